From an optimization exercise on the open Yosys and OpenROAD flow, aimed at small area; shortcuts taken in it are not production practice. At most, simulation tests tie the RTL to the original design; equivalence was not proved. Runs are listed by start time; runs that overlapped did not see each other's results, and the first one shown may already differ from the original design. The series may have gaps, and a smaller design here may also do less where the tests do not look. No functional check of the RTL was part of run 5. No activity file was given, so power comes from the tool's default toggle rates.

==> flow/design.v <==
`timescale 1ns / 1ps
module spi_module
(
    input               I_clk       ,  
    input               I_rst_n     , 
    input               I_tx_en     , 
    input        [15:0]  I_data_in   , 
    output  reg  [7:0]  O_data_out  , 
    input               I_spi_miso  ,  
    output  reg         O_spi_sck   ,  
    output  reg         O_spi_cs    ,  
    output  reg         O_spi_mosi     
);
reg [5:0]   state      ; 
always @(posedge I_clk)
begin
    if(!I_rst_n)
        begin
            state  <=  6'd0    ;
            O_spi_cs    <=  1'b1    ;
            O_spi_sck   <=  1'b0    ;
            O_spi_mosi  <=  1'b0    ;
            O_data_out  <=  8'd0    ;
        end 
    else if(I_tx_en) 
        begin
            if(state==6'd50)
            begin
                state  <=  6'd0                    ; 
            end 
             O_spi_cs    <=  1'b0    ;  
            case(state)
                6'd1, 6'd3 , 6'd5 , 6'd7  , 
                6'd9, 6'd11, 6'd13, 6'd15 ,
                6'd17, 6'd19, 6'd21, 6'd23 ,
                6'd25 , 6'd27, 6'd29, 6'd31 : 
                    begin
                        O_spi_sck   <=  1'b1                ;
                        state  <=  state + 1'b1   ;
                    end
                6'd0:     
                    begin
                        O_spi_mosi  <=  I_data_in[15]        ;
                        O_spi_sck   <=  1'b0                ;
                        state  <=  state + 1'b1   ;          
                    end
                6'd2:     
                    begin
                        O_spi_mosi  <=  I_data_in[14]        ;
                        O_spi_sck   <=  1'b0                ;
                        state  <=  state + 1'b1   ;
                    end
                6'd4:     
                    begin
                        O_spi_mosi  <=  I_data_in[13]        ;
                        O_spi_sck   <=  1'b0                ;
                        state  <=  state + 1'b1   ;
                    end 
                6'd6:     
                    begin
                        O_spi_mosi  <=  I_data_in[12]        ;
                        O_spi_sck   <=  1'b0                ;
                        state  <=  state + 1'b1   ;
                    end 
                6'd8:     
                    begin
                        O_spi_mosi  <=  I_data_in[11]        ;
                        O_spi_sck   <=  1'b0                ;
                        state  <=  state + 1'b1   ;
                    end                            
                6'd10:     
                    begin
                        O_spi_mosi  <=  I_data_in[10]        ;
                        O_spi_sck   <=  1'b0                ;
                        state  <=  state + 1'b1   ;
                    end 
                6'd12:     
                    begin
                        O_spi_mosi  <=  I_data_in[9]        ;
                        O_spi_sck   <=  1'b0                ;
                        state  <=  state + 1'b1   ;
                    end 
                6'd14:     
                    begin
                        O_spi_mosi  <=  I_data_in[8]        ;
                        O_spi_sck   <=  1'b0                ;
                        state  <=  state + 1'b1   ;
                    end
                                   6'd16:     
                                       begin
                                           O_spi_mosi  <=  I_data_in[7]        ;
                                           O_spi_sck   <=  1'b0                ;
                                           state  <=  state + 1'b1   ;
                                       end
                                   6'd18:     
                                       begin
                                           O_spi_mosi  <=  I_data_in[6]        ;
                                           O_spi_sck   <=  1'b0                ;
                                           state  <=  state + 1'b1   ;
                                       end
                                   6'd20:     
                                       begin
                                           O_spi_mosi  <=  I_data_in[5]        ;
                                           O_spi_sck   <=  1'b0                ;
                                           state  <=  state + 1'b1   ;
                                       end 
                                   6'd22:     
                                       begin
                                           O_spi_mosi  <=  I_data_in[4]        ;
                                           O_spi_sck   <=  1'b0                ;
                                           state  <=  state + 1'b1   ;
                                       end 
                                   6'd24:     
                                       begin
                                           O_spi_mosi  <=  I_data_in[3]        ;
                                           O_spi_sck   <=  1'b0                ;
                                           state  <=  state + 1'b1   ;
                                       end                            
                                   6'd26:     
                                       begin
                                           O_spi_mosi  <=  I_data_in[2]        ;
                                           O_spi_sck   <=  1'b0                ;
                                           state  <=  state + 1'b1   ;
                                       end 
                                   6'd28:     
                                       begin
                                           O_spi_mosi  <=  I_data_in[1]        ;
                                           O_spi_sck   <=  1'b0                ;
                                           state  <=  state + 1'b1   ;
                                       end 
                                   6'd30:     
                                       begin
                                           O_spi_mosi  <=  I_data_in[0]        ;
                                           O_spi_sck   <=  1'b0                ;
                                           state  <=  state + 1'b1   ;
                                       end
                6'd32, 6'd34 , 6'd36 , 6'd38  , 
                6'd40, 6'd42, 6'd44, 6'd46, 6'd48 : 
                    begin
                        O_spi_sck  <=  1'b0                ;
                        state  <=  state + 1'b1   ;
                    end
                6'd33:     
                    begin                       
                        O_spi_sck       <=  1'b1                ;
                        state      <=  state + 1'b1   ;
                    end
                6'd35:     
                    begin
                        O_spi_sck       <=  1'b1                ;
                        state      <=  state + 1'b1   ;
                        O_data_out[7]   <=  I_spi_miso          ; 
                    end
                6'd37:     
                    begin
                        O_spi_sck       <=  1'b1                ;
                        state      <=  state + 1'b1   ;
                        O_data_out[6]   <=  I_spi_miso          ; 
                    end 
                6'd39:     
                    begin
                        O_spi_sck       <=  1'b1                ;
                        state      <=  state + 1'b1   ;
                        O_data_out[5]   <=  I_spi_miso          ; 
                    end 
                6'd41:     
                    begin
                        O_spi_sck       <=  1'b1                ;
                        state      <=  state + 1'b1   ;
                        O_data_out[4]   <=  I_spi_miso          ; 
                    end                            
                6'd43:     
                    begin
                        O_spi_sck       <=  1'b1                ;
                        state      <=  state + 1'b1   ;
                        O_data_out[3]   <=  I_spi_miso          ; 
                    end 
                6'd45:     
                    begin
                        O_spi_sck       <=  1'b1                ;
                        state      <=  state + 1'b1   ;
                        O_data_out[2]   <=  I_spi_miso          ; 
                    end 
                6'd47:     
                    begin
                        O_spi_sck       <=  1'b1                ;
                        state      <=  state + 1'b1   ;
                        O_data_out[1]   <=  I_spi_miso          ; 
                    end
                        6'd49:     
                                 begin
                                     O_spi_sck       <=  1'b1                ;
                                     state      <=  state + 1'b1   ;
                                     O_data_out[0]   <=  I_spi_miso          ; 
                                      O_spi_cs<=1'b1;
                                 end
                default:; 
            endcase 
        end    
    else
        begin
            state  <=  6'd0    ;
            O_spi_cs    <=  1'b1    ;
            O_spi_sck   <=  1'b0    ;
            O_spi_mosi  <=  1'b0    ;
            O_data_out  <=  8'd0    ;
        end   
end
endmodule
`timescale 1ns / 1ps
module spi_control(
        clk,
        I_rst_n,
        I_tx_en,
        rst,
        spi_x_out,
        spi_y_out,
        I_spi_miso,
        O_spi_sck,
        O_spi_cs,
        O_spi_mosi
    );
    input clk;
    output reg [3:0]spi_x_out;
    output reg[3:0]spi_y_out;
    input  I_rst_n; 
    input  I_tx_en;
    input  rst; 
    input    I_spi_miso;  
    output  wire         O_spi_sck;  
    output  wire         O_spi_cs  ;  
    output  wire         O_spi_mosi ;    
    wire [7:0]spi_data_out;
    reg [15:0]spi_data_in;
    spi_module spi(
        .I_clk(clk),
        .I_rst_n(I_rst_n), 
        .I_tx_en(I_tx_en), 
        .I_data_in(spi_data_in), 
        .O_data_out(spi_data_out), 
       .I_spi_miso(I_spi_miso) ,  
       .O_spi_sck(O_spi_sck)   ,  
       .O_spi_cs(O_spi_cs)    ,  
       .O_spi_mosi(O_spi_mosi)    
    );
    integer i;
    always@(posedge clk)
    begin
      if(rst)
      begin
        i=0;
        spi_data_in<=16'b0;
        spi_x_out<=4'b0;
        spi_y_out<=4'b0;
      end
      else
      begin
        i=i+1;
        if(i==1)
        begin
            spi_data_in<=16'b0000_1011_0000_1111;
        end
        else if(i==100)
        begin
             spi_y_out<=spi_data_out[3:0];
        end
        else if(i==101)
        begin
            spi_data_in<=16'b0000_1011_0001_0001;
        end
        else if(i==200)
        begin
             spi_x_out<=spi_data_out[3:0];
             i=0;
        end
      end
    end
endmodule
`timescale 1ns / 1ps
module draw_bullet1 #(parameter R=12)(
        clk,
        hcount,
        vcount,
        x,
        y,
        pixel
    );
    input clk;
    input [10:0]hcount;
    input [9:0]vcount;
    output wire [11:0]pixel;
    input [10:0]x;
    input [9:0]y;
    reg[11:0]color;
    always@(posedge clk)
    begin
        if ((hcount-x)*(hcount-x)+(vcount-y)*(vcount-y)<=R*R)
            color<=12'b1111_1111_1111;
        else
            color<=12'b0;
    end
    assign pixel=color;
endmodule
`timescale 1ns / 1ps
module draw_bullet2 #(parameter R=12)(
        clk,
        hcount,
        vcount,
        x,
        y,
        pixel
    );
    input clk;
    input [10:0]hcount;
    input [9:0]vcount;
    output wire [11:0]pixel;
    input [10:0]x;
    input [9:0]y;
    reg[11:0]color;
    always@(posedge clk)
    begin
        if ((hcount-x)*(hcount-x)+(vcount-y)*(vcount-y)<=R*R)
            color<=12'b1111_1111_1111;
        else
            color<=12'b0;
    end
    assign pixel=color;
endmodule
`timescale 1ns / 1ps
module bullet_move #(parameter X=500,Y=500)(
        frame,
        clk,
        rst,
        score,
        x,
        y,
        over
    );
    input frame;
    input clk;
    input rst;
    output reg [15:0]score;  
    output reg [10:0]x;
    output reg [9:0]y;
    input over;
    reg over_reg;
    reg [1:0] v_x;
    reg [1:0] v_y;
    reg sw_x; 
    reg sw_y; 
    always@(posedge clk)
    begin
        if(rst)
        begin
            x<=X;
            y<=Y;
            v_x<=2;
            v_y<=2;
            score<=0;
            sw_x<=0;
            sw_y<=0;
        end
        else if ( frame == 1 &&over==0) 
        begin
                    if(x==2||x==3)begin sw_x<=1;score<=score+1'b1;end
                     else if(x==762||x==761)begin sw_x<=0;score<=score+1'b1;end
                     if(y==36||y==37)begin sw_y<=1;score<=score+1'b1;end
                     else if (y==562||y==561)begin sw_y<=0;score<=score+1'b1;end
              if(sw_x==0)x<=x-v_x;
              else x<=x+v_x;
              if(sw_y==0)y<=y-v_y;
              else y<=y+v_y;
                   if(score[3:0]==10)
                            begin score[3:0]<=0;score[7:4]<=score[7:4]+1;end
                            if(score[7:4]==10)
                            begin score[7:4]<=0;score[11:8]<=score[11:8]+1;end
                            if(score[11:8]==10)
                            begin score[11:8]<=0;score[15:12]<=score[15:12]+1;end
                            if(score[15:12]==10)
                            begin score[11:8]<=0;end      
        end
    end
endmodule
`timescale 1ns / 1ps
module bullet_move2 #(parameter X=200,Y=500)(
        frame,
        clk,
        rst,
        x,
        y
    );
    input frame;
    input clk;
    input rst;
    output reg [10:0]x;
    output reg [9:0]y;
    reg over_reg;
    reg [1:0] v_x;
    reg [1:0] v_y;
    reg sw_x; 
    reg sw_y; 
    reg [3:0]tcount;
    always@(posedge clk)
    begin
         if(rst)
         begin
             sw_x<=0;
             sw_y<=0;
         end
         else
         begin
             if(x<=2)begin sw_x<=1;end
             else if(x>=762)begin sw_x<=0;end
             if(y<=36)begin sw_y<=1;end
             else if (y>=562)begin sw_y<=0;end
         end
    end
    always@(posedge clk)
    begin
        if(rst )
        begin
            x<=X;
            y<=Y;
            v_x<=2;
            v_y<=3;
        end
        else if ( frame == 1 ) 
        begin
              if(sw_x==0)x<=x-v_x;
              else x<=x+v_x;
              if(sw_y==0)y<=y-v_y;
              else y<=y+v_y;
        end
    end
endmodule
`timescale 1ns / 1ps
module draw_player1(
        clk,
        rst,
        frz,
        color_change,
        hcount,
        vcount,
        x,
        y,
        pixel,
        bullet1_x,
        bullet1_y,
        bullet2_x,
        bullet2_y,
        over
    );
    input clk;
    input rst;
    input frz;
    input color_change;
    input [10:0]hcount;
    input [9:0]vcount;
    input [10:0]x;
    input [9:0]y;
    output wire [11:0]pixel;
    input [10:0]bullet1_x;
    input [9:0]bullet1_y;
    input [10:0]bullet2_x;
    input [9:0]bullet2_y;
    output reg over;
    reg [11:0]pixel_reg;
    assign pixel=pixel_reg;
    reg [11:0]color_reg;
    integer R;
    reg [31:0]count;
    always@(posedge clk)
    begin
      if(rst)
      begin
        R<=10;
        count<=0;
        color_reg<=12'b0110_1100_0011;
        over<=0;
      end
      else
      begin
        if(frz)begin color_reg<=12'b0110_1100_0011;over<=0;end
        if(~frz)
         count <=count+1;
         if(count[20]==1&&color_change==0&&R>7)
         begin
            R<=R-2;
            count[20]<=0;
            color_reg<=color_reg+12'b0011_0011_0011;
         end
         if(count[19]==1)
         begin
                count[19] <=0;
                count[20]<=~count[20];
                R<=R+1;
         end
         if(x<2+R||(x+R)>762||(y-R)<36||(y+R)>562||
                  ((x-bullet1_x)*(x-bullet1_x)+(y-bullet1_y)*(y-bullet1_y)<(R+12)*(R+12))
                  ||
                  ((x-bullet2_x)*(x-bullet2_x)+(y-bullet2_y)*(y-bullet2_y)<(R+12)*(R+12))
                  )
         begin over<=1;R<=400;end
         else over<=0;
      end
    end
    always@(posedge clk)
    begin
        if ((hcount-x)*(hcount-x)+(vcount-y)*(vcount-y)<R*R)
        begin
                 pixel_reg<=color_reg;
        end
        else pixel_reg<=12'b0;
    end
endmodule
`timescale 1ns / 1ps
module player1_move #(parameter X = 500, Y = 200)(
    	frame, 
        clk,
        rst,
        frz,
        up,
        down,
        right,
        left,
        x,
        y,
        pattern_select,
        spi_x_out,
        spi_y_out
    );
    input frame;
    input clk;
    input rst;
    input frz;
    input up;
    input down;
    input right;
    input left;
    output reg [10:0]x;
    output reg [9:0]y;
    input pattern_select;
    input [3:0]spi_x_out;
    input [3:0]spi_y_out;
    reg signed [3:0]v_x;
    reg signed [3:0]v_y;
    reg [1:0]xdirect; 
    reg [1:0]ydirect; 
    always@(posedge clk)
    begin
        if ( rst ) 
            begin
                      x<=X;
                      y<=Y;
                      v_x<=1;
                      v_y<=1;
            end
        else if ( frame == 1 ) 
        begin
            if(pattern_select==0)
            begin
               if(left)x<=x-v_x;
               if(right)x<=x+v_x;
               if(up)y<=y-v_y;
               if(down)y<=y+v_y;
            end
            else 
            begin
                if(spi_x_out==1||spi_x_out==2)x<=x-v_x;
                else if(spi_x_out==3||spi_x_out==4)x<=x-2*v_x;
                else if(spi_x_out==4'b1110||spi_x_out==4'b1101)x<=x+v_x;
                else if(spi_x_out==4'b1100||spi_x_out==4'b1011)x<=x+2*v_x;
                if(spi_y_out==1||spi_y_out==2)y<=y+v_y;
                else if(spi_y_out==3||spi_y_out==4)y<=y+2*v_y;
                else if(spi_y_out==4'b1110||spi_y_out==4'b1101)y<=y-v_y;
                else if(spi_y_out==4'b1100||spi_y_out==4'b1011)y<=y-2*v_y;
            end
        end
    end
endmodule
`timescale 1ns / 1ps
module draw_board(
     clk,
     hcount,
     vcount,
     pixel
    );
    input clk;
    input [10:0] hcount;
    input [9:0] vcount;
    output wire [11:0] pixel;
    reg [11:0]pixel_reg;
    assign pixel=pixel_reg;
    always @ (posedge clk)
    begin
        if ( hcount == 0 || vcount == 30 || hcount == 768 || vcount == 568 )
            pixel_reg <= 12'hFFF;
        else
            pixel_reg <= 12'b0;
    end
endmodule
`timescale 1ns / 1ps
module final_out#(parameter WIDTH = 10,   
               HEIGHT = 40)(
    clk,
    rst,
    bullet1,
    bullet2,
    player,
    board,
    final_pixel,
    over,
    hcount,
    vcount
    );
    input clk;
    input rst;
    input [11:0]bullet1;
    input [11:0]bullet2;
    input [11:0]player;
    input [11:0]board;
    input [10:0]hcount;
    input [9:0]vcount;
    input over;
    output reg [11:0]final_pixel;
    reg [11:0]pixel_reg;
    localparam [7:0] x = 120;
    localparam [7:0] y = 245;
    always@(posedge clk)
    begin
        if(rst)begin final_pixel<=0;pixel_reg<=0;end
        else
            if(over==0)
             final_pixel <= board | bullet1 | bullet2 | player;
            else
            begin
                if(over==1)
                  if (
                                    ((hcount >= (x + 5*WIDTH + 3*HEIGHT) && hcount < (x + 6*WIDTH + 3*HEIGHT)) && (vcount >= y && vcount < (y + 2*WIDTH + HEIGHT))) ||  
                                    ((hcount >= (x + 5*WIDTH + 3*HEIGHT) && hcount < (x + 6*WIDTH + 3*HEIGHT)) && (vcount >= (y + 2*WIDTH + HEIGHT) && vcount < (y + 2*WIDTH + 2*HEIGHT))) ||  
                                    ((hcount >= (x + 5*WIDTH + 3*HEIGHT) && hcount < (x + 7*WIDTH + 4*HEIGHT)) && (vcount >= (y + 2*WIDTH + 2*HEIGHT) && vcount < (y + 3*WIDTH + 2*HEIGHT))) ||  
                                    ((hcount >= (x + 8*WIDTH + 4*HEIGHT) && hcount < (x + 10*WIDTH + 5*HEIGHT)) && (vcount >= y && vcount < (y + WIDTH))) ||  
                                    ((hcount >= (x + 8*WIDTH + 4*HEIGHT) && hcount < (x + 9*WIDTH + 4*HEIGHT)) && (vcount >= (y + WIDTH) && vcount < (y + 2*WIDTH + HEIGHT))) ||  
                                    ((hcount >= (x + 8*WIDTH + 4*HEIGHT) && hcount < (x + 9*WIDTH + 4*HEIGHT)) && (vcount >= (y + 2*WIDTH + HEIGHT) && vcount < (y + 2*WIDTH + 2*HEIGHT))) ||  
                                    ((hcount >= (x + 8*WIDTH + 4*HEIGHT) && hcount < (x + 10*WIDTH + 5*HEIGHT)) && (vcount >= (y + 2*WIDTH + 2*HEIGHT) && vcount < (y + 3*WIDTH + 2*HEIGHT))) ||  
                                    ((hcount >= (x + 9*WIDTH + 5*HEIGHT) && hcount < (x + 10*WIDTH + 5*HEIGHT)) && (vcount >= (y + WIDTH) && vcount < (y + 2*WIDTH + HEIGHT))) ||  
                                    ((hcount >= (x + 9*WIDTH + 5*HEIGHT) && hcount < (x + 10*WIDTH + 5*HEIGHT)) && (vcount >= (y + 2*WIDTH + HEIGHT) && vcount < (y + 2*WIDTH + 2*HEIGHT))) || 
                                    ((hcount >= (x + 11*WIDTH + 5*HEIGHT) && hcount < (x + 13*WIDTH + 6*HEIGHT)) && (vcount >= y && vcount < (y + WIDTH))) ||  
                                    ((hcount >= (x + 11*WIDTH + 5*HEIGHT) && hcount < (x + 12*WIDTH + 5*HEIGHT)) && (vcount >= (y + WIDTH) && vcount < (y + WIDTH + HEIGHT))) ||  
                                    ((hcount >= (x + 11*WIDTH + 5*HEIGHT) && hcount < (x + 13*WIDTH + 6*HEIGHT)) && (vcount >= (y + WIDTH + HEIGHT) && vcount < (y + 2*WIDTH + HEIGHT))) ||  
                                    ((hcount >= (x + 12*WIDTH + 6*HEIGHT) && hcount < (x + 13*WIDTH + 6*HEIGHT)) && (vcount >= (y + 2*WIDTH + HEIGHT) && vcount < (y + 2*WIDTH + 2*HEIGHT))) ||  
                                    ((hcount >= (x + 11*WIDTH + 5*HEIGHT) && hcount < (x + 13*WIDTH + 6*HEIGHT)) && (vcount >= (y + 2*WIDTH + 2*HEIGHT) && vcount < (y + 3*WIDTH + 2*HEIGHT))) || 
                                    ((hcount >= (x + 14*WIDTH + 6*HEIGHT) && hcount < (x + 16*WIDTH + 7*HEIGHT)) && (vcount >= y && vcount < (y + WIDTH))) ||  
                                    ((hcount >= (x + 14*WIDTH + 6*HEIGHT + HEIGHT/2) && hcount < (x + 15*WIDTH + 6*HEIGHT + HEIGHT/2)) && (vcount >= y && vcount < (y + 2*WIDTH + HEIGHT))) ||  
                                    ((hcount >= (x + 14*WIDTH + 6*HEIGHT + HEIGHT/2) && hcount < (x + 15*WIDTH + 6*HEIGHT + HEIGHT/2)) && (vcount >= (y + 2*WIDTH + HEIGHT) && vcount < (y + 3*WIDTH + 2*HEIGHT))) 
                                   )
                                   pixel_reg <= 12'h0FF;
                               else 
                                   pixel_reg <= 12'b0;
                  final_pixel<=pixel_reg;     
       end
    end
endmodule
`timescale 1ns / 1ps
module vga(
        clk, 
		rst,
		frz,
		color_change,
		score2,
		vsync,
		hsync,
		VGA_R,
		VGA_G,
		VGA_B,
		up,
		down,
		right,
		left,
		pattern_select,
		over,
		spi_x_out,
		spi_y_out
    );
    input clk; 
    input rst;
    input frz;
    input color_change;
    output vsync;
    output hsync;
    output [3:0] VGA_R;
    output [3:0] VGA_G;
    output [3:0] VGA_B;
    input up;
    input down;
    input right;
    input left;
    wire [15:0]score;
    output wire [15:0]score2;
    input pattern_select;
    input [3:0]spi_x_out;
    input [3:0]spi_y_out;
    wire [11:0]pixel;
    wire [10:0] bullet1_x;
    wire [9:0] bullet1_y;
    wire[11:0]bullet1_pixel;
    wire [10:0] bullet2_x;
    wire [9:0] bullet2_y;
    wire[11:0]bullet2_pixel;
    wire [10:0]player_x;
    wire  [9:0]player_y;
    wire[11:0]player_pixel;
    wire [11:0]board_pixel;
    output wire over;
    reg	 vs;
    reg hs;
    reg [10:0] hcount;
    reg [9:0] vcount;
    reg [9:0] counter;
    reg frame;
    wire hsyncon;
    wire hsyncoff;
    wire hreset;
    wire vclk;
    assign hsyncon = (hcount == 855);
    assign hsyncoff = (hcount == 975);
    assign hreset = (hcount == 1039);
    wire vsyncon,vsyncoff,vreset;
    assign vsyncon = hreset & (vcount == 636);
    assign vsyncoff = hreset & (vcount == 642);
    assign vreset = hreset & (vcount == 665);
    assign vclk = 1'b1;
    always @(posedge clk) 
    begin
        if (rst == 1)  
        begin
            hcount <= 0;
            vcount <= 0;
            vs <= 1;
            hs <= 1;
            counter <= 0;
            frame <= 0;
        end
        else 
        begin
            if ( vclk == 1 ) 
            begin
                hcount <= hreset ? 0 : hcount + 1; 
                hs <= hsyncon ? 0 : hsyncoff ? 1 : hs;   
                vcount <= hreset ? (vreset ? 0 : vcount + 1) : vcount; 
                vs <= vsyncon ? 0 : vsyncoff ? 1 : vs;   
                if ( vs == 0 )
                    counter <= counter + 1;
                if ( counter ==  30 &&  frz == 0)    
                begin
                    counter <= 0;
                    frame <= 1;
                end
                else
                    frame <= 0;
            end
        end
    end
    draw_bullet1 bullet1(
        .clk(clk),
        .hcount(hcount),
        .vcount(vcount),
        .x(bullet1_x),
        .y(bullet1_y),
        .pixel(bullet1_pixel)
    );
    bullet_move movebullet1(
         .frame(frame),
         .clk(clk),
         .rst(rst),
         .score(score2),
         .x(bullet1_x),
         .y(bullet1_y),
         .over(over)
    );
    draw_bullet2 bullet2(
        .clk(clk),
        .hcount(hcount),
        .vcount(vcount),
        .x(bullet2_x),
        .y(bullet2_y),
        .pixel(bullet2_pixel)
    );
    bullet_move2 movebullet2(
         .frame(frame),
         .clk(clk),
         .rst(rst),
         .x(bullet2_x),
         .y(bullet2_y)
    );
    draw_player1 player(
        .clk(clk),
        .rst(rst),
        .frz(frz),
        .hcount(hcount),
        .vcount(vcount),
        .x(player_x),
        .y(player_y),
        .color_change(color_change),
        .pixel(player_pixel),
        .bullet1_x(bullet1_x),
        .bullet1_y(bullet1_y),
        .bullet2_x(bullet2_x),
        .bullet2_y(bullet2_y),
        .over(over)
    );
    player1_move moveplayer1(
    	.frame(frame), 
        .clk(clk),
        .rst(rst),
        .frz(frz),
	    .up(up),
        .down(down),
        .right(right),
        .left(left),
        .x(player_x),
        .y(player_y),
        .pattern_select(pattern_select),
        .spi_x_out(spi_x_out),
        .spi_y_out(spi_y_out)
    );
    draw_board board1(
        .clk(clk),
        .hcount(hcount),
        .vcount(vcount),
        .pixel(board_pixel)
    );
    final_out finalout(
        .clk(clk),
        .rst(rst),
        .bullet1(bullet1_pixel),
        .bullet2(bullet2_pixel),
        .player(player_pixel),
        .board(board_pixel),
        .final_pixel(pixel),
        .over(over),
		.hcount(hcount),
        .vcount(vcount)
    );
    assign VGA_R=pixel[11:8];
    assign VGA_G=pixel[7:4];
    assign VGA_B=pixel[3:0];
    assign vsync = ~vs;
    assign hsync = ~hs;
endmodule
`timescale 1ns / 1ps
module seg_display(
        clk,
        rst,
        seven_seg,
        sel,
        over,
        idata
    );
    input clk;
    input rst;
    input[15:0]idata;
    output [7:0]seven_seg;
    output [7:0]sel;
    input over;
    reg [31:0] count;
    reg [7:0]seg_reg;
    reg[7:0]sel_reg;
    reg [3:0]disp_data;
    assign seven_seg=seg_reg;
    assign sel=sel_reg;
    always@(posedge clk)
    begin
         if(rst)
                count <=0;
         else
         begin
         count <=count+1;
         if(count==500000)
                count <=1;
         end
    end
    always@(*)    
             begin
                 case(count[13:11])
                 3'b000:disp_data<=idata[3:0];
                 3'b001:disp_data<=idata[7:4];
                 3'b010:disp_data<=idata[11:8];
                 3'b011:disp_data<=idata[15:12];             
                 default:disp_data<=4'b1111;
                 endcase
    end 
    always@(*)
    begin
            case(disp_data)
            4'h0: seg_reg=8'hc0;
            4'h1: seg_reg=8'hf9;
            4'h2: seg_reg=8'ha4;
            4'h3: seg_reg=8'hb0;
            4'h4: seg_reg=8'h99;
            4'h5: seg_reg=8'h92;
            4'h6: seg_reg=8'h82;
            4'h7: seg_reg=8'hf8;
            4'h8: seg_reg=8'h80;
            4'h9: seg_reg=8'h90;
            default:seg_reg<=8'hff;
            endcase
    end
    always@(*)
           begin
               case(count[13:11])
               3'b000:sel_reg<=8'b1111_1110;
               3'b001:sel_reg<=8'b1111_1101;
               3'b010:sel_reg<=8'b1111_1011;
               3'b011:sel_reg<=8'b1111_0111;
               3'b100:sel_reg<=8'b1110_1111;
               3'b101:sel_reg<=8'b1101_1111;
               3'b110:sel_reg<=8'b1011_1111;
               3'b111:sel_reg<=8'b0111_1111;
               endcase
     end
endmodule
`timescale 1ns / 1ps
module top_logic(  
		clk,
		rst,
		frz,
		level,
		Dout,
		vsync,
		hsync,
		VGA_R,
		VGA_G,
		VGA_B,
		BTNU,
		BTND,
		BTNL,
		BTNR,
        seven_seg,
        sel,
        pattern_select,
         I_spi_miso,
         O_spi_sck,
         O_spi_cs,
         O_spi_mosi
);
	input clk;
    input rst;
    input frz;
    input [4:0]level;
    input Dout;
    output vsync;
    output hsync;
    output [3:0] VGA_R;
    output [3:0] VGA_G;
    output [3:0] VGA_B;
    input BTNU;
    input BTND;
    input BTNR;
    input BTNL;
    output [7:0]seven_seg;
    output [7:0] sel;
    wire left;
    wire right;
    wire up;
    wire down;
    assign left=BTNL;
    assign right=BTNR;
    assign up=BTNU;
    assign down=BTND;
    input    I_spi_miso;  
    output  wire         O_spi_sck;  
    output  wire         O_spi_cs  ;  
    output  wire         O_spi_mosi ;    
    input pattern_select;
    wire [3:0]spi_x_out;
    wire [3:0]spi_y_out;
    wire [15:0]score;
    wire over;
   spi_control spi(
                .clk(clk),
                .I_rst_n(!rst),
                .I_tx_en(1'b1),
                .rst(rst),
                .spi_x_out(spi_x_out),
                .spi_y_out(spi_y_out),
                .I_spi_miso(I_spi_miso),
                .O_spi_sck(O_spi_sck),
                .O_spi_cs(O_spi_cs),
                .O_spi_mosi(O_spi_mosi)
    );
    vga VGA( 
			 .clk(clk),
			 .rst(rst),
			 .frz(~frz),
			 .color_change(Dout),
			 .score2(score),
			 .vsync(vsync),
			 .hsync(hsync),
			 .VGA_R(VGA_R),
			 .VGA_G(VGA_G),
			 .VGA_B(VGA_B),
			 .up(up),
			 .down(down),
			 .right(right),
			 .left(left),
			 .pattern_select(pattern_select),
			 .over(over),
			 .spi_x_out(spi_x_out),
			 .spi_y_out(spi_y_out)
	);
    seg_display seg(
            .clk(clk),
            .seven_seg(seven_seg),
            .sel(sel),
            .rst(rst),
            .over(over),
            .idata(score)
    );
endmodule
==> flow/run.sh <==
#!/bin/bash
# synth_recipe.tcl (not shown) runs the flow's synth.tcl, then flattens the netlist and writes it again
# the make line also repeats each setting of config.mk as NAME=value (left out here)
make -C /OpenROAD-flow-scripts/flow DESIGN_CONFIG=/design/flow/config.mk WORK_HOME=/design/flow/orfs CLKGATE_MAP_FILE= SYNTH_SCRIPT=/design/flow/synth_recipe.tcl finish
==> flow/config.mk <==
export PLATFORM = sky130hd
export DESIGN_NAME = top_logic
export DESIGN_NICKNAME = top_logic
export VERILOG_FILES = /design/flow/design.v
export SDC_FILE = /design/flow/constraint.sdc
export NUM_CORES = 4
export LEC_CHECK = 0
export CAP_MARGIN = 20
export CORE_MARGIN = 2
export CORE_UTILIZATION = 40
export SLEW_MARGIN = 20
==> flow/constraint.sdc <==
create_clock -name core_clock -period 20.0 [get_ports {clk}]
set_input_delay 4.0000 -clock core_clock [delete_from_list [all_inputs] [get_ports {clk}]]
set_output_delay 4.0000 -clock core_clock [all_outputs]
set_load 0.01 [all_outputs]
==> results of run 1 <==
-- worst max path at each step --
stage	start	to	slack, ns	cells after the start
floorplan	VGA.vcount[0]	VGA.bullet2.color[10]	5.70	60
global placement	VGA.vcount[0]	VGA.bullet2.color[10]	3.61	58
detailed placement	VGA.vcount[0]	VGA.bullet2.color[10]	3.52	58
CTS	VGA.vcount[0]	VGA.bullet2.color[10]	3.51	58
global route	VGA.vcount[0]	VGA.bullet2.color[10]	2.34	58
finish	VGA.vcount[0]	VGA.bullet2.color[10]	3.42	58
-- layer usage --
| metal | vias up | share of wire |
|---|---|---|
| met5 | - | 0 |
| met4 | 0 | 0.022 |
| met3 | 299 | 0.050 |
| met2 | 1879 | 0.47 |
| met1 | 39000 | 0.45 |
| li1 | 36700 | - |
-- through the flow --
step           hold slack [ns]  instance area (um2)  instances   util
2_1_floorplan            0.399               108000      12100      -
3_3_place_gp             0.402               113000      15600  0.421
3_5_place_dp             0.419               113000      15600  0.421
4_1_cts                  0.429               114000      15700  0.426
5_1_grt                  0.431               114000      15700  0.426
6_report                 0.421               114000      15700  0.426
-- cell usage after synthesis, drive strengths merged (47+ instances only) --
library cell / number / area [um2]
a21o: 114 / 856
a21oi: 356 / 1780
and2: 114 / 713
and3: 65 / 407
clkbuf: 227 / 852
clkinv: 47 / 176
dfxtp: 304 / 6090
fa: 2361 / 47300
ha: 1125 / 14100
inv: 3233 / 12100
nand2: 881 / 3310
nand2b: 119 / 744
nand3: 161 / 811
nand4: 83 / 519
nor2: 991 / 3720
nor2b: 61 / 382
nor3: 179 / 951
nor4: 49 / 334
o21a: 59 / 443
o21ai: 242 / 1210
o21bai: 68 / 510
or2: 60 / 375
or3: 64 / 400
xnor2: 422 / 3700
xor2: 216 / 1890
-- cells by family (layout without fill, tap and decap cells) --
family	Yosys count	count (layout)	share of synthesized area
other	2	5	0.0000695
adder cells (fa/ha/maj)	3486	3486	0.568
flip-flops	304	304	0.0563
multiplexers	48	48	0.00496
AND/OR/NAND/NOR	2916	2916	0.124
AO/OA/AOI/OAI	1188	1188	0.0707
XOR/XNOR	639	639	0.0519
buffers and inverters	3553	3544	0.124
-- cell type report --
type / count / area share
flip-flops and latches: 304 / 0.0532
inverters: 3280 / 0.108
clock buffers: 51 / 0.00954
multi-input cells: 8279 / 0.774
well taps: 3552 / 0.0388
repair buffers: 191 / 0.0134
diodes: 3 / 0.0000656
clock inverters: 22 / 0.00339
==> impl_results.md, run 1 <==
- Status: complete, no violations
- Clk sinks: 304
- Post-CTS resize count: 0
- Slew headroom: 0.299
- PortBufs: 41
- CORE AREA: 268000 um2
- Fin crit period: 16.58 ns
- Worst r2r src: VGA.vcount[0]
- Crit share post-route: 0.829
- Hold Startpoint: VGA.movebullet2.x[10]
- Hold Path Depth: 1
- Slew @ Worst Pin: 1.04 ns
- Most used cell, CP: fa_1
- DR vias: 77900
- DIE HEIGHT: 524 um
- Starting Density: 0.403
- Routed wire length: 270000 um
- Slowest-stage cell, CP: fa_1
- Avg Cell Area, Syn: 8.90 um2
- Reg2Reg Capture Point: VGA.bullet2.color[10]
- Routed wire per std cell: 17.2 um
- Final GP Congestion: 0.923
- Fmax: 60.3 MHz
- Worst hold path endpoint: VGA.movebullet2.sw_x
- Vias in the first global route: 81700
- First-pass iteration count of the detailed router: 6
- Area delta synth->final: 5.95%
- Setup crit end kind: flop
- Fin. Hold Viols: 0
- # hold bufs at CTS: 0
- Num rows: 190
- Latest clock arrival within the worst-skew pair: 0.64 ns
- Iteration-0 DRC Markers: 4883
- Most frequent cells in the layout: inv_1 (3229), fa_1 (2361), ha_1 (1125), nor2_1 (990), nand2_1 (880)
- GRT met2 Usage: 0.342
- Pins over their slew limit: 0
- Final HPWL DP: 230000 um
- Post-synthesis cell area: 108000 um2
- Startpoint Class: flop
- Routing usage on met3: 0.0187
- Layout cell share with drive strength beyond 1: 0.0273
- Post-synth ARST share: 0
- FF-to-FF path depth: 58
- Remaining global-route overflow: 0
- Net Count, Synth: 15600
- Fill cell count: 26700
- Post-synth EDFFs: 0
- H-tree levels: 2
- PnR worst setup slack: 3.42 ns
- Critical path type: reg -> reg
- DRC violations left: 0
- M1 GR Usage: 0.286
- Netlist cell types: 97
- Syn Inst Count: 12100
- Setup Fix Bufs, Post-CTS: 0
- Worst min path class: reg -> reg
- CP Buf/Inv Count: 13
- Seq/Total Area, Yosys: 0.0563
- Critical path's top delay family: adder cells
- # nets final: 15600
- CTS tree: built
- RSZ-0062 raised after global routing: false
- Worst path arrival time: 17.13 ns
- Worst EP required: 20.55 ns
- Setup TNS: 0 ns
- CP max FO: 14
- Largest net degree at the start of global routing: 62
- Sequential cell area: 6090 um2
- Routed Antenna Nets: 0
- Clk buf depth: 3
- Max-Cap Viols: 0
- Grt peak-use layer: met2
- Clock slew at reported path FFs: 0.07 ns
- Multi-input gate area: 88600 um2
- First-pass GRT wire length: 445000 um
- Synth Register Bits: 304
- CTS root buffer: clkbuf_16
- Final setup viols: 0
- Detailed-route vias per instance: 4.97
- Worst slack, placed: 3.52 ns
- Die Wd: 524 um
- Worst Skew: 0.0669 ns
- Synth warn: 12
- I/O Pins: 48
- Most common cell after layout, fill and taps aside: inv_1
- Total GRT Usage: 0.203
- Initial antenna violation count: 4
- CTS Buf Count: 40
- Die area: 274000 um2
- CP max stage delay: 0.68 ns
- Ys flop type: dfxtp_1
- Reg-to-reg slack, setup: 3.42 ns
Power of run 1 is left out: the tool's default activity adds up to more than one toggle a clock period on the data nets, which glitch-free logic cannot reach.
==> inputs of run 2 (changes only) <==
==> flow/design.v (replaced) <==
module sq9(input [8:0] r, output [17:0] r2);
    wire s1 = (r[0] & r[7]) ^ (r[1] & r[6]);
    wire s2 = (r[0] & r[7]) & (r[1] & r[6]);
    wire s3 = (r[0] & r[8]) ^ (r[1] & r[7]);
    wire s4 = (r[0] & r[8]) & (r[1] & r[7]);
    wire s5 = (r[1] & r[8]) ^ (r[2] & r[7]) ^ (r[3] & r[6]);
    wire s6 = ((r[1] & r[8]) & (r[2] & r[7])) | ((r[1] & r[8]) & (r[3] & r[6])) | ((r[2] & r[7]) & (r[3] & r[6]));
    wire s7 = (r[0] & r[5]) ^ (r[1] & r[4]);
    wire s8 = (r[0] & r[5]) & (r[1] & r[4]);
    wire s9 = (r[0] & r[6]) ^ (r[1] & r[5]);
    wire s10 = (r[0] & r[6]) & (r[1] & r[5]);
    wire s11 = (r[2] & r[5]) ^ (r[3] & r[4]) ^ r[4];
    wire s12 = ((r[2] & r[5]) & (r[3] & r[4])) | ((r[2] & r[5]) & r[4]) | ((r[3] & r[4]) & r[4]);
    wire s13 = (r[2] & r[6]) ^ (r[3] & r[5]) ^ s3;
    wire s14 = ((r[2] & r[6]) & (r[3] & r[5])) | ((r[2] & r[6]) & s3) | ((r[3] & r[5]) & s3);
    wire s15 = (r[4] & r[5]) ^ r[5] ^ s5;
    wire s16 = ((r[4] & r[5]) & r[5]) | ((r[4] & r[5]) & s5) | (r[5] & s5);
    wire s17 = (r[2] & r[8]) ^ (r[3] & r[7]) ^ (r[4] & r[6]);
    wire s18 = ((r[2] & r[8]) & (r[3] & r[7])) | ((r[2] & r[8]) & (r[4] & r[6])) | ((r[3] & r[7]) & (r[4] & r[6]));
    wire s19 = (r[3] & r[8]) ^ (r[4] & r[7]) ^ (r[5] & r[6]);
    wire s20 = ((r[3] & r[8]) & (r[4] & r[7])) | ((r[3] & r[8]) & (r[5] & r[6])) | ((r[4] & r[7]) & (r[5] & r[6]));
    wire s21 = (r[0] & r[3]) ^ (r[1] & r[2]);
    wire s22 = (r[0] & r[3]) & (r[1] & r[2]);
    wire s23 = (r[0] & r[4]) ^ (r[1] & r[3]);
    wire s24 = (r[0] & r[4]) & (r[1] & r[3]);
    wire s25 = (r[2] & r[3]) ^ r[3] ^ s7;
    wire s26 = ((r[2] & r[3]) & r[3]) | ((r[2] & r[3]) & s7) | (r[3] & s7);
    wire s27 = (r[2] & r[4]) ^ s9 ^ s8;
    wire s28 = ((r[2] & r[4]) & s9) | ((r[2] & r[4]) & s8) | (s9 & s8);
    wire s29 = s1 ^ s11 ^ s10;
    wire s30 = (s1 & s11) | (s1 & s10) | (s11 & s10);
    wire s31 = s2 ^ s13 ^ s12;
    wire s32 = (s2 & s13) | (s2 & s12) | (s13 & s12);
    wire s33 = s4 ^ s15 ^ s14;
    wire s34 = (s4 & s15) | (s4 & s14) | (s15 & s14);
    wire s35 = s6 ^ s17 ^ s16;
    wire s36 = (s6 & s17) | (s6 & s16) | (s17 & s16);
    wire s37 = r[6] ^ s19 ^ s18;
    wire s38 = (r[6] & s19) | (r[6] & s18) | (s19 & s18);
    wire s39 = (r[4] & r[8]) ^ (r[5] & r[7]) ^ s20;
    wire s40 = ((r[4] & r[8]) & (r[5] & r[7])) | ((r[4] & r[8]) & s20) | ((r[5] & r[7]) & s20);
    wire s41 = (r[5] & r[8]) ^ (r[6] & r[7]) ^ r[7];
    wire s42 = ((r[5] & r[8]) & (r[6] & r[7])) | ((r[5] & r[8]) & r[7]) | ((r[6] & r[7]) & r[7]);
    wire s43 = (r[0] & r[1]) ^ r[1];
    wire s44 = (r[0] & r[1]) & r[1];
    wire s45 = (r[0] & r[2]) ^ s44;
    wire s46 = (r[0] & r[2]) & s44;
    wire s47 = r[2] ^ s21 ^ s46;
    wire s48 = (r[2] & s21) | (r[2] & s46) | (s21 & s46);
    wire s49 = s23 ^ s22 ^ s48;
    wire s50 = (s23 & s22) | (s23 & s48) | (s22 & s48);
    wire s51 = s25 ^ s24 ^ s50;
    wire s52 = (s25 & s24) | (s25 & s50) | (s24 & s50);
    wire s53 = s27 ^ s26 ^ s52;
    wire s54 = (s27 & s26) | (s27 & s52) | (s26 & s52);
    wire s55 = s29 ^ s28 ^ s54;
    wire s56 = (s29 & s28) | (s29 & s54) | (s28 & s54);
    wire s57 = s31 ^ s30 ^ s56;
    wire s58 = (s31 & s30) | (s31 & s56) | (s30 & s56);
    wire s59 = s33 ^ s32 ^ s58;
    wire s60 = (s33 & s32) | (s33 & s58) | (s32 & s58);
    wire s61 = s35 ^ s34 ^ s60;
    wire s62 = (s35 & s34) | (s35 & s60) | (s34 & s60);
    wire s63 = s37 ^ s36 ^ s62;
    wire s64 = (s37 & s36) | (s37 & s62) | (s36 & s62);
    wire s65 = s39 ^ s38 ^ s64;
    wire s66 = (s39 & s38) | (s39 & s64) | (s38 & s64);
    wire s67 = s41 ^ s40 ^ s66;
    wire s68 = (s41 & s40) | (s41 & s66) | (s40 & s66);
    wire s69 = (r[6] & r[8]) ^ s42 ^ s68;
    wire s70 = ((r[6] & r[8]) & s42) | ((r[6] & r[8]) & s68) | (s42 & s68);
    wire s71 = (r[7] & r[8]) ^ r[8] ^ s70;
    wire s72 = ((r[7] & r[8]) & r[8]) | ((r[7] & r[8]) & s70) | (r[8] & s70);
    assign r2 = {s72, s71, s69, s67, s65, s63, s61, s59, s57, s55, s53, s51, s49, s47, s45, s43, 1'b0, r[0]};
endmodule
module sq_thr(input [8:0] r, input [17:0] r2, output [17:0] s2);
    wire h1 = r2[4] ^ r[0];
    wire h2 = r2[4] & r[0];
    wire h3 = r2[5] ^ r[1];
    wire h4 = r2[5] & r[1];
    wire h5 = r2[6] ^ r[2];
    wire h6 = r2[6] & r[2];
    wire h7 = r2[7] ^ r[3] ^ r[4];
    wire h8 = (r2[7] & r[3]) | (r2[7] & r[4]) | (r[3] & r[4]);
    wire h9 = r2[8] ^ r[4];
    wire h10 = r2[8] & r[4];
    wire h11 = r2[9] ^ r[5];
    wire h12 = r2[9] & r[5];
    wire h13 = r2[10] ^ r[6];
    wire h14 = r2[10] & r[6];
    wire h15 = r2[11] ^ r[7];
    wire h16 = r2[11] & r[7];
    wire h17 = r[1] ^ 1'b1;
    wire h18 = r[1] & 1'b1;
    wire h19 = r[2] ^ h3 ^ h2;
    wire h20 = (r[2] & h3) | (r[2] & h2) | (h3 & h2);
    wire h21 = r[3] ^ h5 ^ h4;
    wire h22 = (r[3] & h5) | (r[3] & h4) | (h5 & h4);
    wire h23 = 1'b1 ^ h7 ^ h6;
    wire h24 = (1'b1 & h7) | (1'b1 & h6) | (h7 & h6);
    wire h25 = r[5] ^ h9 ^ h8;
    wire h26 = (r[5] & h9) | (r[5] & h8) | (h9 & h8);
    wire h27 = r[6] ^ h11 ^ h10;
    wire h28 = (r[6] & h11) | (r[6] & h10) | (h11 & h10);
    wire h29 = r[7] ^ h13 ^ h12;
    wire h30 = (r[7] & h13) | (r[7] & h12) | (h13 & h12);
    wire h31 = r[8] ^ h15 ^ h14;
    wire h32 = (r[8] & h15) | (r[8] & h14) | (h15 & h14);
    wire h33 = r2[12] ^ r[8] ^ h16;
    wire h34 = (r2[12] & r[8]) | (r2[12] & h16) | (r[8] & h16);
    wire h35 = r2[3] ^ r[0];
    wire h36 = r2[3] & r[0];
    wire h37 = h1 ^ h17 ^ h36;
    wire h38 = (h1 & h17) | (h1 & h36) | (h17 & h36);
    wire h39 = h19 ^ h18 ^ h38;
    wire h40 = (h19 & h18) | (h19 & h38) | (h18 & h38);
    wire h41 = h21 ^ h20 ^ h40;
    wire h42 = (h21 & h20) | (h21 & h40) | (h20 & h40);
    wire h43 = h23 ^ h22 ^ h42;
    wire h44 = (h23 & h22) | (h23 & h42) | (h22 & h42);
    wire h45 = h25 ^ h24 ^ h44;
    wire h46 = (h25 & h24) | (h25 & h44) | (h24 & h44);
    wire h47 = h27 ^ h26 ^ h46;
    wire h48 = (h27 & h26) | (h27 & h46) | (h26 & h46);
    wire h49 = h29 ^ h28 ^ h48;
    wire h50 = (h29 & h28) | (h29 & h48) | (h28 & h48);
    wire h51 = h31 ^ h30 ^ h50;
    wire h52 = (h31 & h30) | (h31 & h50) | (h30 & h50);
    wire h53 = h33 ^ h32 ^ h52;
    wire h54 = (h33 & h32) | (h33 & h52) | (h32 & h52);
    wire h55 = r2[13] ^ h34 ^ h54;
    wire h56 = (r2[13] & h34) | (r2[13] & h54) | (h34 & h54);
    wire h57 = r2[14] ^ h56;
    wire h58 = r2[14] & h56;
    wire h59 = r2[15] ^ h58;
    wire h60 = r2[15] & h58;
    wire h61 = r2[16] ^ h60;
    wire h62 = r2[16] & h60;
    wire h63 = r2[17] ^ h62;
    wire h64 = r2[17] & h62;
    assign s2 = {h63, h61, h59, h57, h55, h53, h51, h49, h47, h45, h43, h41, h39, h37, h35, r2[2], r2[1], r2[0]};
endmodule
module sumsq_lt(input [8:0] a, input [8:0] b, input [17:0] t, output lt);
    wire q1 = (a[0] & a[7]) ^ (a[1] & a[6]) ^ (a[2] & a[5]);
    wire q2 = ((a[0] & a[7]) & (a[1] & a[6])) | ((a[0] & a[7]) & (a[2] & a[5])) | ((a[1] & a[6]) & (a[2] & a[5]));
    wire q3 = (a[0] & a[8]) ^ (a[1] & a[7]);
    wire q4 = (a[0] & a[8]) & (a[1] & a[7]);
    wire q5 = (a[1] & a[8]) ^ (a[2] & a[7]) ^ (a[3] & a[6]);
    wire q6 = ((a[1] & a[8]) & (a[2] & a[7])) | ((a[1] & a[8]) & (a[3] & a[6])) | ((a[2] & a[7]) & (a[3] & a[6]));
    wire q7 = (a[4] & a[5]) ^ a[5];
    wire q8 = (a[4] & a[5]) & a[5];
    wire q9 = (a[0] & a[3]) ^ (a[1] & a[2]);
    wire q10 = (a[0] & a[3]) & (a[1] & a[2]);
    wire q11 = (a[0] & a[5]) ^ (a[1] & a[4]) ^ (a[2] & a[3]);
    wire q12 = ((a[0] & a[5]) & (a[1] & a[4])) | ((a[0] & a[5]) & (a[2] & a[3])) | ((a[1] & a[4]) & (a[2] & a[3]));
    wire q13 = a[3] ^ (b[0] & b[5]);
    wire q14 = a[3] & (b[0] & b[5]);
    wire q15 = (a[0] & a[6]) ^ (a[1] & a[5]) ^ (a[2] & a[4]);
    wire q16 = ((a[0] & a[6]) & (a[1] & a[5])) | ((a[0] & a[6]) & (a[2] & a[4])) | ((a[1] & a[5]) & (a[2] & a[4]));
    wire q17 = (b[0] & b[6]) ^ (b[1] & b[5]);
    wire q18 = (b[0] & b[6]) & (b[1] & b[5]);
    wire q19 = (a[3] & a[4]) ^ a[4] ^ (b[0] & b[7]);
    wire q20 = ((a[3] & a[4]) & a[4]) | ((a[3] & a[4]) & (b[0] & b[7])) | (a[4] & (b[0] & b[7]));
    wire q21 = (b[1] & b[6]) ^ (b[2] & b[5]) ^ (b[3] & b[4]);
    wire q22 = ((b[1] & b[6]) & (b[2] & b[5])) | ((b[1] & b[6]) & (b[3] & b[4])) | ((b[2] & b[5]) & (b[3] & b[4]));
    wire q23 = b[4] ^ ~t[8];
    wire q24 = b[4] & ~t[8];
    wire q25 = (a[2] & a[6]) ^ (a[3] & a[5]) ^ (b[0] & b[8]);
    wire q26 = ((a[2] & a[6]) & (a[3] & a[5])) | ((a[2] & a[6]) & (b[0] & b[8])) | ((a[3] & a[5]) & (b[0] & b[8]));
    wire q27 = (b[1] & b[7]) ^ (b[2] & b[6]) ^ (b[3] & b[5]);
    wire q28 = ((b[1] & b[7]) & (b[2] & b[6])) | ((b[1] & b[7]) & (b[3] & b[5])) | ((b[2] & b[6]) & (b[3] & b[5]));
    wire q29 = ~t[9] ^ q3 ^ q2;
    wire q30 = (~t[9] & q3) | (~t[9] & q2) | (q3 & q2);
    wire q31 = (b[1] & b[8]) ^ (b[2] & b[7]) ^ (b[3] & b[6]);
    wire q32 = ((b[1] & b[8]) & (b[2] & b[7])) | ((b[1] & b[8]) & (b[3] & b[6])) | ((b[2] & b[7]) & (b[3] & b[6]));
    wire q33 = (b[4] & b[5]) ^ b[5] ^ ~t[10];
    wire q34 = ((b[4] & b[5]) & b[5]) | ((b[4] & b[5]) & ~t[10]) | (b[5] & ~t[10]);
    wire q35 = q5 ^ q7 ^ q4;
    wire q36 = (q5 & q7) | (q5 & q4) | (q7 & q4);
    wire q37 = (a[2] & a[8]) ^ (a[3] & a[7]) ^ (a[4] & a[6]);
    wire q38 = ((a[2] & a[8]) & (a[3] & a[7])) | ((a[2] & a[8]) & (a[4] & a[6])) | ((a[3] & a[7]) & (a[4] & a[6]));
    wire q39 = (b[2] & b[8]) ^ (b[3] & b[7]) ^ (b[4] & b[6]);
    wire q40 = ((b[2] & b[8]) & (b[3] & b[7])) | ((b[2] & b[8]) & (b[4] & b[6])) | ((b[3] & b[7]) & (b[4] & b[6]));
    wire q41 = ~t[11] ^ q6 ^ q8;
    wire q42 = (~t[11] & q6) | (~t[11] & q8) | (q6 & q8);
    wire q43 = (a[3] & a[8]) ^ (a[4] & a[7]) ^ (a[5] & a[6]);
    wire q44 = ((a[3] & a[8]) & (a[4] & a[7])) | ((a[3] & a[8]) & (a[5] & a[6])) | ((a[4] & a[7]) & (a[5] & a[6]));
    wire q45 = a[6] ^ (b[3] & b[8]) ^ (b[4] & b[7]);
    wire q46 = (a[6] & (b[3] & b[8])) | (a[6] & (b[4] & b[7])) | ((b[3] & b[8]) & (b[4] & b[7]));
    wire q47 = (b[5] & b[6]) ^ b[6] ^ ~t[12];
    wire q48 = ((b[5] & b[6]) & b[6]) | ((b[5] & b[6]) & ~t[12]) | (b[6] & ~t[12]);
    wire q49 = (a[4] & a[8]) ^ (a[5] & a[7]) ^ (b[4] & b[8]);
    wire q50 = ((a[4] & a[8]) & (a[5] & a[7])) | ((a[4] & a[8]) & (b[4] & b[8])) | ((a[5] & a[7]) & (b[4] & b[8]));
    wire q51 = (a[5] & a[8]) ^ (a[6] & a[7]) ^ a[7];
    wire q52 = ((a[5] & a[8]) & (a[6] & a[7])) | ((a[5] & a[8]) & a[7]) | ((a[6] & a[7]) & a[7]);
    wire q53 = (a[0] & a[1]) ^ a[1];
    wire q54 = (a[0] & a[1]) & a[1];
    wire q55 = a[2] ^ (b[0] & b[3]) ^ (b[1] & b[2]);
    wire q56 = (a[2] & (b[0] & b[3])) | (a[2] & (b[1] & b[2])) | ((b[0] & b[3]) & (b[1] & b[2]));
    wire q57 = (a[0] & a[4]) ^ (a[1] & a[3]) ^ (b[0] & b[4]);
    wire q58 = ((a[0] & a[4]) & (a[1] & a[3])) | ((a[0] & a[4]) & (b[0] & b[4])) | ((a[1] & a[3]) & (b[0] & b[4]));
    wire q59 = (b[1] & b[3]) ^ ~t[5];
    wire q60 = (b[1] & b[3]) & ~t[5];
    wire q61 = (b[1] & b[4]) ^ (b[2] & b[3]) ^ b[3];
    wire q62 = ((b[1] & b[4]) & (b[2] & b[3])) | ((b[1] & b[4]) & b[3]) | ((b[2] & b[3]) & b[3]);
    wire q63 = ~t[6] ^ q11 ^ q13;
    wire q64 = (~t[6] & q11) | (~t[6] & q13) | (q11 & q13);
    wire q65 = (b[2] & b[4]) ^ ~t[7] ^ q15;
    wire q66 = ((b[2] & b[4]) & ~t[7]) | ((b[2] & b[4]) & q15) | (~t[7] & q15);
    wire q67 = q17 ^ q12 ^ q14;
    wire q68 = (q17 & q12) | (q17 & q14) | (q12 & q14);
    wire q69 = q1 ^ q19 ^ q21;
    wire q70 = (q1 & q19) | (q1 & q21) | (q19 & q21);
    wire q71 = q23 ^ q16 ^ q18;
    wire q72 = (q23 & q16) | (q23 & q18) | (q16 & q18);
    wire q73 = q25 ^ q27 ^ q29;
    wire q74 = (q25 & q27) | (q25 & q29) | (q27 & q29);
    wire q75 = q20 ^ q22 ^ q24;
    wire q76 = (q20 & q22) | (q20 & q24) | (q22 & q24);
    wire q77 = q31 ^ q33 ^ q35;
    wire q78 = (q31 & q33) | (q31 & q35) | (q33 & q35);
    wire q79 = q26 ^ q28 ^ q30;
    wire q80 = (q26 & q28) | (q26 & q30) | (q28 & q30);
    wire q81 = q37 ^ q39 ^ q41;
    wire q82 = (q37 & q39) | (q37 & q41) | (q39 & q41);
    wire q83 = q32 ^ q34 ^ q36;
    wire q84 = (q32 & q34) | (q32 & q36) | (q34 & q36);
    wire q85 = q43 ^ q45 ^ q47;
    wire q86 = (q43 & q45) | (q43 & q47) | (q45 & q47);
    wire q87 = q38 ^ q40 ^ q42;
    wire q88 = (q38 & q40) | (q38 & q42) | (q40 & q42);
    wire q89 = (b[5] & b[7]) ^ ~t[13] ^ q49;
    wire q90 = ((b[5] & b[7]) & ~t[13]) | ((b[5] & b[7]) & q49) | (~t[13] & q49);
    wire q91 = q44 ^ q46 ^ q48;
    wire q92 = (q44 & q46) | (q44 & q48) | (q46 & q48);
    wire q93 = (b[5] & b[8]) ^ (b[6] & b[7]) ^ b[7];
    wire q94 = ((b[5] & b[8]) & (b[6] & b[7])) | ((b[5] & b[8]) & b[7]) | ((b[6] & b[7]) & b[7]);
    wire q95 = ~t[14] ^ q51 ^ q50;
    wire q96 = (~t[14] & q51) | (~t[14] & q50) | (q51 & q50);
    wire q97 = (a[6] & a[8]) ^ (b[6] & b[8]) ^ ~t[15];
    wire q98 = ((a[6] & a[8]) & (b[6] & b[8])) | ((a[6] & a[8]) & ~t[15]) | ((b[6] & b[8]) & ~t[15]);
    wire q99 = (a[7] & a[8]) ^ a[8] ^ (b[7] & b[8]);
    wire q100 = ((a[7] & a[8]) & a[8]) | ((a[7] & a[8]) & (b[7] & b[8])) | (a[8] & (b[7] & b[8]));
    wire q101 = a[0] ^ b[0];
    wire q102 = a[0] & b[0];
    wire q103 = (b[0] & b[1]) ^ b[1];
    wire q104 = (b[0] & b[1]) & b[1];
    wire q105 = (a[0] & a[2]) ^ (b[0] & b[2]) ^ ~t[3];
    wire q106 = ((a[0] & a[2]) & (b[0] & b[2])) | ((a[0] & a[2]) & ~t[3]) | ((b[0] & b[2]) & ~t[3]);
    wire q107 = b[2] ^ ~t[4] ^ q9;
    wire q108 = (b[2] & ~t[4]) | (b[2] & q9) | (~t[4] & q9);
    wire q109 = q10 ^ q57 ^ q59;
    wire q110 = (q10 & q57) | (q10 & q59) | (q57 & q59);
    wire q111 = q61 ^ q63 ^ q58;
    wire q112 = (q61 & q63) | (q61 & q58) | (q63 & q58);
    wire q113 = q65 ^ q67 ^ q62;
    wire q114 = (q65 & q67) | (q65 & q62) | (q67 & q62);
    wire q115 = q69 ^ q71 ^ q66;
    wire q116 = (q69 & q71) | (q69 & q66) | (q71 & q66);
    wire q117 = q73 ^ q75 ^ q70;
    wire q118 = (q73 & q75) | (q73 & q70) | (q75 & q70);
    wire q119 = q77 ^ q79 ^ q74;
    wire q120 = (q77 & q79) | (q77 & q74) | (q79 & q74);
    wire q121 = q81 ^ q83 ^ q78;
    wire q122 = (q81 & q83) | (q81 & q78) | (q83 & q78);
    wire q123 = q85 ^ q87 ^ q82;
    wire q124 = (q85 & q87) | (q85 & q82) | (q87 & q82);
    wire q125 = q89 ^ q91 ^ q86;
    wire q126 = (q89 & q91) | (q89 & q86) | (q91 & q86);
    wire q127 = q93 ^ q95 ^ q90;
    wire q128 = (q93 & q95) | (q93 & q90) | (q95 & q90);
    wire q129 = q52 ^ q97 ^ q94;
    wire q130 = (q52 & q97) | (q52 & q94) | (q97 & q94);
    wire q131 = b[8] ^ ~t[16] ^ q99;
    wire q132 = (b[8] & ~t[16]) | (b[8] & q99) | (~t[16] & q99);
    wire q133 = ~t[0] ^ 1'b1;
    wire q134 = ~t[0] & 1'b1;
    wire q135 = ~t[1] ^ q102;
    wire q136 = ~t[1] & q102;
    wire q137 = ~t[2] ^ q53 ^ q103;
    wire q138 = (~t[2] & q53) | (~t[2] & q103) | (q53 & q103);
    wire q139 = q54 ^ q105 ^ q104;
    wire q140 = (q54 & q105) | (q54 & q104) | (q105 & q104);
    wire q141 = q55 ^ q107 ^ q106;
    wire q142 = (q55 & q107) | (q55 & q106) | (q107 & q106);
    wire q143 = q56 ^ q109 ^ q108;
    wire q144 = (q56 & q109) | (q56 & q108) | (q109 & q108);
    wire q145 = q60 ^ q111 ^ q110;
    wire q146 = (q60 & q111) | (q60 & q110) | (q111 & q110);
    wire q147 = q64 ^ q113 ^ q112;
    wire q148 = (q64 & q113) | (q64 & q112) | (q113 & q112);
    wire q149 = q68 ^ q115 ^ q114;
    wire q150 = (q68 & q115) | (q68 & q114) | (q115 & q114);
    wire q151 = q72 ^ q117 ^ q116;
    wire q152 = (q72 & q117) | (q72 & q116) | (q117 & q116);
    wire q153 = q76 ^ q119 ^ q118;
    wire q154 = (q76 & q119) | (q76 & q118) | (q119 & q118);
    wire q155 = q80 ^ q121 ^ q120;
    wire q156 = (q80 & q121) | (q80 & q120) | (q121 & q120);
    wire q157 = q84 ^ q123 ^ q122;
    wire q158 = (q84 & q123) | (q84 & q122) | (q123 & q122);
    wire q159 = q88 ^ q125 ^ q124;
    wire q160 = (q88 & q125) | (q88 & q124) | (q125 & q124);
    wire q161 = q92 ^ q127 ^ q126;
    wire q162 = (q92 & q127) | (q92 & q126) | (q127 & q126);
    wire q163 = q96 ^ q129 ^ q128;
    wire q164 = (q96 & q129) | (q96 & q128) | (q129 & q128);
    wire q165 = q98 ^ q131 ^ q130;
    wire q166 = (q98 & q131) | (q98 & q130) | (q131 & q130);
    wire q167 = ~t[17] ^ q100 ^ q132;
    wire q168 = (~t[17] & q100) | (~t[17] & q132) | (q100 & q132);
    wire q169 = q101 & q133;
    wire q170 = (q135 & q134) | (q135 & q169) | (q134 & q169);
    wire q171 = (q137 & q136) | (q137 & q170) | (q136 & q170);
    wire q172 = (q139 & q138) | (q139 & q171) | (q138 & q171);
    wire q173 = (q141 & q140) | (q141 & q172) | (q140 & q172);
    wire q174 = (q143 & q142) | (q143 & q173) | (q142 & q173);
    wire q175 = (q145 & q144) | (q145 & q174) | (q144 & q174);
    wire q176 = (q147 & q146) | (q147 & q175) | (q146 & q175);
    wire q177 = (q149 & q148) | (q149 & q176) | (q148 & q176);
    wire q178 = (q151 & q150) | (q151 & q177) | (q150 & q177);
    wire q179 = (q153 & q152) | (q153 & q178) | (q152 & q178);
    wire q180 = (q155 & q154) | (q155 & q179) | (q154 & q179);
    wire q181 = (q157 & q156) | (q157 & q180) | (q156 & q180);
    wire q182 = (q159 & q158) | (q159 & q181) | (q158 & q181);
    wire q183 = (q161 & q160) | (q161 & q182) | (q160 & q182);
    wire q184 = (q163 & q162) | (q163 & q183) | (q162 & q183);
    wire q185 = (q165 & q164) | (q165 & q184) | (q164 & q184);
    wire q186 = (q167 & q166) | (q167 & q185) | (q166 & q185);
    wire q187 = (1'b1 & q168) | (1'b1 & q186) | (q168 & q186);
    assign lt = ~q187;
endmodule
module top_logic(
    input clk,
    input rst,
    input frz,
    input [4:0] level,
    input Dout,
    output vsync,
    output hsync,
    output [3:0] VGA_R,
    output [3:0] VGA_G,
    output [3:0] VGA_B,
    input BTNU,
    input BTND,
    input BTNL,
    input BTNR,
    output [7:0] seven_seg,
    output [7:0] sel,
    input pattern_select,
    input I_spi_miso,
    output O_spi_sck,
    output O_spi_cs,
    output O_spi_mosi
);
    reg [10:0] hcount;
    reg [9:0]  vcount;
    reg [9:0]  counter;
    reg        frame;
    wire hreset = (hcount == 11'd1039);
    wire vs = !(vcount >= 10'd637 && vcount <= 10'd642);      
    wire hs = !(hcount >= 11'd856 && hcount <= 11'd975);
    always @(posedge clk) begin
        if (rst) begin
            hcount  <= 0;
            vcount  <= 0;
            counter <= 0;
            frame   <= 0;
        end else begin
            hcount <= hreset ? 11'd0 : hcount + 11'd1;
            if (hreset) vcount <= (vcount == 10'd665) ? 10'd0 : vcount + 10'd1;
            if (counter == 10'd30 && frz) begin
                counter <= 0;
                frame   <= 1;
            end else begin
                if (!vs) counter <= counter + 10'd1;
                frame <= 0;
            end
        end
    end
    assign vsync = ~vs;
    assign hsync = ~hs;
    wire paused = ~frz;
    reg [10:0] b1x;
    reg [9:0]  b1y;
    reg        b1sx, b1sy;
    reg [15:0] score;
    reg        over;
    always @(posedge clk) begin
        if (rst) begin
            b1x <= 11'd500;
            b1y <= 10'd500;
            b1sx <= 0;
            b1sy <= 0;
            score <= 0;
        end else if (frame && !over) begin
            if (b1x == 11'd2 || b1x == 11'd3) begin b1sx <= 1; score <= score + 1'b1; end
            else if (b1x == 11'd762 || b1x == 11'd761) begin b1sx <= 0; score <= score + 1'b1; end
            if (b1y == 10'd36 || b1y == 10'd37) begin b1sy <= 1; score <= score + 1'b1; end
            else if (b1y == 10'd562 || b1y == 10'd561) begin b1sy <= 0; score <= score + 1'b1; end
            b1x <= b1sx ? b1x + 11'd2 : b1x - 11'd2;
            b1y <= b1sy ? b1y + 10'd2 : b1y - 10'd2;
            if (score[3:0] == 10) begin score[3:0] <= 0; score[7:4] <= score[7:4] + 1'b1; end
            if (score[7:4] == 10) begin score[7:4] <= 0; score[11:8] <= score[11:8] + 1'b1; end
            if (score[11:8] == 10) begin score[11:8] <= 0; score[15:12] <= score[15:12] + 1'b1; end
            if (score[15:12] == 10) begin score[11:8] <= 0; end
        end
    end
    reg [10:0] b2x;
    reg [9:0]  b2y;
    reg        b2sx, b2sy;
    always @(posedge clk) begin
        if (rst) begin
            b2sx <= 0;
            b2sy <= 0;
        end else begin
            if (b2x <= 11'd2) b2sx <= 1;
            else if (b2x >= 11'd762) b2sx <= 0;
            if (b2y <= 10'd36) b2sy <= 1;
            else if (b2y >= 10'd562) b2sy <= 0;
        end
    end
    always @(posedge clk) begin
        if (rst) begin
            b2x <= 11'd200;
            b2y <= 10'd500;
        end else if (frame) begin
            b2x <= b2sx ? b2x + 11'd2 : b2x - 11'd2;
            b2y <= b2sy ? b2y + 10'd3 : b2y - 10'd3;
        end
    end
    reg [7:0] spi_i;           
    reg [5:0] state;           
    reg       cs_r, sck_r, mosi_r;
    reg [3:0] dout;
    reg [3:0] spi_x_out, spi_y_out;
    wire sel0f = (spi_i != 8'd0) && (spi_i <= 8'd100);    
    always @(posedge clk) begin
        if (rst) begin
            spi_i <= 0;
            spi_x_out <= 0;
            spi_y_out <= 0;
        end else begin
            spi_i <= (spi_i == 8'd199) ? 8'd0 : spi_i + 8'd1;
            if (spi_i == 8'd99)  spi_y_out <= dout;
            if (spi_i == 8'd199) spi_x_out <= dout;
        end
    end
    reg mosi_bit;
    always @(*) begin
        case (state[4:1])
            4'd4, 4'd6, 4'd7, 4'd15: mosi_bit = 1'b1;
            4'd11: mosi_bit = ~sel0f;
            4'd12, 4'd13, 4'd14: mosi_bit = sel0f;
            default: mosi_bit = 1'b0;
        endcase
    end
    always @(posedge clk) begin
        if (rst) begin
            state <= 0;
            cs_r <= 1;
            sck_r <= 0;
            mosi_r <= 0;
            dout <= 0;
        end else begin
            state <= (state == 6'd50) ? 6'd0 : state + 6'd1;
            cs_r <= (state == 6'd49);
            if (state != 6'd50) sck_r <= state[0];
            if (state <= 6'd30 && !state[0]) mosi_r <= mosi_bit;
            if (state == 6'd43) dout[3] <= I_spi_miso;
            if (state == 6'd45) dout[2] <= I_spi_miso;
            if (state == 6'd47) dout[1] <= I_spi_miso;
            if (state == 6'd49) dout[0] <= I_spi_miso;
        end
    end
    assign O_spi_cs = cs_r;
    assign O_spi_sck = sck_r;
    assign O_spi_mosi = mosi_r;
    reg [10:0] px;
    reg [9:0]  py;
    always @(posedge clk) begin
        if (rst) begin
            px <= 11'd500;
            py <= 10'd200;
        end else if (frame) begin
            if (!pattern_select) begin
                if (BTNL) px <= px - 11'd1;
                if (BTNR) px <= px + 11'd1;
                if (BTNU) py <= py - 10'd1;
                if (BTND) py <= py + 10'd1;
            end else begin
                if (spi_x_out == 4'd1 || spi_x_out == 4'd2) px <= px - 11'd1;
                else if (spi_x_out == 4'd3 || spi_x_out == 4'd4) px <= px - 11'd2;
                else if (spi_x_out == 4'd14 || spi_x_out == 4'd13) px <= px + 11'd1;
                else if (spi_x_out == 4'd12 || spi_x_out == 4'd11) px <= px + 11'd2;
                if (spi_y_out == 4'd1 || spi_y_out == 4'd2) py <= py + 10'd1;
                else if (spi_y_out == 4'd3 || spi_y_out == 4'd4) py <= py + 10'd2;
                else if (spi_y_out == 4'd14 || spi_y_out == 4'd13) py <= py - 10'd1;
                else if (spi_y_out == 4'd12 || spi_y_out == 4'd11) py <= py - 10'd2;
            end
        end
    end
    reg [8:0]  R;              
    reg [18:0] cnt;            
    reg        c19, c20;       
    reg [11:0] color;
    wire [11:0] dx1 = {1'b0, px} - {1'b0, b1x};
    wire [10:0] dy1 = {1'b0, py} - {1'b0, b1y};
    wire [11:0] dx2 = {1'b0, px} - {1'b0, b2x};
    wire [10:0] dy2 = {1'b0, py} - {1'b0, b2y};
    wire [10:0] ax1 = (dx1[10:0] ^ {11{dx1[11]}}) + dx1[11];
    wire [9:0]  ay1 = (dy1[9:0] ^ {10{dy1[10]}}) + dy1[10];
    wire [10:0] ax2 = (dx2[10:0] ^ {11{dx2[11]}}) + dx2[11];
    wire [9:0]  ay2 = (dy2[9:0] ^ {10{dy2[10]}}) + dy2[10];
    wire [17:0] R2, S2;
    sq9    u_r2(.r(R), .r2(R2));
    sq_thr u_s2(.r(R), .r2(R2), .s2(S2));
    wire lt1, lt2;
    sumsq_lt u_h1(.a(ax1[8:0]), .b(ay1[8:0]), .t(S2), .lt(lt1));
    sumsq_lt u_h2(.a(ax2[8:0]), .b(ay2[8:0]), .t(S2), .lt(lt2));
    wire hit1 = (ax1[10:9] == 2'b0) && !ay1[9] && lt1;
    wire hit2 = (ax2[10:9] == 2'b0) && !ay2[9] && lt2;
    wire [9:0]  Rp2 = {1'b0, R} + 10'd2;
    wire [11:0] xpR = {1'b0, px} + {3'b0, R};
    wire [10:0] ypR = {1'b0, py} + {2'b0, R};
    wire [10:0] yR36 = {2'b0, R} + 11'd36;
    wire wall = ({1'b0, px} < {2'b0, Rp2}) || (xpR > 12'd762) ||
                ({1'b0, py} >= {2'b0, R} && {1'b0, py} < yR36) || (ypR > 11'd562);
    wire collide = wall || hit1 || hit2;
    wire shrink = c20 && !Dout && (R > 9'd7);
    always @(posedge clk) begin
        if (rst) begin
            R <= 9'd10;
            cnt <= 0;
            c19 <= 0;
            c20 <= 0;
            color <= 12'h6C3;
            over <= 0;
        end else begin
            if (paused) color <= 12'h6C3;
            if (!paused) {c19, cnt} <= {1'b0, cnt} + 20'd1;
            if (shrink) begin
                R <= R - 9'd2;
                c20 <= 0;
                color <= color + 12'h333;
            end
            if (c19) begin
                c19 <= 0;
                c20 <= ~c20;
                R <= R + 9'd1;
            end
            if (collide) R <= 9'd400;
            over <= collide;
        end
    end
    wire [11:0] h12 = {1'b0, hcount} + 12'd12;
    wire [10:0] v12 = {1'b0, vcount} + 11'd12;
    wire [11:0] ex1 = h12 - {1'b0, b1x};
    wire [10:0] ey1 = v12 - {1'b0, b1y};
    wire [11:0] ex2 = h12 - {1'b0, b2x};
    wire [10:0] ey2 = v12 - {1'b0, b2y};
    wire [4:0] ahx1 = (ex1[4:0] >= 5'd12) ? ex1[4:0] - 5'd12 : 5'd12 - ex1[4:0];
    wire [4:0] avy1 = (ey1[4:0] >= 5'd12) ? ey1[4:0] - 5'd12 : 5'd12 - ey1[4:0];
    wire [4:0] ahx2 = (ex2[4:0] >= 5'd12) ? ex2[4:0] - 5'd12 : 5'd12 - ex2[4:0];
    wire [4:0] avy2 = (ey2[4:0] >= 5'd12) ? ey2[4:0] - 5'd12 : 5'd12 - ey2[4:0];
    wire [8:0] qb1 = ahx1[3:0] * ahx1[3:0] + avy1[3:0] * avy1[3:0];
    wire [8:0] qb2 = ahx2[3:0] * ahx2[3:0] + avy2[3:0] * avy2[3:0];
    wire in_b1 = (ex1 <= 12'd24) && (ey1 <= 11'd24) && (qb1 <= 9'd144);
    wire in_b2 = (ex2 <= 12'd24) && (ey2 <= 11'd24) && (qb2 <= 9'd144);
    wire in_bd = (hcount == 11'd0) || (vcount == 10'd30) || (hcount == 11'd768) || (vcount == 10'd568);
    wire [11:0] hxp = {1'b0, hcount} - {1'b0, px};
    wire [10:0] vyp = {1'b0, vcount} - {1'b0, py};
    wire [10:0] ahxp = (hxp[10:0] ^ {11{hxp[11]}}) + hxp[11];
    wire [9:0]  avyp = (vyp[9:0] ^ {10{vyp[10]}}) + vyp[10];
    wire ltp;
    sumsq_lt u_p(.a(ahxp[8:0]), .b(avyp[8:0]), .t(R2), .lt(ltp));
    wire in_p = (ahxp[10:9] == 2'b0) && !avyp[9] && ltp;
    reg [11:0] s1;             
    always @(posedge clk)
        s1 <= (in_b1 || in_b2 || in_bd) ? 12'hFFF : (in_p ? color : 12'h000);
    localparam WIDTH = 10, HEIGHT = 40;
    localparam [7:0] x = 120;
    localparam [7:0] y = 245;
    wire text =
        ((hcount >= (x + 5*WIDTH + 3*HEIGHT) && hcount < (x + 6*WIDTH + 3*HEIGHT)) && (vcount >= y && vcount < (y + 2*WIDTH + HEIGHT))) ||
        ((hcount >= (x + 5*WIDTH + 3*HEIGHT) && hcount < (x + 6*WIDTH + 3*HEIGHT)) && (vcount >= (y + 2*WIDTH + HEIGHT) && vcount < (y + 2*WIDTH + 2*HEIGHT))) ||
        ((hcount >= (x + 5*WIDTH + 3*HEIGHT) && hcount < (x + 7*WIDTH + 4*HEIGHT)) && (vcount >= (y + 2*WIDTH + 2*HEIGHT) && vcount < (y + 3*WIDTH + 2*HEIGHT))) ||
        ((hcount >= (x + 8*WIDTH + 4*HEIGHT) && hcount < (x + 10*WIDTH + 5*HEIGHT)) && (vcount >= y && vcount < (y + WIDTH))) ||
        ((hcount >= (x + 8*WIDTH + 4*HEIGHT) && hcount < (x + 9*WIDTH + 4*HEIGHT)) && (vcount >= (y + WIDTH) && vcount < (y + 2*WIDTH + HEIGHT))) ||
        ((hcount >= (x + 8*WIDTH + 4*HEIGHT) && hcount < (x + 9*WIDTH + 4*HEIGHT)) && (vcount >= (y + 2*WIDTH + HEIGHT) && vcount < (y + 2*WIDTH + 2*HEIGHT))) ||
        ((hcount >= (x + 8*WIDTH + 4*HEIGHT) && hcount < (x + 10*WIDTH + 5*HEIGHT)) && (vcount >= (y + 2*WIDTH + 2*HEIGHT) && vcount < (y + 3*WIDTH + 2*HEIGHT))) ||
        ((hcount >= (x + 9*WIDTH + 5*HEIGHT) && hcount < (x + 10*WIDTH + 5*HEIGHT)) && (vcount >= (y + WIDTH) && vcount < (y + 2*WIDTH + HEIGHT))) ||
        ((hcount >= (x + 9*WIDTH + 5*HEIGHT) && hcount < (x + 10*WIDTH + 5*HEIGHT)) && (vcount >= (y + 2*WIDTH + HEIGHT) && vcount < (y + 2*WIDTH + 2*HEIGHT))) ||
        ((hcount >= (x + 11*WIDTH + 5*HEIGHT) && hcount < (x + 13*WIDTH + 6*HEIGHT)) && (vcount >= y && vcount < (y + WIDTH))) ||
        ((hcount >= (x + 11*WIDTH + 5*HEIGHT) && hcount < (x + 12*WIDTH + 5*HEIGHT)) && (vcount >= (y + WIDTH) && vcount < (y + WIDTH + HEIGHT))) ||
        ((hcount >= (x + 11*WIDTH + 5*HEIGHT) && hcount < (x + 13*WIDTH + 6*HEIGHT)) && (vcount >= (y + WIDTH + HEIGHT) && vcount < (y + 2*WIDTH + HEIGHT))) ||
        ((hcount >= (x + 12*WIDTH + 6*HEIGHT) && hcount < (x + 13*WIDTH + 6*HEIGHT)) && (vcount >= (y + 2*WIDTH + HEIGHT) && vcount < (y + 2*WIDTH + 2*HEIGHT))) ||
        ((hcount >= (x + 11*WIDTH + 5*HEIGHT) && hcount < (x + 13*WIDTH + 6*HEIGHT)) && (vcount >= (y + 2*WIDTH + 2*HEIGHT) && vcount < (y + 3*WIDTH + 2*HEIGHT))) ||
        ((hcount >= (x + 14*WIDTH + 6*HEIGHT) && hcount < (x + 16*WIDTH + 7*HEIGHT)) && (vcount >= y && vcount < (y + WIDTH))) ||
        ((hcount >= (x + 14*WIDTH + 6*HEIGHT + HEIGHT/2) && hcount < (x + 15*WIDTH + 6*HEIGHT + HEIGHT/2)) && (vcount >= y && vcount < (y + 2*WIDTH + HEIGHT))) ||
        ((hcount >= (x + 14*WIDTH + 6*HEIGHT + HEIGHT/2) && hcount < (x + 15*WIDTH + 6*HEIGHT + HEIGHT/2)) && (vcount >= (y + 2*WIDTH + HEIGHT) && vcount < (y + 3*WIDTH + 2*HEIGHT)));
    reg        txt;            
    reg [11:0] final_pixel;
    always @(posedge clk) begin
        if (rst) begin
            final_pixel <= 0;
            txt <= 0;
        end else if (!over) begin
            final_pixel <= s1;
        end else begin
            txt <= text;
            final_pixel <= {4'h0, {8{txt}}};
        end
    end
    assign VGA_R = final_pixel[11:8];
    assign VGA_G = final_pixel[7:4];
    assign VGA_B = final_pixel[3:0];
    reg [18:0] scnt;
    always @(posedge clk) begin
        if (rst) scnt <= 0;
        else scnt <= (scnt == 19'd500000) ? 19'd1 : scnt + 19'd1;
    end
    reg [3:0] digit;
    always @(*) begin
        case (scnt[13:11])
            3'd0: digit = score[3:0];
            3'd1: digit = score[7:4];
            3'd2: digit = score[11:8];
            3'd3: digit = score[15:12];
            default: digit = 4'hF;
        endcase
    end
    reg [7:0] seg;
    always @(*) begin
        case (digit)
            4'h0: seg = 8'hc0;
            4'h1: seg = 8'hf9;
            4'h2: seg = 8'ha4;
            4'h3: seg = 8'hb0;
            4'h4: seg = 8'h99;
            4'h5: seg = 8'h92;
            4'h6: seg = 8'h82;
            4'h7: seg = 8'hf8;
            4'h8: seg = 8'h80;
            4'h9: seg = 8'h90;
            default: seg = 8'hff;
        endcase
    end
    assign seven_seg = seg;
    assign sel = ~(8'd1 << scnt[13:11]);
endmodule
==> run 2 against run 1 <==
Worst hold slack better by 0.0024 ns. Wire length is 67% lower. Register-to-register slack better by 5.2 ns. Fmax is 46% higher. Via count is 64% lower. Final cell count is 68% lower. First-iteration DRC count is 57% lower. Critical path depth is 21 lower.
==> impl_results.md, run 2 <==
- FF-to-FF path depth: 37 (-36%)
- Final Util: 0.435 (+0.00854)
- Critical path type: reg -> reg
- Routed wire length: 88300 um (-67%)
- Seq/Total Area, Yosys: 0.143 (+0.0866)
- Status: complete, no violations
- Syn Inst Count: 4003 (-67%)
- Final hold slack: 0.424 ns (+0.00241 ns)
- Most used cell, CP: fa_1
- Worst hold path endpoint: b2sx
- Final GP Congestion: 0.913 (-1.1%)
- Total GRT Usage: 0.213 (+0.00999)
- Clock slew at reported path FFs: 0.07 ns (about the same)
- Post-CTS resize count: 0 (unchanged)
- Most common cell after layout, fill and taps aside: inv_1
- Vias in the first global route: 26300 (-68%)
- Area delta synth->final: 7.64%
- Synth warn: 1 (-11)
- Final HPWL DP: 70600 um (-69%)
- First-pass iteration count of the detailed router: 5 (-1)
- Worst Skew: 0.0205 ns (-0.0465 ns)
- # hold bufs at CTS: 0 (unchanged)
- Fmax: 88.0 MHz (+46%)
- Die area: 82100 um2 (-70%)
- CTS Buf Count: 27 (-33%)
- Clk sinks: 228 (-25%)
- DIE HEIGHT: 287 um (-45%)
- DRC violations left: 0 (unchanged)
- Peak supply drop: 86.7 uV
- Crit path launch: R[3]
- CP max FO: 16 (+2)
- Latest clock arrival within the worst-skew pair: 0.57 ns (-0.07 ns)
- Num rows: 103 (-46%)
- PortBufs: 41 (unchanged)
- Fill cell count: 7930 (-70%)
- CTS root buffer: clkbuf_16
- Detailed-route vias per instance: 5.48 (+10%)
- Net Count, Synth: 4614 (-70%)
- Worst path arrival time: 11.76 ns (-5.37 ns)
- Worst EP required: 20.40 ns (-0.15 ns)
- Synth Register Bits: 228 (-25%)
- Starting Density: 0.404 (+0.00159)
- Synth area leader: fa_1
- Slew headroom: 0.251 (-0.0485)
- Reg2Reg Capture Point: R[1]
- CORE AREA: 79000 um2 (-71%)
- Max-Cap Viols: 0 (unchanged)
- First-pass GRT wire length: 142000 um (-68%)
- Post-synth EDFFs: 0 (unchanged)
- Slowest-stage cell, CP: dfxtp_1
- H-tree levels: 1 (-1)
- I/O Pins: 48 (unchanged)
- Setup TNS: 0 ns (unchanged)
- Worst min path class: reg -> reg
- Final setup viols: 0 (unchanged)
- PnR worst setup slack: 8.64 ns (+5.22 ns)
- DR vias: 27700 (-64%)
- Remaining global-route overflow: 0 (unchanged)
- Area share of the leading cell type in the synthesized netlist: 0.171 (-0.267)
- Worst slack, placed: 8.59 ns (+5.07 ns)
- Slew @ Worst Pin: 1.12 ns (+0.0735 ns)
- Commonest cells post-synth: inv_1 (455), nor2_1 (423), nand2_1 (329)
- CP max stage delay: 0.78 ns (+0.10 ns)
- Setup Fix Bufs, Post-CTS: 0 (unchanged)
- Hold Startpoint: b2x[10]
- Fin. Hold Viols: 0 (unchanged)
- Ys flop type: dfxtp_1
- Routed wire per std cell: 17.5 um (+1.4%)
- Startpoint Class: flop
- Setup crit end kind: flop
- Post-synthesis cell area: 31900 um2 (-70%)
- Most frequent cells in the layout: inv_1 (455), nor2_1 (423), nand2_1 (329), ha_1 (324), fa_1 (272)
- Avg Cell Area, Syn: 7.98 um2 (-10%)
- Die Wd: 287 um (-45%)
- Synth area leaders: fa_1 (17%), dfxtp_1 (14%), ha_1 (13%)
- Crit share post-route: 0.568 (-0.261)
- Hold Path Depth: 1 (unchanged)
- # nets final: 4596 (-71%)
- Clk buf depth: 3 (unchanged)
- Iteration-0 DRC Markers: 2087 (-57%)
- Initial antenna violation count: 0 (-4)
- Worst r2r src: R[3]
- Routed Antenna Nets: 0 (unchanged)
- Tot Pwr: 2020 uW
- Pleak: 0.0147 uW
- CTS tree: built
- Ant. Diodes: 0 (-3)
- Post-synth ARST share: 0 (unchanged)
- Largest net degree at the start of global routing: 54 (-13%)
- RSZ-0062 raised after global routing: false
- Pins over their slew limit: 0 (unchanged)
- Layout cell share with drive strength beyond 1: 0.0364 (+0.00915)
- Reg-to-reg slack, setup: 8.64 ns (+5.22 ns)
- Power Density: 58.7 nW/um2
- Most common cell in the netlist: inv_1
- Fin crit period: 11.36 ns (-5.22 ns)
- Netlist cell types: 105 (+8.2%)
run 2: changes by cell type in the layout (fill, tap and decap cells not counted), sizes merged, moves of 102 or more:
cell and change:
xnor2 -202, nor2 -568, inv -2782, a21oi -144, ha -801, buf -110, fa -2089, xor2 -102
nand2 -552
run 2: worst max-delay path by stage:
stage | depth (start not counted) | end | slack (ns)
6_report | 37 | R[1] | 8.64
5_1_grt | 37 | R[1] | 8.02
4_1_cts | 37 | R[1] | 8.57
3_5_place_dp | 34 | R[1] | 8.59
3_3_place_gp | 34 | R[3] | 8.55
2_1_floorplan | 39 | R[1] | 10.22
run 2: area by class of cell:
type,count,area [um2],area share
flip-flops and latches,228,4560,0.133
clock buffers,40,805,0.0234
well taps,1050,1310,0.0382
clock inverters,10,109,0.00317
repair buffers,81,708,0.0206
inverters,462,1740,0.0505
multi-input cells,3185,25100,0.731
run 2: per-layer routing:
metal / track usage / part of all wire
met4: 0.0476 / 0.020
met5: 0 / 0
met2: 0.352 / 0.46
met3: 0.0160 / 0.048
met1: 0.304 / 0.47
run 2: worst max-delay path, delay by kind of cell (launching register included):
family                   cells  cell delay [ns]
AO/OA/AOI/OAI                6             1.66
adder cells (fa/ha/maj)     19             7.09
buffers and inverters       10             0.94
flip-flops                   1             0.78
AND/OR/NAND/NOR              2             0.67
run 2: through the flow:
| stage | std cells | area, um2 |
|---|---|---|
| floorplan | 4003 | 31900 |
| global placement | 5006 | 33400 |
| detailed placement | 5006 | 33400 |
| CTS | 5056 | 34400 |
| global route | 5056 | 34400 |
| finish | 5056 | 34400 |
run 2: kinds of logic (layout without fill, tap and decap cells):
family,after synthesis,after routing,share of synthesized area
adder cells (fa/ha/maj),601,601,0.299
AND/OR/NAND/NOR,1362,1362,0.206
AO/OA/AOI/OAI,853,853,0.176
multiplexers,34,34,0.0123
other,1,1,0.000117
XOR/XNOR,334,334,0.0922
buffers and inverters,590,593,0.0709
flip-flops,228,228,0.143
run 2: where the power goes:
| group | total [uW] | switching (uW) | leakage (uW) | internal (uW) |
|---|---|---|---|---|
| Sequential | 485 | 15.7 | 0.00185 | 469 |
| Combinational | 1020 | 599 | 0.0124 | 425 |
| Clock | 508 | 214 | 0.000441 | 293 |
| Total | 2020 | 829 | 0.0147 | 1190 |
==> inputs of run 3 (changes only) <==
--- a/flow/design.v
+++ b/flow/design.v
@@ -331,4 +331,41 @@
     assign lt = ~q187;
 endmodule
+module rca #(parameter W = 8) (input [W-1:0] a, input [W-1:0] b, input ci,
+                               output [W-1:0] s, output co);
+    wire [W:0] c;
+    assign c[0] = ci;
+    genvar i;
+    generate for (i = 0; i < W; i = i + 1) begin : g
+        assign s[i] = a[i] ^ b[i] ^ c[i];
+        assign c[i+1] = (a[i] & b[i]) | (a[i] & c[i]) | (b[i] & c[i]);
+    end endgenerate
+    assign co = c[W];
+endmodule
+module rinc #(parameter W = 8) (input [W-1:0] a, input ci, output [W-1:0] s, output co);
+    wire [W:0] c;
+    assign c[0] = ci;
+    genvar i;
+    generate for (i = 0; i < W; i = i + 1) begin : g
+        assign s[i] = a[i] ^ c[i];
+        assign c[i+1] = a[i] & c[i];
+    end endgenerate
+    assign co = c[W];
+endmodule
+module rlt #(parameter W = 8) (input [W-1:0] a, input [W-1:0] b, output lt);
+    wire [W:0] c;
+    assign c[0] = 1'b1;
+    genvar i;
+    generate for (i = 0; i < W; i = i + 1) begin : g
+        assign c[i+1] = (a[i] & ~b[i]) | (a[i] & c[i]) | (~b[i] & c[i]);
+    end endgenerate
+    assign lt = ~c[W];
+endmodule
+module absdiff #(parameter W = 8) (input [W-1:0] a, input [W-1:0] b, output [W-1:0] d);
+    wire [W-1:0] s;
+    wire nb;                          
+    rca #(W) u_sub(.a(a), .b(~b), .ci(1'b1), .s(s), .co(nb));
+    wire co_unused;
+    rinc #(W) u_neg(.a(s ^ {W{~nb}}), .ci(~nb), .s(d), .co(co_unused));
+endmodule
 module top_logic(
     input clk,
@@ -361,4 +398,10 @@
     wire vs = !(vcount >= 10'd637 && vcount <= 10'd642);      
     wire hs = !(hcount >= 11'd856 && hcount <= 11'd975);
+    wire [10:0] hcount_inc;
+    wire [9:0]  vcount_inc, counter_inc;
+    wire hco, vco, cco;
+    rinc #(11) u_hinc(.a(hcount), .ci(1'b1), .s(hcount_inc), .co(hco));
+    rinc #(10) u_vinc(.a(vcount), .ci(1'b1), .s(vcount_inc), .co(vco));
+    rinc #(10) u_cinc(.a(counter), .ci(!vs), .s(counter_inc), .co(cco));
     always @(posedge clk) begin
         if (rst) begin
@@ -368,11 +411,11 @@
             frame   <= 0;
         end else begin
-            hcount <= hreset ? 11'd0 : hcount + 11'd1;
-            if (hreset) vcount <= (vcount == 10'd665) ? 10'd0 : vcount + 10'd1;
+            hcount <= hreset ? 11'd0 : hcount_inc;
+            if (hreset) vcount <= (vcount == 10'd665) ? 10'd0 : vcount_inc;
             if (counter == 10'd30 && frz) begin
                 counter <= 0;
                 frame   <= 1;
             end else begin
-                if (!vs) counter <= counter + 10'd1;
+                counter <= counter_inc;
                 frame <= 0;
             end
@@ -382,32 +425,50 @@
     assign hsync = ~hs;
     wire paused = ~frz;
-    reg [10:0] b1x;
-    reg [9:0]  b1y;
+    reg [9:0]  b1xh;
+    reg [8:0]  b1yh;
     reg        b1sx, b1sy;
     reg [15:0] score;
     reg        over;
+    wire [10:0] b1x = {b1xh, 1'b0};
+    wire [9:0]  b1y = {b1yh, 1'b0};
+    wire [9:0]  b1xh_n;
+    wire [8:0]  b1yh_n;
+    wire [15:0] score_inc;
+    wire [3:0]  d1_inc, d2_inc, d3_inc;
+    wire u0, u1, u2, u3, u4, u5;
+    rca  #(10) u_b1x(.a(b1xh), .b({{9{~b1sx}}, 1'b1}), .ci(1'b0), .s(b1xh_n), .co(u0));
+    rca  #(9)  u_b1y(.a(b1yh), .b({{8{~b1sy}}, 1'b1}), .ci(1'b0), .s(b1yh_n), .co(u1));
+    rinc #(16) u_sc(.a(score), .ci(1'b1), .s(score_inc), .co(u2));
+    rinc #(4)  u_d1(.a(score[7:4]), .ci(1'b1), .s(d1_inc), .co(u3));
+    rinc #(4)  u_d2(.a(score[11:8]), .ci(1'b1), .s(d2_inc), .co(u4));
+    rinc #(4)  u_d3(.a(score[15:12]), .ci(1'b1), .s(d3_inc), .co(u5));
     always @(posedge clk) begin
         if (rst) begin
-            b1x <= 11'd500;
-            b1y <= 10'd500;
+            b1xh <= 10'd250;
+            b1yh <= 9'd250;
             b1sx <= 0;
             b1sy <= 0;
             score <= 0;
         end else if (frame && !over) begin
-            if (b1x == 11'd2 || b1x == 11'd3) begin b1sx <= 1; score <= score + 1'b1; end
-            else if (b1x == 11'd762 || b1x == 11'd761) begin b1sx <= 0; score <= score + 1'b1; end
-            if (b1y == 10'd36 || b1y == 10'd37) begin b1sy <= 1; score <= score + 1'b1; end
-            else if (b1y == 10'd562 || b1y == 10'd561) begin b1sy <= 0; score <= score + 1'b1; end
-            b1x <= b1sx ? b1x + 11'd2 : b1x - 11'd2;
-            b1y <= b1sy ? b1y + 10'd2 : b1y - 10'd2;
-            if (score[3:0] == 10) begin score[3:0] <= 0; score[7:4] <= score[7:4] + 1'b1; end
-            if (score[7:4] == 10) begin score[7:4] <= 0; score[11:8] <= score[11:8] + 1'b1; end
-            if (score[11:8] == 10) begin score[11:8] <= 0; score[15:12] <= score[15:12] + 1'b1; end
+            if (b1xh == 10'd1) begin b1sx <= 1; score <= score_inc; end
+            else if (b1xh == 10'd381) begin b1sx <= 0; score <= score_inc; end
+            if (b1yh == 9'd18) begin b1sy <= 1; score <= score_inc; end
+            else if (b1yh == 9'd281) begin b1sy <= 0; score <= score_inc; end
+            b1xh <= b1xh_n;
+            b1yh <= b1yh_n;
+            if (score[3:0] == 10) begin score[3:0] <= 0; score[7:4] <= d1_inc; end
+            if (score[7:4] == 10) begin score[7:4] <= 0; score[11:8] <= d2_inc; end
+            if (score[11:8] == 10) begin score[11:8] <= 0; score[15:12] <= d3_inc; end
             if (score[15:12] == 10) begin score[11:8] <= 0; end
         end
     end
-    reg [10:0] b2x;
+    reg [9:0]  b2xh;
     reg [9:0]  b2y;
     reg        b2sx, b2sy;
+    wire [10:0] b2x = {b2xh, 1'b0};
+    wire [9:0]  b2xh_n, b2y_n;
+    wire u6, u7;
+    rca #(10) u_b2x(.a(b2xh), .b({{9{~b2sx}}, 1'b1}), .ci(1'b0), .s(b2xh_n), .co(u6));
+    rca #(10) u_b2y(.a(b2y), .b({{8{~b2sy}}, 2'b11 ^ {~b2sy, 1'b0}}), .ci(1'b0), .s(b2y_n), .co(u7));
     always @(posedge clk) begin
         if (rst) begin
@@ -415,6 +476,6 @@
             b2sy <= 0;
         end else begin
-            if (b2x <= 11'd2) b2sx <= 1;
-            else if (b2x >= 11'd762) b2sx <= 0;
+            if (b2xh <= 10'd1) b2sx <= 1;
+            else if (b2xh >= 10'd381) b2sx <= 0;
             if (b2y <= 10'd36) b2sy <= 1;
             else if (b2y >= 10'd562) b2sy <= 0;
@@ -423,9 +484,9 @@
     always @(posedge clk) begin
         if (rst) begin
-            b2x <= 11'd200;
+            b2xh <= 10'd100;
             b2y <= 10'd500;
         end else if (frame) begin
-            b2x <= b2sx ? b2x + 11'd2 : b2x - 11'd2;
-            b2y <= b2sy ? b2y + 10'd3 : b2y - 10'd3;
+            b2xh <= b2xh_n;
+            b2y <= b2y_n;
         end
     end
@@ -434,15 +495,30 @@
     reg       cs_r, sck_r, mosi_r;
     reg [3:0] dout;
-    reg [3:0] spi_x_out, spi_y_out;
+    reg [2:0] spi_xd, spi_yd;   
     wire sel0f = (spi_i != 8'd0) && (spi_i <= 8'd100);    
+    reg [2:0] dstep;
+    always @(*) begin
+        case (dout)
+            4'd1, 4'd2:   dstep = 3'b111;
+            4'd3, 4'd4:   dstep = 3'b110;
+            4'd13, 4'd14: dstep = 3'b001;
+            4'd11, 4'd12: dstep = 3'b010;
+            default:      dstep = 3'b000;
+        endcase
+    end
+    wire [7:0] spi_i_inc;
+    wire [5:0] state_inc;
+    wire u8, u9;
+    rinc #(8) u_iinc(.a(spi_i), .ci(1'b1), .s(spi_i_inc), .co(u8));
+    rinc #(6) u_sinc(.a(state), .ci(1'b1), .s(state_inc), .co(u9));
     always @(posedge clk) begin
         if (rst) begin
             spi_i <= 0;
-            spi_x_out <= 0;
-            spi_y_out <= 0;
+            spi_xd <= 0;
+            spi_yd <= 0;
         end else begin
-            spi_i <= (spi_i == 8'd199) ? 8'd0 : spi_i + 8'd1;
-            if (spi_i == 8'd99)  spi_y_out <= dout;
-            if (spi_i == 8'd199) spi_x_out <= dout;
+            spi_i <= (spi_i == 8'd199) ? 8'd0 : spi_i_inc;
+            if (spi_i == 8'd99)  spi_yd <= -dstep;
+            if (spi_i == 8'd199) spi_xd <= dstep;
         end
     end
@@ -464,5 +540,5 @@
             dout <= 0;
         end else begin
-            state <= (state == 6'd50) ? 6'd0 : state + 6'd1;
+            state <= (state == 6'd50) ? 6'd0 : state_inc;
             cs_r <= (state == 6'd49);
             if (state != 6'd50) sck_r <= state[0];
@@ -479,4 +555,19 @@
     reg [10:0] px;
     reg [9:0]  py;
+    reg [2:0]  pdx, pdy;       
+    always @(*) begin
+        if (!pattern_select) begin
+            pdx = BTNR ? 3'b001 : BTNL ? 3'b111 : 3'b000;
+            pdy = BTND ? 3'b001 : BTNU ? 3'b111 : 3'b000;
+        end else begin
+            pdx = spi_xd;
+            pdy = spi_yd;
+        end
+    end
+    wire [10:0] px_n;
+    wire [9:0]  py_n;
+    wire u10, u11;
+    rca #(11) u_px(.a(px), .b({{8{pdx[2]}}, pdx}), .ci(1'b0), .s(px_n), .co(u10));
+    rca #(10) u_py(.a(py), .b({{7{pdy[2]}}, pdy}), .ci(1'b0), .s(py_n), .co(u11));
     always @(posedge clk) begin
         if (rst) begin
@@ -484,19 +575,6 @@
             py <= 10'd200;
         end else if (frame) begin
-            if (!pattern_select) begin
-                if (BTNL) px <= px - 11'd1;
-                if (BTNR) px <= px + 11'd1;
-                if (BTNU) py <= py - 10'd1;
-                if (BTND) py <= py + 10'd1;
-            end else begin
-                if (spi_x_out == 4'd1 || spi_x_out == 4'd2) px <= px - 11'd1;
-                else if (spi_x_out == 4'd3 || spi_x_out == 4'd4) px <= px - 11'd2;
-                else if (spi_x_out == 4'd14 || spi_x_out == 4'd13) px <= px + 11'd1;
-                else if (spi_x_out == 4'd12 || spi_x_out == 4'd11) px <= px + 11'd2;
-                if (spi_y_out == 4'd1 || spi_y_out == 4'd2) py <= py + 10'd1;
-                else if (spi_y_out == 4'd3 || spi_y_out == 4'd4) py <= py + 10'd2;
-                else if (spi_y_out == 4'd14 || spi_y_out == 4'd13) py <= py - 10'd1;
-                else if (spi_y_out == 4'd12 || spi_y_out == 4'd11) py <= py - 10'd2;
-            end
+            px <= px_n;
+            py <= py_n;
         end
     end
@@ -505,12 +583,10 @@
     reg        c19, c20;       
     reg [11:0] color;
-    wire [11:0] dx1 = {1'b0, px} - {1'b0, b1x};
-    wire [10:0] dy1 = {1'b0, py} - {1'b0, b1y};
-    wire [11:0] dx2 = {1'b0, px} - {1'b0, b2x};
-    wire [10:0] dy2 = {1'b0, py} - {1'b0, b2y};
-    wire [10:0] ax1 = (dx1[10:0] ^ {11{dx1[11]}}) + dx1[11];
-    wire [9:0]  ay1 = (dy1[9:0] ^ {10{dy1[10]}}) + dy1[10];
-    wire [10:0] ax2 = (dx2[10:0] ^ {11{dx2[11]}}) + dx2[11];
-    wire [9:0]  ay2 = (dy2[9:0] ^ {10{dy2[10]}}) + dy2[10];
+    wire [10:0] ax1, ax2;
+    wire [9:0]  ay1, ay2;
+    absdiff #(11) u_ax1(.a(px), .b(b1x), .d(ax1));
+    absdiff #(10) u_ay1(.a(py), .b(b1y), .d(ay1));
+    absdiff #(11) u_ax2(.a(px), .b(b2x), .d(ax2));
+    absdiff #(10) u_ay2(.a(py), .b(b2y), .d(ay2));
     wire [17:0] R2, S2;
     sq9    u_r2(.r(R), .r2(R2));
@@ -521,12 +597,24 @@
     wire hit1 = (ax1[10:9] == 2'b0) && !ay1[9] && lt1;
     wire hit2 = (ax2[10:9] == 2'b0) && !ay2[9] && lt2;
-    wire [9:0]  Rp2 = {1'b0, R} + 10'd2;
-    wire [11:0] xpR = {1'b0, px} + {3'b0, R};
-    wire [10:0] ypR = {1'b0, py} + {2'b0, R};
-    wire [10:0] yR36 = {2'b0, R} + 11'd36;
-    wire wall = ({1'b0, px} < {2'b0, Rp2}) || (xpR > 12'd762) ||
-                ({1'b0, py} >= {2'b0, R} && {1'b0, py} < yR36) || (ypR > 11'd562);
+    wire [11:0] xpR;
+    wire [10:0] ypR, ymR;
+    wire [9:0]  Rp2;
+    wire u12, ymR_nneg, c1;
+    assign Rp2[0] = R[0];
+    rinc #(8)  u_rp2(.a(R[8:1]), .ci(1'b1), .s(Rp2[8:1]), .co(Rp2[9]));
+    rlt  #(11) u_c1(.a(px), .b({1'b0, Rp2}), .lt(c1));
+    rca  #(11) u_xpr(.a(px), .b({2'b0, R}), .ci(1'b0), .s(xpR[10:0]), .co(xpR[11]));
+    rca  #(10) u_ypr(.a(py), .b({1'b0, R}), .ci(1'b0), .s(ypR[9:0]), .co(ypR[10]));
+    rca  #(10) u_ymr(.a(py), .b(~{1'b0, R}), .ci(1'b1), .s(ymR[9:0]), .co(ymR_nneg));
+    wire wall = c1 || (xpR > 12'd762) || (ymR_nneg && ymR[9:0] < 10'd36) || (ypR > 11'd562);
     wire collide = wall || hit1 || hit2;
-    wire shrink = c20 && !Dout && (R > 9'd7);
+    wire shrink = c20 && !Dout && (R[8:3] != 6'd0);
+    wire [8:0]  R_n;
+    wire [18:0] cnt_inc;
+    wire [11:0] color_n;
+    wire cnt_co, u16;
+    rca  #(9)  u_rn(.a(R), .b(c19 ? 9'd1 : 9'h1FE), .ci(1'b0), .s(R_n), .co(u12));
+    rinc #(19) u_cnt(.a(cnt), .ci(!paused), .s(cnt_inc), .co(cnt_co));
+    rca  #(12) u_col(.a(color), .b(12'h333), .ci(1'b0), .s(color_n), .co(u16));
     always @(posedge clk) begin
         if (rst) begin
@@ -539,38 +627,37 @@
         end else begin
             if (paused) color <= 12'h6C3;
-            if (!paused) {c19, cnt} <= {1'b0, cnt} + 20'd1;
+            cnt <= cnt_inc;
+            c19 <= cnt_co;
             if (shrink) begin
-                R <= R - 9'd2;
                 c20 <= 0;
-                color <= color + 12'h333;
+                color <= color_n;
             end
             if (c19) begin
                 c19 <= 0;
                 c20 <= ~c20;
-                R <= R + 9'd1;
             end
             if (collide) R <= 9'd400;
+            else if (c19 || shrink) R <= R_n;
             over <= collide;
         end
     end
-    wire [11:0] h12 = {1'b0, hcount} + 12'd12;
-    wire [10:0] v12 = {1'b0, vcount} + 11'd12;
-    wire [11:0] ex1 = h12 - {1'b0, b1x};
-    wire [10:0] ey1 = v12 - {1'b0, b1y};
-    wire [11:0] ex2 = h12 - {1'b0, b2x};
-    wire [10:0] ey2 = v12 - {1'b0, b2y};
-    wire [4:0] ahx1 = (ex1[4:0] >= 5'd12) ? ex1[4:0] - 5'd12 : 5'd12 - ex1[4:0];
-    wire [4:0] avy1 = (ey1[4:0] >= 5'd12) ? ey1[4:0] - 5'd12 : 5'd12 - ey1[4:0];
-    wire [4:0] ahx2 = (ex2[4:0] >= 5'd12) ? ex2[4:0] - 5'd12 : 5'd12 - ex2[4:0];
-    wire [4:0] avy2 = (ey2[4:0] >= 5'd12) ? ey2[4:0] - 5'd12 : 5'd12 - ey2[4:0];
-    wire [8:0] qb1 = ahx1[3:0] * ahx1[3:0] + avy1[3:0] * avy1[3:0];
-    wire [8:0] qb2 = ahx2[3:0] * ahx2[3:0] + avy2[3:0] * avy2[3:0];
-    wire in_b1 = (ex1 <= 12'd24) && (ey1 <= 11'd24) && (qb1 <= 9'd144);
-    wire in_b2 = (ex2 <= 12'd24) && (ey2 <= 11'd24) && (qb2 <= 9'd144);
+    wire [11:0] h12;
+    wire [10:0] v12;
+    rca #(11) u_h12(.a(hcount), .b(11'd12), .ci(1'b0), .s(h12[10:0]), .co(h12[11]));
+    rca #(10) u_v12(.a(vcount), .b(10'd12), .ci(1'b0), .s(v12[9:0]), .co(v12[10]));
+    wire [11:0] ex1, ex2;
+    wire [10:0] ey1, ey2;
+    wire u20, u21, u22, u23;
+    rca #(12) u_ex1(.a(h12), .b(~{1'b0, b1x}), .ci(1'b1), .s(ex1), .co(u20));
+    rca #(11) u_ey1(.a(v12), .b(~{1'b0, b1y}), .ci(1'b1), .s(ey1), .co(u21));
+    rca #(12) u_ex2(.a(h12), .b(~{1'b0, b2x}), .ci(1'b1), .s(ex2), .co(u22));
+    rca #(11) u_ey2(.a(v12), .b(~{1'b0, b2y}), .ci(1'b1), .s(ey2), .co(u23));
+    wire in_b1 = (ex1[11:5] == 7'd0) && (ey1[10:5] == 6'd0) && disc12(ex1[4:0], ey1[4:0]);
+    wire in_b2 = (ex2[11:5] == 7'd0) && (ey2[10:5] == 6'd0) && disc12(ex2[4:0], ey2[4:0]);
     wire in_bd = (hcount == 11'd0) || (vcount == 10'd30) || (hcount == 11'd768) || (vcount == 10'd568);
-    wire [11:0] hxp = {1'b0, hcount} - {1'b0, px};
-    wire [10:0] vyp = {1'b0, vcount} - {1'b0, py};
-    wire [10:0] ahxp = (hxp[10:0] ^ {11{hxp[11]}}) + hxp[11];
-    wire [9:0]  avyp = (vyp[9:0] ^ {10{vyp[10]}}) + vyp[10];
+    wire [10:0] ahxp;
+    wire [9:0]  avyp;
+    absdiff #(11) u_ahp(.a(hcount), .b(px), .d(ahxp));
+    absdiff #(10) u_avp(.a(vcount), .b(py), .d(avyp));
     wire ltp;
     sumsq_lt u_p(.a(ahxp[8:0]), .b(avyp[8:0]), .t(R2), .lt(ltp));
@@ -617,7 +704,10 @@
     assign VGA_B = final_pixel[3:0];
     reg [18:0] scnt;
+    wire [18:0] scnt_inc;
+    wire u30;
+    rinc #(19) u_scnt(.a(scnt), .ci(1'b1), .s(scnt_inc), .co(u30));
     always @(posedge clk) begin
         if (rst) scnt <= 0;
-        else scnt <= (scnt == 19'd500000) ? 19'd1 : scnt + 19'd1;
+        else scnt <= (scnt == 19'd500000) ? 19'd1 : scnt_inc;
     end
     reg [3:0] digit;
@@ -649,3 +739,23 @@
     assign seven_seg = seg;
     assign sel = ~(8'd1 << scnt[13:11]);
+    function disc12(input [4:0] e, input [4:0] f);
+        reg [3:0] a, b, w;
+        begin
+            a = (e >= 5'd12) ? e[3:0] - 4'd12 : 4'd12 - e[3:0];
+            b = (f >= 5'd12) ? f[3:0] - 4'd12 : 4'd12 - f[3:0];
+            case (b)
+                4'd0: w = 4'd12;
+                4'd1, 4'd2, 4'd3, 4'd4: w = 4'd11;
+                4'd5, 4'd6: w = 4'd10;
+                4'd7: w = 4'd9;
+                4'd8: w = 4'd8;
+                4'd9: w = 4'd7;
+                4'd10: w = 4'd6;
+                4'd11: w = 4'd4;
+                4'd12: w = 4'd0;
+                default: w = 4'd0;
+            endcase
+            disc12 = (e <= 5'd24) && (f <= 5'd24) && (a <= w);
+        end
+    endfunction
 endmodule
==> run 3 against run 2 <==
Sequential cell count shrank 2. Global-route usage shrank 1.5 points. Still clean on timing, DRC and antenna. Combinational power grew to 2.7 times the previous value. Final cell count shrank 28%. Fmax shrank 3.1%. Highest routed layer unchanged. Sequential power grew 6.0%.
==> impl_results.md, run 3 <==
- Status: complete, no violations
- # hold bufs at CTS: 0 (unchanged)
- Worst Skew: 0.0132 ns (-0.00732 ns)
- Synth area leader: fa_1
- Grt peak-use layer: met2
- Switching part of the total: 0.489 (+0.0775)
- Fill cell count: 6172 (-22%)
- Clk pwr share: 0.137 (-0.115)
- Hold Path Depth: 1 (unchanged)
- Net Count, Synth: 3475 (-25%)
- # nets final: 3463 (-25%)
- Die area: 67600 um2 (-18%)
- Layout cell share with drive strength beyond 1: 0.0291 (-0.00730)
- Avg Cell Area, Syn: 9.46 um2 (+19%)
- Initial antenna violation count: 0 (unchanged)
- CTS tree: built
- Critical path type: reg -> reg
- Crit share post-route: 0.586 (+0.0183)
- DR vias: 18900 (-32%)
- Most frequent cells in the layout: inv_1 (424), fa_1 (403), ha_1 (286), dfxtp_1 (225), nand2_1 (224)
- M1 GR Usage: 0.263 (-0.0408)
- Latest clock arrival within the worst-skew pair: 0.56 ns (about the same)
- Psw: 1840 uW (+120%)
- Peak supply drop: 140 uV (+62%)
- First-pass GRT wire length: 108000 um (-25%)
- Final GP Congestion: 0.870 (-4.7%)
- Routing usage on met3: 0.0162 (+0.000202)
- Area delta synth->final: 8.14%
- CTS Buf Count: 28 (+3.7%)
- Slowest-stage cell, CP: fa_1
- Area share of the leading cell type in the synthesized netlist: 0.308 (+0.137)
- Setup crit end kind: flop
- Vias in the first global route: 20400 (-23%)
- Post-synthesis cell area: 26200 um2 (-18%)
- Logic gate share of total power: 0.727 (+0.219)
- Starting Density: 0.406 (+0.00179)
- Clock slew at reported path FFs: 0.06 ns (about the same)
- Pleak: 0.0131 uW (-11%)
- Fmax: 85.3 MHz (-3.1%)
- Seq pwr share: 0.136 (-0.104)
- Power Density: 133 nW/um2 (+130%)
- Syn Inst Count: 2771 (-31%)
- Tot Pwr: 3770 uW (+87%)
- Synth Register Bits: 226 (-0.88%)
- First-pass iteration count of the detailed router: 5 (unchanged)
- Startpoint Class: flop
- Slew headroom: 0.320 (+0.0696)
- Setup Fix Bufs, Post-CTS: 0 (unchanged)
- DRC violations left: 0 (unchanged)
- Slew @ Worst Pin: 1.01 ns (-0.105 ns)
- Most common cell in the netlist: inv_1
- Commonest cells post-synth: inv_1 (425), fa_1 (403), ha_1 (286)
- Final HPWL DP: 52000 um (-26%)
- Clk sinks: 226 (-0.88%)
- H-tree levels: 1 (unchanged)
- Synth warn: 1 (unchanged)
- CTS root buffer: clkbuf_16
- Seq/Total Area, Yosys: 0.173 (+0.0296)
- Total GRT Usage: 0.198 (-0.0150)
- FF-to-FF path depth: 37 (unchanged)
- Max-Cap Viols: 0 (unchanged)
- GRT met2 Usage: 0.347 (-0.00502)
- Routed wire length: 64800 um (-27%)
- CORE AREA: 64600 um2 (-18%)
- Worst min path class: reg -> reg
- Remaining global-route overflow: 0 (unchanged)
- CP max FO: 12 (-4)
- Netlist cell types: 79 (-25%)
- Most used cell, CP: fa_1
- Largest net degree at the start of global routing: 70 (+30%)
- Post-synth ARST share: 0 (unchanged)
- Pins over their slew limit: 0 (unchanged)
- Fin crit period: 11.73 ns (+0.366 ns)
- Most common cell after layout, fill and taps aside: inv_1
- Die Wd: 260 um (-9.3%)
- Detailed-route vias per instance: 5.21 (-4.9%)
- Synth area leaders: fa_1 (31%), dfxtp_1 (17%), ha_1 (14%)
- Ys flop type: dfxtp_1
- Cell Int Power: 1930 uW (+62%)
- RSZ-0062 raised after global routing: false
- DIE HEIGHT: 260 um (-9.3%)
- PortBufs: 41 (unchanged)
- Worst EP required: 20.45 ns (+0.05 ns)
- Setup TNS: 0 ns (unchanged)
- I/O Pins: 48 (unchanged)
- Post-synth EDFFs: 0 (unchanged)
- Routed wire per std cell: 17.8 um (+2.2%)
- CP max stage delay: 0.58 ns (-0.20 ns)
- Num rows: 93 (-9.7%)
- Clk buf depth: 3 (unchanged)
- Routed Antenna Nets: 0 (unchanged)
- Post-CTS resize count: 0 (unchanged)
- Iteration-0 DRC Markers: 997 (-52%)
- Ant. Diodes: 0 (unchanged)
- Final setup viols: 0 (unchanged)
- Fin. Hold Viols: 0 (unchanged)
- Worst path arrival time: 12.17 ns (+0.41 ns)
-- run 3: cell types whose count changed after synthesis, sizes merged, moves of 105 or more --
cell,previous run,this run
nor2,423,151
xnor2,220,61
fa,272,403
a21oi,212,88
and2,61,174
nand2,329,224
-- run 3: power groups by stage --
stage | clock network (uW) | registers, uW | logic [uW]
global placement | 0 | 523 | 2670
finish | 515 | 514 | 2740
global route | 547 | 519 | 3180
floorplan | 0 | 507 | 2030
detailed placement | 0 | 523 | 2760
CTS | 529 | 514 | 2780
-- run 3: final timing paths --
| kind | slack (ns) | from | endpoint |
|---|---|---|---|
| worst max-delay path | 8.27 | hcount[0] | s1[1] |
| worst min-delay path | 0.43 | s1[8] | final_pixel[8] |
| worst min register to register | 0.43 | s1[8] | final_pixel[8] |
| worst max register to register | 8.27 | hcount[0] | s1[1] |
-- run 3: area by class of cell --
type                    count  area [um2]  area share
repair buffers             48         460      0.0162
flip-flops and latches    226        4530       0.160
clock inverters            13         139     0.00490
inverters                 428        1610      0.0567
multi-input cells        2027       19700       0.696
clock buffers              37         806      0.0284
well taps                 855        1070      0.0377
-- run 3: through the flow --
step / worst slack, ns / util / instance area [um2] / hold WS (ns) / std cells
floorplan: 9.42 / - / 26200 / 0.406 / 2771
global placement: 8.49 / 0.424 / 27400 / 0.411 / 3584
detailed placement: 8.33 / 0.424 / 27400 / 0.414 / 3584
CTS: 8.28 / 0.439 / 28300 / 0.430 / 3634
global route: 7.70 / 0.439 / 28300 / 0.441 / 3634
finish: 8.27 / 0.439 / 28300 / 0.426 / 3634
-- run 3: cell families after synthesis --
group	Yosys count	share of synthesized area
AOI/OAI and AO/OA	357	0.0886
DFF	226	0.173
muxes	33	0.0147
adders and majority gates	697	0.447
xor gates and xnor gates	126	0.0421
and+or+nand+nor	813	0.160
other	1	0.000143
buffers and inverters	518	0.0747
-- run 3: per-layer routing --
metal	wire, um	vias up
li1	-	8910
met1	28700	9520
met2	32000	392
met3	2310	97
met4	1850	0
met5	0	-
-- run 3: worst max-delay path, delay by kind of cell (launching register included) --
family | cells | cell delay (ns)
adder cells (fa/ha/maj) | 24 | 8.45
AO/OA/AOI/OAI | 5 | 1.37
AND/OR/NAND/NOR | 2 | 0.68
buffers and inverters | 5 | 0.56
flip-flops | 1 | 0.39
XOR/XNOR | 1 | 0.14
==> inputs of run 4 (changes only) <==
--- a/flow/design.v
+++ b/flow/design.v
@@ -331,4 +331,171 @@
     assign lt = ~q187;
 endmodule
+module sumsq(input [8:0] a, input [8:0] b, output [18:0] s);
+    wire u1 = (a[0] & a[7]) ^ (a[1] & a[6]);
+    wire u2 = (a[0] & a[7]) & (a[1] & a[6]);
+    wire u3 = (a[1] & a[8]) ^ (a[2] & a[7]);
+    wire u4 = (a[1] & a[8]) & (a[2] & a[7]);
+    wire u5 = (a[0] & a[5]) ^ (a[1] & a[4]) ^ (a[2] & a[3]);
+    wire u6 = ((a[0] & a[5]) & (a[1] & a[4])) | ((a[0] & a[5]) & (a[2] & a[3])) | ((a[1] & a[4]) & (a[2] & a[3]));
+    wire u7 = (a[0] & a[6]) ^ (a[1] & a[5]);
+    wire u8 = (a[0] & a[6]) & (a[1] & a[5]);
+    wire u9 = (a[2] & a[5]) ^ (a[3] & a[4]) ^ a[4];
+    wire u10 = ((a[2] & a[5]) & (a[3] & a[4])) | ((a[2] & a[5]) & a[4]) | ((a[3] & a[4]) & a[4]);
+    wire u11 = (b[0] & b[7]) ^ (b[1] & b[6]) ^ (b[2] & b[5]);
+    wire u12 = ((b[0] & b[7]) & (b[1] & b[6])) | ((b[0] & b[7]) & (b[2] & b[5])) | ((b[1] & b[6]) & (b[2] & b[5]));
+    wire u13 = (a[0] & a[8]) ^ (a[1] & a[7]) ^ (a[2] & a[6]);
+    wire u14 = ((a[0] & a[8]) & (a[1] & a[7])) | ((a[0] & a[8]) & (a[2] & a[6])) | ((a[1] & a[7]) & (a[2] & a[6]));
+    wire u15 = (a[3] & a[5]) ^ (b[0] & b[8]) ^ (b[1] & b[7]);
+    wire u16 = ((a[3] & a[5]) & (b[0] & b[8])) | ((a[3] & a[5]) & (b[1] & b[7])) | ((b[0] & b[8]) & (b[1] & b[7]));
+    wire u17 = (b[2] & b[6]) ^ (b[3] & b[5]);
+    wire u18 = (b[2] & b[6]) & (b[3] & b[5]);
+    wire u19 = (a[3] & a[6]) ^ (a[4] & a[5]) ^ a[5];
+    wire u20 = ((a[3] & a[6]) & (a[4] & a[5])) | ((a[3] & a[6]) & a[5]) | ((a[4] & a[5]) & a[5]);
+    wire u21 = (b[1] & b[8]) ^ (b[2] & b[7]) ^ (b[3] & b[6]);
+    wire u22 = ((b[1] & b[8]) & (b[2] & b[7])) | ((b[1] & b[8]) & (b[3] & b[6])) | ((b[2] & b[7]) & (b[3] & b[6]));
+    wire u23 = (b[4] & b[5]) ^ b[5] ^ u3;
+    wire u24 = ((b[4] & b[5]) & b[5]) | ((b[4] & b[5]) & u3) | (b[5] & u3);
+    wire u25 = (a[2] & a[8]) ^ (a[3] & a[7]) ^ (a[4] & a[6]);
+    wire u26 = ((a[2] & a[8]) & (a[3] & a[7])) | ((a[2] & a[8]) & (a[4] & a[6])) | ((a[3] & a[7]) & (a[4] & a[6]));
+    wire u27 = (b[2] & b[8]) ^ (b[3] & b[7]) ^ (b[4] & b[6]);
+    wire u28 = ((b[2] & b[8]) & (b[3] & b[7])) | ((b[2] & b[8]) & (b[4] & b[6])) | ((b[3] & b[7]) & (b[4] & b[6]));
+    wire u29 = (a[3] & a[8]) ^ (a[4] & a[7]) ^ (a[5] & a[6]);
+    wire u30 = ((a[3] & a[8]) & (a[4] & a[7])) | ((a[3] & a[8]) & (a[5] & a[6])) | ((a[4] & a[7]) & (a[5] & a[6]));
+    wire u31 = a[6] ^ (b[3] & b[8]) ^ (b[4] & b[7]);
+    wire u32 = (a[6] & (b[3] & b[8])) | (a[6] & (b[4] & b[7])) | ((b[3] & b[8]) & (b[4] & b[7]));
+    wire u33 = (a[0] & a[3]) ^ (a[1] & a[2]) ^ a[2];
+    wire u34 = ((a[0] & a[3]) & (a[1] & a[2])) | ((a[0] & a[3]) & a[2]) | ((a[1] & a[2]) & a[2]);
+    wire u35 = (a[0] & a[4]) ^ (a[1] & a[3]);
+    wire u36 = (a[0] & a[4]) & (a[1] & a[3]);
+    wire u37 = a[3] ^ (b[0] & b[5]) ^ (b[1] & b[4]);
+    wire u38 = (a[3] & (b[0] & b[5])) | (a[3] & (b[1] & b[4])) | ((b[0] & b[5]) & (b[1] & b[4]));
+    wire u39 = (b[2] & b[3]) ^ b[3];
+    wire u40 = (b[2] & b[3]) & b[3];
+    wire u41 = (a[2] & a[4]) ^ (b[0] & b[6]) ^ (b[1] & b[5]);
+    wire u42 = ((a[2] & a[4]) & (b[0] & b[6])) | ((a[2] & a[4]) & (b[1] & b[5])) | ((b[0] & b[6]) & (b[1] & b[5]));
+    wire u43 = (b[2] & b[4]) ^ u7 ^ u6;
+    wire u44 = ((b[2] & b[4]) & u7) | ((b[2] & b[4]) & u6) | (u7 & u6);
+    wire u45 = (b[3] & b[4]) ^ b[4] ^ u1;
+    wire u46 = ((b[3] & b[4]) & b[4]) | ((b[3] & b[4]) & u1) | (b[4] & u1);
+    wire u47 = u9 ^ u11 ^ u8;
+    wire u48 = (u9 & u11) | (u9 & u8) | (u11 & u8);
+    wire u49 = u2 ^ u13 ^ u15;
+    wire u50 = (u2 & u13) | (u2 & u15) | (u13 & u15);
+    wire u51 = u17 ^ u10 ^ u12;
+    wire u52 = (u17 & u10) | (u17 & u12) | (u10 & u12);
+    wire u53 = u19 ^ u21 ^ u23;
+    wire u54 = (u19 & u21) | (u19 & u23) | (u21 & u23);
+    wire u55 = u14 ^ u16 ^ u18;
+    wire u56 = (u14 & u16) | (u14 & u18) | (u16 & u18);
+    wire u57 = u4 ^ u25 ^ u27;
+    wire u58 = (u4 & u25) | (u4 & u27) | (u25 & u27);
+    wire u59 = u20 ^ u22 ^ u24;
+    wire u60 = (u20 & u22) | (u20 & u24) | (u22 & u24);
+    wire u61 = (b[5] & b[6]) ^ b[6] ^ u29;
+    wire u62 = ((b[5] & b[6]) & b[6]) | ((b[5] & b[6]) & u29) | (b[6] & u29);
+    wire u63 = u31 ^ u26 ^ u28;
+    wire u64 = (u31 & u26) | (u31 & u28) | (u26 & u28);
+    wire u65 = (a[4] & a[8]) ^ (a[5] & a[7]) ^ (b[4] & b[8]);
+    wire u66 = ((a[4] & a[8]) & (a[5] & a[7])) | ((a[4] & a[8]) & (b[4] & b[8])) | ((a[5] & a[7]) & (b[4] & b[8]));
+    wire u67 = (b[5] & b[7]) ^ u30 ^ u32;
+    wire u68 = ((b[5] & b[7]) & u30) | ((b[5] & b[7]) & u32) | (u30 & u32);
+    wire u69 = (a[5] & a[8]) ^ (a[6] & a[7]) ^ a[7];
+    wire u70 = ((a[5] & a[8]) & (a[6] & a[7])) | ((a[5] & a[8]) & a[7]) | ((a[6] & a[7]) & a[7]);
+    wire u71 = (b[5] & b[8]) ^ (b[6] & b[7]) ^ b[7];
+    wire u72 = ((b[5] & b[8]) & (b[6] & b[7])) | ((b[5] & b[8]) & b[7]) | ((b[6] & b[7]) & b[7]);
+    wire u73 = (a[0] & a[1]) ^ a[1];
+    wire u74 = (a[0] & a[1]) & a[1];
+    wire u75 = (b[0] & b[3]) ^ (b[1] & b[2]);
+    wire u76 = (b[0] & b[3]) & (b[1] & b[2]);
+    wire u77 = (b[0] & b[4]) ^ (b[1] & b[3]) ^ u35;
+    wire u78 = ((b[0] & b[4]) & (b[1] & b[3])) | ((b[0] & b[4]) & u35) | ((b[1] & b[3]) & u35);
+    wire u79 = u5 ^ u37 ^ u39;
+    wire u80 = (u5 & u37) | (u5 & u39) | (u37 & u39);
+    wire u81 = u41 ^ u43 ^ u38;
+    wire u82 = (u41 & u43) | (u41 & u38) | (u43 & u38);
+    wire u83 = u45 ^ u47 ^ u42;
+    wire u84 = (u45 & u47) | (u45 & u42) | (u47 & u42);
+    wire u85 = u49 ^ u51 ^ u46;
+    wire u86 = (u49 & u51) | (u49 & u46) | (u51 & u46);
+    wire u87 = u53 ^ u55 ^ u50;
+    wire u88 = (u53 & u55) | (u53 & u50) | (u55 & u50);
+    wire u89 = u57 ^ u59 ^ u54;
+    wire u90 = (u57 & u59) | (u57 & u54) | (u59 & u54);
+    wire u91 = u61 ^ u63 ^ u58;
+    wire u92 = (u61 & u63) | (u61 & u58) | (u63 & u58);
+    wire u93 = u65 ^ u67 ^ u62;
+    wire u94 = (u65 & u67) | (u65 & u62) | (u67 & u62);
+    wire u95 = u69 ^ u71 ^ u66;
+    wire u96 = (u69 & u71) | (u69 & u66) | (u71 & u66);
+    wire u97 = (a[6] & a[8]) ^ (b[6] & b[8]) ^ u70;
+    wire u98 = ((a[6] & a[8]) & (b[6] & b[8])) | ((a[6] & a[8]) & u70) | ((b[6] & b[8]) & u70);
+    wire u99 = (a[7] & a[8]) ^ a[8] ^ (b[7] & b[8]);
+    wire u100 = ((a[7] & a[8]) & a[8]) | ((a[7] & a[8]) & (b[7] & b[8])) | (a[8] & (b[7] & b[8]));
+    wire u101 = (b[0] & b[1]) ^ b[1];
+    wire u102 = (b[0] & b[1]) & b[1];
+    wire u103 = (a[0] & a[2]) ^ (b[0] & b[2]) ^ u74;
+    wire u104 = ((a[0] & a[2]) & (b[0] & b[2])) | ((a[0] & a[2]) & u74) | ((b[0] & b[2]) & u74);
+    wire u105 = b[2] ^ u33 ^ u75;
+    wire u106 = (b[2] & u33) | (b[2] & u75) | (u33 & u75);
+    wire u107 = u34 ^ u77 ^ u76;
+    wire u108 = (u34 & u77) | (u34 & u76) | (u77 & u76);
+    wire u109 = u36 ^ u79 ^ u78;
+    wire u110 = (u36 & u79) | (u36 & u78) | (u79 & u78);
+    wire u111 = u40 ^ u81 ^ u80;
+    wire u112 = (u40 & u81) | (u40 & u80) | (u81 & u80);
+    wire u113 = u44 ^ u83 ^ u82;
+    wire u114 = (u44 & u83) | (u44 & u82) | (u83 & u82);
+    wire u115 = u48 ^ u85 ^ u84;
+    wire u116 = (u48 & u85) | (u48 & u84) | (u85 & u84);
+    wire u117 = u52 ^ u87 ^ u86;
+    wire u118 = (u52 & u87) | (u52 & u86) | (u87 & u86);
+    wire u119 = u56 ^ u89 ^ u88;
+    wire u120 = (u56 & u89) | (u56 & u88) | (u89 & u88);
+    wire u121 = u60 ^ u91 ^ u90;
+    wire u122 = (u60 & u91) | (u60 & u90) | (u91 & u90);
+    wire u123 = u64 ^ u93 ^ u92;
+    wire u124 = (u64 & u93) | (u64 & u92) | (u93 & u92);
+    wire u125 = u68 ^ u95 ^ u94;
+    wire u126 = (u68 & u95) | (u68 & u94) | (u95 & u94);
+    wire u127 = u72 ^ u97 ^ u96;
+    wire u128 = (u72 & u97) | (u72 & u96) | (u97 & u96);
+    wire u129 = b[8] ^ u99 ^ u98;
+    wire u130 = (b[8] & u99) | (b[8] & u98) | (u99 & u98);
+    wire u131 = a[0] ^ b[0];
+    wire u132 = a[0] & b[0];
+    wire u133 = u73 ^ u101;
+    wire u134 = u73 & u101;
+    wire u135 = u103 ^ u102 ^ u134;
+    wire u136 = (u103 & u102) | (u103 & u134) | (u102 & u134);
+    wire u137 = u105 ^ u104 ^ u136;
+    wire u138 = (u105 & u104) | (u105 & u136) | (u104 & u136);
+    wire u139 = u107 ^ u106 ^ u138;
+    wire u140 = (u107 & u106) | (u107 & u138) | (u106 & u138);
+    wire u141 = u109 ^ u108 ^ u140;
+    wire u142 = (u109 & u108) | (u109 & u140) | (u108 & u140);
+    wire u143 = u111 ^ u110 ^ u142;
+    wire u144 = (u111 & u110) | (u111 & u142) | (u110 & u142);
+    wire u145 = u113 ^ u112 ^ u144;
+    wire u146 = (u113 & u112) | (u113 & u144) | (u112 & u144);
+    wire u147 = u115 ^ u114 ^ u146;
+    wire u148 = (u115 & u114) | (u115 & u146) | (u114 & u146);
+    wire u149 = u117 ^ u116 ^ u148;
+    wire u150 = (u117 & u116) | (u117 & u148) | (u116 & u148);
+    wire u151 = u119 ^ u118 ^ u150;
+    wire u152 = (u119 & u118) | (u119 & u150) | (u118 & u150);
+    wire u153 = u121 ^ u120 ^ u152;
+    wire u154 = (u121 & u120) | (u121 & u152) | (u120 & u152);
+    wire u155 = u123 ^ u122 ^ u154;
+    wire u156 = (u123 & u122) | (u123 & u154) | (u122 & u154);
+    wire u157 = u125 ^ u124 ^ u156;
+    wire u158 = (u125 & u124) | (u125 & u156) | (u124 & u156);
+    wire u159 = u127 ^ u126 ^ u158;
+    wire u160 = (u127 & u126) | (u127 & u158) | (u126 & u158);
+    wire u161 = u129 ^ u128 ^ u160;
+    wire u162 = (u129 & u128) | (u129 & u160) | (u128 & u160);
+    wire u163 = u100 ^ u130 ^ u162;
+    wire u164 = (u100 & u130) | (u100 & u162) | (u130 & u162);
+    assign s = {u164, u163, u161, u159, u157, u155, u153, u151, u149, u147, u145, u143, u141, u139, u137, u135, u133, u132, u131};
+endmodule
 module rca #(parameter W = 8) (input [W-1:0] a, input [W-1:0] b, input ci,
                                output [W-1:0] s, output co);
@@ -439,8 +606,12 @@
     rca  #(10) u_b1x(.a(b1xh), .b({{9{~b1sx}}, 1'b1}), .ci(1'b0), .s(b1xh_n), .co(u0));
     rca  #(9)  u_b1y(.a(b1yh), .b({{8{~b1sy}}, 1'b1}), .ci(1'b0), .s(b1yh_n), .co(u1));
-    rinc #(16) u_sc(.a(score), .ci(1'b1), .s(score_inc), .co(u2));
+    assign score_inc[15:4] = score[15:4];
+    rinc #(4)  u_sc(.a(score[3:0]), .ci(1'b1), .s(score_inc[3:0]), .co(u2));
     rinc #(4)  u_d1(.a(score[7:4]), .ci(1'b1), .s(d1_inc), .co(u3));
     rinc #(4)  u_d2(.a(score[11:8]), .ci(1'b1), .s(d2_inc), .co(u4));
     rinc #(4)  u_d3(.a(score[15:12]), .ci(1'b1), .s(d3_inc), .co(u5));
+    wire b1mv = frame && !over;
+    wire [9:0] b1xh_nx = b1mv ? b1xh_n : b1xh;     
+    wire [8:0] b1yh_nx = b1mv ? b1yh_n : b1yh;
     always @(posedge clk) begin
         if (rst) begin
@@ -450,5 +621,5 @@
             b1sy <= 0;
             score <= 0;
-        end else if (frame && !over) begin
+        end else if (b1mv) begin
             if (b1xh == 10'd1) begin b1sx <= 1; score <= score_inc; end
             else if (b1xh == 10'd381) begin b1sx <= 0; score <= score_inc; end
@@ -557,5 +728,8 @@
     reg [2:0]  pdx, pdy;       
     always @(*) begin
-        if (!pattern_select) begin
+        if (!frame) begin
+            pdx = 3'b000;
+            pdy = 3'b000;
+        end else if (!pattern_select) begin
             pdx = BTNR ? 3'b001 : BTNL ? 3'b111 : 3'b000;
             pdy = BTND ? 3'b001 : BTNU ? 3'b111 : 3'b000;
@@ -574,5 +748,5 @@
             px <= 11'd500;
             py <= 10'd200;
-        end else if (frame) begin
+        end else begin
             px <= px_n;
             py <= py_n;
@@ -582,19 +756,41 @@
     reg [18:0] cnt;            
     reg        c19, c20;       
-    reg [11:0] color;
-    wire [10:0] ax1, ax2;
-    wire [9:0]  ay1, ay2;
-    absdiff #(11) u_ax1(.a(px), .b(b1x), .d(ax1));
-    absdiff #(10) u_ay1(.a(py), .b(b1y), .d(ay1));
-    absdiff #(11) u_ax2(.a(px), .b(b2x), .d(ax2));
-    absdiff #(10) u_ay2(.a(py), .b(b2y), .d(ay2));
+    reg [11:0] colorD;         
+    reg [1:0]  cop;            
+    reg frame_d;
+    reg [18:0] D1, D2;
+    reg far1, far2;
+    wire [10:0] ub_x = frame ? {b1xh_nx, 1'b0} : b2x;
+    wire [9:0]  ub_y = frame ? {b1yh_nx, 1'b0} : b2y;
+    wire [10:0] uax;
+    wire [9:0]  uay;
+    absdiff #(11) u_uax(.a(px_n), .b(ub_x), .d(uax));
+    absdiff #(10) u_uay(.a(py_n), .b(ub_y), .d(uay));
+    wire [18:0] uD;
+    sumsq u_sq(.a(uax[8:0]), .b(uay[8:0]), .s(uD));
+    wire ufar = (uax[10:9] != 2'b0) || uay[9];
+    always @(posedge clk) begin
+        if (rst) begin
+            frame_d <= 0;
+            D1 <= 19'd90000;       
+            D2 <= 19'd180000;      
+            far1 <= 0;
+            far2 <= 0;
+        end else begin
+            frame_d <= frame;
+            if (frame) begin D1 <= uD; far1 <= ufar; end
+            if (frame_d) begin D2 <= uD; far2 <= ufar; end
+        end
+    end
+    wire [18:0] D2x = frame_d ? uD : D2;
+    wire far2x = frame_d ? ufar : far2;
     wire [17:0] R2, S2;
     sq9    u_r2(.r(R), .r2(R2));
     sq_thr u_s2(.r(R), .r2(R2), .s2(S2));
     wire lt1, lt2;
-    sumsq_lt u_h1(.a(ax1[8:0]), .b(ay1[8:0]), .t(S2), .lt(lt1));
-    sumsq_lt u_h2(.a(ax2[8:0]), .b(ay2[8:0]), .t(S2), .lt(lt2));
-    wire hit1 = (ax1[10:9] == 2'b0) && !ay1[9] && lt1;
-    wire hit2 = (ax2[10:9] == 2'b0) && !ay2[9] && lt2;
+    rlt #(19) u_lt1(.a(D1), .b({1'b0, S2}), .lt(lt1));
+    rlt #(19) u_lt2(.a(D2x), .b({1'b0, S2}), .lt(lt2));
+    wire hit1 = !far1 && lt1;
+    wire hit2 = !far2x && lt2;
     wire [11:0] xpR;
     wire [10:0] ypR, ymR;
@@ -616,5 +812,6 @@
     rca  #(9)  u_rn(.a(R), .b(c19 ? 9'd1 : 9'h1FE), .ci(1'b0), .s(R_n), .co(u12));
     rinc #(19) u_cnt(.a(cnt), .ci(!paused), .s(cnt_inc), .co(cnt_co));
-    rca  #(12) u_col(.a(color), .b(12'h333), .ci(1'b0), .s(color_n), .co(u16));
+    rca  #(12) u_col(.a(colorD), .b(12'h333), .ci(1'b0), .s(color_n), .co(u16));
+    wire [11:0] color = cop[1] ? 12'h6C3 : cop[0] ? color_n : colorD;
     always @(posedge clk) begin
         if (rst) begin
@@ -623,14 +820,9 @@
             c19 <= 0;
             c20 <= 0;
-            color <= 12'h6C3;
             over <= 0;
         end else begin
-            if (paused) color <= 12'h6C3;
             cnt <= cnt_inc;
             c19 <= cnt_co;
-            if (shrink) begin
-                c20 <= 0;
-                color <= color_n;
-            end
+            if (shrink) c20 <= 0;
             if (c19) begin
                 c19 <= 0;
@@ -642,4 +834,8 @@
         end
     end
+    always @(posedge clk) begin
+        colorD <= color;
+        cop <= rst ? 2'd2 : shrink ? 2'd1 : paused ? 2'd2 : 2'd0;
+    end
     wire [11:0] h12;
     wire [10:0] v12;
@@ -663,7 +859,10 @@
     sumsq_lt u_p(.a(ahxp[8:0]), .b(avyp[8:0]), .t(R2), .lt(ltp));
     wire in_p = (ahxp[10:9] == 2'b0) && !avyp[9] && ltp;
-    reg [11:0] s1;             
-    always @(posedge clk)
-        s1 <= (in_b1 || in_b2 || in_bd) ? 12'hFFF : (in_p ? color : 12'h000);
+    reg wd, pd;                
+    always @(posedge clk) begin
+        wd <= in_b1 || in_b2 || in_bd;
+        pd <= in_p;
+    end
+    wire [11:0] s1 = wd ? 12'hFFF : (pd ? colorD : 12'h000);
     localparam WIDTH = 10, HEIGHT = 40;
     localparam [7:0] x = 120;
==> run 4 against run 3 <==
Register-to-register slack worse by 3.4 ns. Sequential share of layout area is 3.4 points higher. Power is 40% lower. Worst setup slack worse by 7.2 ns. Non-clock buffer count is 5 higher. Wire length is 12% lower. Global-route usage is 1.1 points lower. Design area is 5.4% lower. Clock skew is 0.020 ns higher. Core utilization is 0.37 points higher. Largest cell class unchanged. Highest routed layer is now met5.
==> impl_results.md, run 4 <==
- Worst EP required: 20.39 ns (-0.06 ns)
- Setup Fix Bufs, Post-CTS: 0 (unchanged)
- Routed Antenna Nets: 0 (unchanged)
- Pleak: 0.0119 uW (-9.2%)
- CP max FO: 11 (-1)
- Clock slew at reported path FFs: 0.06 ns (about the same)
- Num rows: 90 (-3.2%)
- Starting Density: 0.406 (+0.000453)
- Worst path arrival time: 19.28 ns (+7.11 ns)
- Final hold slack: 0.459 ns (+0.0327 ns)
- Crit share post-route: 0.945 (+0.358)
- FF-to-FF path depth: 47 (+27%)
- Reg2Reg Capture Point: R[1]
- Worst r2r src: frame
- CP max stage delay: 0.64 ns (+0.06 ns)
- Seq/Total Area, Yosys: 0.211 (+0.0380)
- # nets final: 3211 (-7.3%)
- Ys flop type: dfxtp_1
- I/O Pins: 48 (unchanged)
- Placed Area: 25700 um2 (-6.2%)
- Die Wd: 252 um (-3.0%)
- # hold bufs at CTS: 0 (unchanged)
- Startpoint Class: primary input
- Slew headroom: 0.388 (+0.0679)
- H-tree levels: 2 (+1)
- Sequential cell area: 5190 um2 (+15%)
- Worst min path class: reg -> reg
- Worst Skew: 0.0331 ns (+0.0199 ns)
- Final setup viols: 0 (unchanged)
- Net Count, Synth: 3214 (-7.5%)
- Post-synth EDFFs: 0 (unchanged)
- First-pass GRT wire length: 96000 um (-11%)
- Pins over their slew limit: 0 (unchanged)
- Cell Int Power: 1340 uW (-30%)
- RSZ-0062 raised after global routing: false
- Largest net degree at the start of global routing: 73 (+4.3%)
- Final HPWL DP: 45200 um (-13%)
- Commonest cells post-synth: inv_1 (359), fa_1 (317), dfxtp_1 (259), ha_1 (259), nand2_1 (207)
- Synth area leader: fa_1
- Most common cell after layout, fill and taps aside: inv_1
- Vias in the first global route: 18700 (-8.4%)
- Detailed-route vias per instance: 5.20 (about the same)
- Clk sinks: 259 (+15%)
- Fill cell count: 5834 (-5.5%)
- Power Density: 84.2 nW/um2 (-37%)
- Latest clock arrival within the worst-skew pair: 0.57 ns (about the same)
- Setup TNS: 0 ns (unchanged)
- Fin. Hold Viols: 0 (unchanged)
- DIE HEIGHT: 252 um (-3.0%)
- Worst hold path endpoint: b2sx
- Final GP Congestion: 0.896 (+3.0%)
- CTS tree: built
- CORE AREA: 60600 um2 (-6.2%)
- DRC violations left: 0 (unchanged)
- Routed wire length: 57000 um (-12%)
- Post-synth ARST share: 0 (unchanged)
- Fin crit period: 18.90 ns (+7.17 ns)
- Critical path type: in -> reg
- Total GRT Usage: 0.187 (-0.0115)
- Iteration-0 DRC Markers: 852 (-15%)
- Netlist cell types: 90 (+14%)
- Layout cell share with drive strength beyond 1: 0.0404 (+0.0113)
- Slowest-stage cell, CP: fa_1
- Area share of the leading cell type in the synthesized netlist: 0.258 (-0.0500)
- Most used cell, CP: fa_1
- Most common cell in the netlist: inv_1
- DR vias: 17800 (-5.7%)
- Fmax: 52.9 MHz (-38%)
- Final Util: 0.443 (+0.00369)
- Multi-input gate area: 17700 um2 (-10%)
- Most frequent cells in the layout: inv_1 (359), fa_1 (317), ha_1 (259), dfxtp_1 (258), nand2_1 (207)
- Max-Cap Viols: 0 (unchanged)
- Post-synthesis cell area: 24600 um2 (-6.1%)
- Synth Register Bits: 259 (+15%)
- Syn Inst Count: 2623 (-5.3%)
- Switching part of the total: 0.406 (-0.0829)
- Ant. Diodes: 0 (unchanged)
- Status: complete, no violations
- Routed wire per std cell: 16.6 um (-6.8%)
- Design area: 26800 um2 (-5.4%)
- Area delta synth->final: 8.92%
- PnR worst setup slack: 1.10 ns (-7.17 ns)
- Peak supply drop: 61.9 uV (-56%)
- Reg-to-reg slack, setup: 4.85 ns (-3.42 ns)
- Logic gate share of total power: 0.483 (-0.244)
- Seq pwr share: 0.248 (+0.112)
- Synth area leaders: fa_1 (26%), dfxtp_1 (21%), ha_1 (13%)
- Clk pwr share: 0.269 (+0.132)
- Die area: 63500 um2 (-6.0%)
- CTS Buf Count: 35 (+25%)
- Clk buf depth: 3 (unchanged)
- Avg Cell Area, Syn: 9.39 um2 (-0.79%)
- PortBufs: 41 (unchanged)
- Worst slack, placed: 0.596 ns (-7.73 ns)
- Synth warn: 1 (unchanged)
- Remaining global-route overflow: 0 (unchanged)
- Hold Startpoint: b2xh[9]
- Slew @ Worst Pin: 0.918 ns (-0.0946 ns)
- Post-CTS resize count: 0 (unchanged)
- CTS root buffer: clkbuf_16
- Psw: 916 uW (-50%)
- Initial antenna violation count: 2 (+2)
- Setup crit end kind: flop
- First-pass iteration count of the detailed router: 6 (+1)
- Hold Path Depth: 1 (unchanged)
-- run 4: changes by cell type in the layout (fill, tap and decap cells not counted), sizes merged, moves of 13 or more --
cell	before	now
nand2	224	207
fa	403	317
xor2	65	52
o21ai	84	111
and2	174	143
nor2	151	170
ha	286	259
mux2i	25	45
or2	2	15
inv	425	363
dfxtp	226	259
-- run 4: worst max-delay path by stage --
stage	slack, ns	to	from	depth (start not counted)
final	1.10	R[1]	pattern_select	48
after floorplan	2.03	R[0]	pattern_select	51
after CTS	1.13	R[1]	pattern_select	48
after global placement	0.73	R[3]	pattern_select	48
after detailed placement	0.60	R[1]	pattern_select	48
after global routing	0.43	R[0]	pattern_select	49
-- run 4: cell type report --
| cell class | instances | share of cell area |
|---|---|---|
| Sequential cell | 259 | 0.193 |
| Clock inverter | 14 | 0.00509 |
| Multi-Input combinational cell | 1908 | 0.659 |
| Tap cell | 782 | 0.0365 |
| Clock buffer | 49 | 0.0365 |
| Timing Repair Buffer | 53 | 0.0186 |
| Inverter | 363 | 0.0508 |
-- run 4: worst max-delay path, delay by kind of cell --
| kind | cells | cell delay (ns) |
|---|---|---|
| adders and majority gates | 33 | 12.54 |
| AOI/OAI and AO/OA | 3 | 0.67 |
| xor gates and xnor gates | 1 | 0.25 |
| and+or+nand+nor | 3 | 0.82 |
| buffers and inverters | 8 | 0.99 |
-- run 4: power by group through the flow --
stage | Combinational [uW] | Sequential [uW] | Clock (uW)
final | 1090 | 560 | 608
after global routing | 1250 | 563 | 646
after CTS | 1100 | 560 | 629
after detailed placement | 1090 | 572 | 0
after global placement | 1060 | 572 | 0
after floorplan | 824 | 562 | 0
-- run 4: cells by family (layout without fill, tap and decap cells) --
kind of cell | after synthesis | count (layout) | share of synthesized area
AND/OR/NAND/NOR | 791 | 791 | 0.164
buffers and inverters | 456 | 479 | 0.0718
AO/OA/AOI/OAI | 367 | 367 | 0.0971
flip-flops | 259 | 259 | 0.211
multiplexers | 53 | 53 | 0.0238
XOR/XNOR | 106 | 106 | 0.0377
adder cells (fa/ha/maj) | 590 | 590 | 0.395
other | 1 | 1 | 0.000152
-- run 4: metal layers --
layer / up-vias / wire, um / track usage
met2: 340 / 27400 / 0.323
met1: 8839 / 26000 / 0.248
met3: 76 / 2280 / 0.0229
met5: - / 13 / 0
li1: 8577 / - / -
met4: 2 / 1220 / 0.0500
-- run 4: per-stage QoR --
step / power, uW / std cells
global placement: 1630 / 3365
global route: 2460 / 3428
detailed placement: 1660 / 3365
finish: 2260 / 3428
CTS: 2290 / 3428
floorplan: 1390 / 2623
==> inputs of run 5 (changes only) <==
--- a/flow/design.v
+++ b/flow/design.v
@@ -758,5 +758,4 @@
     reg [11:0] colorD;         
     reg [1:0]  cop;            
-    reg frame_d;
     reg [18:0] D1, D2;
     reg far1, far2;
@@ -772,17 +771,17 @@
     always @(posedge clk) begin
         if (rst) begin
-            frame_d <= 0;
             D1 <= 19'd90000;       
-            D2 <= 19'd180000;      
             far1 <= 0;
-            far2 <= 0;
-        end else begin
-            frame_d <= frame;
-            if (frame) begin D1 <= uD; far1 <= ufar; end
-            if (frame_d) begin D2 <= uD; far2 <= ufar; end
+        end else if (frame) begin
+            D1 <= uD;
+            far1 <= ufar;
         end
     end
-    wire [18:0] D2x = frame_d ? uD : D2;
-    wire far2x = frame_d ? ufar : far2;
+    always @(posedge clk) begin
+        D2 <= uD;
+        far2 <= ufar;
+    end
+    wire [18:0] D2x = frame ? D2 : uD;
+    wire far2x = frame ? far2 : ufar;
     wire [17:0] R2, S2;
     sq9    u_r2(.r(R), .r2(R2));
--- a/flow/config.mk
+++ b/flow/config.mk
@@ -9,3 +9,5 @@
 export CORE_MARGIN = 2
 export CORE_UTILIZATION = 40
+export CTS_BUF_LIST = sky130_fd_sc_hd__clkbuf_4
+export CTS_CLUSTER_SIZE = 30
 export SLEW_MARGIN = 20
==> run 5 against run 4 <==
Sequential share of layout area up 0.089 points. Clock power down 15%. Combinational power up 9%. Core utilization down 0.21 points. Fmax up 2.4%. Synthesized cell count down 1.2%. Clock skew up 0.041 ns. Power up 0.30%. Area after synthesis down 0.67%. Largest power group unchanged. Highest routed layer is now met4.
==> impl_results.md, run 5 <==
- Final Util: 0.441 (-0.00208)
- Clk buf depth: 3 (unchanged)
- Slew headroom: 0.341 (-0.0476)
- Final setup viols: 0 (unchanged)
- Setup TNS: 0 ns (unchanged)
- FF-to-FF path depth: 47 (unchanged)
- PortBufs: 41 (unchanged)
- Fin. Hold Viols: 0 (unchanged)
- Remaining global-route overflow: 0 (unchanged)
- GRT met2 Usage: 0.302 (-0.0201)
- H-tree levels: 3 (+1)
- Pins over their slew limit: 0 (unchanged)
- First-pass GRT wire length: 95300 um (-0.68%)
- Most frequent cells in the layout: inv_1 (362), fa_1 (318), dfxtp_1 (257), ha_1 (255), nand2_1 (183)
- DIE HEIGHT: 251 um (-0.33%)
- Ys flop type: dfxtp_1
- Layout cell share with drive strength beyond 1: 0.0684 (+0.0279)
- CP Buf/Inv Count: 5 (-3)
- Starting Density: 0.405 (-0.00120)
- Post-synth ARST share: 0 (unchanged)
- # nets final: 3219 (+0.25%)
- Routing usage on met3: 0.0311 (+0.00820)
- Area share of the leading cell type in the synthesized netlist: 0.260 (+0.00255)
- Worst EP required: 20.62 ns (+0.23 ns)
- Routed Antenna Nets: 0 (unchanged)
- CORE AREA: 60400 um2 (-0.37%)
- Worst min path class: reg -> reg
- Post-placement cell count: 3334 (-0.92%)
- Final HPWL DP: 45200 um (about the same)
- Synth area leader: fa_1
- Synth area leaders: fa_1 (26%), dfxtp_1 (21%), ha_1 (13%)
- Latest clock arrival within the worst-skew pair: 0.83 ns (+0.26 ns)
- RSZ-0062 raised after global routing: false
- CP max FO: 10 (-1)
- Status: complete, no violations
- Post-synthesis cell area: 24500 um2 (-0.67%)
- CP max stage delay: 0.58 ns (-0.06 ns)
- Reg2Reg Capture Point: R[1]
- CTS tree: built
- Final GP Congestion: 0.883 (-1.4%)
- Critical path's top delay family: adder cells
- Tot Pwr: 2260 uW (+0.30%)
- DRC violations left: 0 (unchanged)
- Initial antenna violation count: 3 (+1)
- Area delta synth->final: 8.73%
- Setup crit end kind: flop
- DR vias: 17800 (-0.44%)
- Grt peak-use layer: met2
- Synth warn: 1 (unchanged)
- Die area: 63100 um2 (-0.65%)
- Clock slew at reported path FFs: 0.07 ns (about the same)
- Pleak: 0.0121 uW (+1.5%)
- Syn Inst Count: 2591 (-1.2%)
- Critical path type: in -> reg
- Slowest-stage cell, CP: clkdlybuf4s50_1
- Synth Register Bits: 258 (-0.39%)
- Peak supply drop: 66.9 uV (+8.1%)
- CTS Buf Count: 76 (+120%)
- Detailed-route vias per instance: 5.11 (-1.8%)
- Hold Startpoint: b2xh[9]
- I/O Pins: 48 (unchanged)
- Max-Cap Viols: 0 (unchanged)
- Worst Skew: 0.0745 ns (+0.0414 ns)
- Routed wire length: 57300 um (+0.48%)
- Hold Path Depth: 1 (unchanged)
- Fmax: 54.2 MHz (+2.4%)
- Crit share post-route: 0.923 (-0.0219)
- Largest net degree at the start of global routing: 79 (+8.2%)
- Startpoint Class: primary input
- Commonest cells post-synth: inv_1 (362), fa_1 (318), dfxtp_1 (258)
- Setup Fix Bufs, Post-CTS: 0 (unchanged)
- M1 GR Usage: 0.259 (+0.0118)
- Worst path arrival time: 19.08 ns (-0.20 ns)
- Power Density: 85.1 nW/um2 (+1.2%)
- Seq/Total Area, Yosys: 0.211 (+0.000593)
- Net Count, Synth: 3179 (-1.1%)
- Fill cell count: 5870 (+0.62%)
- Netlist cell types: 80 (-11%)
- Reg-to-reg slack, setup: 4.57 ns (-0.28 ns)
- Iteration-0 DRC Markers: 1026 (+20%)
- Most common cell in the netlist: inv_1
- Post-route insts no fill: 3476 (+1.4%)
- Die Wd: 251 um (-0.33%)
- Slew @ Worst Pin: 0.979 ns (+0.0611 ns)
- Num rows: 90 (unchanged)
- Most used cell, CP: fa_1
- CTS root buffer: clkbuf_4
- Worst r2r src: frame
- Routed wire per std cell: 16.5 um (-0.91%)
- Clk sinks: 258 (-0.39%)
- Most common cell after layout, fill and taps aside: inv_1
- Fin crit period: 18.46 ns (-0.439 ns)
- Avg Cell Area, Syn: 9.44 um2 (+0.56%)
- Total GRT Usage: 0.188 (+0.00116)
- Post-CTS resize count: 0 (unchanged)
- First-pass iteration count of the detailed router: 6 (unchanged)
- # hold bufs at CTS: 0 (unchanged)
- Vias in the first global route: 18500 (-1.0%)
- Worst hold path endpoint: b2sx
- Post-synth EDFFs: 0 (unchanged)
-- run 5: cell types whose count changed after synthesis, sizes merged, moves of 9 or more --
cell / before / now
nand2b: 27 / 36
and2: 143 / 128
o21ai: 111 / 98
buf: 14 / 24
nor2: 170 / 182
nand2: 207 / 183
clkbuf: 79 / 66
-- run 5: cells by family (layout without fill, tap and decap cells) --
group | count (synthesis) | count (layout) | share of synthesized area
multiplexers | 59 | 59 | 0.0269
other | 1 | 3 | 0.000153
AND/OR/NAND/NOR | 775 | 775 | 0.162
flip-flops | 258 | 258 | 0.211
AO/OA/AOI/OAI | 352 | 352 | 0.0963
adder cells (fa/ha/maj) | 581 | 581 | 0.394
XOR/XNOR | 105 | 105 | 0.0376
buffers and inverters | 460 | 561 | 0.0715
-- run 5: layer usage --
metal | vias up | share of wire
met4 | 0 | 0.023
li1 | 8612 | -
met2 | 397 | 0.46
met3 | 85 | 0.049
met1 | 8661 | 0.47
met5 | - | 0
-- run 5: area by class of cell --
type	count	area, um2	share of cell area
clock buffer	108	811	0.0305
tap	782	978	0.0368
inverter	370	1390	0.0522
multi-input combinational	1873	17600	0.660
sequential	258	5170	0.194
clock inverter	31	183	0.00687
antenna	2	5.00	0.000188
timing repair buffer	52	503	0.0189
-- run 5: worst max-delay path by stage --
| stage | from | depth (start not counted) | slack (ns) | to |
|---|---|---|---|---|
| 2_1_floorplan | pattern_select | 48 | 2.22 | R[1] |
| 5_1_grt | pattern_select | 46 | 0.94 | R[1] |
| 6_report | pattern_select | 46 | 1.54 | R[1] |
| 3_3_place_gp | pattern_select | 46 | 0.90 | R[1] |
| 3_5_place_dp | pattern_select | 46 | 0.72 | R[3] |
| 4_1_cts | pattern_select | 46 | 1.62 | R[1] |
-- run 5: where the power goes --
| group | internal, uW | switching, uW |
|---|---|---|
| registers | 531 | 28.5 |
| clock network | 267 | 250 |
| logic | 505 | 681 |
| total | 1300 | 960 |
-- run 5: worst reg2reg max path, delay by kind of cell (launching register included) --
family,cells,cell delay [ns]
muxes,1,0.26
DFF,1,0.64
buffers and inverters,7,0.76
xor gates and xnor gates,1,0.14
AOI/OAI and AO/OA,5,1.61
and+or+nand+nor,2,0.27
adders and majority gates,31,11.52
-- run 5: stage by stage --
stage | hold slack [ns] | setup slack, ns | area, um2
finish | 0.445 | 1.54 | 26600
global route | 0.464 | 0.942 | 26600
CTS | 0.449 | 1.62 | 26600
detailed placement | 0.440 | 0.722 | 25600
global placement | 0.438 | 0.905 | 25600
floorplan | 0.421 | 2.22 | 24500
==> inputs of run 6 (changes only) <==
--- a/flow/design.v
+++ b/flow/design.v
@@ -528,4 +528,11 @@
     assign lt = ~c[W];
 endmodule
+module absdiff_n #(parameter W = 8) (input [W-1:0] a, input [W-1:0] nb, output [W-1:0] d);
+    wire [W-1:0] s;
+    wire ge;                          
+    rca #(W) u_sub(.a(a), .b(nb), .ci(1'b1), .s(s), .co(ge));
+    wire co_unused;
+    rinc #(W) u_neg(.a(s ^ {W{~ge}}), .ci(~ge), .s(d), .co(co_unused));
+endmodule
 module absdiff #(parameter W = 8) (input [W-1:0] a, input [W-1:0] b, output [W-1:0] d);
     wire [W-1:0] s;
@@ -569,5 +576,5 @@
     wire hco, vco, cco;
     rinc #(11) u_hinc(.a(hcount), .ci(1'b1), .s(hcount_inc), .co(hco));
-    rinc #(10) u_vinc(.a(vcount), .ci(1'b1), .s(vcount_inc), .co(vco));
+    rinc #(10) u_vinc(.a(vcount), .ci(hreset), .s(vcount_inc), .co(vco));
     rinc #(10) u_cinc(.a(counter), .ci(!vs), .s(counter_inc), .co(cco));
     always @(posedge clk) begin
@@ -579,5 +586,5 @@
         end else begin
             hcount <= hreset ? 11'd0 : hcount_inc;
-            if (hreset) vcount <= (vcount == 10'd665) ? 10'd0 : vcount_inc;
+            vcount <= (hreset && vcount == 10'd665) ? 10'd0 : vcount_inc;
             if (counter == 10'd30 && frz) begin
                 counter <= 0;
@@ -592,18 +599,17 @@
     assign hsync = ~hs;
     wire paused = ~frz;
-    reg [9:0]  b1xh;
-    reg [8:0]  b1yh;
+    reg [9:0]  nb1xh;
+    reg [8:0]  nb1yh;
     reg        b1sx, b1sy;
     reg [15:0] score;
     reg        over;
-    wire [10:0] b1x = {b1xh, 1'b0};
-    wire [9:0]  b1y = {b1yh, 1'b0};
-    wire [9:0]  b1xh_n;
-    wire [8:0]  b1yh_n;
+    wire [9:0]  nb1xh_n;       
+    wire [8:0]  nb1yh_n;
     wire [15:0] score_inc;
     wire [3:0]  d1_inc, d2_inc, d3_inc;
     wire u0, u1, u2, u3, u4, u5;
-    rca  #(10) u_b1x(.a(b1xh), .b({{9{~b1sx}}, 1'b1}), .ci(1'b0), .s(b1xh_n), .co(u0));
-    rca  #(9)  u_b1y(.a(b1yh), .b({{8{~b1sy}}, 1'b1}), .ci(1'b0), .s(b1yh_n), .co(u1));
+    wire b1mv = frame && !over;
+    rca  #(10) u_b1x(.a(nb1xh), .b({{9{b1mv & b1sx}}, b1mv}), .ci(1'b0), .s(nb1xh_n), .co(u0));
+    rca  #(9)  u_b1y(.a(nb1yh), .b({{8{b1mv & b1sy}}, b1mv}), .ci(1'b0), .s(nb1yh_n), .co(u1));
     assign score_inc[15:4] = score[15:4];
     rinc #(4)  u_sc(.a(score[3:0]), .ci(1'b1), .s(score_inc[3:0]), .co(u2));
@@ -611,21 +617,23 @@
     rinc #(4)  u_d2(.a(score[11:8]), .ci(1'b1), .s(d2_inc), .co(u4));
     rinc #(4)  u_d3(.a(score[15:12]), .ci(1'b1), .s(d3_inc), .co(u5));
-    wire b1mv = frame && !over;
-    wire [9:0] b1xh_nx = b1mv ? b1xh_n : b1xh;     
-    wire [8:0] b1yh_nx = b1mv ? b1yh_n : b1yh;
     always @(posedge clk) begin
         if (rst) begin
-            b1xh <= 10'd250;
-            b1yh <= 9'd250;
+            nb1xh <= ~10'd250;
+            nb1yh <= ~9'd250;
+        end else begin
+            nb1xh <= nb1xh_n;
+            nb1yh <= nb1yh_n;
+        end
+    end
+    always @(posedge clk) begin
+        if (rst) begin
             b1sx <= 0;
             b1sy <= 0;
             score <= 0;
         end else if (b1mv) begin
-            if (b1xh == 10'd1) begin b1sx <= 1; score <= score_inc; end
-            else if (b1xh == 10'd381) begin b1sx <= 0; score <= score_inc; end
-            if (b1yh == 9'd18) begin b1sy <= 1; score <= score_inc; end
-            else if (b1yh == 9'd281) begin b1sy <= 0; score <= score_inc; end
-            b1xh <= b1xh_n;
-            b1yh <= b1yh_n;
+            if (nb1xh == ~10'd1) begin b1sx <= 1; score <= score_inc; end
+            else if (nb1xh == ~10'd381) begin b1sx <= 0; score <= score_inc; end
+            if (nb1yh == ~9'd18) begin b1sy <= 1; score <= score_inc; end
+            else if (nb1yh == ~9'd281) begin b1sy <= 0; score <= score_inc; end
             if (score[3:0] == 10) begin score[3:0] <= 0; score[7:4] <= d1_inc; end
             if (score[7:4] == 10) begin score[7:4] <= 0; score[11:8] <= d2_inc; end
@@ -634,12 +642,11 @@
         end
     end
-    reg [9:0]  b2xh;
-    reg [9:0]  b2y;
+    reg [9:0]  nb2xh;
+    reg [9:0]  nb2y;
     reg        b2sx, b2sy;
-    wire [10:0] b2x = {b2xh, 1'b0};
-    wire [9:0]  b2xh_n, b2y_n;
+    wire [9:0]  nb2xh_n, nb2y_n;
     wire u6, u7;
-    rca #(10) u_b2x(.a(b2xh), .b({{9{~b2sx}}, 1'b1}), .ci(1'b0), .s(b2xh_n), .co(u6));
-    rca #(10) u_b2y(.a(b2y), .b({{8{~b2sy}}, 2'b11 ^ {~b2sy, 1'b0}}), .ci(1'b0), .s(b2y_n), .co(u7));
+    rca #(10) u_b2x(.a(nb2xh), .b({{9{frame & b2sx}}, frame}), .ci(1'b0), .s(nb2xh_n), .co(u6));
+    rca #(10) u_b2y(.a(nb2y), .b({{8{frame & b2sy}}, frame & ~b2sy, frame}), .ci(1'b0), .s(nb2y_n), .co(u7));
     always @(posedge clk) begin
         if (rst) begin
@@ -647,17 +654,17 @@
             b2sy <= 0;
         end else begin
-            if (b2xh <= 10'd1) b2sx <= 1;
-            else if (b2xh >= 10'd381) b2sx <= 0;
-            if (b2y <= 10'd36) b2sy <= 1;
-            else if (b2y >= 10'd562) b2sy <= 0;
+            if (nb2xh >= ~10'd1) b2sx <= 1;
+            else if (nb2xh <= ~10'd381) b2sx <= 0;
+            if (nb2y >= ~10'd36) b2sy <= 1;
+            else if (nb2y <= ~10'd562) b2sy <= 0;
         end
     end
     always @(posedge clk) begin
         if (rst) begin
-            b2xh <= 10'd100;
-            b2y <= 10'd500;
-        end else if (frame) begin
-            b2xh <= b2xh_n;
-            b2y <= b2y_n;
+            nb2xh <= ~10'd100;
+            nb2y <= ~10'd500;
+        end else begin
+            nb2xh <= nb2xh_n;
+            nb2y <= nb2y_n;
         end
     end
@@ -758,29 +765,29 @@
     reg [11:0] colorD;         
     reg [1:0]  cop;            
-    reg [18:0] D1, D2;
+    reg [17:0] D1, D2;
     reg far1, far2;
-    wire [10:0] ub_x = frame ? {b1xh_nx, 1'b0} : b2x;
-    wire [9:0]  ub_y = frame ? {b1yh_nx, 1'b0} : b2y;
+    wire [10:0] nub_x = frame ? {nb1xh_n, 1'b1} : {nb2xh, 1'b1};
+    wire [9:0]  nub_y = frame ? {nb1yh_n, 1'b1} : nb2y;
     wire [10:0] uax;
     wire [9:0]  uay;
-    absdiff #(11) u_uax(.a(px_n), .b(ub_x), .d(uax));
-    absdiff #(10) u_uay(.a(py_n), .b(ub_y), .d(uay));
+    absdiff_n #(11) u_uax(.a(px_n), .nb(nub_x), .d(uax));
+    absdiff_n #(10) u_uay(.a(py_n), .nb(nub_y), .d(uay));
     wire [18:0] uD;
     sumsq u_sq(.a(uax[8:0]), .b(uay[8:0]), .s(uD));
-    wire ufar = (uax[10:9] != 2'b0) || uay[9];
+    wire ufar = (uax[10:9] != 2'b0) || uay[9] || uD[18];
     always @(posedge clk) begin
         if (rst) begin
-            D1 <= 19'd90000;       
+            D1 <= 18'd90000;       
             far1 <= 0;
         end else if (frame) begin
-            D1 <= uD;
+            D1 <= uD[17:0];
             far1 <= ufar;
         end
     end
     always @(posedge clk) begin
-        D2 <= uD;
+        D2 <= uD[17:0];
         far2 <= ufar;
     end
-    wire [18:0] D2x = frame ? D2 : uD;
+    wire [17:0] D2x = frame ? D2 : uD[17:0];
     wire far2x = frame ? far2 : ufar;
     wire [17:0] R2, S2;
@@ -788,6 +795,6 @@
     sq_thr u_s2(.r(R), .r2(R2), .s2(S2));
     wire lt1, lt2;
-    rlt #(19) u_lt1(.a(D1), .b({1'b0, S2}), .lt(lt1));
-    rlt #(19) u_lt2(.a(D2x), .b({1'b0, S2}), .lt(lt2));
+    rlt #(18) u_lt1(.a(D1), .b(S2), .lt(lt1));
+    rlt #(18) u_lt2(.a(D2x), .b(S2), .lt(lt2));
     wire hit1 = !far1 && lt1;
     wire hit2 = !far2x && lt2;
@@ -809,5 +816,5 @@
     wire [11:0] color_n;
     wire cnt_co, u16;
-    rca  #(9)  u_rn(.a(R), .b(c19 ? 9'd1 : 9'h1FE), .ci(1'b0), .s(R_n), .co(u12));
+    rca  #(9)  u_rn(.a(R), .b({{7{shrink & !c19}}, shrink & !c19, c19}), .ci(1'b0), .s(R_n), .co(u12));
     rinc #(19) u_cnt(.a(cnt), .ci(!paused), .s(cnt_inc), .co(cnt_co));
     rca  #(12) u_col(.a(colorD), .b(12'h333), .ci(1'b0), .s(color_n), .co(u16));
@@ -828,6 +835,5 @@
                 c20 <= ~c20;
             end
-            if (collide) R <= 9'd400;
-            else if (c19 || shrink) R <= R_n;
+            R <= collide ? 9'd400 : R_n;
             over <= collide;
         end
@@ -844,8 +850,8 @@
     wire [10:0] ey1, ey2;
     wire u20, u21, u22, u23;
-    rca #(12) u_ex1(.a(h12), .b(~{1'b0, b1x}), .ci(1'b1), .s(ex1), .co(u20));
-    rca #(11) u_ey1(.a(v12), .b(~{1'b0, b1y}), .ci(1'b1), .s(ey1), .co(u21));
-    rca #(12) u_ex2(.a(h12), .b(~{1'b0, b2x}), .ci(1'b1), .s(ex2), .co(u22));
-    rca #(11) u_ey2(.a(v12), .b(~{1'b0, b2y}), .ci(1'b1), .s(ey2), .co(u23));
+    rca #(12) u_ex1(.a(h12), .b({1'b1, nb1xh, 1'b1}), .ci(1'b1), .s(ex1), .co(u20));
+    rca #(11) u_ey1(.a(v12), .b({1'b1, nb1yh, 1'b1}), .ci(1'b1), .s(ey1), .co(u21));
+    rca #(12) u_ex2(.a(h12), .b({1'b1, nb2xh, 1'b1}), .ci(1'b1), .s(ex2), .co(u22));
+    rca #(11) u_ey2(.a(v12), .b({1'b1, nb2y}), .ci(1'b1), .s(ey2), .co(u23));
     wire in_b1 = (ex1[11:5] == 7'd0) && (ey1[10:5] == 6'd0) && disc12(ex1[4:0], ey1[4:0]);
     wire in_b2 = (ex2[11:5] == 7'd0) && (ey2[10:5] == 6'd0) && disc12(ex2[4:0], ey2[4:0]);
--- a/flow/config.mk
+++ b/flow/config.mk
@@ -9,5 +9,3 @@
 export CORE_MARGIN = 2
 export CORE_UTILIZATION = 40
-export CTS_BUF_LIST = sky130_fd_sc_hd__clkbuf_4
-export CTS_CLUSTER_SIZE = 30
 export SLEW_MARGIN = 20
==> run 6 against run 5 <==
Clock skew fell by 0.057 ns. Sequential cell count is 2 lower. Global-route usage down 0.84 points. Count of clock-buffer cells in the layout fell by 63. Power shrank 3.0%. Sequential power hardly changed. Register-to-register slack got worse by 0.08 ns. Design area down 2.3%. Critical endpoint is now R[1]. Largest power group unchanged. Highest routed layer unchanged.
==> impl_results.md, run 6 <==
- Setup TNS: 0 ns (unchanged)
- Total GRT Usage: 0.180 (-0.00836)
- Fmax: 53.7 MHz (-0.95%)
- Fin. Hold Viols: 0 (unchanged)
- Fin crit period: 18.63 ns (+0.176 ns)
- Num rows: 89 (-1.1%)
- Die Wd: 248 um (-1.4%)
- Starting Density: 0.403 (-0.00196)
- CTS Buf Count: 30 (-61%)
- First-pass iteration count of the detailed router: 5 (-1)
- Placed Area: 24900 um2 (-2.6%)
- Design area: 26000 um2 (-2.3%)
- Synth Register Bits: 256 (-0.78%)
- Ys flop type: dfxtp_1
- Setup crit end kind: flop
- Pins over their slew limit: 0 (unchanged)
- Worst Skew: 0.0178 ns (-0.0567 ns)
- Worst path arrival time: 19.10 ns (+0.02 ns)
- Synth area leaders: fa_1 (27%), dfxtp_1 (22%), ha_1 (14%)
- CORE AREA: 58900 um2 (-2.4%)
- Most used cell, CP: fa_1
- Area share of the leading cell type in the synthesized netlist: 0.268 (+0.00771)
- Detailed-route vias per instance: 5.03 (-1.5%)
- Synth warn: 1 (unchanged)
- Post-synth ARST share: 0 (unchanged)
- Slowest-stage cell, CP: clkdlybuf4s50_1
- Clock slew at reported path FFs: 0.06 ns (about the same)
- Pleak: 0.0116 uW (-4.3%)
- FF-to-FF path depth: 47 (unchanged)
- Avg Cell Area, Syn: 9.62 um2 (+1.9%)
- Ant. Diodes: 0 (-2)
- Largest net degree at the start of global routing: 81 (+2.5%)
- Crit share post-route: 0.932 (+0.00882)
- Post-synthesis cell area: 23800 um2 (-2.9%)
- RSZ-0062 raised after global routing: false
- Final hold slack: 0.473 ns (+0.0274 ns)
- Power Density: 84.6 nW/um2 (-0.63%)
- Routed Antenna Nets: 0 (unchanged)
- Slew @ Worst Pin: 0.940 ns (-0.0386 ns)
- Initial antenna violation count: 0 (-3)
- PortBufs: 41 (unchanged)
- Commonest cells post-synth: inv_1 (367), fa_1 (318), ha_1 (259)
- Layout cell share with drive strength beyond 1: 0.0412 (-0.0272)
- Worst min path class: reg -> reg
- DR vias: 16500 (-7.3%)
- Most common cell in the netlist: inv_1
- Max-Cap Viols: 0 (unchanged)
- Die area: 61300 um2 (-2.8%)
- First-pass GRT wire length: 89000 um (-6.7%)
- Netlist cell types: 74 (-7.5%)
- Seq/Total Area, Yosys: 0.216 (+0.00457)
- CTS tree: built
- Final GP Congestion: 0.853 (-3.4%)
- Setup Fix Bufs, Post-CTS: 0 (unchanged)
- Hold Path Depth: 2 (+1)
- Critical path type: in -> reg
- Fill cell count: 5519 (-6.0%)
- Routed wire length: 53100 um (-7.2%)
- Slew headroom: 0.371 (+0.0303)
- CTS root buffer: clkbuf_16
- Latest clock arrival within the worst-skew pair: 0.58 ns (-0.25 ns)
- # nets final: 3070 (-4.6%)
- # hold bufs at CTS: 0 (unchanged)
- Vias in the first global route: 17300 (-6.1%)
- Routed wire per std cell: 16.2 um (-1.4%)
- Area delta synth->final: 9.33%
- Post-synth EDFFs: 0 (unchanged)
- Worst EP required: 20.46 ns (-0.16 ns)
- Multi-input gate area: 17000 um2 (-3.3%)
- DRC violations left: 0 (unchanged)
- CP max FO: 10 (unchanged)
- Clk sinks: 256 (-0.78%)
- Sequential cell area: 5130 um2 (-0.82%)
- H-tree levels: 1 (-2)
- Final HPWL DP: 42700 um (-5.4%)
- Startpoint Class: primary input
- Remaining global-route overflow: 0 (unchanged)
- Most common cell after layout, fill and taps aside: inv_1
- Post-CTS resize count: 0 (unchanged)
- DIE HEIGHT: 248 um (-1.4%)
- Net Count, Synth: 3061 (-3.7%)
- Syn Inst Count: 2469 (-4.7%)
- Iteration-0 DRC Markers: 910 (-11%)
- Most frequent cells in the layout: inv_1 (367), fa_1 (318), ha_1 (259), dfxtp_1 (255), nand2_1 (160)
- Final setup viols: 0 (unchanged)
- I/O Pins: 48 (unchanged)
- CP max stage delay: 0.60 ns (+0.02 ns)
- Clk buf depth: 3 (unchanged)
- Status: complete, no violations
- Peak supply drop: 69.9 uV (+4.4%)
- Synth area leader: fa_1
[run 6: cell types whose count changed after synthesis, sizes merged, moves of 9 or more]
cell | before | now
a21oi | 71 | 81
o211ai | 21 | 5
o21ai | 98 | 70
nand3 | 12 | 24
nor2 | 182 | 142
and3 | 17 | 1
nand2 | 183 | 160
or2 | 13 | 22
and2 | 128 | 141
nor2b | 83 | 102
o21a | 11 | 2
nor3 | 37 | 28
clkbuf | 66 | 52
[run 6: layout make-up]
cell class              instances  area share
clock buffers                  45      0.0338
multi-input cells            1771       0.653
inverters                     372      0.0538
clock inverters                 9     0.00708
flip-flops and latches        256       0.197
repair buffers                 47      0.0174
well taps                     773      0.0372
[run 6: worst max-delay path: cells and delay by family]
| family | cells | cell delay, ns |
|---|---|---|
| buffers and inverters | 4 | 0.98 |
| XOR/XNOR | 1 | 0.15 |
| adder cells (fa/ha/maj) | 32 | 12.15 |
| AND/OR/NAND/NOR | 3 | 0.66 |
| AO/OA/AOI/OAI | 6 | 1.13 |
[run 6: path summary, 6_finish.rpt]
| path | slack [ns] | to | from |
|---|---|---|---|
| max | 1.37 | R[1] | pattern_select |
| min | 0.47 | final_pixel[5] | colorD[5] |
| max reg2reg | 4.49 | R[1] | over |
| min reg2reg | 0.47 | final_pixel[5] | colorD[5] |
[run 6: cell families after synthesis]
| family | synth area share |
|---|---|
| buffers and inverters | 0.0702 |
| other | 0.000158 |
| AO/OA/AOI/OAI | 0.0773 |
| AND/OR/NAND/NOR | 0.166 |
| flip-flops | 0.216 |
| XOR/XNOR | 0.0358 |
| multiplexers | 0.0270 |
| adder cells (fa/ha/maj) | 0.408 |
[run 6: stage by stage]
| stage | power, uW | utilization | instances | setup slack (ns) |
|---|---|---|---|---|
| floorplan | 1350 | - | 2469 | 1.75 |
| global placement | 1610 | 0.423 | 3219 | 0.975 |
| detailed placement | 1630 | 0.423 | 3219 | 0.835 |
| CTS | 2230 | 0.441 | 3273 | 1.39 |
| global route | 2400 | 0.441 | 3273 | 0.749 |
| finish | 2200 | 0.441 | 3273 | 1.37 |
[run 6: per-layer routing]
| layer | share of wire | GRT usage |
|---|---|---|
| met5 | 0 | 0 |
| met4 | 0.023 | 0.0458 |
| met3 | 0.040 | 0.0252 |
| met2 | 0.47 | 0.302 |
| met1 | 0.47 | 0.244 |
[run 6: where the power goes]
group	switching [uW]	internal, uW	total [uW]
logic	611	445	1060
registers	30.8	527	558
clock network	218	365	583
total	859	1340	2200
==> inputs of run 7 (changes only) <==
--- a/flow/config.mk
+++ b/flow/config.mk
@@ -9,3 +9,5 @@
 export CORE_MARGIN = 2
 export CORE_UTILIZATION = 40
+export CTS_CLUSTER_DIAMETER = 100
+export CTS_CLUSTER_SIZE = 20
 export SLEW_MARGIN = 20
==> run 7 against run 6 <==
Still clean on timing, DRC and antenna. Global-route usage is 0.13 points lower. Combinational power hardly changed. Sequential share of layout area is 0.38 points higher. Worst hold slack better by 0.0044 ns. First-iteration DRC count is 12% lower. Core utilization is 0.83 points lower. Design area is 1.9% lower. Final cell count is 0.86% lower. Fmax hardly changed. Count of clock-buffer cells in the layout is 25 lower. Highest routed layer unchanged.
==> impl_results.md, run 7 <==
- Status: complete, no violations
- DRC violations left: 0 (unchanged)
- Post-route insts no fill: 3245 (-0.86%)
- Slowest-stage cell, CP: clkdlybuf4s50_1
- Setup crit end kind: flop
- Pins over their slew limit: 0 (unchanged)
- Area delta synth->final: 7.27%
- Pleak: 0.0113 uW (-2.0%)
- # hold bufs at CTS: 0 (unchanged)
- Initial antenna violation count: 0 (unchanged)
- Worst min path class: reg -> reg
- Slew @ Worst Pin: 0.935 ns (-0.00505 ns)
- Remaining global-route overflow: 0 (unchanged)
- Worst Skew: 0.0326 ns (+0.0148 ns)
- DIE HEIGHT: 248 um (unchanged)
- Startpoint Class: primary input
- CP max FO: 10 (unchanged)
- Critical path type: in -> reg
- Fill cell count: 5568 (+0.89%)
- # nets final: 3059 (-0.36%)
- Vias in the first global route: 17200 (-0.59%)
- DR vias: 16400 (-0.52%)
- Post-placement cell count: 3219 (unchanged)
- CTS Buf Count: 19 (-37%)
- Ys flop type: dfxtp_1
- Switching part of the total: 0.422 (+0.0304)
- Routed wire length: 52800 um (-0.62%)
- Seq pwr share: 0.279 (+0.025)
- Logic gate share of total power: 0.529 (+0.048)
- Worst EP required: 20.43 ns (-0.03 ns)
- Synth area leader: fa_1
- Ant. Diodes: 0 (unchanged)
- Slew headroom: 0.374 (+0.00338)
- Num rows: 89 (unchanged)
- CTS tree: built
- Latest clock arrival within the worst-skew pair: 0.54 ns (-0.04 ns)
- Syn Inst Count: 2469 (unchanged)
- Clk sinks: 256 (unchanged)
- Fin crit period: 18.64 ns (+0.00519 ns)
- Max-Cap Viols: 0 (unchanged)
- Synth warn: 1 (unchanged)
- Worst r2r src: over
- I/O Pins: 48 (unchanged)
- CP max stage delay: 0.59 ns (about the same)
- Layout cell share with drive strength beyond 1: 0.0336 (-0.00762)
- Post-CTS resize count: 0 (unchanged)
- Fmax: 53.7 MHz (about the same)
- Area share of the leading cell type in the synthesized netlist: 0.268 (unchanged)
- Largest net degree at the start of global routing: 81 (unchanged)
- Crit share post-route: 0.932 (about the same)
- Psw: 842 uW (-2.1%)
- Die area: 61300 um2 (unchanged)
- Seq/Total Area, Yosys: 0.216 (unchanged)
- Final HPWL DP: 42700 um (unchanged)
- Synth area leaders: fa_1 (27%), dfxtp_1 (22%), ha_1 (14%)
- First-pass iteration count of the detailed router: 5 (unchanged)
- Routed wire per std cell: 16.3 um (+0.24%)
- Worst path arrival time: 19.07 ns (-0.03 ns)
- Final setup viols: 0 (unchanged)
- Most common cell after layout, fill and taps aside: inv_1
- Post-synth ARST share: 0 (unchanged)
- Setup Fix Bufs, Post-CTS: 0 (unchanged)
- Iteration-0 DRC Markers: 803 (-12%)
- Commonest cells post-synth: inv_1 (367), fa_1 (318), ha_1 (259)
- RSZ-0062 raised after global routing: false
- Detailed-route vias per instance: 5.05 (+0.34%)
- Die Wd: 248 um (unchanged)
- H-tree levels: 1 (unchanged)
- Clock slew at reported path FFs: 0.09 ns (+0.03 ns)
- Most frequent cells in the layout: inv_1 (367), fa_1 (318), ha_1 (259), dfxtp_1 (255), nand2_1 (160)
- Peak supply drop: 69.7 uV (-0.18%)
- PortBufs: 41 (unchanged)
- Crit path launch: pattern_select
- CTS root buffer: clkbuf_16
- Routed Antenna Nets: 0 (unchanged)
- CORE AREA: 58900 um2 (unchanged)
- Netlist cell types: 74 (unchanged)
- Final Util: 0.433 (-0.00833)
- Final GP Congestion: 0.853 (unchanged)
- Cell Int Power: 1160 uW (-14%)
- Clk buf depth: 3 (unchanged)
- Total GRT Usage: 0.178 (-0.00130)
- Setup TNS: 0 ns (unchanged)
- Post-synthesis cell area: 23800 um2 (unchanged)
- Most used cell, CP: fa_1
- Power Density: 78.4 nW/um2 (-7.4%)
- Clk pwr share: 0.192 (-0.073)
- Hold Startpoint: colorD[5]
- Net Count, Synth: 3061 (unchanged)
- Avg Cell Area, Syn: 9.62 um2 (unchanged)
- Fin. Hold Viols: 0 (unchanged)
- First-pass GRT wire length: 88300 um (-0.73%)
- Most common cell in the netlist: inv_1
- Worst slack, placed: 0.835 ns (unchanged)
- Post-synth EDFFs: 0 (unchanged)
- Starting Density: 0.403 (unchanged)
- PnR worst setup slack: 1.36 ns (-0.00519 ns)
- Synth Register Bits: 256 (unchanged)
## run 7: cell count changes in the layout (fill, tap and decap cells not counted)
cell | previous run | this run
clkbuf_16 | 30 | 19
inv_12 | 0 | 1
clkbuf_8 | 7 | 1
clkinvlp_4 | 1 | 0
inv_6 | 0 | 2
inv_8 | 0 | 1
clkbuf_1 | 8 | 0
inv_16 | 0 | 1
bufinv_16 | 5 | 0
clkinv_2 | 2 | 0
## run 7: per-layer routing
metal | routed length [um] | vias up | part of all wire | global-route usage
li1 | - | 7954 | - | -
met2 | 24900 | 276 | 0.47 | 0.300
met1 | 24700 | 8080 | 0.47 | 0.244
met4 | 1240 | 0 | 0.023 | 0.0470
met5 | 0 | - | 0 | 0
met3 | 1960 | 64 | 0.037 | 0.0196
## run 7: cell families after synthesis
kind of cell | count (synthesis) | share of synthesized area
DFF | 256 | 0.216
buffers and inverters | 442 | 0.0702
adders and majority gates | 585 | 0.408
and+or+nand+nor | 747 | 0.166
other | 1 | 0.000158
muxes | 58 | 0.0270
AOI/OAI and AO/OA | 283 | 0.0773
xor gates and xnor gates | 97 | 0.0358
## run 7: cell type report
class | count | area (um2) | share of cell area
Tap cell | 773 | 967 | 0.0380
Clock inverter | 6 | 81.3 | 0.00319
Timing Repair Buffer | 47 | 453 | 0.0178
Clock buffer | 20 | 489 | 0.0192
Inverter | 372 | 1400 | 0.0548
Sequential cell | 256 | 5130 | 0.201
Multi-Input combinational cell | 1771 | 17000 | 0.666
## run 7: worst max-delay path: cells and delay by family
family | cells | cell delay [ns]
buffers and inverters | 4 | 0.97
AND/OR/NAND/NOR | 3 | 0.66
AO/OA/AOI/OAI | 6 | 1.13
adder cells (fa/ha/maj) | 32 | 12.14
XOR/XNOR | 1 | 0.15
## run 7: power by group through the flow
stage / registers (uW) / clock network [uW] / logic, uW
2_1_floorplan: 558 / 0 / 790
3_3_place_gp: 569 / 0 / 1040
3_5_place_dp: 570 / 0 / 1060
4_1_cts: 558 / 399 / 1070
5_1_grt: 560 / 415 / 1220
6_report: 558 / 383 / 1060
## run 7: path summary, 6_finish.rpt
| path | to | depth (start not counted) | slack, ns |
|---|---|---|---|
| worst max-delay path | R[1] | 46 | 1.36 |
| worst min-delay path | final_pixel[5] | 2 | 0.48 |
| worst max register to register | R[1] | 47 | 4.52 |
| worst min register to register | final_pixel[5] | 2 | 0.48 |
## run 7: per-stage QoR
step           hold slack [ns]  instance area, um2  total power [uW]
6_report                 0.477               25500              2000
5_1_grt                  0.503               25500              2190
4_1_cts                  0.478               25500              2030
3_5_place_dp             0.460               24900              1630
3_3_place_gp             0.454               24900              1610
2_1_floorplan            0.436               23800              1350
==> inputs of run 8 (changes only) <==
--- a/flow/config.mk
+++ b/flow/config.mk
@@ -9,5 +9,5 @@
 export CORE_MARGIN = 2
 export CORE_UTILIZATION = 40
-export CTS_CLUSTER_DIAMETER = 100
-export CTS_CLUSTER_SIZE = 20
+export CTS_CLUSTER_DIAMETER = 120
+export CTS_CLUSTER_SIZE = 30
 export SLEW_MARGIN = 20
==> run 8 against run 7 <==
Design area is 0.76% lower. Final cell count fell by 0.28%. Clock skew is 0.00067 ns lower. Die area stayed put. Power is 4.0% lower. Non-clock buffer count unchanged. Sequential power barely moved. Via count down 0.26%. Sequential share of layout area rose by 0.15 points. First-iteration DRC count is 5.7% higher. Worst setup slack got worse by 0.018 ns. Area after synthesis is the same. Highest routed layer unchanged.
==> impl_results.md, run 8 <==
- RSZ-0062 raised after global routing: false
- Clk sinks: 256 (unchanged)
- Critical path type: in -> reg
- Vias in the first global route: 17100 (-0.88%)
- Routed wire length: 52800 um (about the same)
- Largest family of logic cells by synthesized area: adder cells
- Hold Startpoint: scnt[0]
- Most used cell, CP: fa_1
- Clock slew at reported path FFs: 0.12 ns (+0.03 ns)
- Mux cell area share after synthesis: 0.0270 (unchanged)
- Largest net degree at the start of global routing: 81 (unchanged)
- Commonest cells post-synth: inv_1 (367), fa_1 (318), ha_1 (259)
- Startpoint Class: primary input
- Iteration-0 DRC Markers: 849 (+5.7%)
- Fill cell count: 5588 (+0.36%)
- Die area: 61300 um2 (unchanged)
- Synth warn: 1 (unchanged)
- Clk buf depth: 3 (unchanged)
- CORE AREA: 58900 um2 (unchanged)
- Worst EP required: 20.43 ns (about the same)
- Pins over their slew limit: 0 (unchanged)
- Post-synth ARST share: 0 (unchanged)
- Power Density: 75.8 nW/um2 (-3.2%)
- Final HPWL DP: 42700 um (unchanged)
- Routed wire per std cell: 16.3 um (+0.20%)
- Avg Cell Area, Syn: 9.62 um2 (unchanged)
- Num rows: 89 (unchanged)
- Setup TNS: 0 ns (unchanged)
- Xor/xnor cell area share of the yosys netlist: 0.0358 (unchanged)
- H-tree levels: 1 (unchanged)
- Simple-gate portion of the synthesized area: 0.166 (unchanged)
- Die Wd: 248 um (unchanged)
- Slew headroom: 0.364 (-0.0109)
- Synth area leader: fa_1
- Sequential cell area: 5130 um2 (unchanged)
- Most frequent cells in the layout: inv_1 (367), fa_1 (318), ha_1 (259), dfxtp_1 (255), nand2_1 (160)
- DR vias: 16300 (-0.26%)
- Syn Inst Count: 2469 (unchanged)
- Post-synthesis cell area: 23800 um2 (unchanged)
- Multi-input gate area: 17000 um2 (unchanged)
- # hold bufs at CTS: 0 (unchanged)
- Synth Register Bits: 256 (unchanged)
- Post-synthesis compound-gate area fraction: 0.0773 (unchanged)
- Fmax: 53.6 MHz (about the same)
- Routing usage on met3: 0.0229 (+0.00335)
- I/O Pins: 48 (unchanged)
- CP max FO: 10 (unchanged)
- Post-placement cell count: 3219 (unchanged)
- CP max stage delay: 0.59 ns (about the same)
- Setup Fix Bufs, Post-CTS: 0 (unchanged)
- Worst min path class: reg -> reg
- Starting Density: 0.403 (unchanged)
- Synth area leaders: fa_1 (27%), dfxtp_1 (22%), ha_1 (14%)
- CTS root buffer: clkbuf_16
- Slew @ Worst Pin: 0.951 ns (+0.0163 ns)
- First-pass GRT wire length: 88100 um (-0.23%)
- Routed Antenna Nets: 0 (unchanged)
- Total GRT Usage: 0.178 (-0.000187)
- Detailed-route vias per instance: 5.05 (about the same)
- Crit share post-route: 0.933 (about the same)
- Initial antenna violation count: 0 (unchanged)
- Fin. Hold Viols: 0 (unchanged)
- Latest clock arrival within the worst-skew pair: 0.52 ns (-0.02 ns)
- Final setup viols: 0 (unchanged)
- Crit path launch: pattern_select
- Ant. Diodes: 0 (unchanged)
- Seq/Total Area, Yosys: 0.216 (unchanged)
- Ys flop type: dfxtp_1
- Pleak: 0.0113 uW (-0.84%)
- Final GP Congestion: 0.853 (unchanged)
- First-pass iteration count of the detailed router: 6 (+1)
- PortBufs: 41 (unchanged)
- Most common cell in the netlist: inv_1
- Area delta synth->final: 6.46%
- Fin crit period: 18.66 ns (+0.0177 ns)
- Grt peak-use layer: met2
- DRC violations left: 0 (unchanged)
- CTS Buf Count: 13 (-6)
- # nets final: 3053 (-0.20%)
- CTS tree: built
- Post-CTS resize count: 0 (unchanged)
- Most common cell after layout, fill and taps aside: inv_1
- GRT met2 Usage: 0.301 (+0.00107)
- Post-route insts no fill: 3236 (-0.28%)
- Layout cell share with drive strength beyond 1: 0.0300 (-0.00353)
- Worst path arrival time: 19.08 ns (about the same)
- Synth Area in Adders: 0.408 (unchanged)
- Remaining global-route overflow: 0 (unchanged)
- Status: complete, no violations
- M1 GR Usage: 0.244 (about the same)
- Peak supply drop: 69.8 uV (about the same)
- Setup crit end kind: flop
- Netlist cell types: 74 (unchanged)
- Worst r2r src: over
- Slowest-stage cell, CP: clkdlybuf4s50_1
- Worst Skew: 0.0319 ns (-0.000671 ns)
- Area share of the leading cell type in the synthesized netlist: 0.268 (unchanged)
- Max-Cap Viols: 0 (unchanged)
- Net Count, Synth: 3061 (unchanged)
- DIE HEIGHT: 248 um (unchanged)
- Post-synth EDFFs: 0 (unchanged)
[run 8: cell counts after synthesis]
Identical to the previous run, type by type.
[run 8: final cells by class]
class	count	share of cell area
clock inverters	4	0.00208
multi-input cells	1771	0.671
flip-flops and latches	256	0.203
repair buffers	47	0.0179
inverters	372	0.0552
well taps	773	0.0382
clock buffers	13	0.0129
[run 8: worst max-delay path: cells and delay by family]
| kind | cells | cell delay, ns |
|---|---|---|
| fa+ha+maj | 32 | 12.15 |
| buf+inv | 4 | 0.97 |
| compound gates | 6 | 1.13 |
| xor+xnor | 1 | 0.15 |
| simple gates | 3 | 0.67 |
[run 8: final timing paths]
check                               end  slack, ns  cells after the start
worst max-delay path               R[1]       1.34                     46
worst min-delay path            scnt[0]       0.48                      1
worst max register to register     R[1]       4.54                     47
worst min register to register  scnt[0]       0.48                      1
[run 8: where the power goes]
part	internal, uW	leakage [uW]	total [uW]	switching (uW)
logic	445	0.00899	1060	611
registers	527	0.00207	558	31.0
clock network	124	0.000185	303	179
total	1100	0.0113	1920	821
[run 8: stage by stage]
step | power [uW] | hold slack, ns | utilization | cell area (um2) | setup slack, ns
finish | 1920 | 0.481 | 0.429 | 25300 | 1.34
floorplan | 1350 | 0.436 | - | 23800 | 1.75
CTS | 1950 | 0.482 | 0.429 | 25300 | 1.36
global route | 2110 | 0.508 | 0.429 | 25300 | 0.751
detailed placement | 1630 | 0.460 | 0.423 | 24900 | 0.835
global placement | 1610 | 0.454 | 0.423 | 24900 | 0.975
[run 8: logic make-up (layout without fill, tap and decap cells)]
group	after synthesis	in the layout
adders and majority gates	585	585
xor gates and xnor gates	97	97
DFF	256	256
AOI/OAI and AO/OA	283	283
buffers and inverters	442	436
and+or+nand+nor	747	747
muxes	58	58
other	1	1
[run 8: layer usage]
layer  vias up  part of all wire
met5         -                 0
met4         0             0.019
met3        51             0.034
met2       252              0.47
met1      8087              0.47
li1       7941                 -
==> inputs of run 9 (changes only) <==
--- a/flow/design.v
+++ b/flow/design.v
@@ -542,4 +542,22 @@
     rinc #(W) u_neg(.a(s ^ {W{~nb}}), .ci(~nb), .s(d), .co(co_unused));
 endmodule
+module absdiff9 #(parameter W = 11) (input [W-1:0] a, input [W-1:0] b, output [8:0] d, output big);
+    wire [W-1:0] s, m;
+    wire ge;                          
+    rca #(W) u_sub(.a(a), .b(~b), .ci(1'b1), .s(s), .co(ge));
+    assign m = s ^ {W{~ge}};
+    wire co;
+    rinc #(9) u_neg(.a(m[8:0]), .ci(~ge), .s(d), .co(co));
+    assign big = co || (m[W-1:9] != 0);
+endmodule
+module absdiff9_n #(parameter W = 11) (input [W-1:0] a, input [W-1:0] nb, output [8:0] d, output big);
+    wire [W-1:0] s, m;
+    wire ge;
+    rca #(W) u_sub(.a(a), .b(nb), .ci(1'b1), .s(s), .co(ge));
+    assign m = s ^ {W{~ge}};
+    wire co;
+    rinc #(9) u_neg(.a(m[8:0]), .ci(~ge), .s(d), .co(co));
+    assign big = co || (m[W-1:9] != 0);
+endmodule
 module top_logic(
     input clk,
@@ -769,11 +787,11 @@
     wire [10:0] nub_x = frame ? {nb1xh_n, 1'b1} : {nb2xh, 1'b1};
     wire [9:0]  nub_y = frame ? {nb1yh_n, 1'b1} : nb2y;
-    wire [10:0] uax;
-    wire [9:0]  uay;
-    absdiff_n #(11) u_uax(.a(px_n), .nb(nub_x), .d(uax));
-    absdiff_n #(10) u_uay(.a(py_n), .nb(nub_y), .d(uay));
+    wire [8:0] uax, uay;
+    wire uxbig, uybig;
+    absdiff9_n #(11) u_uax(.a(px_n), .nb(nub_x), .d(uax), .big(uxbig));
+    absdiff9_n #(10) u_uay(.a(py_n), .nb(nub_y), .d(uay), .big(uybig));
     wire [18:0] uD;
-    sumsq u_sq(.a(uax[8:0]), .b(uay[8:0]), .s(uD));
-    wire ufar = (uax[10:9] != 2'b0) || uay[9] || uD[18];
+    sumsq u_sq(.a(uax), .b(uay), .s(uD));
+    wire ufar = uxbig || uybig || uD[18];
     always @(posedge clk) begin
         if (rst) begin
@@ -843,25 +861,23 @@
         cop <= rst ? 2'd2 : shrink ? 2'd1 : paused ? 2'd2 : 2'd0;
     end
-    wire [11:0] h12;
-    wire [10:0] v12;
-    rca #(11) u_h12(.a(hcount), .b(11'd12), .ci(1'b0), .s(h12[10:0]), .co(h12[11]));
-    rca #(10) u_v12(.a(vcount), .b(10'd12), .ci(1'b0), .s(v12[9:0]), .co(v12[10]));
-    wire [11:0] ex1, ex2;
-    wire [10:0] ey1, ey2;
+    wire [11:0] dx1, dx2;
+    wire [10:0] dy1, dy2;
     wire u20, u21, u22, u23;
-    rca #(12) u_ex1(.a(h12), .b({1'b1, nb1xh, 1'b1}), .ci(1'b1), .s(ex1), .co(u20));
-    rca #(11) u_ey1(.a(v12), .b({1'b1, nb1yh, 1'b1}), .ci(1'b1), .s(ey1), .co(u21));
-    rca #(12) u_ex2(.a(h12), .b({1'b1, nb2xh, 1'b1}), .ci(1'b1), .s(ex2), .co(u22));
-    rca #(11) u_ey2(.a(v12), .b({1'b1, nb2y}), .ci(1'b1), .s(ey2), .co(u23));
-    wire in_b1 = (ex1[11:5] == 7'd0) && (ey1[10:5] == 6'd0) && disc12(ex1[4:0], ey1[4:0]);
-    wire in_b2 = (ex2[11:5] == 7'd0) && (ey2[10:5] == 6'd0) && disc12(ex2[4:0], ey2[4:0]);
+    rca #(12) u_dx1(.a({1'b0, hcount}), .b({1'b1, nb1xh, 1'b1}), .ci(1'b1), .s(dx1), .co(u20));
+    rca #(11) u_dy1(.a({1'b0, vcount}), .b({1'b1, nb1yh, 1'b1}), .ci(1'b1), .s(dy1), .co(u21));
+    rca #(12) u_dx2(.a({1'b0, hcount}), .b({1'b1, nb2xh, 1'b1}), .ci(1'b1), .s(dx2), .co(u22));
+    rca #(11) u_dy2(.a({1'b0, vcount}), .b({1'b1, nb2y}), .ci(1'b1), .s(dy2), .co(u23));
+    wire in_b1 = disc12(dx1[11], (dx1[11:4] == {8{dx1[11]}}), dx1[3:0],
+                        dy1[10], (dy1[10:4] == {7{dy1[10]}}), dy1[3:0]);
+    wire in_b2 = disc12(dx2[11], (dx2[11:4] == {8{dx2[11]}}), dx2[3:0],
+                        dy2[10], (dy2[10:4] == {7{dy2[10]}}), dy2[3:0]);
     wire in_bd = (hcount == 11'd0) || (vcount == 10'd30) || (hcount == 11'd768) || (vcount == 10'd568);
-    wire [10:0] ahxp;
-    wire [9:0]  avyp;
-    absdiff #(11) u_ahp(.a(hcount), .b(px), .d(ahxp));
-    absdiff #(10) u_avp(.a(vcount), .b(py), .d(avyp));
+    wire [8:0] ahxp, avyp;
+    wire hxbig, vybig;
+    absdiff9 #(11) u_ahp(.a(hcount), .b(px), .d(ahxp), .big(hxbig));
+    absdiff9 #(10) u_avp(.a(vcount), .b(py), .d(avyp), .big(vybig));
     wire ltp;
-    sumsq_lt u_p(.a(ahxp[8:0]), .b(avyp[8:0]), .t(R2), .lt(ltp));
-    wire in_p = (ahxp[10:9] == 2'b0) && !avyp[9] && ltp;
+    sumsq_lt u_p(.a(ahxp), .b(avyp), .t(R2), .lt(ltp));
+    wire in_p = !hxbig && !vybig && ltp;
     reg wd, pd;                
     always @(posedge clk) begin
@@ -891,16 +907,15 @@
         ((hcount >= (x + 14*WIDTH + 6*HEIGHT + HEIGHT/2) && hcount < (x + 15*WIDTH + 6*HEIGHT + HEIGHT/2)) && (vcount >= y && vcount < (y + 2*WIDTH + HEIGHT))) ||
         ((hcount >= (x + 14*WIDTH + 6*HEIGHT + HEIGHT/2) && hcount < (x + 15*WIDTH + 6*HEIGHT + HEIGHT/2)) && (vcount >= (y + 2*WIDTH + HEIGHT) && vcount < (y + 3*WIDTH + 2*HEIGHT)));
-    reg        txt;            
+    reg        txt;
     reg [11:0] final_pixel;
+    always @(posedge clk)
+        txt <= over && text;
     always @(posedge clk) begin
-        if (rst) begin
+        if (rst)
             final_pixel <= 0;
-            txt <= 0;
-        end else if (!over) begin
+        else if (!over)
             final_pixel <= s1;
-        end else begin
-            txt <= text;
+        else
             final_pixel <= {4'h0, {8{txt}}};
-        end
     end
     assign VGA_R = final_pixel[11:8];
@@ -943,22 +958,24 @@
     assign seven_seg = seg;
     assign sel = ~(8'd1 << scnt[13:11]);
-    function disc12(input [4:0] e, input [4:0] f);
-        reg [3:0] a, b, w;
+    function disc12(input sx, input hx, input [3:0] lx, input sy, input hy, input [3:0] ly);
+        reg [3:0] mx, my, w;
+        reg rx, ry;
         begin
-            a = (e >= 5'd12) ? e[3:0] - 4'd12 : 4'd12 - e[3:0];
-            b = (f >= 5'd12) ? f[3:0] - 4'd12 : 4'd12 - f[3:0];
-            case (b)
-                4'd0: w = 4'd12;
-                4'd1, 4'd2, 4'd3, 4'd4: w = 4'd11;
-                4'd5, 4'd6: w = 4'd10;
-                4'd7: w = 4'd9;
-                4'd8: w = 4'd8;
-                4'd9: w = 4'd7;
-                4'd10: w = 4'd6;
-                4'd11: w = 4'd4;
-                4'd12: w = 4'd0;
-                default: w = 4'd0;
+            mx = lx ^ {4{sx}};             
+            my = ly ^ {4{sy}};             
+            rx = hx && (sx ? (mx <= 4'd11) : (mx <= 4'd12));    
+            ry = hy && (sy ? (my <= 4'd11) : (my <= 4'd12));
+            case ({sy, my})                
+                5'd0:  w = 4'd12;                                         
+                5'd1, 5'd2, 5'd3, 5'd4, 5'd16, 5'd17, 5'd18, 5'd19: w = 4'd11;    
+                5'd5, 5'd6, 5'd20, 5'd21: w = 4'd10;                      
+                5'd7, 5'd22: w = 4'd9;
+                5'd8, 5'd23: w = 4'd8;
+                5'd9, 5'd24: w = 4'd7;
+                5'd10, 5'd25: w = 4'd6;
+                5'd11, 5'd26: w = 4'd4;
+                default: w = 4'd0;                                        
             endcase
-            disc12 = (e <= 5'd24) && (f <= 5'd24) && (a <= w);
+            disc12 = rx && ry && (sx ? (mx < w) : (mx <= w));
         end
     endfunction
--- a/flow/config.mk
+++ b/flow/config.mk
@@ -9,5 +9,5 @@
 export CORE_MARGIN = 2
 export CORE_UTILIZATION = 40
-export CTS_CLUSTER_DIAMETER = 120
-export CTS_CLUSTER_SIZE = 30
+export CTS_CLUSTER_DIAMETER = 100
+export CTS_CLUSTER_SIZE = 20
 export SLEW_MARGIN = 20
==> run 9 against run 8 <==
Sequential power down 0.7%. Sequential share of layout area rose by 0.13 points. Final cell count shrank 0.90%. Design area is 0.65% lower. Sequential cell count did not move. Largest cell class unchanged. Area after synthesis fell by 1.3%. Largest power group unchanged. Via count up 0.47%. Critical endpoint is now R[3]. Register-to-register slack worse by 0.57 ns.
==> impl_results.md, run 9 <==
- CORE AREA: 57800 um2 (-1.9%)
- Post-synthesis cell area: 23400 um2 (-1.3%)
- First-pass iteration count of the detailed router: 5 (-1)
- Routed wire length: 52900 um (+0.26%)
- Iteration-0 DRC Markers: 667 (-21%)
- Ant. Diodes: 0 (unchanged)
- Commonest cells post-synth: inv_1 (341), fa_1 (318), dfxtp_1 (256)
- Post-CTS resize count: 0 (unchanged)
- Clk buf depth: 3 (unchanged)
- Latest clock arrival within the worst-skew pair: 0.54 ns (+0.02 ns)
- Synth area leader: fa_1
- Final GP Congestion: 0.869 (+1.9%)
- Xor/xnor cell area share of the yosys netlist: 0.0370 (+0.00122)
- Area share of the leading cell type in the synthesized netlist: 0.272 (+0.00352)
- Synth warn: 1 (unchanged)
- Pins over their slew limit: 0 (unchanged)
- Most frequent cells in the layout: inv_1 (340), fa_1 (318), dfxtp_1 (255), ha_1 (228), nand2_1 (172)
- Fin crit period: 18.78 ns (+0.128 ns)
- Most used cell, CP: fa_1
- Fmax: 53.2 MHz (-0.68%)
- Starting Density: 0.406 (+0.00236)
- Die Wd: 246 um (-0.64%)
- Slew headroom: 0.361 (-0.00235)
- Vias in the first global route: 17100 (+0.35%)
- DR vias: 16400 (+0.47%)
- Crit share post-route: 0.939 (+0.00640)
- CP max stage delay: 0.60 ns (about the same)
- Startpoint Class: primary input
- H-tree levels: 1 (unchanged)
- Critical path type: in -> reg
- Ys flop type: dfxtp_1
- CTS Buf Count: 19 (+6)
- Fill cell count: 5561 (-0.48%)
- Setup TNS: 0 ns (unchanged)
- Avg Cell Area, Syn: 9.59 um2 (-0.29%)
- Worst min path class: reg -> reg
- Setup Fix Bufs, Post-CTS: 0 (unchanged)
- Simple-gate portion of the synthesized area: 0.174 (+0.00853)
- Post-synth EDFFs: 0 (unchanged)
- First-pass GRT wire length: 88200 um (about the same)
- Routed wire per std cell: 16.5 um (+1.2%)
- Remaining global-route overflow: 0 (unchanged)
- CTS tree: built
- I/O Pins: 48 (unchanged)
- Mux cell area share after synthesis: 0.0228 (-0.00418)
- Most common cell in the netlist: inv_1
- Pleak: 0.0112 uW (-0.46%)
- Final Util: 0.435 (+0.00535)
- Most common cell after layout, fill and taps aside: inv_1
- Synth area leaders: fa_1 (27%), dfxtp_1 (22%), ha_1 (12%)
- Worst path arrival time: 19.17 ns (+0.09 ns)
- Peak supply drop: 62.2 uV (-11%)
- DIE HEIGHT: 246 um (-0.64%)
- Layout cell share with drive strength beyond 1: 0.0356 (+0.00558)
- PortBufs: 41 (unchanged)
- Netlist cell types: 92 (+24%)
- Worst EP required: 20.39 ns (-0.04 ns)
- Clock slew at reported path FFs: 0.09 ns (-0.03 ns)
- RSZ-0062 raised after global routing: false
- Largest family of logic cells by synthesized area: adder cells
- Num rows: 88 (-1.1%)
- Clk sinks: 256 (unchanged)
- Final HPWL DP: 42600 um (-0.31%)
- Seq/Total Area, Yosys: 0.219 (+0.00283)
- Synth Register Bits: 256 (unchanged)
- Slew @ Worst Pin: 0.955 ns (+0.00351 ns)
- Final hold slack: 0.474 ns (-0.00692 ns)
- Slowest-stage cell, CP: or4b_4
- Post-synth ARST share: 0 (unchanged)
- DRC violations left: 0 (unchanged)
- # hold bufs at CTS: 0 (unchanged)
- CP max FO: 10 (unchanged)
- Net Count, Synth: 3005 (-1.8%)
- Routed Antenna Nets: 0 (unchanged)
- Largest net degree at the start of global routing: 80 (-1.2%)
- Status: complete, no violations
- Worst Skew: 0.0238 ns (-0.00813 ns)
- Total GRT Usage: 0.181 (+0.00300)
- Post-synthesis compound-gate area fraction: 0.0805 (+0.00315)
- Setup crit end kind: flop
- Synth Area in Adders: 0.397 (-0.0110)
- Power Density: 79.6 nW/um2 (+5.0%)
- Syn Inst Count: 2444 (-1.0%)
- # nets final: 2995 (-1.9%)
- Area delta synth->final: 7.16%
- Detailed-route vias per instance: 5.12 (+1.4%)
- CTS root buffer: clkbuf_16
- Final setup viols: 0 (unchanged)
- Die area: 60600 um2 (-1.3%)
- Max-Cap Viols: 0 (unchanged)
- Fin. Hold Viols: 0 (unchanged)
- Initial antenna violation count: 1 (+1)
==> run 9: cell count changes after synthesis, moves of 10 or more <==
cell	delta
nor2_1	+13
mux2i_1	-11
ha_1	-31
inv_1	-26
nor4_1	+10
clkbuf_1	+14
a21oi_1	-12
nand2_1	+12
and3_1	+16
nand2b_1	-13
==> run 9: where the power goes <==
group | total, uW | switching, uW | internal (uW)
registers | 554 | 28.7 | 525
clock network | 393 | 208 | 186
logic | 1050 | 611 | 441
total | 2000 | 848 | 1150
==> run 9: per-layer routing <==
layer / GRT usage / part of all wire
met1: 0.242 / 0.46
met2: 0.306 / 0.47
met3: 0.0209 / 0.037
met4: 0.0569 / 0.031
met5: 0 / 0
==> run 9: logic make-up (layout without fill, tap and decap cells) <==
family,count (synthesis),after routing
muxes,47,47
DFF,256,256
buffers and inverters,427,425
other,1,1
xor gates and xnor gates,99,99
adders and majority gates,554,554
and+or+nand+nor,778,778
AOI/OAI and AO/OA,282,282
==> run 9: layout make-up <==
type	instances	area, um2	share of cell area
Inverter	347	1310	0.0519
Sequential cell	256	5130	0.204
Clock buffer	22	497	0.0198
Tap cell	765	957	0.0381
Timing Repair Buffer	49	468	0.0186
Clock inverter	7	82.6	0.00329
Multi-Input combinational cell	1761	16700	0.664
==> run 9: final timing paths <==
kind	start	cells past startpoint	end	slack (ns)
worst min-delay path	sck_r	2	sck_r	0.47
worst min register to register	sck_r	2	sck_r	0.47
worst max register to register	over	48	R[3]	3.97
worst max-delay path	pattern_select	45	R[3]	1.22
==> run 9: worst max-delay path: cells and delay by family <==
| kind | cells | cell delay [ns] |
|---|---|---|
| adder cells (fa/ha/maj) | 32 | 12.45 |
| buffers and inverters | 4 | 0.61 |
| XOR/XNOR | 1 | 0.18 |
| AND/OR/NAND/NOR | 3 | 1.05 |
| AO/OA/AOI/OAI | 5 | 0.89 |
==> run 9: through the flow <==
| stage | total power, uW | instance area [um2] | worst slack, ns | cells |
|---|---|---|---|---|
| 2_1_floorplan | 1350 | 23400 | 1.81 | 2444 |
| 3_3_place_gp | 1590 | 24500 | 0.812 | 3178 |
| 3_5_place_dp | 1630 | 24500 | 0.686 | 3178 |
| 4_1_cts | 2030 | 25100 | 1.24 | 3207 |
| 5_1_grt | 2200 | 25100 | 0.672 | 3207 |
| 6_report | 2000 | 25100 | 1.22 | 3207 |
==> inputs of run 10 (changes only) <==
--- a/flow/config.mk
+++ b/flow/config.mk
@@ -9,5 +9,5 @@
 export CORE_MARGIN = 2
 export CORE_UTILIZATION = 40
-export CTS_CLUSTER_DIAMETER = 100
-export CTS_CLUSTER_SIZE = 20
+export CTS_CLUSTER_DIAMETER = 110
+export CTS_CLUSTER_SIZE = 25
 export SLEW_MARGIN = 20
==> run 10 against run 9 <==
Power shrank 1.6%. Worst setup slack gained 0.0022 ns. Combinational power is essentially flat. Count of clock-buffer cells in the layout shrank 5. Area after synthesis is the same. Sequential cell count is the same. Worst hold slack gained 0.0034 ns. Via count shrank 0.47%. Critical path type unchanged. Critical endpoint unchanged.
==> impl_results.md, run 10 <==
- Area share of the leading cell type in the synthesized netlist: 0.272 (unchanged)
- Slew headroom: 0.370 (+0.00879)
- # nets final: 2992 (-0.10%)
- Largest net degree at the start of global routing: 80 (unchanged)
- Routed wire length: 52800 um (-0.28%)
- Post-synth EDFFs: 0 (unchanged)
- Area delta synth->final: 6.83%
- Worst hold path endpoint: sck_r
- DIE HEIGHT: 246 um (unchanged)
- Post-synthesis cell area: 23400 um2 (unchanged)
- Commonest cells post-synth: inv_1 (341), fa_1 (318), dfxtp_1 (256)
- Fin crit period: 18.78 ns (-0.00224 ns)
- Worst slack, placed: 0.686 ns (unchanged)
- PortBufs: 41 (unchanged)
- Most frequent cells in the layout: inv_1 (340), fa_1 (318), dfxtp_1 (255), ha_1 (228), nand2_1 (172)
- Most used cell, CP: fa_1
- First-pass iteration count of the detailed router: 5 (unchanged)
- Power Density: 78.6 nW/um2 (-1.3%)
- Slowest-stage cell, CP: or4b_4
- Multi-input gate area: 16700 um2 (unchanged)
- Fill cell count: 5580 (+0.34%)
- Fmax: 53.2 MHz (about the same)
- Reg2Reg Capture Point: R[3]
- Setup crit end kind: flop
- Post-synth ARST share: 0 (unchanged)
- Crit share post-route: 0.939 (about the same)
- Ys flop type: dfxtp_1
- Iteration-0 DRC Markers: 780 (+17%)
- CORE AREA: 57800 um2 (unchanged)
- Worst Skew: 0.0319 ns (+0.00811 ns)
- Final GP Congestion: 0.869 (unchanged)
- Starting Density: 0.406 (unchanged)
- Mux cell area share after synthesis: 0.0228 (unchanged)
- Fin. Hold Viols: 0 (unchanged)
- # hold bufs at CTS: 0 (unchanged)
- I/O Pins: 48 (unchanged)
- DR vias: 16300 (-0.47%)
- Seq/Total Area, Yosys: 0.219 (unchanged)
- Seq pwr share: 0.282 (+0.005)
- Simple-gate portion of the synthesized area: 0.174 (unchanged)
- H-tree levels: 1 (unchanged)
- Vias in the first global route: 17100 (-0.36%)
- Most common cell after layout, fill and taps aside: inv_1
- Sequential cell area: 5130 um2 (unchanged)
- First-pass GRT wire length: 88200 um (about the same)
- Routed Antenna Nets: 0 (unchanged)
- CTS tree: built
- Avg Cell Area, Syn: 9.59 um2 (unchanged)
- Synth warn: 1 (unchanged)
- CP max FO: 10 (unchanged)
- Worst r2r src: over
- Die Wd: 246 um (unchanged)
- PnR worst setup slack: 1.22 ns (+0.00224 ns)
- Setup Fix Bufs, Post-CTS: 0 (unchanged)
- Critical path type: in -> reg
- Post-CTS resize count: 0 (unchanged)
- Synth area leaders: fa_1 (27%), dfxtp_1 (22%), ha_1 (12%)
- RSZ-0062 raised after global routing: false
- Final setup viols: 0 (unchanged)
- Netlist cell types: 92 (unchanged)
- Clk buf depth: 3 (unchanged)
- Synth Register Bits: 256 (unchanged)
- Xor/xnor cell area share of the yosys netlist: 0.0370 (unchanged)
- Setup TNS: 0 ns (unchanged)
- Net Count, Synth: 3005 (unchanged)
- CP max stage delay: 0.60 ns (about the same)
- CTS Buf Count: 16 (-3)
- Layout cell share with drive strength beyond 1: 0.0337 (-0.00195)
- Pins over their slew limit: 0 (unchanged)
- Switching part of the total: 0.426 (+0.00224)
- CTS root buffer: clkbuf_16
- Max-Cap Viols: 0 (unchanged)
- Slew @ Worst Pin: 0.942 ns (-0.0131 ns)
- Syn Inst Count: 2444 (unchanged)
- Clk pwr share: 0.183 (-0.014)
- Final HPWL DP: 42600 um (unchanged)
- Clock slew at reported path FFs: 0.10 ns (about the same)
- Post-synthesis compound-gate area fraction: 0.0805 (unchanged)
- Peak supply drop: 62.0 uV (-0.31%)
- Worst min path class: reg -> reg
- Status: complete, no violations
- Total GRT Usage: 0.181 (-0.000372)
- Most common cell in the netlist: inv_1
- Worst path arrival time: 19.16 ns (about the same)
- Worst EP required: 20.38 ns (about the same)
- Hold Path Depth: 2 (unchanged)
- Latest clock arrival within the worst-skew pair: 0.54 ns (about the same)
- Reg-to-reg slack, setup: 3.99 ns (+0.02 ns)
- Cell Int Power: 1130 uW (-2.0%)
- Final Util: 0.433 (-0.00132)
- Hold Startpoint: sck_r
- Startpoint Class: primary input
- Die area: 60600 um2 (unchanged)
- Synth area leader: fa_1
- Logic gate share of total power: 0.535 (+0.009)
- DRC violations left: 0 (unchanged)
- Ant. Diodes: 0 (unchanged)
- Remaining global-route overflow: 0 (unchanged)
- FF-to-FF path depth: 48 (unchanged)
- Num rows: 88 (unchanged)
- Largest family of logic cells by synthesized area: adder cells
- Initial antenna violation count: 1 (unchanged)
- Detailed-route vias per instance: 5.10 (-0.25%)
- Clk sinks: 256 (unchanged)
- Routed wire per std cell: 16.5 um (about the same)
- Psw: 838 uW (-1.1%)
- Synth Area in Adders: 0.397 (unchanged)
- Pleak: 0.0112 uW (-0.35%)
## run 10: cell counts after synthesis
Identical to the previous run, type by type.
## run 10: worst max path at each step
| stage | end | startpoint | slack (ns) | depth (start not counted) |
|---|---|---|---|---|
| detailed placement | R[3] | pattern_select | 0.69 | 45 |
| floorplan | R[1] | pattern_select | 1.81 | 47 |
| CTS | R[3] | pattern_select | 1.24 | 45 |
| global placement | R[3] | pattern_select | 0.81 | 45 |
| global route | R[3] | pattern_select | 0.67 | 45 |
| finish | R[3] | pattern_select | 1.22 | 45 |
## run 10: logic make-up (layout without fill, tap and decap cells)
kind of cell / count (synthesis) / count (layout)
buffers and inverters: 427 / 418
AOI/OAI and AO/OA: 282 / 282
adders and majority gates: 554 / 554
xor gates and xnor gates: 99 / 99
and+or+nand+nor: 778 / 778
muxes: 47 / 47
other: 1 / 1
DFF: 256 / 256
## run 10: layer usage
metal / up-vias / share of wire / GRT usage
li1: 7894 / - / -
met1: 8081 / 0.46 / 0.241
met2: 279 / 0.48 / 0.309
met3: 77 / 0.037 / 0.0196
met4: 0 / 0.030 / 0.0513
met5: - / 0 / 0
## run 10: cell type report
type / instances / area share
Tap cell: 765 / 0.0382
Timing Repair Buffer: 49 / 0.0187
Multi-Input combinational cell: 1761 / 0.666
Clock buffer: 17 / 0.0170
Clock inverter: 5 / 0.00310
Sequential cell: 256 / 0.205
Inverter: 347 / 0.0521
## run 10: per-stage QoR
step           cell area [um2]  power (uW)  instances  hold WS, ns
6_report                 25000        1970       3200        0.478
5_1_grt                  25000        2170       3200        0.514
4_1_cts                  25000        2000       3200        0.481
3_5_place_dp             24500        1630       3178        0.464
3_3_place_gp             24500        1590       3178        0.461
2_1_floorplan            23400        1350       2444        0.440
## run 10: power by group through the flow
stage | logic [uW] | clock network (uW) | registers [uW]
final | 1050 | 361 | 554
after global routing | 1220 | 393 | 558
after CTS | 1070 | 378 | 555
after detailed placement | 1060 | 0 | 566
after global placement | 1020 | 0 | 566
after floorplan | 792 | 0 | 558
## run 10: worst max-delay path: cells and delay by family
kind	cells	cell delay, ns
buf+inv	4	0.60
compound gates	5	0.89
fa+ha+maj	32	12.45
simple gates	3	1.06
xor+xnor	1	0.18
==> inputs of run 11 (changes only) <==
==> flow/flow/run.sh (new file) <==
#!/bin/bash
# Own layout flow: the standard flow (standard.sh) with one netlist step
# between synthesis and floorplan. polfix.py chooses the polarity of every full
# adder cell (a full adder is self-dual) so that fewer inverters are needed
# around the adder trees; registers and all other cells are left as they are.
# Each step writes its full output to its own log file in this folder.
set -euo pipefail
R=orfs/results/${FLOW_PLATFORM}/top_logic/base
bash standard.sh synth > log_1_synth.txt 2>&1
cp "$R/1_2_yosys.v" "$R/1_2_yosys_std.v"
python3 flow/polfix.py "$R/1_2_yosys_std.v" "$R/1_2_yosys.v" > log_2_polfix.txt 2>&1
rm -f "$R/1_synth.odb" "$R/1_synth.sdc"
bash standard.sh finish > log_3_finish.txt 2>&1
==> flow/flow/polfix.py (new file) <==
#!/usr/bin/env python3
"""Remove inverters around sky130 full-adder cells in a mapped netlist.

A full adder is self-dual: FA(~a, ~b, ~c) = (~sum, ~cout).  Synthesis often
leaves inverters on full-adder inputs or outputs that a different choice of
polarity per full adder would make unnecessary.  This pass chooses a polarity
("flip") for every fa cell by local search so that the number of inverters
needed is as small as possible, and rewrites the netlist accordingly.  The
function of every net that the rest of the design sees is unchanged; flops,
ports and all other cells are untouched.

usage: polfix.py IN.v OUT.v
"""
import re, sys, collections

INV = "sky130_fd_sc_hd__inv_1"
FA_PREFIX = "sky130_fd_sc_hd__fa_"
OUT_PINS = {"X", "Y", "Q", "Q_N", "SUM", "COUT", "HI", "LO"}


def main(src, dst):
    text = open(src).read()
    m = re.search(r"\bmodule\b", text)
    inst_re = re.compile(r"^(\s*)(sky130_fd_sc_hd__\w+)\s+(\S+)\s*\((.*?)\);\n", re.S | re.M)
    pin_re = re.compile(r"\.(\w+)\(\s*((?:\\\S+\s)|[^()\s]+)\s*\)")
    cells = []
    for mm in inst_re.finditer(text):
        pins = [(p, n.strip()) for p, n in pin_re.findall(mm.group(4))]
        cells.append(dict(type=mm.group(2), name=mm.group(3), pins=pins, span=mm.span()))
    ports = set()
    for kind in ("input", "output"):
        for mm in re.finditer(r"^\s*%s\s+(?:\[(\d+):(\d+)\]\s+)?(\S+);" % kind, text, re.M):
            if mm.group(1) is not None:
                hi, lo = int(mm.group(1)), int(mm.group(2))
                for i in range(min(hi, lo), max(hi, lo) + 1):
                    ports.add("%s[%d]" % (mm.group(3), i))
            ports.add(mm.group(3))

    drv = {}
    for c in cells:
        for p, n in c["pins"]:
            if p in OUT_PINS:
                drv[n] = c
    # inverters that may be removed/recreated: both nets internal
    def is_free_inv(c):
        if c["type"] != INV:
            return False
        a = dict(c["pins"])["A"]; y = dict(c["pins"])["Y"]
        return a not in ports and y not in ports
    free_inv = [c for c in cells if is_free_inv(c)]
    free_names = set(c["name"] for c in free_inv)

    # base(n): follow free inverters back; returns (base_net, parity)
    def base(n):
        q = 0
        seen = 0
        while n in drv and drv[n]["name"] in free_names and seen < 50:
            n = dict(drv[n]["pins"])["A"]; q ^= 1; seen += 1
        return n, q

    fas = [c for c in cells if c["type"].startswith(FA_PREFIX)]
    fa_idx = {c["name"]: i for i, c in enumerate(fas)}
    # output base nets of each fa
    # consumers: every input pin of a non-free-inverter cell, and every port net that is
    # driven through free inverters (output ports keep their own driver; we require those
    # inverters to stay by not treating them as free).
    need = collections.defaultdict(list)   # base net -> list of (fa index or -1, parity)
    consumers = []                          # (cell, pin, base, parity)
    for c in cells:
        if c["name"] in free_names:
            continue
        fi = fa_idx.get(c["name"], -1)
        for p, n in c["pins"]:
            if p in OUT_PINS:
                continue
            b, q = base(n)
            consumers.append((c, p, b, q, fi))
            need[b].append((fi, q))
    drv_fa = {}
    for i, c in enumerate(fas):
        for p, n in c["pins"]:
            if p in ("SUM", "COUT"):
                drv_fa[n] = i
    pinned = set()
    for n in ports:
        if n in drv_fa:
            pinned.add(drv_fa[n])
    flip = [0] * len(fas)

    def net_cost(b):
        f = flip[drv_fa[b]] if b in drv_fa else 0
        for fi, q in need[b]:
            if (q ^ (flip[fi] if fi >= 0 else 0) ^ f):
                return 1
        return 0

    touch = collections.defaultdict(set)
    for b, lst in need.items():
        for fi, q in lst:
            if fi >= 0:
                touch[fi].add(b)
        if b in drv_fa:
            touch[drv_fa[b]].add(b)
    before = sum(net_cost(b) for b in need)
    improved = True
    passes = 0
    while improved and passes < 50:
        improved = False
        passes += 1
        for i in range(len(fas)):
            if i in pinned:
                continue
            nets = touch[i]
            c0 = sum(net_cost(b) for b in nets)
            flip[i] ^= 1
            c1 = sum(net_cost(b) for b in nets)
            if c1 < c0:
                improved = True
            else:
                flip[i] ^= 1
    after = sum(net_cost(b) for b in need)

    # rebuild: physical net for (base, wanted parity)
    phys_pol = lambda b: flip[drv_fa[b]] if b in drv_fa else 0
    inv_net = {}
    new_invs = []
    counter = [0]

    def phys(b, q):
        if q ^ phys_pol(b) == 0:
            return b
        if b not in inv_net:
            counter[0] += 1
            nn = "_pol%d_" % counter[0]
            inv_net[b] = nn
            new_invs.append((b, nn))
        return inv_net[b]

    newpins = {}
    for c, p, b, q, fi in consumers:
        want = q ^ (flip[fi] if fi >= 0 else 0)
        newpins[(c["name"], p)] = phys(b, want)

    out = []
    last = 0
    wires = []
    for c in cells:
        s, e = c["span"]
        out.append(text[last:s])
        last = e
        if c["name"] in free_names:
            continue
        pins = []
        for p, n in c["pins"]:
            if p in OUT_PINS:
                pins.append((p, n))
            else:
                pins.append((p, newpins[(c["name"], p)]))
        out.append("  %s %s (\n%s\n  );\n" % (c["type"], c["name"],
                   ",\n".join("    .%s(%s)" % (p, n if not n.startswith("\\") else n + " ") for p, n in pins)))
    for b, nn in new_invs:
        out.append("  %s %s_i (\n    .A(%s),\n    .Y(%s)\n  );\n" % (INV, nn, b if not b.startswith("\\") else b + " ", nn))
        wires.append(nn)
    out.append(text[last:])
    res = "".join(out)
    # declare new wires after the module port list
    decl = "".join("  wire %s;\n" % w for w in wires)
    k = res.index(";\n", res.index("module")) + 2
    res = res[:k] + decl + res[k:]
    open(dst, "w").write(res)
    sys.stderr.write("polfix: %d fa cells, %d flipped; inverters %d -> %d (free before %d)\n"
                     % (len(fas), sum(flip), before, len(new_invs), len(free_inv)))


if __name__ == "__main__":
    main(sys.argv[1], sys.argv[2])
==> flow/standard.sh (new file) <==
#!/bin/bash
# synth_recipe.tcl (not shown) runs the flow's synth.tcl, then flattens the netlist and writes it again
# the make line also repeats each setting of config.mk as NAME=value (left out here)
make -C /OpenROAD-flow-scripts/flow DESIGN_CONFIG=/design/flow/config.mk WORK_HOME=/design/flow/orfs CLKGATE_MAP_FILE= SYNTH_SCRIPT=/design/flow/synth_recipe.tcl "${@:-finish}"
--- a/flow/config.mk
+++ b/flow/config.mk
@@ -9,5 +9,5 @@
 export CORE_MARGIN = 2
 export CORE_UTILIZATION = 40
-export CTS_CLUSTER_DIAMETER = 110
-export CTS_CLUSTER_SIZE = 25
+export CTS_CLUSTER_DIAMETER = 100
+export CTS_CLUSTER_SIZE = 20
 export SLEW_MARGIN = 20
removed: flow/run.sh
==> run 11 against run 10 <==
First-iteration DRC count grew 7.3%. Core utilization down 0.21 points. Sequential cell count did not move. Wire length down 1.8%. Die area is 1.3% lower. Critical path type unchanged. Largest cell class unchanged.
==> impl_results.md, run 11 <==
- Status: complete, no violations
- Routed wire per std cell: 16.6 um (+0.65%)
- Final GP Congestion: 0.880 (+1.2%)
- Final setup viols: 0 (unchanged)
- Max-Cap Viols: 0 (unchanged)
- Setup TNS: 0 ns (unchanged)
- Remaining global-route overflow: 0 (unchanged)
- Iteration-0 DRC Markers: 837 (+7.3%)
- Met1 wire length: 24100 um (+0.13%)
- Post-route insts no fill: 3121 (-2.5%)
- Slew headroom: 0.347 (-0.0234)
- Most common cell after layout, fill and taps aside: fa_1
- CTS tree: built
- Final hold slack: 0.477 ns (-0.000203 ns)
- Syn Inst Count: 2362 (-3.4%)
- Routed wire length: 51800 um (-1.8%)
- I/O Pins: 48 (unchanged)
- Avg Cell Area, Syn: 9.80 um2 (+2.1%)
- Pleak: 0.0110 uW (-1.6%)
- Starting Density: 0.403 (-0.00302)
- Synth warn: 1 (unchanged)
- Clk buf depth: 3 (unchanged)
- Num rows: 88 (unchanged)
- CTS Buf Count: 18 (+2)
- Final HPWL DP: 41500 um (-2.5%)
- # nets final: 2912 (-2.7%)
- Slowest-stage cell, CP: clkdlybuf4s50_1
- Fmax: 52.9 MHz (-0.68%)
- Initial antenna violation count: 1 (unchanged)
- Slew @ Worst Pin: 0.977 ns (+0.0350 ns)
- Hold Path Depth: 2 (unchanged)
- Met2 wire length: 24600 um (-2.3%)
- Vias in the first global route: 16900 (-1.2%)
- Peak supply drop: 96.6 uV (+56%)
- Total GRT Usage: 0.181 (-0.000301)
- H-tree levels: 1 (unchanged)
- CTS root buffer: clkbuf_16
- Post-placement cell count: 3096 (-2.6%)
- CP max FO: 10 (unchanged)
- Clock slew at reported path FFs: 0.08 ns (-0.02 ns)
- Die Wd: 245 um (-0.65%)
- Worst Skew: 0.0369 ns (+0.00502 ns)
- Most frequent cells in the layout: fa_1 (318), inv_1 (258), dfxtp_1 (255), ha_1 (228), nand2_1 (172)
- First-pass iteration count of the detailed router: 5 (unchanged)
- Ant. Diodes: 0 (unchanged)
- Fin crit period: 18.91 ns (+0.128 ns)
- DIE HEIGHT: 245 um (-0.65%)
- Power Density: 79.5 nW/um2 (+1.2%)
- DR vias: 16000 (-2.2%)
- Worst path arrival time: 19.30 ns (+0.14 ns)
- Die area: 59800 um2 (-1.3%)
- FF-to-FF path depth: 46 (-4.2%)
- Net Count, Synth: 2923 (-2.7%)
- Clk sinks: 256 (unchanged)
- Worst slack, placed: 0.544 ns (-0.142 ns)
- # hold bufs at CTS: 0 (unchanged)
- Latest clock arrival within the worst-skew pair: 0.55 ns (about the same)
- DRC violations left: 0 (unchanged)
- CP max stage delay: 0.59 ns (about the same)
- Routed Antenna Nets: 0 (unchanged)
- Pins over their slew limit: 0 (unchanged)
- Startpoint Class: primary input
- Fin. Hold Viols: 0 (unchanged)
- Setup crit end kind: flop
- Area delta synth->final: 7.12%
- Post-synthesis cell area: 23100 um2 (-1.3%)
- Layout cell share with drive strength beyond 1: 0.0361 (+0.00240)
- CORE AREA: 57500 um2 (-0.57%)
- Worst EP required: 20.39 ns (about the same)
- Largest net degree at the start of global routing: 78 (-2.5%)
- Setup Fix Bufs, Post-CTS: 0 (unchanged)
- Post-CTS resize count: 0 (unchanged)
- Crit share post-route: 0.945 (+0.00638)
- Worst min path class: reg -> reg
- Most used cell, CP: fa_1
- PnR worst setup slack: 1.09 ns (-0.128 ns)
- RSZ-0062 raised after global routing: false
- Detailed-route vias per instance: 5.12 (+0.25%)
- First-pass GRT wire length: 87500 um (-0.77%)
- Final Util: 0.431 (-0.00208)
- PortBufs: 41 (unchanged)
- Routed met3 length: 1950 um (-0.20%)
- Critical path type: in -> reg
- Max layer used: met4
## run 11: final timing paths
path | endpoint | startpoint | slack [ns]
max | R[3] | pattern_select | 1.09
max reg2reg | R[3] | over | 4.01
min | sck_r | sck_r | 0.48
min reg2reg | sck_r | sck_r | 0.48
## run 11: worst max-delay path, delay by kind of cell
| family | cells | cell delay, ns |
|---|---|---|
| simple gates | 3 | 1.10 |
| fa+ha+maj | 33 | 12.45 |
| xor+xnor | 1 | 0.18 |
| buf+inv | 3 | 0.72 |
| compound gates | 5 | 0.87 |
## run 11: layer usage
metal,vias up,global-route usage
li1,7748,-
met4,0,0.0420
met3,66,0.0207
met1,7896,0.247
met2,257,0.306
met5,-,0
## run 11: area by class of cell
class,instances,area (um2)
tap,765,957
clock inverter,7,97.6
fill,5515,32700
timing repair buffer,49,468
inverter,265,997
sequential,256,5130
clock buffer,18,450
multi-input combinational,1761,16700
## run 11: through the flow
step                      area (um2)  power (uW)
after global routing           24800        2160
after floorplan                23100        1340
after CTS                      24800        2000
final                          24800        1970
after global placement         24200        1590
after detailed placement       24200        1610
## run 11: power by group
part	leakage, uW	internal, uW	switching (uW)	total [uW]
registers	0.00207	525	27.5	553
logic	0.00864	451	592	1040
clock network	0.000269	181	194	375
total	0.0110	1160	813	1970
==> inputs of run 12 (changes only) <==
--- a/flow/config.mk
+++ b/flow/config.mk
@@ -9,5 +9,5 @@
 export CORE_MARGIN = 2
 export CORE_UTILIZATION = 40
-export CTS_CLUSTER_DIAMETER = 100
-export CTS_CLUSTER_SIZE = 20
+export CTS_CLUSTER_DIAMETER = 110
+export CTS_CLUSTER_SIZE = 25
 export SLEW_MARGIN = 20
==> run 12 against run 11 <==
Still clean. Synthesized cell count did not move. Sequential cell count did not move. Clock power fell by 8.3%. Die area did not move. Sequential share of layout area rose by 0.069 points. Global-route usage barely moved. Power fell by 1.4%. Core utilization fell by 0.14 points. Fmax barely moved. Count of clock-buffer cells in the layout fell by 3.
==> impl_results.md, run 12 <==
- Status: complete, no violations
- First-pass GRT wire length: 87300 um (-0.14%)
- DR vias: 15900 (-0.14%)
- Num rows: 88 (unchanged)
- # nets final: 2909 (-0.10%)
- Final HPWL DP: 41500 um (unchanged)
- Setup Fix Bufs, Post-CTS: 0 (unchanged)
- Worst r2r src: over
- Crit share post-route: 0.946 (about the same)
- Power Density: 78.6 nW/um2 (-1.1%)
- Worst hold path endpoint: sck_r
- Routed Antenna Nets: 0 (unchanged)
- Post-placement cell count: 3096 (unchanged)
- Vias in the first global route: 16800 (-0.20%)
- Die Wd: 245 um (unchanged)
- CP max FO: 10 (unchanged)
- Remaining global-route overflow: 0 (unchanged)
- Total GRT Usage: 0.180 (-0.000341)
- # hold bufs at CTS: 0 (unchanged)
- CTS tree: built
- Final setup viols: 0 (unchanged)
- Max-Cap Viols: 0 (unchanged)
- Most used cell, CP: fa_1
- Pleak: 0.0109 uW (-0.39%)
- Worst EP required: 20.38 ns (about the same)
- Hold Path Depth: 2 (unchanged)
- Routed wire length: 51900 um (+0.19%)
- DIE HEIGHT: 245 um (unchanged)
- Ant. Diodes: 0 (unchanged)
- Worst Skew: 0.0248 ns (-0.0122 ns)
- Setup TNS: 0 ns (unchanged)
- Latest clock arrival within the worst-skew pair: 0.52 ns (-0.03 ns)
- Sequential cell area: 5130 um2 (unchanged)
- Fmax: 52.9 MHz (about the same)
- Slowest-stage cell, CP: clkdlybuf4s50_1
- Reg-to-reg slack, setup: 4.07 ns (+0.06 ns)
- Crit path launch: pattern_select
- Net Count, Synth: 2923 (unchanged)
- Routed wire per std cell: 16.7 um (+0.35%)
- Tot Pwr: 1940 uW (-1.4%)
- Fin. Hold Viols: 0 (unchanged)
- Layout cell share with drive strength beyond 1: 0.0340 (-0.00205)
- CP max stage delay: 0.58 ns (about the same)
- Fill cell count: 5517 (+0.036%)
- Multi-input gate area: 16700 um2 (unchanged)
- Syn Inst Count: 2362 (unchanged)
- Final Util: 0.430 (-0.00144)
- Slew @ Worst Pin: 0.982 ns (+0.00555 ns)
- Synth warn: 1 (unchanged)
- Clk buf depth: 3 (unchanged)
- Largest net degree at the start of global routing: 78 (unchanged)
- PortBufs: 41 (unchanged)
- Critical path's top delay family: adder cells
- Detailed-route vias per instance: 5.12 (about the same)
- CORE AREA: 57500 um2 (unchanged)
- Initial antenna violation count: 1 (unchanged)
- First-pass iteration count of the detailed router: 5 (unchanged)
- Startpoint Class: primary input
- Fin crit period: 18.91 ns (+0.00143 ns)
- Area delta synth->final: 6.76%
- CP Buf/Inv Count: 3 (unchanged)
- Clk sinks: 256 (unchanged)
- Final hold slack: 0.480 ns (+0.00268 ns)
- Post-CTS resize count: 0 (unchanged)
- Hold Startpoint: sck_r
- Starting Density: 0.403 (unchanged)
- Worst min path class: reg -> reg
- CTS root buffer: clkbuf_16
- Post-synthesis cell area: 23100 um2 (unchanged)
- Critical path type: in -> reg
- DRC violations left: 0 (unchanged)
- Slew headroom: 0.343 (-0.00371)
- Reg2Reg Capture Point: R[3]
- H-tree levels: 1 (unchanged)
- Most common cell after layout, fill and taps aside: fa_1
- I/O Pins: 48 (unchanged)
- RSZ-0062 raised after global routing: false
- Pins over their slew limit: 0 (unchanged)
- CTS Buf Count: 15 (-3)
- Worst path arrival time: 19.30 ns (about the same)
- FF-to-FF path depth: 46 (unchanged)
- Levels on crit path: 45 (unchanged)
- Peak supply drop: 96.5 uV (about the same)
- Die area: 59800 um2 (unchanged)
- Avg Cell Area, Syn: 9.80 um2 (unchanged)
- Setup crit end kind: flop
- Post-route insts no fill: 3116 (-0.16%)
- Final GP Congestion: 0.880 (unchanged)
- Clock slew at reported path FFs: 0.10 ns (+0.02 ns)
- Most frequent cells in the layout: fa_1 (318), inv_1 (258), dfxtp_1 (255), ha_1 (228), nand2_1 (172)
- Iteration-0 DRC Markers: 797 (-4.8%)
## run 12: report_power, final
group | switching, uW | internal (uW) | leakage [uW] | total (uW)
Sequential | 27.4 | 526 | 0.00207 | 553
Clock | 189 | 156 | 0.000226 | 344
Combinational | 594 | 451 | 0.00864 | 1050
Total | 810 | 1130 | 0.0109 | 1940
## run 12: worst max path at each step
stage	to	slack (ns)
6_report	R[3]	1.09
5_1_grt	R[3]	0.43
4_1_cts	R[3]	1.06
3_5_place_dp	R[1]	0.54
3_3_place_gp	R[3]	0.84
2_1_floorplan	R[1]	1.92
## run 12: worst register-to-register path: cells and delay by family (launching register included)
family / cells / cell delay, ns
XOR/XNOR: 1 / 0.18
adder cells (fa/ha/maj): 31 / 11.78
AND/OR/NAND/NOR: 4 / 1.29
flip-flops: 1 / 0.64
AO/OA/AOI/OAI: 4 / 0.75
multiplexers: 1 / 0.30
buffers and inverters: 5 / 0.88
## run 12: per-layer routing
layer  vias to the layer above  track usage  wire length (um)
li1                       7726            -                 -
met1                      7901        0.247             24200
met2                       259        0.306             24700
met3                        59       0.0195              1960
met4                         0       0.0396              1060
met5                         -            0                 0
## run 12: layout make-up
cell class / count / share of cell area
multi-input cells: 1761 / 0.676
flip-flops and latches: 256 / 0.208
inverters: 265 / 0.0404
well taps: 765 / 0.0387
repair buffers: 49 / 0.0189
clock buffers: 15 / 0.0152
clock inverters: 5 / 0.00365
## run 12: per-stage QoR
| step | worst slack, ns | instance area (um2) |
|---|---|---|
| after floorplan | 1.92 | 23100 |
| after global placement | 0.844 | 24200 |
| after detailed placement | 0.544 | 24200 |
| after CTS | 1.06 | 24700 |
| after global routing | 0.427 | 24700 |
| final | 1.09 | 24700 |
==> inputs of run 13 (changes only) <==
--- a/flow/design.v
+++ b/flow/design.v
@@ -922,15 +922,25 @@
     assign VGA_G = final_pixel[7:4];
     assign VGA_B = final_pixel[3:0];
-    reg [18:0] scnt;
-    wire [18:0] scnt_inc;
+    reg [10:0] slo;
+    reg [7:0]  shi;
+    wire slo_fb = slo[10] ^ slo[8] ^ (slo[9:0] == 10'd0);
+    wire slo_last = (slo == 11'd1024);
+    wire swrap = (shi == 8'd244) && (slo == 11'd792);
+    wire [7:0] shi_inc;
     wire u30;
-    rinc #(19) u_scnt(.a(scnt), .ci(1'b1), .s(scnt_inc), .co(u30));
+    rinc #(8) u_shi(.a(shi), .ci(slo_last), .s(shi_inc), .co(u30));
     always @(posedge clk) begin
-        if (rst) scnt <= 0;
-        else scnt <= (scnt == 19'd500000) ? 19'd1 : scnt_inc;
+        if (rst || swrap) begin
+            slo <= {10'd0, swrap};
+            shi <= 0;
+        end else begin
+            slo <= {slo[9:0], slo_fb};
+            shi <= shi_inc;
+        end
     end
+    wire [2:0] sdig = shi[2:0];      
     reg [3:0] digit;
     always @(*) begin
-        case (scnt[13:11])
+        case (sdig)
             3'd0: digit = score[3:0];
             3'd1: digit = score[7:4];
@@ -957,5 +967,5 @@
     end
     assign seven_seg = seg;
-    assign sel = ~(8'd1 << scnt[13:11]);
+    assign sel = ~(8'd1 << sdig);
     function disc12(input sx, input hx, input [3:0] lx, input sy, input hy, input [3:0] ly);
         reg [3:0] mx, my, w;
==> run 13 against run 12 <==
Design area is 0.57% lower. Clock skew is 0.0065 ns higher. Worst setup slack better by 0.13 ns. Area after synthesis is 0.48% lower. Highest routed layer unchanged.
==> impl_results.md, run 13 <==
- Status: complete, no violations
- I/O Pins: 48 (unchanged)
- Fmax: 53.3 MHz (+0.71%)
- Slew @ Worst Pin: 1.01 ns (+0.0322 ns)
- Pins over their slew limit: 0 (unchanged)
- Total GRT Usage: 0.185 (+0.00472)
- Most used cell, CP: fa_1
- Largest net degree at the start of global routing: 82 (+5.1%)
- Peak supply drop: 56.3 uV (-42%)
- Area delta synth->final: 6.66% (about the same)
- Ant. Diodes: 0 (unchanged)
- First-pass iteration count of the detailed router: 5 (unchanged)
- CORE AREA: 56600 um2 (-1.5%)
- Slew headroom: 0.317 (-0.0262)
- Fin. Hold Viols: 0 (unchanged)
- Starting Density: 0.407 (+0.00423)
- Setup Fix Bufs, Post-CTS: 0 (unchanged)
- Max-Cap Viols: 0 (unchanged)
- Net Count, Synth: 2912 (-0.38%)
- Slowest-stage cell, CP: clkdlybuf4s50_1
- # nets final: 2894 (-0.52%)
- Design area: 24600 um2 (-0.57%)
- RSZ-0062 raised after global routing: false
- CTS Buf Count: 15 (unchanged)
- Clk sinks: 256 (unchanged)
- Routed wire per std cell: 17.1 um (+2.5%)
- Most common cell after layout, fill and taps aside: fa_1
- Iteration-0 DRC Markers: 715 (-10%)
- CP max FO: 10 (unchanged)
- Die Wd: 244 um (-0.24%)
- Worst Skew: 0.0312 ns (+0.00645 ns)
- Latest clock arrival within the worst-skew pair: 0.53 ns (about the same)
- First-pass GRT wire length: 89200 um (+2.2%)
- CP max stage delay: 0.70 ns (+0.12 ns)
- Critical path's top delay family: adder cells
- Routed wire length: 53000 um (+2.1%)
- Avg Cell Area, Syn: 9.75 um2 (-0.44%)
- PnR worst setup slack: 1.22 ns (+0.134 ns)
- Layout cell share with drive strength beyond 1: 0.0303 (-0.00376)
- CP Buf/Inv Count: 3 (unchanged)
- Crit share post-route: 0.939 (-0.00670)
- Most frequent cells in the layout: fa_1 (318), dfxtp_1 (255), inv_1 (245), ha_1 (218), nand2_1 (179)
- Pleak: 0.0109 uW (-0.29%)
- Final HPWL DP: 41700 um (+0.47%)
- CTS root buffer: clkbuf_16
- Routed Antenna Nets: 0 (unchanged)
- Post-synthesis cell area: 23000 um2 (-0.48%)
- CTS tree: built
- Die area: 59500 um2 (-0.47%)
- Worst path arrival time: 19.15 ns (-0.15 ns)
- Power Density: 76.3 nW/um2 (-2.9%)
- Biggest register: cnt
- Initial antenna violation count: 0 (-1)
- Final setup viols: 0 (unchanged)
- Setup TNS: 0 ns (unchanged)
- Worst EP required: 20.37 ns (about the same)
- Placed Area: 24100 um2 (-0.49%)
- DRC violations left: 0 (unchanged)
- Startpoint Class: primary input
- Remaining global-route overflow: 0 (unchanged)
- Syn Inst Count: 2361 (-0.042%)
- Post-CTS resize count: 0 (unchanged)
- PortBufs: 41 (unchanged)
- Worst min path class: reg -> reg
- Max reg flops: 19
- Worst slack, placed: 0.667 ns (+0.123 ns)
- Critical path type: in -> reg
- Clk buf depth: 3 (unchanged)
- Clock slew at reported path FFs: 0.09 ns (about the same)
- H-tree levels: 1 (unchanged)
- DR vias: 16200 (+1.9%)
- Final hold slack: 0.470 ns (-0.00977 ns)
- # hold bufs at CTS: 0 (unchanged)
- Num rows: 87 (-1.1%)
- Fin crit period: 18.78 ns (-0.134 ns)
- Setup crit end kind: flop
- DIE HEIGHT: 244 um (-0.24%)
- Synth warn: 1 (unchanged)
- Final GP Congestion: 0.879 (about the same)
- Detailed-route vias per instance: 5.24 (+2.4%)
- Vias in the first global route: 17100 (+1.4%)
==> run 13: path summary, 6_finish.rpt <==
| check | start | end | slack, ns | cells past startpoint |
|---|---|---|---|---|
| setup / recovery | pattern_select | R[1] | 1.22 | 47 |
| hold / removal | slo[5] | slo[6] | 0.47 | 1 |
| setup reg to reg | over | R[1] | 4.25 | 47 |
| hold reg to reg | slo[5] | slo[6] | 0.47 | 1 |
==> run 13: final cells by class <==
class	instances	area, um2
clock buffer	15	375
clock inverter	5	66.3
fill	5463	32000
inverter	248	931
multi-input combinational	1771	16600
sequential	256	5130
tap	756	946
timing repair buffer	51	483
==> run 13: power breakdown <==
| part | internal (uW) | switching, uW |
|---|---|---|
| Clock | 143 | 193 |
| Sequential | 525 | 27.5 |
| Combinational | 431 | 555 |
| Total | 1100 | 775 |
==> run 13: per-layer routing <==
layer,track usage,routed length [um],vias to the layer above
met1,0.252,24400,8073
met5,0,0,-
met3,0.0237,2220,99
met4,0.0534,1610,0
met2,0.308,24800,350
li1,-,-,7725
==> run 13: metrics by stage <==
stage | cells | total power [uW] | util
global placement | 3082 | 1530 | 0.426
floorplan | 2361 | 1300 | -
finish | 3102 | 1870 | 0.434
detailed placement | 3082 | 1550 | 0.426
global route | 3102 | 2060 | 0.434
CTS | 3102 | 1900 | 0.434

==> re-timing with driven ports <==
How much do the figures lean on ideal ports? The routed layouts below were timed once more, with nothing changed but the port constraints.
Step 1, drivers: a clkbuf_16 drives clk and a buf_2 each remaining input, both assumed.
Step 2 times the ports against the registers' clock, not the clock port: input delays grow and output delays shrink by t, the midpoint of the rising clock arrivals with the driver on.
Three values: no drivers, after step 1, after step 2; two values: the first two.
| run | t, ns | slack for setup (ns) | worst register clock-pin slew, ns | pins driven straight from the clock port |
|---|---|---|---|---|
| run 1 | 0.690 | 3.419 / 3.419 / 3.419 | 0.07 / 0.07 | 1 |
| run 2 | 0.623 | 8.638 / 8.638 / 8.638 | 0.07 / 0.07 | 1 |
| run 3 | 0.601 | 8.272 / 8.272 / 8.272 | 0.06 / 0.06 | 1 |
| run 4 | 0.613 | 1.104 / 1.132 / 0.519 | 0.07 / 0.07 | 1 |
| run 5 | 0.841 | 1.543 / 1.572 / 0.731 | 0.08 / 0.08 | 1 |
| run 6 | 0.626 | 1.366 / 1.401 / 0.775 | 0.06 / 0.06 | 1 |
| run 7 | 0.576 | 1.361 / 1.393 / 0.818 | 0.09 / 0.09 | 1 |
| run 8 | 0.563 | 1.343 / 1.382 / 0.819 | 0.12 / 0.12 | 1 |
| run 9 | 0.590 | 1.216 / 1.256 / 0.666 | 0.09 / 0.09 | 1 |
| run 10 | 0.580 | 1.218 / 1.256 / 0.676 | 0.11 / 0.11 | 1 |
| run 11 | 0.585 | 1.090 / 1.111 / 0.525 | 0.09 / 0.09 | 1 |
| run 12 | 0.571 | 1.089 / 1.109 / 0.538 | 0.11 / 0.11 | 1 |
| run 13 | 0.574 | 1.223 / 1.254 / 0.680 | 0.12 / 0.12 | 1 |
After both steps every run listed still meets setup and hold. For run 5, which loses most, drivers alone change the setup slack by +0.029 ns; drivers and shift together by -0.812 ns.
